Source: an optimization exercise on an open RTL-to-GDS flow (aim: small area). Production flows keep margins and buffers that such runs may drop. RTL that was checked went through simulation tests only; none was proved equivalent to the original. Order is by start time. A run may have started before the one above it ended, and the first run may already hold edits. Some runs may be left out. An edit can pass the tests and still lose a function that they never use. The RTL of runs 1 to 3 was laid out without a check of its function. No driver is modelled on the clock port, so clocking that relies on it looks cheaper here than on a real chip. Power and IR drop assume default switching activity.

<file path="flow/design.v">
`timescale 1ns/10ps
module async_reset
  (
    input wire    clk,
    input wire    CPU_RESETN,
    output logic  reset,
    output logic  reset_d1,
    output logic  reset_d2
   );
  logic [3:0] reset_sync;
  always_ff @(posedge clk) reset_sync <= {reset_sync[2:0], ~CPU_RESETN};
  assign reset    = reset_sync[1];
  assign reset_d1 = reset_sync[2];
  assign reset_d2 = reset_sync[3];
endmodule  
`timescale 1ns/10ps
module btn_debouncer
  (
    input wire    clk,
    input wire    reset,
    input wire    BTNC,
    output logic  button_down_d2
   );
  logic [2:0] button_sync;
  logic       counter_en;
  logic [7:0] button_debouncer;
  logic       button_down, button_down_d1;
  always @(posedge clk) begin
    button_down <= '0;
    button_sync <= button_sync << 1 | BTNC;
    if (button_sync[2:1] == 2'b01) counter_en <= '1;
    else if (~button_sync[1]) begin
      counter_en <= '0;
      button_debouncer <= '0;
    end
    if (counter_en) begin
      button_debouncer <= button_debouncer + 1'b1;
      if (&button_debouncer) begin
        counter_en <= '0;
        button_debouncer <= '0;
        button_down <= '1;
      end
    end
    if (reset) begin
      counter_en <= '0;
      button_debouncer <= '0;
      button_down <= '0;
    end
  end
  always @(posedge clk) begin
    button_down_d1 <= button_down;
    button_down_d2 <= button_down_d1;
  end
endmodule  
`timescale 1ns/10ps
module cathode_top
  (
   input wire [3:0]   encoded,
   output logic [6:0] cathode
   );
  always_comb begin
    case (encoded)
      4'h0: cathode = 7'b1000000;
      4'h1: cathode = 7'b1111001;
      4'h2: cathode = 7'b0100100;
      4'h3: cathode = 7'b0110000;
      4'h4: cathode = 7'b0011001;
      4'h5: cathode = 7'b0010010;
      4'h6: cathode = 7'b0000010;
      4'h7: cathode = 7'b1111000;
      4'h8: cathode = 7'b0000000;
      4'h9: cathode = 7'b0010000;
      4'hA: cathode = 7'b0001000;
      4'hB: cathode = 7'b0000011;
      4'hC: cathode = 7'b1000110;
      4'hD: cathode = 7'b0100001;
      4'hE: cathode = 7'b0000110;
      default: cathode = 7'b0001110;
    endcase
  end
endmodule
`timescale 1ns/10ps
module counter
  (
    input wire          clk,
    input wire          reset,
    input wire          button_down,
    output logic [7:0]  hex,
    output logic [7:0]  dec
   );
  always @(posedge clk) begin
    if (button_down) begin
      hex <= hex + 1'b1;
      if (dec[3:0] == 4'd9) begin
        dec[3:0] <= 4'd0;
        dec[7:4] <= (dec[7:4] == 4'd9) ? 4'd0 : dec[7:4] + 1'b1;
      end else dec[3:0] <= dec[3:0] + 1'b1;
    end
    if (reset) begin
      hex <= '0;
      dec <= '0;
    end
  end
endmodule  
`timescale 1ns/10ps
module seven_segment
  #
  (
   parameter CLK_PER      = 10,   
   parameter REFR_RATE    = 1000  
   )
  (
   input wire         clk,
   input wire         reset,
   output logic [1:0] anode_count
   );
  localparam INTERVAL = 100000000 / (CLK_PER * REFR_RATE);
  logic [$clog2(INTERVAL)-1:0] refresh_count;
  always @(posedge clk) begin
    if (refresh_count == INTERVAL) begin
      refresh_count <= '0;
      anode_count   <= anode_count + 1'b1;
    end else refresh_count <= refresh_count + 1'b1;
    if (reset) begin
      refresh_count <= '0;
      anode_count   <= '0;
    end
  end
endmodule
`timescale 1ns/10ps
module seven_segment_pmod
  (
   input wire         clk,
   input wire         sel,
   input wire  [6:0]  live,
   output logic [6:0] value
   );
  logic [6:0] held;
  assign value = sel ? live : held;
  always @(posedge clk) held <= value;
endmodule
`timescale 1ns/10ps
module top_2displays_counters
  (
    input wire          clk,
    input wire  [1:0]   BTNC_flat,
    input wire          CPU_RESETN,
    output logic [7:0]  anode_flat,
    output logic [15:0] cathode_flat,
    output logic        pmod_anodeSel,
    output logic [6:0]  pmod_cathode,
    output logic [23:0] LED_flat
   );
  logic reset, reset_d1, reset_d2;
  async_reset resetCleaner
    (
     .clk(clk), .CPU_RESETN(CPU_RESETN),
     .reset(reset), .reset_d1(reset_d1), .reset_d2(reset_d2)
    );
  logic [1:0] button_down;
  logic [1:0][7:0] hex, dec;
  logic [1:0][6:0] seg;
  logic [1:0] anode_count;
  seven_segment refresh_i
    (
     .clk(clk), .reset(reset_d1), .anode_count(anode_count)
    );
  generate
    genvar i;
    for (i = 0; i < 2; i = i + 1) begin : connects
      btn_debouncer btnClean_i
        (
         .clk(clk), .reset(reset), .BTNC(BTNC_flat[i]),
         .button_down_d2(button_down[i])
        );
      counter counter_i
        (
         .clk(clk), .reset(reset_d2), .button_down(button_down[i]),
         .hex(hex[i]), .dec(dec[i])
        );
      logic [3:0] digit;
      always_comb begin
        case (anode_count)
          2'd0: digit = dec[i][3:0];
          2'd1: digit = dec[i][7:4];
          2'd2: digit = hex[i][3:0];
          default: digit = hex[i][7:4];
        endcase
      end
      cathode_top ct_i (.encoded(digit), .cathode(seg[i]));
      assign anode_flat[4*i +: 4] = ~(4'b0001 << (2'd3 - anode_count));
      assign cathode_flat[8*i +: 8] = {1'b1, seg[i]};
    end
  endgenerate
  logic [6:0] pmod_seg;
  cathode_top ct_pmod_i
    (
     .encoded(anode_count[0] ? hex[0][7:4] : hex[0][3:0]),
     .cathode(pmod_seg)
    );
  assign pmod_cathode  = pmod_seg;
  assign pmod_anodeSel = ~anode_count[0];
  logic [6:0] led0, led1, led2;
  seven_segment_pmod led0_i (.clk(clk), .sel(anode_count == 2'd2), .live(~seg[0]), .value(led0));
  seven_segment_pmod led1_i (.clk(clk), .sel(anode_count == 2'd3), .live(~seg[0]), .value(led1));
  seven_segment_pmod led2_i (.clk(clk), .sel(~anode_count[0]),     .live(pmod_seg), .value(led2));
  assign LED_flat = {1'b1, led2, 1'b0, led1, 1'b0, led0};
endmodule  
</file>
<file path="flow/run.sh">
#!/bin/bash
# synth_recipe.tcl (not shown) runs the flow's synth.tcl, then flattens the netlist and writes it again
# the make line also repeats each setting of config.mk as NAME=value (left out here)
make -C /OpenROAD-flow-scripts/flow DESIGN_CONFIG=/design/flow/config.mk WORK_HOME=/design/flow/orfs CLKGATE_MAP_FILE= SYNTH_SCRIPT=/design/flow/synth_recipe.tcl finish
</file>
<file path="flow/config.mk">
export PLATFORM = sky130hd
export DESIGN_NAME = top_2displays_counters
export DESIGN_NICKNAME = top_2displays_counters
export VERILOG_FILES = /design/flow/design.v
export SDC_FILE = /design/flow/constraint.sdc
export NUM_CORES = 4
export LEC_CHECK = 0
export CAP_MARGIN = 20
export CORE_MARGIN = 2
export CORE_UTILIZATION = 40
export SLEW_MARGIN = 20
</file>
<file path="flow/constraint.sdc">
create_clock -name core_clock -period 10.0 [get_ports {clk}]
set_input_delay 2.0000 -clock core_clock [delete_from_list [all_inputs] [get_ports {clk}]]
set_output_delay 2.0000 -clock core_clock [all_outputs]
set_load 0.01 [all_outputs]
</file>
==> results of run 1 <==
cell usage after synthesis, types with 9 or more instances:
library cell,n
nor2_1,75
nor2b_1,14
a21oi_1,34
nand3_1,16
dfxtp_1,103
mux2_2,23
mux2i_1,18
ha_1,31
buf_4,9
nand2_1,42
xnor2_1,17
xor2_1,17
clkbuf_1,15
inv_1,29
nor3_1,10
o21ai_0,30
where the power goes:
part / internal, µW / switching (µW)
combinational: 19.9 / 16.2
clock: 228 / 156
sequential: 421 / 8.53
total: 669 / 181
cell type report:
class / count / area, µm²
fillers: 1232 / 6491
clock buffers: 10 / 239.0
well taps: 172 / 215.2
inverters: 32 / 120.1
multi-input cells: 413 / 2756
clock inverters: 6 / 91.34
repair buffers: 54 / 540.5
flip-flops and latches: 103 / 2063
worst min path at each step:
stage,endpoint,cells after the start
2_1_floorplan,connects[0].btnClean_i.button_down_d1,0
3_3_place_gp,connects[0].btnClean_i.button_down_d2,0
3_5_place_dp,resetCleaner.reset_sync[1],0
4_1_cts,resetCleaner.reset_sync[1],0
5_1_grt,connects[1].btnClean_i.button_down_d2,0
6_report,connects[1].btnClean_i.button_down_d2,0
flip-flops by register name, summed over array words and instances (netlist names):
signal,flops
connects.btnClean_i.button_down_d1,2
connects.btnClean_i.button_down_d2,2
refresh_i.refresh_count,14
connects.btnClean_i.button_debouncer,16
led2_i.held,7
connects.btnClean_i.button_down,2
led0_i.held,7
connects.counter_i.hex,16
refresh_i.anode_count,2
connects.counter_i.dec,16
led1_i.held,7
resetCleaner.reset_sync,4
connects.btnClean_i.button_sync,6
connects.btnClean_i.counter_en,2
through the flow:
step           std cells  power, µW  util, %  hold slack, ns
2_1_floorplan        577      457.6        -          0.3096
6_report             790      850.2    48.14          0.3272
3_3_place_gp         774      474.7    45.49          0.3102
5_1_grt              790      883.6    48.14          0.3347
3_5_place_dp         774      476.0    45.49          0.3121
4_1_cts              790      861.6    48.13          0.3288
worst max-delay path: stages, from the launching register on:
cell and delay (ns):
dfxtp_1 0.59, inv_2 0.22, ha_1 0.49, a222oi_1 0.43, mux2_2 0.31, inv_1 0.08, ha_1 0.24, and3_1 0.15
a221o_1 0.29, a21oi_1 0.20, clkdlybuf4s50_1 0.56
cell families (layout without fill, tap and decap cells):
group / after synthesis / count (layout)
XOR/XNOR: 34 / 34
multiplexers: 44 / 44
buffers and inverters: 61 / 102
flip-flops: 103 / 103
adder cells (fa/ha/maj): 31 / 31
AO/OA/AOI/OAI: 100 / 100
other: 2 / 5
AND/OR/NAND/NOR: 199 / 199
routing by layer:
metal  vias up  share of wire [%]  GRT usage, %
met4         0                1.9         7.059
li1       2039                  -             -
met1      1886                 46         19.58
met5         -                  0             0
met3        13                3.7         2.575
met2        78                 48         26.28
==> results.toml, run 1 <==
[outcome]
status = "no timing/DRC/antenna violations"

[critical_path]
path_max_fanout = 16
worstPathArrival_ns = 3.93
ff2ff_setup_slack_ns = 6.90
cp.required_ns = 8.00
cp-start-kind = "register"
r2r-start = "refresh_i.anode_count[0]"
cp-end-kind = "primary output"
endpoint = "LED_flat[0]"
crit_start = "refresh_i.anode_count[0]"
critPathKind = "reg -> out"
reg2regPathDepth = 9
timing.rr.end = "led0_i.held[0]"

[logic_synthesis]
synth_cells = 574
netlist_area_um2 = 5087
yosys.area.top_type_share_pct = 40.53
synth_area_per_cell_um2 = 8.863
synthAdderAreaFrac_pct = 7.624
synth_edf_count = 0
synth_area_leaders = "dfxtp_1 41%, ha_1 7.6%, nor2_1 5.5%"
synthXorXnorAreaFrac_pct = 5.853
yosys.area.top_type = "dfxtp_1"
synthMuxAreaShare_pct = 9.567
yosys_warnings = 7
yosysSeqAreaShare_pct = 40.53
synthArstFlopShare_pct = 0
ys_types = 50
synth_top_family_by_area = "simple AND/OR/NAND/NOR gates"
ys_ff_latch = 103
synthFlopType = "dfxtp_1"
synth_simple_gate_area_share_pct = 18.69
synth_compound_area_share_pct = 12.08

[floorplanning]
die_w_um = 116.8
std_cell_rows = 41
coreArea_um2 = 12520
initial_core_util_pct = 40.64
pin_count = 60
chipHeight_um = 116.8
fp.dieArea_um2 = 13640

[routing]
viasPerCell = 5.084
drtPass1Iterations = 5
initialDrtViolationCount = 248
drt_wl_total_um = 10040
drcViolationCount = 0
antenna_left = 0
wl_per_cell_um = 12.71
via_count = 4016

[clock_network]
post_cts_buffers = 0
h-tree-depth = 3
hold_buffers = 0
cts_sinks = 103
cts_buffers = 9
path_clk_slew_ns = 0.07
cts_tree = "done"
cts-resized-gates = 0
cts_root_buf = "clkbuf_16"
cts_buffer_depth = 2
clock_latency_ns = 0.35

[place]
dpl_cell_area_um2 = 5694
io_buffers = 54
place_hpwl_um = 7247
gp_congestion = 0.8386
post-place-ws_ns = 4.450

[global_routing]
gr-total-overflow = 0
grt_pass1_wl_um = 17000
antenna_found_initial = 0
grt_max_degree = 33
grt_pass1_vias = 3746
grt_use_total_pct = 15.57

[timing]
tns_ns = 0
fmax_mhz = 168.6
fin_ws_ns = 4.069
hold_violations = 0
maxSlewHeadroom_pct = 41.10
tightest_slew_ns = 0.8836
drv_slew = 0
fin_skew_ns = 0.005434
min_period_over_period_pct = 59.31
setup_viol = 0
rsz0062_at_grt = "false"
period_needed_ns = 5.931

[pwr]
ir_worst_vdd_uv = 81.57
cellLeakagePower_uw = 0.002366
p_per_area_nw_per_um2 = 141.1

[min_path]
worstHoldStart = "connects[1].btnClean_i.button_down_d1"
hp-class = "reg -> reg"

[layout]
areaGrowthSynthToFinish_pct = 18.45
layout_common_cells = "102 x dfxtp_1, 75 x nor2_1, 54 x clkdlybuf4s50_1"
final_common_cell = "dfxtp_1"
drive_gt1_share_pct = 7.605
antenna_cells = 0
fin_area_um2 = 6026
layout.nets = 648

[run]
max_cap_violations = 0
==> run 2: changes to the inputs <==
==> flow/flow/run.sh (new file) <==
#!/bin/bash
# Standard ORFS layout (standard.sh) with these changes:
#  - synthesis without the half/full-adder extraction and the Kogge-Stone
#    adder map, so ABC maps all combinational logic (registers unchanged);
#  - port buffers use the smallest buffer cell;
#  - CTS without dummy loads.
set -euo pipefail
CTS_ARGS_V="-sink_clustering_enable -repair_clock_nets -dont_use_dummy_load"
bash standard.sh ADDER_MAP_FILE= SYNTH_OPERATIONS_ARGS=-nofsm synth > synth.log 2>&1
bash standard.sh ADDER_MAP_FILE= SYNTH_OPERATIONS_ARGS=-nofsm \
  "BUFFER_PORTS_ARGS=-buffer_cell sky130_fd_sc_hd__buf_1" \
  "CTS_ARGS=$CTS_ARGS_V" finish > finish.log 2>&1
==> flow/standard.sh (new file) <==
#!/bin/bash
# synth_recipe.tcl (not shown) runs the flow's synth.tcl, then flattens the netlist and writes it again
# the make line also repeats each setting of config.mk as NAME=value (left out here)
make -C /OpenROAD-flow-scripts/flow DESIGN_CONFIG=/design/flow/config.mk WORK_HOME=/design/flow/orfs CLKGATE_MAP_FILE= SYNTH_SCRIPT=/design/flow/synth_recipe.tcl "${@:-finish}"
removed: flow/run.sh
==> run 2 against run 1 <==
  * Clock-buffer cell count fell by 1
  * Flip-flop and latch count did not move
  * Die area fell by 8.6%
  * Final cell count fell by 12%
  * Worst setup slack improved by 1.3 ns
  * First-iteration DRC count fell by 43%
  * Area after synthesis fell by 8.9%
  * Synthesized cell count fell by 10%
  * Still clean
  * Combinational power fell by 34%
  * Critical path depth fell by 4
  * Clock power fell by 23%
==> results.toml, run 2 <==
[timing]
drv_slew = 0
period_needed_ns = 4.681
tns_ns = 0
tightest_slew_ns = 0.8047
rsz0062_at_grt = "false"
fmax_mhz = 213.6
maxSlewHeadroom_pct = 44.82
setup_viol = 0
min_period_over_period_pct = 46.81
hold_violations = 0
fin_ws_ns = 5.319
fin_skew_ns = 0.01898

[layout]
layout.nets = 557
reg_top3 = "connects.btnClean_i.button_debouncer (16), connects.counter_i.dec (16), connects.counter_i.hex (16)"
antenna_cells = 0
drive_gt1_share_pct = 7.260
areaGrowthSynthToFinish_pct = 9.452
fin_area_um2 = 5071
layout_common_cells = "101 x dfxtp_1, 75 x nor2_1, 54 x buf_1"
final_common_cell = "dfxtp_1"

[logic_synthesis]
yosys.area.top_type_share_pct = 44.50
synth_edf_count = 0
ys_types = 50
synth_cells = 516
ys_ff_latch = 103
yosys.area.top_type = "dfxtp_1"
synth_area_leaders = "dfxtp_1 45%, nor2_1 6.1%, xor2_1 4.3%"
synth_common_cells = "103 x dfxtp_1, 75 x nor2_1, 43 x nand2_1"
yosysSeqAreaShare_pct = 44.50
synthFlopType = "dfxtp_1"
yosys.cell_count.top_type = "dfxtp_1"
synthArstFlopShare_pct = 0
yosys_warnings = 7
netlist_area_um2 = 4633
synth_area_per_cell_um2 = 8.979

[clock_network]
cts-resized-gates = 0
cts_buffers = 9
post_cts_buffers = 0
path_clk_slew_ns = 0.06
cts_tree = "done"
clock_latency_ns = 0.35
cts_root_buf = "clkbuf_16"
cts_buffer_depth = 2
h-tree-depth = 3
hold_buffers = 0
cts_sinks = 103

[global_routing]
grt_pass1_wl_um = 14860
grt_pass1_vias = 3276
grt_max_degree = 33
antenna_found_initial = 0
grt_use_total_pct = 14.21
gr-total-overflow = 0

[routing]
via_count = 3527
drcViolationCount = 0
wl_per_cell_um = 12.23
drt_wl_total_um = 8487
viasPerCell = 5.082
antenna_left = 0
drtPass1Iterations = 4
initialDrtViolationCount = 142

[pwr]
cellLeakagePower_uw = 0.001808
p_per_area_nw_per_um2 = 147.4
ir_worst_vdd_uv = 125.4
fin_total_pwr_uw = 747.6

[critical_path]
critPathKind = "reg -> out"
cp-start-kind = "register"
r2r-start = "refresh_i.anode_count[0]"
worstPathArrival_ns = 2.68
crit_start = "refresh_i.anode_count[0]"
cp.required_ns = 8.00
path_max_fanout = 22
cp-end-kind = "primary output"

[place]
dpl_cell_area_um2 = 4843
io_buffers = 54
place_hpwl_um = 6004
gp_congestion = 0.8525
post-place-ws_ns = 5.221

[floorplanning]
std_cell_rows = 39
die_w_um = 111.6
pin_count = 60
coreArea_um2 = 11370
chipHeight_um = 111.6
initial_core_util_pct = 40.75
fp.dieArea_um2 = 12460

[outcome]
status = "no timing/DRC/antenna violations"

[min_path]
hp-class = "reg -> reg"
worstHoldStart = "connects[0].btnClean_i.button_sync[0]"

[run]
max_cap_violations = 0
## run 2: area by class of cell
type	count	area [µm²]
repair buffers	54	202.7
inverters	11	41.29
well taps	143	178.9
flip-flops and latches	103	2064
multi-input cells	374	2359
clock buffers	9	225.2
fillers	1136	6299
## run 2: where the power goes
group / internal (µW) / switching [µW] / leakage (µW) / total, µW
Combinational: 8.69 / 15.3 / 0.000858 / 24.0
Clock: 159 / 135 / 0.000111 / 294
Sequential: 421 / 8.27 / 0.000839 / 429
Total: 589 / 159 / 0.00181 / 748
## run 2: worst paths after layout
kind | to | depth (start not counted) | slack (ns)
setup reg to reg | led1_i.held[3] | 5 | 7.67
hold / removal | connects[0].btnClean_i.button_sync[1] | 0 | 0.33
hold reg to reg | connects[0].btnClean_i.button_sync[1] | 0 | 0.33
setup / recovery | LED_flat[11] | 6 | 5.32
## run 2: cells by family (layout without fill, tap and decap cells)
group / Yosys count / in the layout / synth area share (%)
simple gates: 197 / 197 / 20.52
flops: 103 / 103 / 44.50
compound gates: 102 / 102 / 12.85
buf+inv: 42 / 74 / 4.834
xor+xnor: 41 / 41 / 7.750
mux: 29 / 29 / 9.371
other cells: 2 / 5 / 0.1621
## run 2: metrics by stage
step,instances,hold WS [ns],utilization [%]
after floorplan,519,0.3096,-
after global placement,685,0.3105,42.60
after detailed placement,685,0.3143,42.60
after global routing,694,0.3341,44.60
after CTS,694,0.3295,44.58
final,694,0.3267,44.60
## run 2: routing by layer
metal  up-vias  track usage [%]  wire length (µm)
met4         0            3.457                59
met1      1636            17.74              4204
li1       1840                -                 -
met5         -                0                 0
met3         5            4.409               278
met2        46            24.08              3945
## run 2: critical path, cell delays in order (launching register included)
cell	delay, ns
dfxtp_2	0.71
mux4_2	0.67
nand2b_1	0.21
a211o_1	0.34
o21ai_2	0.10
a31oi_1	0.13
buf_1	0.18
==> run 3: changes to the inputs <==
--- a/flow/flow/run.sh
+++ b/flow/flow/run.sh
@@ -6,5 +6,5 @@
 #  - CTS without dummy loads.
 set -euo pipefail
-CTS_ARGS_V="-sink_clustering_enable -repair_clock_nets -dont_use_dummy_load"
+CTS_ARGS_V="-sink_clustering_enable -dont_use_dummy_load -buf_list sky130_fd_sc_hd__clkbuf_8 -sink_clustering_size 50 -sink_clustering_max_diameter 200"
 bash standard.sh ADDER_MAP_FILE= SYNTH_OPERATIONS_ARGS=-nofsm synth > synth.log 2>&1
 bash standard.sh ADDER_MAP_FILE= SYNTH_OPERATIONS_ARGS=-nofsm \
==> run 3 against run 2 <==
  * Synthesized cell count unchanged
  * Critical path type unchanged
  * Non-clock buffer count is the same
  * Global-route usage down 0.10 points
  * Sequential share of layout area is 0.83 points higher
  * Largest cell class unchanged
  * Final cell count unchanged
  * Critical path depth is 1 lower
  * Sequential power about the same
  * Register-to-register slack is essentially flat
  * Clock-buffer cell count unchanged
==> results.toml, run 3 <==
[logic_synthesis]
ys_types = 50
synthFlopType = "dfxtp_1"
synthArstFlopShare_pct = 0
ys_ff_latch = 103
synth_cells = 516
synth_area_leaders = "dfxtp_1 45%, nor2_1 6.1%, xor2_1 4.3%"
netlist_area_um2 = 4633
synth_area_per_cell_um2 = 8.979
yosys.area.top_type_share_pct = 44.50
synth_common_cells = "103 x dfxtp_1, 75 x nor2_1, 43 x nand2_1"
synth_edf_count = 0
yosys_warnings = 7
yosys.area.top_type = "dfxtp_1"
yosys.cell_count.top_type = "dfxtp_1"
yosysSeqAreaShare_pct = 44.50

[outcome]
status = "no timing/DRC/antenna violations"

[global_routing]
grt_use_total_pct = 14.11
grt_use_met2_pct = 24.00
grt_max_degree = 33
gr-total-overflow = 0
grt_pass1_vias = 3291
grt_util_met3_pct = 3.430
antenna_found_initial = 0
grt_pass1_wl_um = 14810
top_usage_layer = "met2"
grt.met1_usage_pct = 17.61

[clock_network]
clock_latency_ns = 0.37
cts_buffer_depth = 2
cts-resized-gates = 0
hold_buffers = 0
path_clk_slew_ns = 0.08
h-tree-depth = 3
cts_root_buf = "clkbuf_8"
cts_buffers = 9
cts_sinks = 103
post_cts_buffers = 0
cts_tree = "done"

[layout]
layout.nets = 557
fin_area_um2 = 4970
stdcell_count = 694
n_fill_cell = 1143
areaGrowthSynthToFinish_pct = 7.264
antenna_cells = 0
layout_common_cells = "101 x dfxtp_1, 75 x nor2_1, 54 x buf_1"
reg_top3 = "connects.btnClean_i.button_debouncer (16), connects.counter_i.dec (16), connects.counter_i.hex (16)"
drive_gt1_share_pct = 7.260
final_common_cell = "dfxtp_1"

[place]
dp_cells = 685
dpl_cell_area_um2 = 4843
post-place-ws_ns = 5.221
gp_congestion = 0.8525
place_hpwl_um = 6004
io_buffers = 54

[pwr]
ir_worst_vdd_uv = 103.0
p_per_area_nw_per_um2 = 132.7
cellLeakagePower_uw = 0.001762
fin_total_pwr_uw = 659.7

[timing]
hold_violations = 0
period_needed_ns = 4.711
tns_ns = 0
min_period_over_period_pct = 47.11
maxSlewHeadroom_pct = 44.59
rsz0062_at_grt = "false"
fmax_mhz = 212.3
fin_skew_ns = 0.03217
fin_ws_ns = 5.289
tightest_slew_ns = 0.8080
drv_slew = 0
setup_viol = 0

[floorplanning]
fp.dieArea_um2 = 12460
pin_count = 60
std_cell_rows = 39
chipHeight_um = 111.6
die_w_um = 111.6
initial_core_util_pct = 40.75
coreArea_um2 = 11370

[critical_path]
cp-end-kind = "primary output"
cp-start-kind = "register"
path_max_fanout = 22
worstPathArrival_ns = 2.71
cp.required_ns = 8.00
critPathKind = "reg -> out"

[routing]
drcViolationCount = 0
drtPass1Iterations = 4
initialDrtViolationCount = 146
via_count = 3537
antenna_left = 0
drt_wl_total_um = 8447
wl_per_cell_um = 12.17
viasPerCell = 5.097

[min_path]
hp-class = "reg -> reg"

[run]
max_cap_violations = 0
[run 3: path summary, 6_finish.rpt]
kind	slack (ns)	depth (start not counted)	end	from
min	0.33	0	connects[1].btnClean_i.button_down_d2	connects[1].btnClean_i.button_down_d1
max	5.29	5	LED_flat[6]	refresh_i.anode_count[0]
max reg2reg	7.67	5	led1_i.held[3]	refresh_i.anode_count[0]
min reg2reg	0.33	0	connects[1].btnClean_i.button_down_d2	connects[1].btnClean_i.button_down_d1
[run 3: through the flow]
stage	hold WS, ns	util, %
floorplan	0.3096	-
global placement	0.3105	42.60
detailed placement	0.3143	42.60
CTS	0.3311	43.69
global route	0.3417	43.71
finish	0.3267	43.71
[run 3: power breakdown]
part / internal [µW] / switching [µW]
sequential: 421 / 8.28
combinational: 8.69 / 15.3
clock: 81.1 / 126
[run 3: final cells by class]
cell class                 count  area, µm²  area share [%]
timing repair buffer          54      202.7           4.079
inverter                      11      41.29          0.8308
multi-input combinational    374       2359           47.46
clock buffer                   9      123.9           2.492
sequential                   103       2064           41.54
tap                          143      178.9           3.600
[run 3: cell families (layout without fill, tap and decap cells)]
kind of cell / Yosys count / in the layout / synth area share (%)
flops: 103 / 103 / 44.50
buf+inv: 42 / 74 / 4.834
other cells: 2 / 5 / 0.1621
compound gates: 102 / 102 / 12.85
mux: 29 / 29 / 9.371
simple gates: 197 / 197 / 20.52
xor+xnor: 41 / 41 / 7.750
[run 3: per-layer routing]
layer / wire (µm) / up-vias
li1: - / 1836
met1: 4119 / 1634
met2: 3902 / 57
met3: 302 / 10
met4: 122 / 0
met5: 0 / -
[run 3: worst max-delay path, stage by stage (launching register included)]
cell     delay, ns
dfxtp_2       0.72
mux4_2        0.67
and2_1        0.24
a211o_1       0.34
a21oi_1       0.20
buf_1         0.18
==> run 4: changes to the inputs <==
--- a/flow/design.v
+++ b/flow/design.v
@@ -26,29 +26,22 @@
   logic [7:0] button_debouncer;
   logic       button_down, button_down_d1;
+  logic       rising, keep;
+  logic [8:0] carry;
+  assign rising = button_sync[1] & ~button_sync[2];
+  assign keep   = ~reset & (counter_en | rising);
+  assign carry[0] = counter_en;
+  generate
+    genvar k;
+    for (k = 0; k < 8; k = k + 1) begin : inc
+      assign carry[k+1] = carry[k] & button_debouncer[k];
+    end
+  endgenerate
   always @(posedge clk) begin
-    button_down <= '0;
-    button_sync <= button_sync << 1 | BTNC;
-    if (button_sync[2:1] == 2'b01) counter_en <= '1;
-    else if (~button_sync[1]) begin
-      counter_en <= '0;
-      button_debouncer <= '0;
-    end
-    if (counter_en) begin
-      button_debouncer <= button_debouncer + 1'b1;
-      if (&button_debouncer) begin
-        counter_en <= '0;
-        button_debouncer <= '0;
-        button_down <= '1;
-      end
-    end
-    if (reset) begin
-      counter_en <= '0;
-      button_debouncer <= '0;
-      button_down <= '0;
-    end
-  end
-  always @(posedge clk) begin
-    button_down_d1 <= button_down;
-    button_down_d2 <= button_down_d1;
+    button_sync      <= {button_sync[1:0], BTNC};
+    button_debouncer <= (button_debouncer ^ carry[7:0]) & {8{keep}};
+    counter_en       <= ~reset & ~carry[8] & button_sync[1] & (counter_en | ~button_sync[2]);
+    button_down      <= ~reset & carry[8];
+    button_down_d1   <= button_down;
+    button_down_d2   <= button_down_d1;
   end
 endmodule  
@@ -89,25 +82,29 @@
     output logic [7:0]  dec
    );
+  logic [8:0] hc;
+  logic [7:0] dt;
+  logic       dcarry;
+  assign hc[0] = button_down;
+  generate
+    genvar k;
+    for (k = 0; k < 8; k = k + 1) begin : inc
+      assign hc[k+1] = hc[k] & hex[k];
+    end
+  endgenerate
+  function automatic [3:0] bcd_toggle(input [3:0] d);
+    bcd_toggle[0] = 1'b1;
+    bcd_toggle[1] = d[0] & ~d[3];
+    bcd_toggle[2] = d[0] & d[1];
+    bcd_toggle[3] = d[0] & (d[3] | (d[1] & d[2]));
+  endfunction
+  assign dcarry = button_down & dec[0] & dec[3];
+  assign dt = {bcd_toggle(dec[7:4]) & {4{dcarry}}, bcd_toggle(dec[3:0]) & {4{button_down}}};
   always @(posedge clk) begin
-    if (button_down) begin
-      hex <= hex + 1'b1;
-      if (dec[3:0] == 4'd9) begin
-        dec[3:0] <= 4'd0;
-        dec[7:4] <= (dec[7:4] == 4'd9) ? 4'd0 : dec[7:4] + 1'b1;
-      end else dec[3:0] <= dec[3:0] + 1'b1;
-    end
-    if (reset) begin
-      hex <= '0;
-      dec <= '0;
-    end
+    hex <= (hex ^ hc[7:0]) & {8{~reset}};
+    dec <= (dec ^ dt) & {8{~reset}};
   end
 endmodule  
 `timescale 1ns/10ps
 module seven_segment
-  #
-  (
-   parameter CLK_PER      = 10,   
-   parameter REFR_RATE    = 1000  
-   )
   (
    input wire         clk,
@@ -115,15 +112,14 @@
    output logic [1:0] anode_count
    );
-  localparam INTERVAL = 100000000 / (CLK_PER * REFR_RATE);
-  logic [$clog2(INTERVAL)-1:0] refresh_count;
+  localparam logic [13:0] MASK = 14'h1eff;
+  localparam logic [13:0] TERM = 14'h0675;
+  logic [13:0] refresh_count;
+  logic        last, clear;
+  assign last  = ((refresh_count ^ TERM) & MASK) == 14'd0;
+  assign clear = reset | last;
   always @(posedge clk) begin
-    if (refresh_count == INTERVAL) begin
-      refresh_count <= '0;
-      anode_count   <= anode_count + 1'b1;
-    end else refresh_count <= refresh_count + 1'b1;
-    if (reset) begin
-      refresh_count <= '0;
-      anode_count   <= '0;
-    end
+    refresh_count <= ~({refresh_count[12:0], refresh_count[0] ^ refresh_count[13]} | {14{clear}});
+    if (last) anode_count <= anode_count + 1'b1;
+    if (reset) anode_count <= '0;
   end
 endmodule
==> run 4 against run 3 <==
  * Flip-flop and latch count is the same
  * Combinational power shrank 7%
  * Via count shrank 10%
  * Clock power shrank 4%
  * Largest cell class unchanged
  * Still clean
  * Worst setup slack lost 0.023 ns
==> results.toml, run 4 <==
[clock_network]
cts-resized-gates = 0
clock_latency_ns = 0.35
hold_buffers = 0
cts_root_buf = "clkbuf_8"
post_cts_buffers = 0
cts_tree = "done"
cts_sinks = 103
cts_buffer_depth = 2
cts_buffers = 9
path_clk_slew_ns = 0.08
h-tree-depth = 3

[floorplanning]
chipHeight_um = 108.2
coreArea_um2 = 10700
fp.dieArea_um2 = 11710
initial_core_util_pct = 40.62
std_cell_rows = 38
pin_count = 60
die_w_um = 108.2

[logic_synthesis]
ys_ff_latch = 103
yosys_warnings = 7
synth_cells = 464
yosys.cell_count.top_type = "dfxtp_1"
netlist_area_um2 = 4345
yosysSeqAreaShare_pct = 47.45
synth_area_per_cell_um2 = 9.365
yosys.area.top_type = "dfxtp_1"
ys_types = 49
synthFlopType = "dfxtp_1"
synth_area_leaders = "dfxtp_1 47%, nor2_1 6.1%, xnor2_1 5.2%"
yosys.area.top_type_share_pct = 47.45
synth_common_cells = "103 x dfxtp_1, 71 x nor2_1, 44 x nand2_1"
synthArstFlopShare_pct = 0
synth_edf_count = 0

[critical_path]
cp-end-kind = "primary output"
r2r-start = "refresh_i.anode_count[0]"
worstPathArrival_ns = 2.73
cp.required_ns = 8.00
crit_start = "refresh_i.anode_count[0]"
path_max_fanout = 23
critPathKind = "reg -> out"
cp-start-kind = "register"

[place]
place_hpwl_um = 5445
gp_congestion = 0.8085
dpl_cell_area_um2 = 4553
io_buffers = 54

[global_routing]
grt_pass1_wl_um = 12550
antenna_found_initial = 0
gr-total-overflow = 0
grt_pass1_vias = 2800
grt_use_total_pct = 13.31
grt_max_degree = 33

[timing]
tightest_slew_ns = 0.5657
maxSlewHeadroom_pct = 61.21
setup_viol = 0
tns_ns = 0
min_period_over_period_pct = 47.34
fin_skew_ns = 0.02188
hold_violations = 0
rsz0062_at_grt = "false"
fmax_mhz = 211.2
drv_slew = 0
period_needed_ns = 4.734

[routing]
initialDrtViolationCount = 138
wl_per_cell_um = 11.88
drt_wl_total_um = 7612
drcViolationCount = 0
drtPass1Iterations = 4
via_count = 3172
viasPerCell = 4.949
antenna_left = 0

[layout]
areaGrowthSynthToFinish_pct = 7.688
drive_gt1_share_pct = 8.383
register_area_um2 = 2064
fin_area_um2 = 4679
layout.nets = 507
multi_input_area_um2 = 2072
final_common_cell = "dfxtp_1"
n_fill_cell = 1049
reg_top3 = "connects.btnClean_i.button_debouncer (16), connects.counter_i.dec (16), connects.counter_i.hex (16)"
antenna_cells = 0
layout_common_cells = "101 x dfxtp_1, 71 x nor2_1, 54 x buf_1"

[min_path]
hp-class = "reg -> reg"
worstHoldStart = "connects[1].btnClean_i.button_down_d1"

[pwr]
p_per_area_nw_per_um2 = 139.7
fin_total_pwr_uw = 653.5
cellLeakagePower_uw = 0.001634
ir_worst_vdd_uv = 72.95

[run]
max_cap_violations = 0

[outcome]
status = "no timing/DRC/antenna violations"
==> run 4: cell count changes after synthesis, moves of 3 or more <==
cell / before / now
nor2_1: 75 / 71
clkbuf_1: 13 / 9
o21ai_2: 1 / 5
a211oi_1: 4 / 0
a21oi_1: 37 / 17
nand3b_1: 6 / 0
o22ai_1: 6 / 2
o21ai_0: 27 / 24
xnor2_1: 18 / 26
nor3b_1: 6 / 2
or3_1: 0 / 6
nor2b_1: 12 / 2
a31oi_1: 3 / 0
and3_1: 10 / 5
==> run 4: final timing paths <==
kind,end,slack (ns),depth (start not counted)
setup / recovery,LED_flat[10],5.27,5
hold / removal,connects[1].btnClean_i.button_down_d2,0.33,0
setup reg to reg,led1_i.held[2],7.64,4
hold reg to reg,connects[1].btnClean_i.button_down_d2,0.33,0
==> run 4: stage by stage <==
step | std cells | utilization [%] | hold WS (ns) | setup slack, ns
after floorplan | 467 | - | 0.3096 | 6.143
final | 641 | 43.74 | 0.3292 | 5.266
after global routing | 641 | 43.74 | 0.3384 | 5.103
after detailed placement | 632 | 42.56 | 0.3121 | 5.223
after CTS | 641 | 43.72 | 0.3328 | 4.852
after global placement | 632 | 42.56 | 0.3114 | 5.274
==> run 4: cell type report <==
type                    instances  area share [%]
clock buffers                   9           2.647
repair buffers                 54           4.332
inverters                      11          0.8824
well taps                     140           3.743
flip-flops and latches        103           44.12
multi-input cells             324           44.28
==> run 4: critical path: stages (launching register included) <==
cell and delay, ns:
dfxtp_2 0.72, mux4_2 0.72, or4_4 0.57, o21ai_2 0.13, o21ai_2 0.10, buf_1 0.14
==> run 4: cell families (layout without fill, tap and decap cells) <==
| logic type | after synthesis | in the layout | share of synthesized area [%] |
|---|---|---|---|
| AND/OR/NAND/NOR | 176 | 176 | 19.03 |
| flip-flops | 103 | 103 | 47.45 |
| AO/OA/AOI/OAI | 68 | 68 | 9.358 |
| XOR/XNOR | 48 | 48 | 9.675 |
| buffers and inverters | 40 | 74 | 5.125 |
| multiplexers | 26 | 26 | 8.955 |
| other | 2 | 5 | 0.1728 |
| adder cells (fa/ha/maj) | 1 | 1 | 0.2304 |
==> run 4: metal layers <==
layer  wire, µm  track usage (%)  vias to the layer above
met5          0                0                        -
met4         54            4.579                        0
met3        314            3.315                        6
met2       3644            22.96                       56
met1       3598            16.18                     1492
li1           -                -                     1618
==> run 4: where the power goes <==
| group | switching (µW) | total, µW | leakage, µW | internal, µW |
|---|---|---|---|---|
| combinational | 13.8 | 22.4 | 0.000726 | 8.63 |
| clock | 118 | 199 | 0.0000647 | 81.0 |
| sequential | 8.02 | 432 | 0.000843 | 424 |
==> run 5: changes to the inputs <==
--- a/flow/flow/run.sh
+++ b/flow/flow/run.sh
@@ -7,6 +7,6 @@
 set -euo pipefail
 CTS_ARGS_V="-sink_clustering_enable -dont_use_dummy_load -buf_list sky130_fd_sc_hd__clkbuf_8 -sink_clustering_size 50 -sink_clustering_max_diameter 200"
-bash standard.sh ADDER_MAP_FILE= SYNTH_OPERATIONS_ARGS=-nofsm synth > synth.log 2>&1
-bash standard.sh ADDER_MAP_FILE= SYNTH_OPERATIONS_ARGS=-nofsm \
+bash standard.sh ADDER_MAP_FILE= SYNTH_OPERATIONS_ARGS=-nofsm ABC_AREA=1 synth > synth.log 2>&1
+bash standard.sh ADDER_MAP_FILE= SYNTH_OPERATIONS_ARGS=-nofsm ABC_AREA=1 \
   "BUFFER_PORTS_ARGS=-buffer_cell sky130_fd_sc_hd__buf_1" \
   "CTS_ARGS=$CTS_ARGS_V" finish > finish.log 2>&1
==> run 5 against run 4 <==
  * Critical path type unchanged
  * Clock power increased by 3%
  * Clock skew rose by 0.0090 ns
  * Largest cell class is now flip-flops and latches
  * Worst setup slack lost 0.34 ns
  * Critical endpoint is now LED_flat[4]
  * Combinational power increased by 12%
  * Largest power group unchanged
  * Design area is 0.62% higher
  * Final cell count rose by 21%
  * Utilization grew 1.5 points
  * Global-route usage is 2.3 points higher
  * Clock-buffer cell count unchanged
  * Area after synthesis fell by 0.35%
  * Worst hold slack hardly changed
  * Register-to-register slack got worse by 0.32 ns
==> results.toml, run 5 <==
[outcome]
status = "no timing/DRC/antenna violations"

[clock_network]
cts_buffers = 9
h-tree-depth = 3
cts-resized-gates = 0
cts_root_buf = "clkbuf_8"
cts_tree = "done"
cts_buffer_depth = 2
clock_latency_ns = 0.38
path_clk_slew_ns = 0.10
post_cts_buffers = 0
hold_buffers = 0
cts_sinks = 103

[layout]
fin_area_um2 = 4708
final_common_cell = "nand2_1"
antenna_cells = 0
areaGrowthSynthToFinish_pct = 8.726
drive_gt1_share_pct = 5.651
final_util_pct = 45.20
n_fill_cell = 1075
layout_common_cells = "139 x nand2_1, 103 x dfxtp_1, 78 x nor2_1"
reg_top3 = "connects.btnClean_i.button_debouncer (16), connects.counter_i.dec (16), connects.counter_i.hex (16)"
stdcell_count = 773
layout.nets = 643

[logic_synthesis]
synth_edf_count = 0
netlist_area_um2 = 4330
synthAdderAreaFrac_pct = 0
synth_simple_gate_area_share_pct = 30.19
yosys_warnings = 7
synthArstFlopShare_pct = 0
ys_ff_latch = 103
ys_types = 35
synth_cells = 591
synth_top_family_by_area = "simple AND/OR/NAND/NOR gates"
synthFlopType = "dfxtp_1"
synthXorXnorAreaFrac_pct = 0.6068
yosys.cell_count.top_type = "nand2_1"
yosys.area.top_type = "dfxtp_1"
synthMuxAreaShare_pct = 0
synth_area_per_cell_um2 = 7.327
synth_compound_area_share_pct = 11.47
synth_area_leaders = "dfxtp_1 48%, nand2_1 12%, nor2_1 6.8%"
yosysSeqAreaShare_pct = 47.62
synth_common_cells = "139 x nand2_1, 103 x dfxtp_1, 78 x nor2_1"
yosys.area.top_type_share_pct = 47.62

[critical_path]
critPathKind = "reg -> out"
cp_common_cell = "o21ai_1"
critical-path-top-delay-family = "flip-flops"
worstPathArrival_ns = 3.07
cp-end-kind = "primary output"
max_stage_delay_ns = 1.00
path_cells = "inv_2 > nor2_2 > nand2_1 > o211ai_1 > nand2_2 > nand3_1 > o21ai_1 > o21ai_1 > buf_1"
path_max_fanout = 25
cp.required_ns = 8.00
path_buf_inv = 2
cpMaxStageDelayCell = "dfxtp_1"
cp-start-kind = "register"

[timing]
fmax_mhz = 197.2
fin_skew_ns = 0.03090
tns_ns = 0
period_needed_ns = 5.070
maxSlewHeadroom_pct = 33.05
rsz0062_at_grt = "false"
setup_viol = 0
drv_slew = 0
hold_violations = 0
tightest_slew_ns = 1.003
min_period_over_period_pct = 50.70

[run]
max_cap_violations = 0

[pwr]
ir_worst_vdd_uv = 73.01
p_per_area_nw_per_um2 = 139.9
cellLeakagePower_uw = 0.002072

[place]
place_hpwl_um = 6306
io_buffers = 54
dp_cells = 764
dpl_cell_area_um2 = 4584
gp_congestion = 0.8268

[routing]
via_count = 3685
initialDrtViolationCount = 173
antenna_left = 0
viasPerCell = 4.767
drtPass1Iterations = 5
wl_per_cell_um = 11.00
drt_wl_total_um = 8504
drcViolationCount = 0

[global_routing]
grt_max_degree = 26
grt_pass1_wl_um = 14660
antenna_found_initial = 0
grt_pass1_vias = 3358
gr-total-overflow = 0
grt_use_total_pct = 15.59

[floorplanning]
initial_core_util_pct = 41.57
chipHeight_um = 108.1
std_cell_rows = 37
pin_count = 60
die_w_um = 108.1
fp.dieArea_um2 = 11670
coreArea_um2 = 10420

[min_path]
hp-class = "reg -> reg"
## run 5: final cells by class
type                       instances  area (µm²)  share of cell area [%]
timing repair buffer              54       202.7                   4.305
inverter                          80       300.3                   6.378
multi-input combinational        391        1849                   39.28
sequential                       103        2062                   43.79
clock buffer                       9       123.9                   2.631
tap                              136       170.2                   3.614
## run 5: power breakdown
part	internal [µW]	total [µW]	switching (µW)
sequential	423	429	6.04
clock	81.0	204	123
combinational	8.59	25.1	16.5
## run 5: logic make-up after synthesis
group / Yosys count
AO/OA/AOI/OAI: 86
XOR/XNOR: 3
buffers and inverters: 100
flip-flops: 103
other: 2
AND/OR/NAND/NOR: 297
## run 5: path summary, 6_finish.rpt
path / cells after the start / to / slack, ns / start
min reg2reg: 0 / resetCleaner.reset_sync[1] / 0.33 / resetCleaner.reset_sync[0]
max: 9 / LED_flat[4] / 4.93 / refresh_i.anode_count[0]
max reg2reg: 7 / led0_i.held[4] / 7.32 / refresh_i.anode_count[0]
min: 0 / resetCleaner.reset_sync[1] / 0.33 / resetCleaner.reset_sync[0]
## run 5: routing by layer
layer | share of wire [%] | track usage, % | routed length [µm]
met1 | 48 | 18.98 | 4058
met2 | 46 | 26.24 | 3928
met3 | 4.5 | 4.521 | 380
met4 | 1.6 | 5.586 | 136
met5 | 0 | 0 | 0
## run 5: metrics by stage
stage	hold WS, ns	power [µW]	setup WS [ns]
after floorplan	0.3096	456.8	6.511
after global placement	0.3097	463.6	5.369
after detailed placement	0.3121	464.6	5.319
after CTS	0.3310	668.5	4.875
after global routing	0.3384	691.7	4.578
final	0.3292	658.8	4.930
==> run 6: changes to the inputs <==
==> flow/flow/run.sh (replaced) <==
#!/bin/bash
# Standard ORFS layout (standard.sh) with these changes:
#  - synthesis without the half/full-adder extraction and the Kogge-Stone
#    adder map, and with an area-oriented ABC script (flow/area.abc) in place
#    of the delay-oriented one; registers are mapped exactly as in the
#    standard synthesis;
#  - port buffers use the smallest buffer cell;
#  - CTS with clkbuf_8 and no dummy loads.
set -euo pipefail
HERE=$(pwd)
{ cat <<'TCL'
proc abc {args} {
  set i [lsearch -exact $args -script]
  if {$i >= 0} { set args [lreplace $args [expr {$i + 1}] [expr {$i + 1}] $::env(AREA_ABC_SCRIPT)] }
  puts "abc (area script): $args"
  yosys abc {*}$args
}
TCL
cat synth_recipe.tcl; } > flow_synth.tcl
export AREA_ABC_SCRIPT=$HERE/flow/area.abc
SYN=(ADDER_MAP_FILE= SYNTH_OPERATIONS_ARGS=-nofsm SYNTH_SCRIPT=$HERE/flow_synth.tcl)
CTS="-sink_clustering_enable -dont_use_dummy_load -buf_list sky130_fd_sc_hd__clkbuf_8 -sink_clustering_size 50 -sink_clustering_max_diameter 200"
bash standard.sh "${SYN[@]}" synth > synth.log 2>&1
grep -q "abc (area script)" orfs/logs/sky130hd/top_2displays_counters/base/1_2_yosys.log
bash standard.sh "${SYN[@]}" \
  "BUFFER_PORTS_ARGS=-buffer_cell sky130_fd_sc_hd__buf_1" \
  "CTS_ARGS=$CTS" finish > finish.log 2>&1
==> flow/flow/area.abc (new file) <==
strash
&get -n
&st
&synch2
&if -K 6
&mfs
&st
&dch
&nf -R 1000
&put
topo
==> run 6 against run 5 <==
  * Register-to-register slack got worse by 0.83 ns
  * Worst setup slack got worse by 0.81 ns
  * Design area decreased by 7.9%
  * Wire length decreased by 7.4%
  * Die area decreased by 9.6%
  * Utilization about the same
  * Critical path type unchanged
  * Largest power group unchanged
  * Sequential share of layout area increased by 3.8 points
  * Combinational power decreased by 31%
  * Non-clock buffer count unchanged
  * Area after synthesis decreased by 10%
==> results.toml, run 6 <==
[critical_path]
worstPathArrival_ns = 3.88
cp.required_ns = 8.00
cp-end-kind = "primary output"
path_max_fanout = 18
critPathKind = "reg -> out"
cp-start-kind = "register"

[floorplanning]
coreArea_um2 = 9594
initial_core_util_pct = 40.64
die_w_um = 102.7
fp.dieArea_um2 = 10550
pin_count = 60
chipHeight_um = 102.7
std_cell_rows = 36

[timing]
rsz0062_at_grt = "false"
hold_violations = 0
fmax_mhz = 170.1
setup_viol = 0
maxSlewHeadroom_pct = 39.76
drv_slew = 0
fin_skew_ns = 0.02956
min_period_over_period_pct = 58.81
tightest_slew_ns = 0.9035
period_needed_ns = 5.881
tns_ns = 0

[layout]
n_fill_cell = 950
stdcell_count = 622
multi_input_area_um2 = 1739
register_area_um2 = 2063
areaGrowthSynthToFinish_pct = 11.23
antenna_cells = 0
reg_top3 = "connects.btnClean_i.button_debouncer (16), connects.counter_i.dec (16), connects.counter_i.hex (16)"
layout.nets = 495
layout_common_cells = "102 x dfxtp_1, 71 x nor2_1, 54 x buf_1"
drive_gt1_share_pct = 2.045
final_common_cell = "dfxtp_1"

[logic_synthesis]
synth_common_cells = "103 x dfxtp_1, 71 x nor2_1, 41 x a21oi_1"
yosys.area.top_type_share_pct = 52.89
yosys_warnings = 7
ys_types = 35
netlist_area_um2 = 3899
synth_edf_count = 0
ys_ff_latch = 103
synth_area_leaders = "dfxtp_1 53%, nor2_1 6.8%, a21oi_1 5.3%"
synth_area_per_cell_um2 = 9.025
synthFlopType = "dfxtp_1"
synth_cells = 432
yosys.area.top_type = "dfxtp_1"
synthArstFlopShare_pct = 0
yosysSeqAreaShare_pct = 52.89
yosys.cell_count.top_type = "dfxtp_1"

[routing]
wl_per_cell_um = 12.67
initialDrtViolationCount = 157
drt_wl_total_um = 7878
viasPerCell = 5.061
via_count = 3148
drtPass1Iterations = 4
drcViolationCount = 0
antenna_left = 0

[pwr]
seqPwrFrac_pct = 66.2
combPwrFrac_pct = 2.7
net-switching-power_uw = 139.3
internal_power_uw = 509.4
p_per_area_nw_per_um2 = 149.6
ir_worst_vdd_uv = 74.76
cellLeakagePower_uw = 0.001617
clkPwrFrac_pct = 31.1
switching_share_pct = 21.47

[place]
io_buffers = 54
gp_congestion = 0.7676
place_hpwl_um = 5652
dp_cells = 613

[outcome]
status = "no timing/DRC/antenna violations"

[run]
max_cap_violations = 0

[global_routing]
grt_use_total_pct = 15.82
grt_pass1_wl_um = 13180
grt_max_degree = 33
antenna_found_initial = 0
gr-total-overflow = 0
grt_pass1_vias = 2795

[clock_network]
cts_root_buf = "clkbuf_8"
path_clk_slew_ns = 0.09
cts_sinks = 103
cts_buffer_depth = 2
cts_buffers = 9
post_cts_buffers = 0
cts_tree = "done"
clock_latency_ns = 0.36
hold_buffers = 0
h-tree-depth = 3
cts-resized-gates = 0

[min_path]
hp-class = "reg -> reg"
==> run 6: final timing paths <==
check                                startpoint                               endpoint  slack (ns)  depth (start not counted)
max reg2reg            refresh_i.anode_count[0]                         led1_i.held[0]        6.49                         10
max                    refresh_i.anode_count[0]                            LED_flat[8]        4.12                         11
min          connects[1].btnClean_i.button_down  connects[1].btnClean_i.button_down_d1        0.33                          0
min reg2reg  connects[1].btnClean_i.button_down  connects[1].btnClean_i.button_down_d1        0.33                          0
==> run 6: worst max-delay path, stage by stage, from the launching register on <==
cell      delay, ns
dfxtp_1        0.75
clkinv_1       0.48
nor2_1         0.46
clkinv_1       0.29
o22ai_1        0.27
a21o_1         0.27
a21oi_1        0.15
a211oi_1       0.26
a21oi_1        0.06
nor2_1         0.24
a21oi_1        0.13
buf_1          0.17
==> run 6: area by class of cell <==
cell class	instances	area share [%]
clock buffer	9	2.856
sequential	103	47.58
tap	133	3.837
timing repair buffer	54	4.674
inverter	11	0.9521
multi-input combinational	312	40.10
==> run 6: cell families after synthesis <==
| group | Yosys count | synth area share, % |
|---|---|---|
| xor gates and xnor gates | 15 | 3.370 |
| and+or+nand+nor | 172 | 20.12 |
| muxes | 14 | 3.883 |
| DFF | 103 | 52.89 |
| buffers and inverters | 20 | 2.792 |
| other | 2 | 0.1926 |
| AOI/OAI and AO/OA | 106 | 16.75 |
==> run 6: per-stage QoR <==
stage / area [µm²] / setup slack (ns) / util (%) / total power (µW) / hold WS, ns
final: 4337 / 4.119 / 45.20 / 648.7 / 0.3327
after global routing: 4337 / 3.663 / 45.20 / 677.6 / 0.3414
after CTS: 4335 / 4.151 / 45.19 / 657.4 / 0.3328
after detailed placement: 4212 / 4.554 / 43.90 / 456.8 / 0.3121
after global placement: 4212 / 4.777 / 43.90 / 455.6 / 0.3110
after floorplan: 3910 / 4.985 / - / 450.5 / 0.3096
==> run 6: power by group through the flow <==
| stage | Combinational, µW | Clock (µW) | Sequential [µW] |
|---|---|---|---|
| after floorplan | 13.6 | 0 | 437 |
| after global routing | 20.2 | 226 | 431 |
| after detailed placement | 17.7 | 0 | 439 |
| after global placement | 16.9 | 0 | 439 |
| after CTS | 17.7 | 210 | 430 |
| final | 17.2 | 202 | 429 |
==> run 6: per-layer routing <==
metal  GRT usage [%]  vias up  wire, µm
met5               0        -         0
met4           3.692        0        75
met3           4.271       10       308
met2           25.59       52      3598
met1           21.22     1457      3896
li1                -     1629         -
==> run 7: changes to the inputs <==
--- a/flow/flow/run.sh
+++ b/flow/flow/run.sh
@@ -20,5 +20,5 @@
 export AREA_ABC_SCRIPT=$HERE/flow/area.abc
 SYN=(ADDER_MAP_FILE= SYNTH_OPERATIONS_ARGS=-nofsm SYNTH_SCRIPT=$HERE/flow_synth.tcl)
-CTS="-sink_clustering_enable -dont_use_dummy_load -buf_list sky130_fd_sc_hd__clkbuf_8 -sink_clustering_size 50 -sink_clustering_max_diameter 200"
+CTS="-sink_clustering_enable -dont_use_dummy_load -buf_list {sky130_fd_sc_hd__clkbuf_2 sky130_fd_sc_hd__clkbuf_4 sky130_fd_sc_hd__clkbuf_8} -sink_clustering_size 20 -sink_clustering_max_diameter 100"
 bash standard.sh "${SYN[@]}" synth > synth.log 2>&1
 grep -q "abc (area script)" orfs/logs/sky130hd/top_2displays_counters/base/1_2_yosys.log
==> run 7 against run 6 <==
  * Still clean
  * Largest cell class unchanged
  * Combinational power about the same
  * Utilization unchanged
  * Design area is the same
  * Worst setup slack unchanged
  * Sequential share of layout area is the same
  * Clock skew unchanged
  * Critical path depth unchanged
  * Register-to-register slack hardly changed
  * Highest routed layer unchanged
  * Clock power hardly changed
  * Die area unchanged
==> results.toml, run 7 <==
[logic_synthesis]
synth_area_leaders = "dfxtp_1 53%, nor2_1 6.8%, a21oi_1 5.3%"
ys_ff_latch = 103
synth_area_per_cell_um2 = 9.025
yosys_warnings = 7
yosysSeqAreaShare_pct = 52.89
synth_edf_count = 0
synth_cells = 432
synthFlopType = "dfxtp_1"
synthArstFlopShare_pct = 0
synth_common_cells = "103 x dfxtp_1, 71 x nor2_1, 41 x a21oi_1"
yosys.cell_count.top_type = "dfxtp_1"
yosys.area.top_type_share_pct = 52.89
ys_types = 35
yosys.area.top_type = "dfxtp_1"
netlist_area_um2 = 3899

[clock_network]
path_clk_slew_ns = 0.09
post_cts_buffers = 0
clock_latency_ns = 0.36
cts_tree = "done"
cts-resized-gates = 0
cts_root_buf = "clkbuf_8"
cts_buffers = 9
cts_sinks = 103
hold_buffers = 0
cts_buffer_depth = 2
h-tree-depth = 3

[routing]
initialDrtViolationCount = 157
wl_per_cell_um = 12.67
dr_wl_met2_um = 3598
viasPerCell = 5.061
antenna_left = 0
via_count = 3148
drt_wl_total_um = 7878
highest_layer = "met4"
drcViolationCount = 0
wl_met3_um = 308
drtPass1Iterations = 4
wl_met1_um = 3896

[place]
dpl_cell_area_um2 = 4212
place_hpwl_um = 5652
gp_congestion = 0.7676
io_buffers = 54

[critical_path]
cp.required_ns = 8.00
path_max_fanout = 18
worstPathArrival_ns = 3.88
cp-start-kind = "register"
critPathKind = "reg -> out"
cp-end-kind = "primary output"

[timing]
setup_viol = 0
fin_skew_ns = 0.02956
maxSlewHeadroom_pct = 39.76
rsz0062_at_grt = "false"
drv_slew = 0
tightest_slew_ns = 0.9035
hold_violations = 0
min_period_over_period_pct = 58.81
period_needed_ns = 5.881
hold_ws_ns = 0.3327
tns_ns = 0
fmax_mhz = 170.1

[global_routing]
grt_pass1_vias = 2795
antenna_found_initial = 0
grt_pass1_wl_um = 13180
grt_max_degree = 33
grt_use_total_pct = 15.82
gr-total-overflow = 0

[layout]
final_common_cell = "dfxtp_1"
drive_gt1_share_pct = 2.045
antenna_cells = 0
layout_common_cells = "102 x dfxtp_1, 71 x nor2_1, 54 x buf_1"
fin_area_um2 = 4337
layout.nets = 495
areaGrowthSynthToFinish_pct = 11.23
reg_top3 = "connects.btnClean_i.button_debouncer (16), connects.counter_i.dec (16), connects.counter_i.hex (16)"

[outcome]
status = "no timing/DRC/antenna violations"

[floorplanning]
initial_core_util_pct = 40.64
std_cell_rows = 36
fp.dieArea_um2 = 10550
die_w_um = 102.7
coreArea_um2 = 9594
pin_count = 60
chipHeight_um = 102.7

[run]
max_cap_violations = 0

[pwr]
p_per_area_nw_per_um2 = 149.6
cellLeakagePower_uw = 0.001617
ir_worst_vdd_uv = 74.76

[min_path]
hp-class = "reg -> reg"
[run 7: cell counts after synthesis]
Identical to the previous run, type by type.
[run 7: path summary, 6_finish.rpt]
path / startpoint / endpoint / slack, ns / cells after the start
worst max-delay path: refresh_i.anode_count[0] / LED_flat[8] / 4.12 / 11
worst min-delay path: connects[1].btnClean_i.button_down / connects[1].btnClean_i.button_down_d1 / 0.33 / 0
worst max register to register: refresh_i.anode_count[0] / led1_i.held[0] / 6.49 / 10
worst min register to register: connects[1].btnClean_i.button_down / connects[1].btnClean_i.button_down_d1 / 0.33 / 0
[run 7: cells by family (layout without fill, tap and decap cells)]
logic type	after synthesis	count (layout)	synth area share, %
xor gates and xnor gates	15	15	3.370
muxes	14	14	3.883
DFF	103	103	52.89
other	2	5	0.1926
buffers and inverters	20	74	2.792
and+or+nand+nor	172	172	20.12
AOI/OAI and AO/OA	106	106	16.75
[run 7: per-stage QoR]
step                      worst slack [ns]  cells  power [µW]  util, %
after floorplan                      4.985    435       450.5        -
after global placement               4.777    613       455.6    43.90
after detailed placement             4.554    613       456.8    43.90
after CTS                            4.151    622       657.4    45.19
after global routing                 3.663    622       677.6    45.20
final                                4.119    622       648.7    45.20
[run 7: power by group]
group          internal [µW]  switching (µW)  leakage (µW)  total [µW]
logic                   6.26            11.0      0.000712        17.2
clock network           81.1             121     0.0000647         202
registers                422            7.42      0.000841         429
[run 7: final cells by class]
type                       count  area [µm²]
fill                         950        5258
sequential                   103        2063
multi-input combinational    312        1739
timing repair buffer          54       202.7
tap                          133       166.4
clock buffer                   9       123.9
inverter                      11       41.29
[run 7: worst max-delay path: stages, from the launching register on]
cell	delay (ns)
dfxtp_1	0.75
clkinv_1	0.48
nor2_1	0.46
clkinv_1	0.29
o22ai_1	0.27
a21o_1	0.27
a21oi_1	0.15
a211oi_1	0.26
a21oi_1	0.06
nor2_1	0.24
a21oi_1	0.13
buf_1	0.17
[run 7: layer usage]
layer | vias up | GRT usage (%)
met2 | 52 | 25.59
li1 | 1629 | -
met4 | 0 | 3.692
met3 | 10 | 4.271
met5 | - | 0
met1 | 1457 | 21.22
==> run 8: changes to the inputs <==
--- a/flow/flow/run.sh
+++ b/flow/flow/run.sh
@@ -20,5 +20,5 @@
 export AREA_ABC_SCRIPT=$HERE/flow/area.abc
 SYN=(ADDER_MAP_FILE= SYNTH_OPERATIONS_ARGS=-nofsm SYNTH_SCRIPT=$HERE/flow_synth.tcl)
-CTS="-sink_clustering_enable -dont_use_dummy_load -buf_list {sky130_fd_sc_hd__clkbuf_2 sky130_fd_sc_hd__clkbuf_4 sky130_fd_sc_hd__clkbuf_8} -sink_clustering_size 20 -sink_clustering_max_diameter 100"
+CTS="-sink_clustering_enable -dont_use_dummy_load -buf_list sky130_fd_sc_hd__clkbuf_8 -sink_clustering_size 50 -sink_clustering_max_diameter 200"
 bash standard.sh "${SYN[@]}" synth > synth.log 2>&1
 grep -q "abc (area script)" orfs/logs/sky130hd/top_2displays_counters/base/1_2_yosys.log
==> flow/flow/area.abc (replaced) <==
strash
&get -n
&st
&synch2
&if -K 6
&mfs
&st
&deepsyn -T 30
&st
&dch
&nf -R 1000 -p
&put
topo
==> run 8 against run 7 <==
  * Design area shrank 2.3%
  * Largest power group unchanged
  * Register-to-register slack gained 0.38 ns
  * Critical path depth is the same
  * Still clean on timing, DRC and antenna
  * Total power increased by 3.2%
  * Utilization increased by 0.64 points
  * Worst hold slack gained 0.0015 ns
  * Synthesized cell count down 2.8%
  * Flip-flop and latch count is the same
==> results.toml, run 8 <==
[routing]
drt_wl_total_um = 6910
initialDrtViolationCount = 79
drtPass1Iterations = 4
antenna_left = 0
drcViolationCount = 0
wl_per_cell_um = 11.40
via_count = 3028
viasPerCell = 4.997

[pwr]
ir_worst_vdd_uv = 89.39
cellLeakagePower_uw = 0.001582
p_per_area_nw_per_um2 = 158.1
net-switching-power_uw = 146.6
internal_power_uw = 523.0
clkPwrFrac_pct = 29.3
combPwrFrac_pct = 5.3
seqPwrFrac_pct = 65.4
fin_total_pwr_uw = 669.6
switching_share_pct = 21.90

[global_routing]
antenna_found_initial = 0
grt_pass1_wl_um = 11670
grt_use_total_pct = 13.87
grt_max_degree = 33
gr-total-overflow = 0
grt_pass1_vias = 2726

[logic_synthesis]
synthArstFlopShare_pct = 0
yosysSeqAreaShare_pct = 54.23
yosys.area.top_type = "dfxtp_1"
synth_common_cells = "103 x dfxtp_1, 57 x nor2_1, 36 x a21oi_1"
yosys.cell_count.top_type = "dfxtp_1"
synth_edf_count = 0
synth_cells = 420
synthFlopType = "dfxtp_1"
synth_area_leaders = "dfxtp_1 54%, nor2_1 5.6%, a21oi_1 4.7%"
yosys.area.top_type_share_pct = 54.23
ys_ff_latch = 103
synth_area_per_cell_um2 = 9.053
netlist_area_um2 = 3802
yosys_warnings = 7
ys_types = 36

[timing]
fin_skew_ns = 0.02615
period_needed_ns = 5.881
drv_slew = 0
fin_ws_ns = 4.119
min_period_over_period_pct = 58.81
maxSlewHeadroom_pct = 54.99
fmax_mhz = 170.0
tns_ns = 0
rsz0062_at_grt = "false"
hold_ws_ns = 0.3342
tightest_slew_ns = 0.6681
hold_violations = 0
setup_viol = 0

[layout]
final_util_pct = 45.84
drive_gt1_share_pct = 2.096
reg_top3 = "connects.btnClean_i.button_debouncer (16), connects.counter_i.dec (16), connects.counter_i.hex (16)"
n_fill_cell = 900
antenna_cells = 0
areaGrowthSynthToFinish_pct = 11.39
layout.nets = 483
layout_common_cells = "102 x dfxtp_1, 57 x nor2_1, 54 x buf_1"
final_common_cell = "dfxtp_1"

[floorplanning]
pin_count = 60
chipHeight_um = 101.5
die_w_um = 101.5
coreArea_um2 = 9240
std_cell_rows = 35
initial_core_util_pct = 41.15
fp.dieArea_um2 = 10300

[clock_network]
h-tree-depth = 3
cts-resized-gates = 0
cts_sinks = 103
cts_buffers = 9
hold_buffers = 0
cts_root_buf = "clkbuf_8"
path_clk_slew_ns = 0.09
cts_tree = "done"
cts_buffer_depth = 2
post_cts_buffers = 0
clock_latency_ns = 0.35

[place]
gp_congestion = 0.8670
post-place-ws_ns = 4.486
place_hpwl_um = 5072
io_buffers = 54

[critical_path]
cp-end-kind = "primary output"
reg2regPathDepth = 10
r2r-start = "refresh_i.anode_count[0]"
ff2ff_setup_slack_ns = 6.87
worstPathArrival_ns = 3.88
cp-start-kind = "register"
cp.required_ns = 8.00
timing.rr.end = "led2_i.held[5]"
path_max_fanout = 20
critPathKind = "reg -> out"

[min_path]
worstHoldStart = "resetCleaner.reset_sync[0]"
hp-class = "reg -> reg"
whs_path_depth = 0
min_to = "resetCleaner.reset_sync[1]"

[run]
max_cap_violations = 0

[outcome]
status = "no timing/DRC/antenna violations"
-- run 8: cell types whose count changed after synthesis, sizes merged, moves of 5 or more --
cell / previous run / this run
o21a: 1 / 13
a21oi: 41 / 36
and3: 21 / 16
xnor2: 12 / 6
a211oi: 11 / 3
nor2b: 1 / 7
nor3: 25 / 30
nor2: 71 / 57
-- run 8: through the flow --
| step | instance area (µm²) | cells |
|---|---|---|
| global placement | 4110 | 597 |
| detailed placement | 4110 | 597 |
| floorplan | 3814 | 423 |
| global route | 4235 | 606 |
| CTS | 4234 | 606 |
| finish | 4235 | 606 |
-- run 8: logic make-up after synthesis --
| kind of cell | Yosys count | synth area share [%] |
|---|---|---|
| AND/OR/NAND/NOR | 178 | 22.38 |
| flip-flops | 103 | 54.23 |
| AO/OA/AOI/OAI | 102 | 16.03 |
| buffers and inverters | 17 | 2.567 |
| XOR/XNOR | 9 | 2.073 |
| multiplexers | 9 | 2.534 |
| other | 2 | 0.1975 |
-- run 8: area by class of cell --
cell class | instances | area (µm²) | share of cell area (%)
Timing Repair Buffer | 54 | 202.7 | 4.786
Multi-Input combinational cell | 303 | 1654 | 39.05
Sequential cell | 103 | 2063 | 48.71
Clock buffer | 9 | 123.9 | 2.925
Inverter | 8 | 30.03 | 0.7090
Tap cell | 129 | 161.4 | 3.811
-- run 8: how the worst max path moves through the flow --
stage	start	depth (start not counted)	end	slack (ns)
finish	refresh_i.anode_count[0]	11	cathode_flat[12]	4.12
detailed placement	refresh_i.anode_count[0]	11	cathode_flat[10]	4.49
floorplan	refresh_i.anode_count[0]	10	cathode_flat[10]	4.83
CTS	refresh_i.anode_count[0]	11	cathode_flat[10]	4.08
global route	refresh_i.anode_count[0]	11	cathode_flat[10]	3.71
global placement	refresh_i.anode_count[0]	11	cathode_flat[10]	4.77
-- run 8: power by group through the flow --
stage | combinational, µW | sequential, µW | clock (µW)
2_1_floorplan | 25.2 | 446 | 0
3_3_place_gp | 34.7 | 448 | 0
3_5_place_dp | 35.8 | 448 | 0
4_1_cts | 35.9 | 439 | 207
5_1_grt | 41.1 | 441 | 221
6_report | 35.3 | 438 | 196
-- run 8: worst max-delay path: stages (launching register included) --
cell	delay [ns]
dfxtp_1	0.68
clkinv_1	0.38
nand2_1	0.53
o22ai_1	0.15
nor2_1	0.20
clkinv_1	0.20
xnor2_1	0.29
or3_1	0.17
o21ai_0	0.11
o31ai_1	0.48
o22ai_1	0.17
buf_1	0.16
-- run 8: routing by layer --
metal / up-vias / share of wire (%) / GRT usage [%]
li1: 1587 / - / -
met1: 1376 / 49 / 16.90
met2: 61 / 46 / 23.53
met3: 4 / 4.7 / 4.555
met4: 0 / 0.74 / 3.742
met5: - / 0 / 0
==> run 9: changes to the inputs <==
--- a/flow/config.mk
+++ b/flow/config.mk
@@ -8,4 +8,5 @@
 export CAP_MARGIN = 20
 export CORE_MARGIN = 2
-export CORE_UTILIZATION = 40
+export CORE_UTILIZATION = 65
+export PLACE_DENSITY = 0.8
 export SLEW_MARGIN = 20
==> run 9 against run 8 <==
  * Still clean
  * Non-clock buffer count unchanged
  * Global-route usage up 9.3 points
  * Die area down 36%
  * Worst setup slack worse by 0.056 ns
  * Clock skew up 0.0038 ns
  * Synthesized cell count up 3.8%
  * Design area down 0.65%
  * Highest routed layer unchanged
==> results.toml, run 9 <==
[layout]
n_fill_cell = 438
layout.nets = 499
multi_input_area_um2 = 1694
antenna_cells = 0
layout_common_cells = "102 x dfxtp_1, 66 x nor2_1, 54 x buf_1"
final_common_cell = "dfxtp_1"
register_area_um2 = 2063
areaGrowthSynthToFinish_pct = 9.508
drive_gt1_share_pct = 2.028
reg_top3 = "connects.btnClean_i.button_debouncer (16), connects.counter_i.dec (16), connects.counter_i.hex (16)"
fin_area_um2 = 4208

[logic_synthesis]
yosysSeqAreaShare_pct = 53.66
yosys.area.top_type_share_pct = 53.66
synthArstFlopShare_pct = 0
synth_area_leaders = "dfxtp_1 54%, nor2_1 6.4%, a21oi_1 4.7%"
ys_ff_latch = 103
synthFlopType = "dfxtp_1"
netlist_area_um2 = 3842
yosys_warnings = 7
ys_types = 34
synth_common_cells = "103 x dfxtp_1, 66 x nor2_1, 46 x nand2_1"
yosys.cell_count.top_type = "dfxtp_1"
synth_cells = 436
synth_edf_count = 0
yosys.area.top_type = "dfxtp_1"
synth_area_per_cell_um2 = 8.813

[critical_path]
ff2ff_setup_slack_ns = 6.50
worstPathArrival_ns = 3.94
critPathKind = "reg -> out"
cp-end-kind = "primary output"
path_max_fanout = 22
reg2regPathDepth = 12
cp_common_cell = "nor2_1"
path_cells = "clkinv_1 > nor2_1 > a22oi_1 > nand2_1 > nor2_1 > nor2b_1 > clkinv_1 > a221oi_1 > nor2_1 > a21oi_1 > nor2_1 > o21ai_0 > buf_1"
cp-start-kind = "register"
cpMaxStageDelayCell = "dfxtp_1"
cp.required_ns = 8.00
r2r-start = "refresh_i.anode_count[0]"
timing.rr.end = "led1_i.held[1]"
max_stage_delay_ns = 0.83

[global_routing]
grt_use_met2_pct = 41.07
grt_pass1_vias = 2803
grt.met1_usage_pct = 27.34
top_usage_layer = "met2"
gr-total-overflow = 0
grt_util_met3_pct = 3.556
grt_max_degree = 33
grt_use_total_pct = 23.18
grt_pass1_wl_um = 11900
antenna_found_initial = 0

[run]
max_cap_violations = 0

[place]
io_buffers = 54
place_hpwl_um = 5233
gp_congestion = 0.8847
dpl_cell_area_um2 = 4083

[timing]
rsz0062_at_grt = "false"
tns_ns = 0
period_needed_ns = 5.937
fin_skew_ns = 0.03000
tightest_slew_ns = 0.7807
drv_slew = 0
setup_viol = 0
maxSlewHeadroom_pct = 47.88
fmax_mhz = 168.4
hold_violations = 0
min_period_over_period_pct = 59.37

[floorplanning]
coreArea_um2 = 5816
die_w_um = 80.89
chipHeight_um = 80.89
fp.dieArea_um2 = 6542
std_cell_rows = 28
initial_core_util_pct = 66.07
pin_count = 60

[routing]
wl_per_cell_um = 12.95
viasPerCell = 5.544
drt_wl_total_um = 7357
antenna_left = 0
drcViolationCount = 0
drtPass1Iterations = 4
initialDrtViolationCount = 135
via_count = 3149

[pwr]
ir_worst_vdd_uv = 157.0
p_per_area_nw_per_um2 = 156.0
cellLeakagePower_uw = 0.001639

[clock_network]
cts_sinks = 103
post_cts_buffers = 0
cts_buffer_depth = 2
h-tree-depth = 3
clock_latency_ns = 0.36
hold_buffers = 0
path_clk_slew_ns = 0.10
cts_root_buf = "clkbuf_8"
cts_tree = "done"
cts-resized-gates = 0
cts_buffers = 9

[min_path]
whs_path_depth = 0
worstHoldStart = "connects[1].btnClean_i.button_sync[0]"
min_to = "connects[1].btnClean_i.button_sync[1]"
hp-class = "reg -> reg"

[outcome]
status = "no timing/DRC/antenna violations"
==> run 9: cell families (layout without fill, tap and decap cells) <==
kind of cell | after synthesis | after routing | synth area share [%]
flip-flops | 103 | 103 | 53.66
AND/OR/NAND/NOR | 192 | 192 | 23.09
multiplexers | 11 | 11 | 3.061
other | 2 | 5 | 0.1954
AO/OA/AOI/OAI | 106 | 106 | 16.31
XOR/XNOR | 5 | 5 | 1.140
buffers and inverters | 17 | 71 | 2.540
==> run 9: final cells by class <==
type / count / area share (%)
clock buffer: 9 / 2.944
inverter: 8 / 0.7136
multi-input combinational: 319 / 40.26
sequential: 103 / 49.03
tap: 75 / 2.230
timing repair buffer: 54 / 4.817
==> run 9: routing by layer <==
| metal | vias up | wire length (µm) |
|---|---|---|
| met5 | - | 0 |
| met4 | 0 | 136 |
| met3 | 14 | 307 |
| met2 | 83 | 3624 |
| met1 | 1428 | 3288 |
| li1 | 1624 | - |
==> run 9: stage by stage <==
stage	worst slack, ns	hold WS [ns]	util, %	power [µW]	cells
floorplan	4.806	0.3096	-	458.8	439
global placement	4.768	0.3101	70.20	466.0	559
detailed placement	4.517	0.3132	70.20	468.0	559
CTS	4.094	0.3074	72.33	659.3	568
global route	3.613	0.3177	72.35	679.5	568
finish	4.063	0.3085	72.35	656.3	568
==> run 9: worst max-delay path by stage <==
| stage | startpoint | to | slack, ns | cells after the start |
|---|---|---|---|---|
| 3_5_place_dp | refresh_i.anode_count[0] | LED_flat[9] | 4.52 | 13 |
| 3_3_place_gp | refresh_i.anode_count[0] | LED_flat[9] | 4.77 | 13 |
| 6_report | refresh_i.anode_count[0] | LED_flat[9] | 4.06 | 13 |
| 2_1_floorplan | refresh_i.anode_count[0] | LED_flat[9] | 4.81 | 12 |
| 5_1_grt | refresh_i.anode_count[0] | LED_flat[9] | 3.61 | 13 |
| 4_1_cts | refresh_i.anode_count[0] | LED_flat[9] | 4.09 | 13 |
==> run 9: critical path, delay by kind of cell, from the launching register on <==
family	cells	cell delay, ns
AOI/OAI and AO/OA	4	1.05
DFF	1	0.83
and+or+nand+nor	6	0.99
buffers and inverters	3	0.74
==> run 9: report_power, final <==
group | internal, µW | total, µW | switching, µW
Combinational | 9.24 | 25.4 | 16.1
Sequential | 425 | 433 | 8.00
Clock | 81.0 | 198 | 117
==> run 10: changes to the inputs <==
==> flow/flow/area.abc (replaced) <==
strash
&get -n
&st
&synch2
&if -K 6
&mfs
&st
&deepsyn -J 1000 -T 300
&st
&dch
&nf -R 1000 -p
&put
topo
--- a/flow/config.mk
+++ b/flow/config.mk
@@ -8,5 +8,4 @@
 export CAP_MARGIN = 20
 export CORE_MARGIN = 2
-export CORE_UTILIZATION = 65
-export PLACE_DENSITY = 0.8
+export CORE_UTILIZATION = 40
 export SLEW_MARGIN = 20
==> run 10 against run 9 <==
  * Area after synthesis did not move
  * Worst hold slack better by 0.024 ns
  * Non-clock buffer count stayed put
==> results.toml, run 10 <==
[floorplanning]
die_w_um = 102.0
pin_count = 60
fp.dieArea_um2 = 10410
chipHeight_um = 102.0
coreArea_um2 = 9284
initial_core_util_pct = 41.39
std_cell_rows = 35

[layout]
layout.nets = 499
areaGrowthSynthToFinish_pct = 11.27
drive_gt1_share_pct = 2.028
final_common_cell = "dfxtp_1"
antenna_cells = 0
fin_area_um2 = 4275
reg_top3 = "connects.btnClean_i.button_debouncer (16), connects.counter_i.dec (16), connects.counter_i.hex (16)"
layout_common_cells = "102 x dfxtp_1, 66 x nor2_1, 54 x buf_1"
n_fill_cell = 910

[timing]
period_needed_ns = 5.937
min_period_over_period_pct = 59.37
tightest_slew_ns = 0.7981
rsz0062_at_grt = "false"
hold_ws_ns = 0.3323
fin_skew_ns = 0.02998
drv_slew = 0
fmax_mhz = 168.4
hold_violations = 0
tns_ns = 0
setup_viol = 0
maxSlewHeadroom_pct = 46.72

[global_routing]
grt_pass1_wl_um = 12630
gr-total-overflow = 0
grt_pass1_vias = 2758
grt_max_degree = 33
antenna_found_initial = 0
grt_use_total_pct = 15.34

[pwr]
ir_worst_vdd_uv = 90.49
fin_total_pwr_uw = 658.6
internal_power_uw = 515.0
p_per_area_nw_per_um2 = 154.0
clkPwrFrac_pct = 30.5
combPwrFrac_pct = 3.8
seqPwrFrac_pct = 65.7
net-switching-power_uw = 143.6
switching_share_pct = 21.80
cellLeakagePower_uw = 0.001639

[routing]
drtPass1Iterations = 4
initialDrtViolationCount = 149
wl_per_cell_um = 12.19
antenna_left = 0
drt_wl_total_um = 7584
drcViolationCount = 0
viasPerCell = 5.013
via_count = 3118

[logic_synthesis]
yosys_warnings = 7
synthFlopType = "dfxtp_1"
yosysSeqAreaShare_pct = 53.66
synthArstFlopShare_pct = 0
synth_common_cells = "103 x dfxtp_1, 66 x nor2_1, 46 x nand2_1"
yosys.area.top_type = "dfxtp_1"
synth_area_leaders = "dfxtp_1 54%, nor2_1 6.4%, a21oi_1 4.7%"
ys_ff_latch = 103
synth_cells = 436
yosys.area.top_type_share_pct = 53.66
synth_area_per_cell_um2 = 8.813
ys_types = 34
synth_edf_count = 0
yosys.cell_count.top_type = "dfxtp_1"
netlist_area_um2 = 3842

[critical_path]
path_max_fanout = 22
critPathKind = "reg -> out"
path_cells = "clkinv_1 > nor2_1 > a22oi_1 > nand2_1 > nor2_1 > nor2b_1 > clkinv_1 > a221oi_1 > nor2_1 > a21oi_1 > nor2_1 > o21ai_0 > buf_1"
critical-path-top-delay-family = "simple AND/OR/NAND/NOR gates"
worstPathArrival_ns = 3.94
path_buf_inv = 3
cpMaxStageDelayCell = "dfxtp_1"
max_stage_delay_ns = 0.84
cp_common_cell = "nor2_1"
cp-start-kind = "register"
cp-end-kind = "primary output"
cp.required_ns = 8.00

[clock_network]
cts_sinks = 103
hold_buffers = 0
cts_buffer_depth = 2
h-tree-depth = 3
cts_root_buf = "clkbuf_8"
cts_buffers = 9
clock_latency_ns = 0.37
cts-resized-gates = 0
post_cts_buffers = 0
path_clk_slew_ns = 0.08
cts_tree = "done"

[run]
max_cap_violations = 0

[place]
io_buffers = 54
place_hpwl_um = 5535
gp_congestion = 0.8554
dpl_cell_area_um2 = 4150

[outcome]
status = "no timing/DRC/antenna violations"

[min_path]
hp-class = "reg -> reg"
## run 10: power groups by stage
stage,combinational (µW),sequential [µW],clock (µW)
after detailed placement,25.5,442,0
after floorplan,19.0,440,0
after global placement,24.9,442,0
final,25.1,433,201
after global routing,29.2,435,224
after CTS,25.6,433,211
## run 10: worst register-to-register path: stages (launching register included)
cell      delay [ns]
dfxtp_1         0.84
clkinv_1        0.44
nor2_1          0.39
a22oi_1         0.17
nand2_1         0.15
nor2_1          0.09
nor2b_1         0.16
clkinv_1        0.12
a221oi_1        0.47
nor2_1          0.13
a21oi_1         0.14
nor2_1          0.08
o21ai_0         0.22
## run 10: logic make-up (layout without fill, tap and decap cells)
logic type | Yosys count | after routing | synth area share, %
compound gates | 106 | 106 | 16.31
xor+xnor | 5 | 5 | 1.140
buf+inv | 17 | 71 | 2.540
flops | 103 | 103 | 53.66
mux | 11 | 11 | 3.061
other cells | 2 | 5 | 0.1954
simple gates | 192 | 192 | 23.09
## run 10: path summary, 6_finish.rpt
path                                         start  slack, ns  cells after the start                                    end
max                       refresh_i.anode_count[0]       4.06                     13                            LED_flat[1]
min reg2reg  connects[1].btnClean_i.button_down_d1       0.33                      0  connects[1].btnClean_i.button_down_d2
max reg2reg               refresh_i.anode_count[0]       6.49                     12                         led0_i.held[1]
min          connects[1].btnClean_i.button_down_d1       0.33                      0  connects[1].btnClean_i.button_down_d2
## run 10: area by class of cell
| type | instances | area (µm²) | share of cell area, % |
|---|---|---|---|
| inverters | 8 | 30.03 | 0.7024 |
| well taps | 129 | 161.4 | 3.775 |
| multi-input cells | 319 | 1694 | 39.63 |
| clock buffers | 9 | 123.9 | 2.897 |
| flip-flops and latches | 103 | 2063 | 48.26 |
| repair buffers | 54 | 202.7 | 4.741 |
## run 10: per-stage QoR
| stage | setup slack [ns] | util (%) | std cells |
|---|---|---|---|
| after global placement | 4.662 | 44.70 | 613 |
| after detailed placement | 4.440 | 44.70 | 613 |
| after CTS | 4.058 | 46.04 | 622 |
| after global routing | 3.517 | 46.05 | 622 |
| final | 4.063 | 46.05 | 622 |
| after floorplan | 4.806 | - | 439 |
## run 10: routing by layer
| layer | wire, µm | GRT usage, % | up-vias |
|---|---|---|---|
| met5 | 0 | 0 | - |
| met4 | 144 | 6.769 | 0 |
| met3 | 354 | 4.036 | 11 |
| met2 | 3489 | 24.80 | 70 |
| met1 | 3595 | 19.34 | 1416 |
| li1 | - | - | 1621 |
==> run 11: changes to the inputs <==
--- a/flow/flow/run.sh
+++ b/flow/flow/run.sh
@@ -6,5 +6,7 @@
 #    standard synthesis;
 #  - port buffers use the smallest buffer cell;
-#  - CTS with clkbuf_8 and no dummy loads.
+#  - CTS with clkbuf_8 and no dummy loads, then each clock buffer shrunk to
+#    the smallest size that keeps the clock pins' slew within a target
+#    (flow/shrink.tcl).
 set -euo pipefail
 HERE=$(pwd)
@@ -25,3 +27,3 @@
 bash standard.sh "${SYN[@]}" \
   "BUFFER_PORTS_ARGS=-buffer_cell sky130_fd_sc_hd__buf_1" \
-  "CTS_ARGS=$CTS" finish > finish.log 2>&1
+  "CTS_ARGS=$CTS" "POST_CTS_TCL=$HERE/flow/shrink.tcl" finish > finish.log 2>&1
==> flow/flow/shrink.tcl (new file) <==
# Clock buffer downsizing after CTS: each clock buffer becomes the smallest
# clkbuf whose use keeps every flip-flop clock pin's slew below the target.
proc shrink_worst_clk_slew {} {
  set w 0
  foreach p [get_pins -hierarchical */CLK] {
    foreach k {slew_max_rise slew_max_fall} {
      set s [get_property $p $k]
      if {$s > $w} { set w $s }
    }
  }
  return $w
}
set shrink_target 0.105
set shrink_sizes {sky130_fd_sc_hd__clkbuf_1 sky130_fd_sc_hd__clkbuf_2 sky130_fd_sc_hd__clkbuf_4 sky130_fd_sc_hd__clkbuf_8 sky130_fd_sc_hd__clkbuf_16}
estimate_parasitics -placement
set shrink_start [shrink_worst_clk_slew]
set shrink_limit [expr {max($shrink_target, $shrink_start)}]
foreach inst [get_cells clkbuf_*] {
  set orig [get_property $inst ref_name]
  set oi [lsearch $shrink_sizes $orig]
  if {$oi < 0} { continue }
  set chosen $orig
  for {set i 0} {$i < $oi} {incr i} {
    set m [lindex $shrink_sizes $i]
    replace_cell $inst $m
    estimate_parasitics -placement
    if {[shrink_worst_clk_slew] <= $shrink_limit} { set chosen $m; break }
  }
  replace_cell $inst $chosen
  estimate_parasitics -placement
  puts "shrink: [get_full_name $inst] $orig -> $chosen"
}
puts "shrink: worst clock pin slew [format %.1f [expr {$shrink_start * 1000}]] -> [format %.1f [expr {[shrink_worst_clk_slew] * 1000}]] ps"
==> run 11 against run 10 <==
  * Worst hold slack better by 0.0053 ns
  * Clock power down 7%
  * Non-clock buffer count unchanged
  * Area after synthesis unchanged
  * Die area unchanged
  * Maximum frequency down 0.63%
  * Synthesized cell count unchanged
  * Utilization down 0.20 points
  * Combinational power about the same
  * Global-route usage about the same
  * Critical path type unchanged
  * Critical endpoint unchanged
==> results.toml, run 11 <==
[outcome]
status = "no timing/DRC/antenna violations"

[layout]
fin_area_um2 = 4257
layout_common_cells = "102 x dfxtp_1, 66 x nor2_1, 54 x buf_1"
stdcell_count = 622
layout.nets = 499
final_common_cell = "dfxtp_1"
multi_input_area_um2 = 1694
antenna_cells = 0
reg_top3 = "connects.btnClean_i.button_debouncer (16), connects.counter_i.dec (16), connects.counter_i.hex (16)"
final_util_pct = 45.85
areaGrowthSynthToFinish_pct = 10.78
drive_gt1_share_pct = 2.028
register_area_um2 = 2063
n_fill_cell = 914

[logic_synthesis]
yosys.area.top_type = "dfxtp_1"
yosys.cell_count.top_type = "dfxtp_1"
synth_edf_count = 0
synth_common_cells = "103 x dfxtp_1, 66 x nor2_1, 46 x nand2_1"
synth_area_per_cell_um2 = 8.813
synth_area_leaders = "dfxtp_1 54%, nor2_1 6.4%, a21oi_1 4.7%"
synth_cells = 436
netlist_area_um2 = 3842
ys_ff_latch = 103
synthFlopType = "dfxtp_1"
yosysSeqAreaShare_pct = 53.66
ys_types = 34
synthArstFlopShare_pct = 0
yosys_warnings = 7
yosys.area.top_type_share_pct = 53.66

[pwr]
cellLeakagePower_uw = 0.001631
p_per_area_nw_per_um2 = 151.3
ir_worst_vdd_uv = 90.53

[routing]
wl_per_cell_um = 12.25
highest_layer = "met4"
viasPerCell = 5.018
wl_met1_um = 3577
dr_wl_met2_um = 3517
via_count = 3121
antenna_left = 0
wl_met3_um = 373
drcViolationCount = 0
drtPass1Iterations = 4
drt_wl_total_um = 7620
initialDrtViolationCount = 134

[clock_network]
clock_latency_ns = 0.37
cts_tree = "done"
cts_sinks = 103
path_clk_slew_ns = 0.12

[critical_path]
crit_start = "refresh_i.anode_count[0]"
critPathKind = "reg -> out"
max_stage_delay_ns = 0.86
cp-start-kind = "register"
cpMaxStageDelayCell = "dfxtp_1"
r2r-start = "refresh_i.anode_count[0]"
cp-end-kind = "primary output"
timing.rr.end = "led0_i.held[1]"
worstPathArrival_ns = 3.97
cp.required_ns = 8.00
reg2regPathDepth = 12
cp_common_cell = "nor2_1"
path_cells = "clkinv_1 > nor2_1 > a22oi_1 > nand2_1 > nor2_1 > nor2b_1 > clkinv_1 > a221oi_1 > nor2_1 > a21oi_1 > nor2_1 > o21ai_0 > buf_1"
ff2ff_setup_slack_ns = 6.48
path_max_fanout = 22
endpoint = "LED_flat[1]"

[global_routing]
grt_pass1_wl_um = 12620
antenna_found_initial = 0
grt_pass1_vias = 2763
grt_use_total_pct = 15.32
grt_max_degree = 33
gr-total-overflow = 0

[floorplanning]
fp.dieArea_um2 = 10410
pin_count = 60
std_cell_rows = 35
coreArea_um2 = 9284
die_w_um = 102.0
initial_core_util_pct = 41.39
chipHeight_um = 102.0

[place]
dpl_cell_area_um2 = 4150
dp_cells = 613
post-place-ws_ns = 4.440
gp_congestion = 0.8554
place_hpwl_um = 5535
io_buffers = 54

[timing]
fmax_mhz = 167.4
tightest_slew_ns = 0.7917
fin_skew_ns = 0.03960
min_period_over_period_pct = 59.74
hold_violations = 0
drv_slew = 0
tns_ns = 0
maxSlewHeadroom_pct = 47.15
period_needed_ns = 5.974
fin_ws_ns = 4.026
rsz0062_at_grt = "false"
setup_viol = 0

[run]
max_cap_violations = 0

[min_path]
hp-class = "reg -> reg"
[run 11: cell counts after synthesis]
No cell type changed its count.
[run 11: layer usage]
layer  GRT usage, %  up-vias
li1               -     1622
met1          19.21     1415
met2          24.90       72
met3          4.036       12
met4          6.769        0
met5              0        -
[run 11: how the worst min path moves through the flow]
stage | startpoint | end | slack (ns) | cells after the start
after floorplan | connects[0].btnClean_i.button_down | connects[0].btnClean_i.button_down_d1 | 0.31 | 0
after global placement | resetCleaner.reset_sync[0] | resetCleaner.reset_sync[1] | 0.31 | 0
after detailed placement | connects[1].btnClean_i.button_down_d1 | connects[1].btnClean_i.button_down_d2 | 0.31 | 0
after global routing | connects[0].btnClean_i.button_down_d1 | connects[0].btnClean_i.button_down_d2 | 0.35 | 0
final | connects[0].btnClean_i.button_down_d1 | connects[0].btnClean_i.button_down_d2 | 0.34 | 0
[run 11: final cells by class]
type	instances	share of cell area, %
tap	129	3.792
clock buffer	9	2.469
sequential	103	48.47
inverter	8	0.7055
multi-input combinational	319	39.80
timing repair buffer	54	4.762
[run 11: critical path: cells and delay by family, from the launching register on]
kind,cells,cell delay [ns]
AND/OR/NAND/NOR,6,1.00
flip-flops,1,0.86
AO/OA/AOI/OAI,4,1.00
buffers and inverters,3,0.74
[run 11: kinds of logic after synthesis]
kind of cell | synth area share, %
simple gates | 23.09
other cells | 0.1954
mux | 3.061
flops | 53.66
xor+xnor | 1.140
compound gates | 16.31
buf+inv | 2.540
[run 11: power breakdown]
part | switching (µW) | total (µW) | internal [µW]
Combinational | 15.8 | 25.1 | 9.24
Sequential | 7.83 | 433 | 425
Clock | 118 | 186 | 68.4
[run 11: metrics by stage]
step | total power [µW] | hold WS, ns
floorplan | 458.8 | 0.3096
global placement | 466.7 | 0.3133
detailed placement | 467.8 | 0.3136
global route | 672.9 | 0.3455
finish | 644.2 | 0.3375
==> run 12: changes to the inputs <==
--- a/flow/flow/run.sh
+++ b/flow/flow/run.sh
@@ -26,4 +26,4 @@
 grep -q "abc (area script)" orfs/logs/sky130hd/top_2displays_counters/base/1_2_yosys.log
 bash standard.sh "${SYN[@]}" \
-  "BUFFER_PORTS_ARGS=-buffer_cell sky130_fd_sc_hd__buf_1" \
+  "BUFFER_PORTS_ARGS=-buffer_cell sky130_fd_sc_hd__buf_1" SKIP_REPAIR_TIE_FANOUT=1 \
   "CTS_ARGS=$CTS" "POST_CTS_TCL=$HERE/flow/shrink.tcl" finish > finish.log 2>&1
==> run 12 against run 11 <==
  * Sequential share of layout area shrank 0.085 points
  * Clock power grew 9%
  * Combinational power is essentially flat
  * Worst hold slack lost 0.0057 ns
  * Global-route usage shrank 0.48 points
  * Highest routed layer unchanged
  * Design area grew 0.18%
==> results.toml, run 12 <==
[place]
gp_congestion = 0.8751
place_hpwl_um = 5509
io_buffers = 54
dp_cells = 610

[global_routing]
gr-total-overflow = 0
grt_use_total_pct = 14.84
grt_pass1_wl_um = 12170
grt_pass1_vias = 2737
grt_max_degree = 33
antenna_found_initial = 0

[routing]
drcViolationCount = 0
initialDrtViolationCount = 116
wl_per_cell_um = 12.20
viasPerCell = 5.027
drt_wl_total_um = 7549
drtPass1Iterations = 4
via_count = 3112
antenna_left = 0

[timing]
fmax_mhz = 169.9
setup_viol = 0
tns_ns = 0
rsz0062_at_grt = "false"
min_period_over_period_pct = 58.85
fin_skew_ns = 0.02878
hold_violations = 0
drv_slew = 0
period_needed_ns = 5.885
tightest_slew_ns = 0.7801
maxSlewHeadroom_pct = 47.92

[layout]
stdcell_count = 619
drive_gt1_share_pct = 2.041
final_common_cell = "dfxtp_1"
layout_common_cells = "102 x dfxtp_1, 66 x nor2_1, 54 x buf_1"
areaGrowthSynthToFinish_pct = 10.97
reg_top3 = "connects.btnClean_i.button_debouncer (16), connects.counter_i.dec (16), connects.counter_i.hex (16)"
layout.nets = 496
multi_input_area_um2 = 1683
n_fill_cell = 944
register_area_um2 = 2063
antenna_cells = 0

[critical_path]
cp_common_cell = "nor2_1"
cpMaxStageDelayCell = "dfxtp_1"
cp-end-kind = "primary output"
worstPathArrival_ns = 3.88
path_max_fanout = 22
cp-start-kind = "register"
critPathKind = "reg -> out"
max_stage_delay_ns = 0.83
path_buf_inv = 3
critical-path-top-delay-family = "simple AND/OR/NAND/NOR gates"
path_cells = "clkinv_1 > nor2_1 > a22oi_1 > nand2_1 > nor2_1 > nor2b_1 > clkinv_1 > a221oi_1 > nor2_1 > a21oi_1 > nor2_1 > o21ai_0 > buf_1"
cp.required_ns = 8.00

[pwr]
ir_worst_vdd_uv = 100.8
seqPwrFrac_pct = 65.5
combPwrFrac_pct = 3.8
cellLeakagePower_uw = 0.001629
net-switching-power_uw = 144.9
internal_power_uw = 515.1
p_per_area_nw_per_um2 = 154.8
switching_share_pct = 21.96
clkPwrFrac_pct = 30.7

[logic_synthesis]
netlist_area_um2 = 3842
synthArstFlopShare_pct = 0
synth_area_per_cell_um2 = 8.813
yosys.area.top_type_share_pct = 53.66
synth_edf_count = 0
synth_common_cells = "103 x dfxtp_1, 66 x nor2_1, 46 x nand2_1"
ys_ff_latch = 103
yosysSeqAreaShare_pct = 53.66
yosys.cell_count.top_type = "dfxtp_1"
synth_cells = 436
yosys.area.top_type = "dfxtp_1"
yosys_warnings = 7
synthFlopType = "dfxtp_1"
ys_types = 34
synth_area_leaders = "dfxtp_1 54%, nor2_1 6.4%, a21oi_1 4.7%"

[floorplanning]
initial_core_util_pct = 41.39
std_cell_rows = 35
die_w_um = 102.0
pin_count = 60
chipHeight_um = 102.0
coreArea_um2 = 9284
fp.dieArea_um2 = 10410

[outcome]
status = "no timing/DRC/antenna violations"

[run]
max_cap_violations = 0

[clock_network]
path_clk_slew_ns = 0.08
cts_tree = "done"
clock_latency_ns = 0.36
cts_sinks = 103

[min_path]
hp-class = "reg -> reg"
[run 12: cell types whose count changed in the layout (fill, tap and decap cells not counted), sizes merged]
cell  before  now
conb       5    2
[run 12: layer usage]
layer | global-route usage (%) | up-vias | share of wire (%)
li1 | - | 1627 | -
met2 | 25.15 | 74 | 46
met1 | 18.33 | 1403 | 48
met5 | 0 | - | 0
met3 | 3.420 | 8 | 4.2
met4 | 5.846 | 0 | 1.5
[run 12: worst reg2reg max path, delay by kind of cell (launching register included)]
kind	cells	cell delay [ns]
AND/OR/NAND/NOR	6	1.17
AO/OA/AOI/OAI	3	0.77
buffers and inverters	2	0.57
flip-flops	1	0.83
[run 12: worst paths after layout]
path              slack, ns  cells past startpoint                               start                               endpoint
setup / recovery       4.12                     13            refresh_i.anode_count[0]                            LED_flat[9]
hold / removal         0.33                      0  connects[1].btnClean_i.button_down  connects[1].btnClean_i.button_down_d1
setup reg to reg       6.52                     11            refresh_i.anode_count[0]                         led1_i.held[4]
hold reg to reg        0.33                      0  connects[1].btnClean_i.button_down  connects[1].btnClean_i.button_down_d1
[run 12: logic make-up (layout without fill, tap and decap cells)]
logic type,Yosys count,count (layout),synth area share [%]
AO/OA/AOI/OAI,106,106,16.31
other,2,2,0.1954
flip-flops,103,103,53.66
AND/OR/NAND/NOR,192,192,23.09
XOR/XNOR,5,5,1.140
buffers and inverters,17,71,2.540
multiplexers,11,11,3.061
[run 12: area by class of cell]
class | instances | area share [%]
tap | 129 | 3.785
clock buffer | 9 | 2.905
timing repair buffer | 54 | 4.754
multi-input combinational | 316 | 39.47
sequential | 103 | 48.39
inverter | 8 | 0.7042
[run 12: power by group through the flow]
stage / clock [µW] / combinational, µW / sequential (µW)
2_1_floorplan: 0 / 19.0 / 440
5_1_grt: 222 / 28.9 / 434
6_report: 203 / 24.8 / 432
3_5_place_dp: 0 / 25.4 / 442
3_3_place_gp: 0 / 24.9 / 442
[run 12: through the flow]
stage / area, µm² / hold WS [ns] / total power [µW] / utilization (%) / setup slack, ns
after detailed placement: 4139 / 0.3121 / 467.7 / 44.58 / 4.437
after global routing: 4264 / 0.3397 / 685.3 / 45.93 / 3.583
final: 4264 / 0.3318 / 660.0 / 45.93 / 4.115
after global placement: 4139 / 0.3116 / 466.7 / 44.58 / 4.613
after floorplan: 3842 / 0.3096 / 458.8 / - / 4.806
==> run 13: changes to the inputs <==
--- a/flow/flow/shrink.tcl
+++ b/flow/flow/shrink.tcl
@@ -11,5 +11,5 @@
   return $w
 }
-set shrink_target 0.105
+set shrink_target 0.115
 set shrink_sizes {sky130_fd_sc_hd__clkbuf_1 sky130_fd_sc_hd__clkbuf_2 sky130_fd_sc_hd__clkbuf_4 sky130_fd_sc_hd__clkbuf_8 sky130_fd_sc_hd__clkbuf_16}
 estimate_parasitics -placement
--- a/flow/config.mk
+++ b/flow/config.mk
@@ -8,4 +8,4 @@
 export CAP_MARGIN = 20
 export CORE_MARGIN = 2
-export CORE_UTILIZATION = 40
+export CORE_UTILIZATION = 60
 export SLEW_MARGIN = 20
==> run 13 against run 12 <==
  * Maximum frequency decreased by 8.0%
  * Critical path type unchanged
  * Total power decreased by 3.2%
  * First-iteration DRC count decreased by 6.9%
  * Die area decreased by 32%
  * Utilization increased by 21 points
  * Highest routed layer unchanged
  * Critical endpoint unchanged
  * Clock power decreased by 11%
==> results.toml, run 13 <==
[outcome]
status = "no timing/DRC/antenna violations"

[critical_path]
cp-end-kind = "primary output"
timing.rr.end = "led1_i.held[1]"
critPathKind = "reg -> out"
endpoint = "LED_flat[9]"
path_max_fanout = 22
cp-start-kind = "register"
r2r-start = "refresh_i.anode_count[0]"
crit_start = "refresh_i.anode_count[0]"
cp.required_ns = 8.00
reg2regPathDepth = 12
worstPathArrival_ns = 4.39
ff2ff_setup_slack_ns = 6.47

[logic_synthesis]
yosys.area.top_type_share_pct = 53.66
ys_types = 34
ys_ff_latch = 103
synth_cells = 436
synth_common_cells = "103 x dfxtp_1, 66 x nor2_1, 46 x nand2_1"
yosysSeqAreaShare_pct = 53.66
yosys.cell_count.top_type = "dfxtp_1"
synth_area_per_cell_um2 = 8.813
synthArstFlopShare_pct = 0
yosys_warnings = 7
synth_edf_count = 0
synth_area_leaders = "dfxtp_1 54%, nor2_1 6.4%, a21oi_1 4.7%"
yosys.area.top_type = "dfxtp_1"
netlist_area_um2 = 3842
synthFlopType = "dfxtp_1"

[routing]
drcViolationCount = 0
viasPerCell = 5.507
drt_wl_total_um = 7017
via_count = 3128
antenna_left = 0
initialDrtViolationCount = 108
drtPass1Iterations = 4
wl_per_cell_um = 12.35

[timing]
min_period_over_period_pct = 63.95
period_needed_ns = 6.395
tns_ns = 0
rsz0062_at_grt = "false"
hold_violations = 0
maxSlewHeadroom_pct = 46.33
drv_slew = 0
fin_ws_ns = 3.605
fmax_mhz = 156.4
tightest_slew_ns = 0.8039
setup_viol = 0
fin_skew_ns = 0.03749

[pwr]
fin_total_pwr_uw = 639.1
p_per_area_nw_per_um2 = 152.7
cellLeakagePower_uw = 0.001621
ir_worst_vdd_uv = 123.4

[layout]
layout.nets = 496
final_common_cell = "dfxtp_1"
reg_top3 = "connects.btnClean_i.button_debouncer (16), connects.counter_i.dec (16), connects.counter_i.hex (16)"
areaGrowthSynthToFinish_pct = 8.922
layout_common_cells = "102 x dfxtp_1, 66 x nor2_1, 54 x buf_1"
drive_gt1_share_pct = 1.837

[global_routing]
gr-total-overflow = 0
antenna_found_initial = 0
grt_pass1_wl_um = 12590
grt_pass1_vias = 2885
grt_max_degree = 33
grt_use_total_pct = 21.84

[min_path]
hp-class = "reg -> reg"

[clock_network]
clock_latency_ns = 0.81
cts_sinks = 103
cts_tree = "done"
path_clk_slew_ns = 0.09

[place]
post-place-ws_ns = 4.493
place_hpwl_um = 4972
gp_congestion = 0.8948
io_buffers = 54

[run]
max_cap_violations = 0

[floorplanning]
pin_count = 60
fp.dieArea_um2 = 7060
std_cell_rows = 29
chipHeight_um = 84.03
die_w_um = 84.03
initial_core_util_pct = 61.21
coreArea_um2 = 6277
## run 13: cell families after synthesis
family	after synthesis	share of synthesized area, %
XOR/XNOR	5	1.140
AO/OA/AOI/OAI	106	16.31
other	2	0.1954
buffers and inverters	17	2.540
multiplexers	11	3.061
AND/OR/NAND/NOR	192	23.09
flip-flops	103	53.66
## run 13: worst min-delay path by stage
stage | startpoint | slack, ns | depth (start not counted) | to
6_report | connects[0].btnClean_i.button_down_d1 | 0.33 | 0 | connects[0].btnClean_i.button_down_d2
2_1_floorplan | connects[0].btnClean_i.button_down | 0.31 | 0 | connects[0].btnClean_i.button_down_d1
3_3_place_gp | connects[0].btnClean_i.button_down | 0.31 | 0 | connects[0].btnClean_i.button_down_d1
5_1_grt | resetCleaner.reset_sync[0] | 0.34 | 0 | resetCleaner.reset_sync[1]
3_5_place_dp | connects[0].btnClean_i.button_down_d1 | 0.31 | 0 | connects[0].btnClean_i.button_down_d2
## run 13: per-layer routing
layer	vias to the layer above	track usage (%)	share of wire, %
met5	-	0	0
li1	1628	-	-
met2	88	34.85	45
met3	8	6.231	4.9
met4	0	7.478	1.6
met1	1404	28.46	49
## run 13: where the power goes
group	switching (µW)	internal (µW)
clock	114	67.8
sequential	7.79	425
combinational	15.8	9.23
## run 13: stage by stage
stage	instance area [µm²]	std cells	hold slack [ns]	utilization [%]
floorplan	3842	436	0.3096	-
global placement	4074	558	0.3104	64.90
detailed placement	4074	558	0.3143	64.90
global route	4183	567	0.3435	66.63
finish	4185	568	0.3334	66.67
## run 13: layout make-up
class | count | area (µm²)
fillers | 536 | 2092
flip-flops and latches | 103 | 2063
multi-input cells | 316 | 1683
repair buffers | 54 | 202.7
clock buffers | 9 | 107.6
well taps | 77 | 96.34
inverters | 8 | 30.03
diodes | 1 | 2.502
## run 13: critical path: stages (launching register included)
cell and delay [ns]:
dfxtp_1 0.85, clkinv_1 0.46, nor2_1 0.36, a22oi_1 0.16, nand2_1 0.15, nor2_1 0.09
nor2b_1 0.19, clkinv_1 0.13, a221oi_1 0.49, nor2_1 0.13, a21oi_1 0.13, nor2_1 0.08
o21ai_0 0.21, buf_1 0.18
==> run 14: changes to the inputs <==
--- a/flow/config.mk
+++ b/flow/config.mk
@@ -8,4 +8,4 @@
 export CAP_MARGIN = 20
 export CORE_MARGIN = 2
-export CORE_UTILIZATION = 60
+export CORE_UTILIZATION = 40
 export SLEW_MARGIN = 20
==> run 14 against run 13 <==
  * Critical path depth is the same
  * Largest power group unchanged
  * Sequential power is essentially flat
  * Wire length up 7.4%
  * Critical endpoint unchanged
  * Flip-flop and latch count did not move
  * Combinational power barely moved
  * Clock skew decreased by 0.0090 ns
  * Area after synthesis is the same
  * Global-route usage down 7.0 points
  * Utilization shrank 21 points
  * Worst hold slack worse by 0.00079 ns
  * Largest cell class unchanged
  * Clock-buffer cell count did not move
  * Critical path type unchanged
  * Worst setup slack better by 0.33 ns
==> results.toml, run 14 <==
[timing]
fin_skew_ns = 0.02850
drv_slew = 0
hold_ws_ns = 0.3326
rsz0062_at_grt = "false"
fmax_mhz = 164.9
maxSlewHeadroom_pct = 47.98
period_needed_ns = 6.064
setup_viol = 0
tns_ns = 0
tightest_slew_ns = 0.7793
min_period_over_period_pct = 60.64
hold_violations = 0

[logic_synthesis]
synthArstFlopShare_pct = 0
synth_cells = 436
synth_compound_area_share_pct = 16.31
synth_top_family_by_area = "simple AND/OR/NAND/NOR gates"
ys_ff_latch = 103
synth_area_leaders = "dfxtp_1 54%, nor2_1 6.4%, a21oi_1 4.7%"
synth_area_per_cell_um2 = 8.813
synthXorXnorAreaFrac_pct = 1.140
synth_common_cells = "103 x dfxtp_1, 66 x nor2_1, 46 x nand2_1"
yosys.area.top_type = "dfxtp_1"
synthFlopType = "dfxtp_1"
yosys.area.top_type_share_pct = 53.66
netlist_area_um2 = 3842
yosysSeqAreaShare_pct = 53.66
yosys.cell_count.top_type = "dfxtp_1"
synthAdderAreaFrac_pct = 0
synth_simple_gate_area_share_pct = 23.09
yosys_warnings = 7
ys_types = 34
synthMuxAreaShare_pct = 3.061
synth_edf_count = 0

[global_routing]
grt_use_total_pct = 14.84
grt_pass1_wl_um = 12170
gr-total-overflow = 0
grt_max_degree = 33
grt_pass1_vias = 2737
antenna_found_initial = 0

[critical_path]
critPathKind = "reg -> out"
cp-end-kind = "primary output"
cp_common_cell = "nor2_1"
path_max_fanout = 22
worstPathArrival_ns = 4.06
max_stage_delay_ns = 0.83
cpMaxStageDelayCell = "dfxtp_1"
cp-start-kind = "register"
cp.required_ns = 8.00
path_cells = "clkinv_1 > nor2_1 > a22oi_1 > nand2_1 > nor2_1 > nor2b_1 > clkinv_1 > a221oi_1 > nor2_1 > a21oi_1 > nor2_1 > o21ai_0 > buf_1"

[layout]
drive_gt1_share_pct = 2.041
final_common_cell = "dfxtp_1"
antenna_cells = 0
areaGrowthSynthToFinish_pct = 10.75
layout_common_cells = "102 x dfxtp_1, 66 x nor2_1, 54 x buf_1"
layout.nets = 496
reg_top3 = "connects.btnClean_i.button_debouncer (16), connects.counter_i.dec (16), connects.counter_i.hex (16)"
fin_area_um2 = 4255
n_fill_cell = 947

[pwr]
net-switching-power_uw = 145.1
internal_power_uw = 506.9
clkPwrFrac_pct = 29.9
switching_share_pct = 22.25
ir_worst_vdd_uv = 100.2
cellLeakagePower_uw = 0.001626
p_per_area_nw_per_um2 = 153.2
fin_total_pwr_uw = 651.9
seqPwrFrac_pct = 66.3
combPwrFrac_pct = 3.8

[routing]
initialDrtViolationCount = 114
drt_wl_total_um = 7537
drtPass1Iterations = 4
antenna_left = 0
via_count = 3105
drcViolationCount = 0
viasPerCell = 5.016
wl_per_cell_um = 12.18

[place]
place_hpwl_um = 5509
gp_congestion = 0.8751
dpl_cell_area_um2 = 4139
io_buffers = 54

[floorplanning]
pin_count = 60
die_w_um = 102.0
std_cell_rows = 35
fp.dieArea_um2 = 10410
chipHeight_um = 102.0
coreArea_um2 = 9284
initial_core_util_pct = 41.39

[clock_network]
cts_sinks = 103
path_clk_slew_ns = 0.09
cts_tree = "done"
clock_latency_ns = 0.54

[min_path]
hp-class = "reg -> reg"

[outcome]
status = "no timing/DRC/antenna violations"

[run]
max_cap_violations = 0
==> run 14: cells by family (layout without fill, tap and decap cells) <==
kind of cell	after synthesis	in the layout
flip-flops	103	103
AND/OR/NAND/NOR	192	192
XOR/XNOR	5	5
multiplexers	11	11
AO/OA/AOI/OAI	106	106
other	2	2
buffers and inverters	17	71
==> run 14: final cells by class <==
cell class              count  area, µm²  share of cell area [%]
multi-input cells         316       1683                   39.55
repair buffers             54      202.7                   4.763
clock buffers               9      115.1                   2.705
flip-flops and latches    103       2063                   48.49
inverters                   8      30.03                  0.7057
well taps                 129      161.4                   3.793
==> run 14: critical path, delay by kind of cell, from the launching register on <==
family                 cells  cell delay [ns]
AO/OA/AOI/OAI              4             0.96
buffers and inverters      3             0.75
flip-flops                 1             0.83
AND/OR/NAND/NOR            6             1.00
==> run 14: power by group through the flow <==
| stage | sequential (µW) | clock, µW | combinational [µW] |
|---|---|---|---|
| 2_1_floorplan | 440 | 0 | 19.0 |
| 3_3_place_gp | 442 | 0 | 24.9 |
| 3_5_place_dp | 442 | 0 | 25.4 |
| 5_1_grt | 434 | 214 | 28.9 |
| 6_report | 432 | 195 | 24.8 |
==> run 14: stage by stage <==
| step | worst slack (ns) | instances | util (%) |
|---|---|---|---|
| 3_5_place_dp | 4.437 | 610 | 44.58 |
| 2_1_floorplan | 4.806 | 436 | - |
| 6_report | 3.936 | 619 | 45.84 |
| 5_1_grt | 3.385 | 619 | 45.84 |
| 3_3_place_gp | 4.613 | 610 | 44.58 |
==> run 14: per-layer routing <==
layer / global-route usage (%) / wire (µm) / up-vias
met5: 0 / 0 / -
met4: 5.846 / 65 / 0
met3: 3.420 / 308 / 4
met2: 25.15 / 3518 / 72
met1: 18.33 / 3644 / 1403
li1: - / - / 1626
==> run 14: final timing paths <==
path / cells past startpoint / end / from / slack [ns]
setup / recovery: 13 / LED_flat[9] / refresh_i.anode_count[0] / 3.94
hold reg to reg: 0 / connects[1].btnClean_i.button_down_d1 / connects[1].btnClean_i.button_down / 0.33
hold / removal: 0 / connects[1].btnClean_i.button_down_d1 / connects[1].btnClean_i.button_down / 0.33
setup reg to reg: 11 / led1_i.held[4] / refresh_i.anode_count[0] / 6.52
==> run 15: changes to the inputs <==
--- a/flow/flow/shrink.tcl
+++ b/flow/flow/shrink.tcl
@@ -11,10 +11,12 @@
   return $w
 }
-set shrink_target 0.115
+set shrink_target 0.118
 set shrink_sizes {sky130_fd_sc_hd__clkbuf_1 sky130_fd_sc_hd__clkbuf_2 sky130_fd_sc_hd__clkbuf_4 sky130_fd_sc_hd__clkbuf_8 sky130_fd_sc_hd__clkbuf_16}
 estimate_parasitics -placement
 set shrink_start [shrink_worst_clk_slew]
 set shrink_limit [expr {max($shrink_target, $shrink_start)}]
-foreach inst [get_cells clkbuf_*] {
+# leaf buffers (clkbuf_<level>_...) before the root (clkbuf_0_...)
+set shrink_insts [lsort -decreasing -command {apply {{a b} {string compare [get_full_name $a] [get_full_name $b]}}} [get_cells clkbuf_*]]
+foreach inst $shrink_insts {
   set orig [get_property $inst ref_name]
   set oi [lsearch $shrink_sizes $orig]
--- a/flow/config.mk
+++ b/flow/config.mk
@@ -8,4 +8,4 @@
 export CAP_MARGIN = 20
 export CORE_MARGIN = 2
-export CORE_UTILIZATION = 40
+export CORE_UTILIZATION = 60
 export SLEW_MARGIN = 20
==> run 15 against run 14 <==
  * Combinational power about the same
  * Clock power shrank 9.7%
  * Sequential share of layout area grew 0.92 points
  * Via count is 0.35% higher
  * Synthesized cell count is the same
  * Worst setup slack worse by 0.28 ns
  * Critical path depth stayed put
  * Wire length shrank 7.1%
  * Clock-buffer cell count did not move
  * Global-route usage grew 7.1 points
  * Worst hold slack better by 0.00070 ns
==> results.toml, run 15 <==
[critical_path]
r2r-start = "refresh_i.anode_count[0]"
endpoint = "LED_flat[9]"
cp.required_ns = 8.00
path_max_fanout = 22
worstPathArrival_ns = 4.35
cp-start-kind = "register"
crit_start = "refresh_i.anode_count[0]"
critPathKind = "reg -> out"
reg2regPathDepth = 11
timing.rr.end = "led1_i.held[4]"
cp-end-kind = "primary output"
ff2ff_setup_slack_ns = 6.52

[layout]
n_fill_cell = 536
layout.nets = 496
stdcell_count = 567
reg_top3 = "connects.btnClean_i.button_debouncer (16), connects.counter_i.dec (16), connects.counter_i.hex (16)"
layout_common_cells = "102 x dfxtp_1, 66 x nor2_1, 54 x buf_1"
multi_input_area_um2 = 1683
final_common_cell = "dfxtp_1"
register_area_um2 = 2063
antenna_cells = 0
areaGrowthSynthToFinish_pct = 8.694
drive_gt1_share_pct = 1.837

[routing]
antenna_left = 0
viasPerCell = 5.496
wl_per_cell_um = 12.35
initialDrtViolationCount = 98
drcViolationCount = 0
via_count = 3116
drtPass1Iterations = 4
drt_wl_total_um = 7005

[logic_synthesis]
netlist_area_um2 = 3842
yosys.cell_count.top_type = "dfxtp_1"
ys_types = 34
synth_common_cells = "103 x dfxtp_1, 66 x nor2_1, 46 x nand2_1"
yosys_warnings = 7
synth_edf_count = 0
ys_ff_latch = 103
synth_area_per_cell_um2 = 8.813
yosys.area.top_type_share_pct = 53.66
synthArstFlopShare_pct = 0
synthFlopType = "dfxtp_1"
yosysSeqAreaShare_pct = 53.66
synth_cells = 436
synth_area_leaders = "dfxtp_1 54%, nor2_1 6.4%, a21oi_1 4.7%"
yosys.area.top_type = "dfxtp_1"

[clock_network]
path_clk_slew_ns = 0.09
cts_sinks = 103
cts_tree = "done"
clock_latency_ns = 0.79

[place]
io_buffers = 54
gp_congestion = 0.8948
place_hpwl_um = 4972
dp_cells = 558

[global_routing]
gr-total-overflow = 0
grt_max_degree = 33
grt_pass1_wl_um = 12580
grt_pass1_vias = 2891
grt_use_total_pct = 21.90
antenna_found_initial = 0

[timing]
fmax_mhz = 157.6
drv_slew = 0
tightest_slew_ns = 0.7987
maxSlewHeadroom_pct = 46.68
hold_violations = 0
tns_ns = 0
fin_skew_ns = 0.03810
period_needed_ns = 6.347
rsz0062_at_grt = "false"
min_period_over_period_pct = 63.47
setup_viol = 0

[floorplanning]
chipHeight_um = 84.03
pin_count = 60
coreArea_um2 = 6277
std_cell_rows = 29
die_w_um = 84.03
fp.dieArea_um2 = 7060
initial_core_util_pct = 61.21

[pwr]
p_per_area_nw_per_um2 = 151.7
ir_worst_vdd_uv = 123.7
cellLeakagePower_uw = 0.001618

[min_path]
hp-class = "reg -> reg"
worstHoldStart = "connects[0].btnClean_i.button_down_d1"

[run]
max_cap_violations = 0

[outcome]
status = "no timing/DRC/antenna violations"
## run 15: layer usage
layer	routed length, µm	up-vias	GRT usage, %
li1	-	1626	-
met1	3453	1400	28.46
met2	3099	84	34.85
met3	355	6	6.825
met4	97	0	7.038
met5	0	-	0
## run 15: cells by family (layout without fill, tap and decap cells)
family                    count (synthesis)  in the layout  synth area share (%)
and+or+nand+nor                         192            192                 23.09
AOI/OAI and AO/OA                       106            106                 16.31
DFF                                     103            103                 53.66
buffers and inverters                    17             71                 2.540
muxes                                    11             11                 3.061
xor gates and xnor gates                  5              5                 1.140
other                                     2              2                0.1954
## run 15: cell type report
cell class,count,share of cell area (%)
multi-input cells,316,40.29
clock buffers,9,2.427
flip-flops and latches,103,49.40
well taps,77,2.307
inverters,8,0.7190
repair buffers,54,4.853
## run 15: critical path, cell delays in order (launching register included)
cell and delay, ns:
dfxtp_1 0.85, clkinv_1 0.46, nor2_1 0.36, a22oi_1 0.16
nand2_1 0.15, nor2_1 0.09, nor2b_1 0.18, clkinv_1 0.13
a221oi_1 0.48, nor2_1 0.13, a21oi_1 0.13, nor2_1 0.08
o21ai_0 0.21, buf_1 0.18
## run 15: how the worst min path moves through the flow
stage                                                 end  slack [ns]  cells past startpoint
floorplan           connects[0].btnClean_i.button_down_d1        0.31                      0
global placement    connects[0].btnClean_i.button_down_d1        0.31                      0
detailed placement  connects[0].btnClean_i.button_down_d2        0.31                      0
global route                   resetCleaner.reset_sync[1]        0.34                      0
finish              connects[0].btnClean_i.button_down_d2        0.33                      0
## run 15: power breakdown
| group | total (µW) | internal [µW] | switching, µW |
|---|---|---|---|
| Clock | 176 | 63.6 | 113 |
| Combinational | 25.1 | 9.23 | 15.8 |
| Sequential | 432 | 425 | 7.75 |
## run 15: per-stage QoR
stage               instance area, µm²  utilization [%]  total power [µW]  hold WS, ns  worst slack, ns
global route                      4177            66.53             663.7       0.3435            2.966
global placement                  4074            64.90             466.1       0.3104            4.736
detailed placement                4074            64.90             467.4       0.3143            4.493
floorplan                         3842                -             458.8       0.3096            4.806
finish                            4177            66.53             633.8       0.3333            3.653
==> run 16: changes to the inputs <==
--- a/flow/config.mk
+++ b/flow/config.mk
@@ -8,4 +8,4 @@
 export CAP_MARGIN = 20
 export CORE_MARGIN = 2
-export CORE_UTILIZATION = 60
+export CORE_UTILIZATION = 40
 export SLEW_MARGIN = 20
==> run 16 against run 15 <==
  * Flip-flop and latch count is the same
  * Total power grew 0.46%
  * Highest routed layer unchanged
  * Largest power group unchanged
  * Worst setup slack gained 0.33 ns
  * Area after synthesis is the same
  * Still clean on timing, DRC and antenna
  * Sequential share of layout area shrank 0.70 points
  * Wire length grew 7.5%
  * Maximum frequency grew 5.5%
  * Combinational power is essentially flat
  * Worst hold slack lost 0.012 ns
  * Sequential power is essentially flat
  * Design area grew 1.4%
  * Utilization shrank 21 points
==> results.toml, run 16 <==
[outcome]
status = "no timing/DRC/antenna violations"

[place]
post-place-ws_ns = 4.437
gp_congestion = 0.8751
io_buffers = 54
place_hpwl_um = 5509

[run]
max_cap_violations = 0

[layout]
layout.nets = 496
n_fill_cell = 952
drive_gt1_share_pct = 2.041
final_common_cell = "dfxtp_1"
antenna_cells = 0
reg_top3 = "connects.btnClean_i.button_debouncer (16), connects.counter_i.dec (16), connects.counter_i.hex (16)"
multi_input_area_um2 = 1683
layout_common_cells = "102 x dfxtp_1, 66 x nor2_1, 54 x buf_1"
final_util_pct = 45.63
areaGrowthSynthToFinish_pct = 10.26
register_area_um2 = 2063

[floorplanning]
die_w_um = 102.0
coreArea_um2 = 9284
pin_count = 60
initial_core_util_pct = 41.39
chipHeight_um = 102.0
fp.dieArea_um2 = 10410
std_cell_rows = 35

[timing]
fin_skew_ns = 0.03023
maxSlewHeadroom_pct = 47.94
hold_violations = 0
rsz0062_at_grt = "false"
period_needed_ns = 6.015
fin_ws_ns = 3.985
tns_ns = 0
tightest_slew_ns = 0.7798
min_period_over_period_pct = 60.15
drv_slew = 0
fmax_mhz = 166.3
setup_viol = 0

[logic_synthesis]
ys_ff_latch = 103
synth_area_leaders = "dfxtp_1 54%, nor2_1 6.4%, a21oi_1 4.7%"
yosys.area.top_type = "dfxtp_1"
synthFlopType = "dfxtp_1"
yosys_warnings = 7
synthArstFlopShare_pct = 0
yosysSeqAreaShare_pct = 53.66
synth_cells = 436
ys_types = 34
synth_area_per_cell_um2 = 8.813
synth_edf_count = 0
yosys.area.top_type_share_pct = 53.66
netlist_area_um2 = 3842
synth_common_cells = "103 x dfxtp_1, 66 x nor2_1, 46 x nand2_1"
yosys.cell_count.top_type = "dfxtp_1"

[routing]
wl_per_cell_um = 12.16
drcViolationCount = 0
drtPass1Iterations = 4
viasPerCell = 5.021
antenna_left = 0
via_count = 3108
initialDrtViolationCount = 115
drt_wl_total_um = 7530

[global_routing]
grt_pass1_wl_um = 12170
grt_max_degree = 33
antenna_found_initial = 0
grt_use_total_pct = 14.84
gr-total-overflow = 0
grt_pass1_vias = 2737

[critical_path]
cp-start-kind = "register"
critPathKind = "reg -> out"
path_cells = "clkinv_1 > nor2_1 > a22oi_1 > nand2_1 > nor2_1 > nor2b_1 > clkinv_1 > a221oi_1 > nor2_1 > a21oi_1 > nor2_1 > o21ai_0 > buf_1"
cp.required_ns = 8.00
cpMaxStageDelayCell = "dfxtp_1"
worstPathArrival_ns = 4.01
max_stage_delay_ns = 0.83
path_buf_inv = 3
critical-path-top-delay-family = "simple AND/OR/NAND/NOR gates"
path_max_fanout = 22
cp-end-kind = "primary output"
cp_common_cell = "nor2_1"

[pwr]
internal_power_uw = 494.4
combPwrFrac_pct = 3.9
ir_worst_vdd_uv = 100.2
seqPwrFrac_pct = 67.9
switching_share_pct = 22.34
p_per_area_nw_per_um2 = 150.3
cellLeakagePower_uw = 0.001619
net-switching-power_uw = 142.3
clkPwrFrac_pct = 28.2

[clock_network]
cts_tree = "done"
clock_latency_ns = 0.51
path_clk_slew_ns = 0.11
cts_sinks = 103

[min_path]
hp-class = "reg -> reg"
==> run 16: cell counts after synthesis <==
No cell type changed its count.
==> run 16: area by class of cell <==
cell class                      count  share of cell area [%]
Clock buffer                        9                   2.274
Inverter                            8                  0.7088
Multi-Input combinational cell    316                   39.72
Sequential cell                   103                   48.70
Tap cell                          129                   3.810
Timing Repair Buffer               54                   4.784
==> run 16: worst paths after layout <==
path | start | end | slack [ns] | cells after the start
worst max-delay path | refresh_i.anode_count[0] | LED_flat[9] | 3.99 | 13
worst min-delay path | connects[1].btnClean_i.button_down_d1 | connects[1].btnClean_i.button_down_d2 | 0.32 | 0
worst min register to register | connects[1].btnClean_i.button_down_d1 | connects[1].btnClean_i.button_down_d2 | 0.32 | 0
worst max register to register | refresh_i.anode_count[0] | led1_i.held[4] | 6.52 | 11
==> run 16: logic make-up after synthesis <==
kind of cell | Yosys count | synth area share, %
AND/OR/NAND/NOR | 192 | 23.09
AO/OA/AOI/OAI | 106 | 16.31
flip-flops | 103 | 53.66
buffers and inverters | 17 | 2.540
multiplexers | 11 | 3.061
XOR/XNOR | 5 | 1.140
other | 2 | 0.1954
==> run 16: power by group through the flow <==
stage          clock (µW)  sequential (µW)  combinational (µW)
5_1_grt               199              435                28.9
3_3_place_gp            0              442                24.9
3_5_place_dp            0              442                25.4
6_report              179              432                24.8
2_1_floorplan           0              440                19.0
==> run 16: metal layers <==
| layer | GRT usage (%) | part of all wire [%] | wire, µm | vias up |
|---|---|---|---|---|
| met5 | 0 | 0 | 0 | - |
| met4 | 5.846 | 1.5 | 116 | 0 |
| met3 | 3.420 | 4.2 | 315 | 8 |
| met2 | 25.15 | 46 | 3464 | 70 |
| met1 | 18.33 | 48 | 3633 | 1401 |
| li1 | - | - | - | 1629 |
==> run 16: worst reg2reg max path, cell delays in order (launching register included) <==
cell and delay (ns):
dfxtp_1 0.83, clkinv_1 0.44, nor2_1 0.41, a22oi_1 0.17, nand2_1 0.14, nor2_1 0.09, nor2b_1 0.16, clkinv_1 0.12
a221oi_1 0.44, nor2_1 0.12, nor2b_1 0.26, o21ai_0 0.16
==> run 16: per-stage QoR <==
stage          hold slack [ns]  instances  area (µm²)  power [µW]
2_1_floorplan           0.3096        436        3842       458.8
3_3_place_gp            0.3116        610        4139       466.7
3_5_place_dp            0.3121        610        4139       467.7
5_1_grt                 0.3245        619        4237       662.5
6_report                0.3217        619        4237       636.7
==> run 17: changes to the inputs <==
--- a/flow/config.mk
+++ b/flow/config.mk
@@ -8,4 +8,5 @@
 export CAP_MARGIN = 20
 export CORE_MARGIN = 2
-export CORE_UTILIZATION = 40
+export CORE_UTILIZATION = 70
+export PLACE_DENSITY = 0.9
 export SLEW_MARGIN = 20
==> run 17 against run 16 <==
  * Sequential share of layout area increased by 0.86 points
  * Highest routed layer unchanged
  * Die area decreased by 41%
  * Sequential power about the same
  * Clock-buffer cell count unchanged
==> results.toml, run 17 <==
[routing]
via_count = 3198
viasPerCell = 5.711
drt_wl_total_um = 7395
drcViolationCount = 0
wl_per_cell_um = 13.21
drtPass1Iterations = 4
antenna_left = 0
initialDrtViolationCount = 193

[global_routing]
grt_pass1_vias = 3027
grt_max_degree = 33
grt_use_total_pct = 26.26
grt_pass1_wl_um = 12880
gr-total-overflow = 0
antenna_found_initial = 0

[layout]
final_util_pct = 79.93
multi_input_area_um2 = 1683
final_common_cell = "dfxtp_1"
antenna_cells = 0
areaGrowthSynthToFinish_pct = 8.271
n_fill_cell = 367
layout_common_cells = "103 x dfxtp_1, 66 x nor2_1, 54 x buf_1"
reg_top3 = "connects.btnClean_i.button_debouncer (16), connects.counter_i.dec (16), connects.counter_i.hex (16)"
register_area_um2 = 2062
drive_gt1_share_pct = 1.633
layout.nets = 496

[floorplanning]
std_cell_rows = 26
fp.dieArea_um2 = 6098
die_w_um = 78.09
chipHeight_um = 78.09
coreArea_um2 = 5205
pin_count = 60
initial_core_util_pct = 73.82

[clock_network]
cts_sinks = 103
clock_latency_ns = 0.79
path_clk_slew_ns = 0.10
cts_tree = "done"

[timing]
period_needed_ns = 6.443
drv_slew = 0
min_period_over_period_pct = 64.43
rsz0062_at_grt = "false"
tns_ns = 0
fin_skew_ns = 0.03225
maxSlewHeadroom_pct = 27.90
setup_viol = 0
fmax_mhz = 155.2
tightest_slew_ns = 1.080
hold_violations = 0

[logic_synthesis]
synth_area_per_cell_um2 = 8.813
yosys.area.top_type_share_pct = 53.66
yosys.area.top_type = "dfxtp_1"
yosys.cell_count.top_type = "dfxtp_1"
synthXorXnorAreaFrac_pct = 1.140
synth_compound_area_share_pct = 16.31
ys_types = 34
yosys_warnings = 7
synth_top_family_by_area = "simple AND/OR/NAND/NOR gates"
synthAdderAreaFrac_pct = 0
synthFlopType = "dfxtp_1"
synth_area_leaders = "dfxtp_1 54%, nor2_1 6.4%, a21oi_1 4.7%"
ys_ff_latch = 103
synthArstFlopShare_pct = 0
synth_simple_gate_area_share_pct = 23.09
yosysSeqAreaShare_pct = 53.66
netlist_area_um2 = 3842
synth_common_cells = "103 x dfxtp_1, 66 x nor2_1, 46 x nand2_1"
synth_cells = 436
synthMuxAreaShare_pct = 3.061
synth_edf_count = 0

[min_path]
hp-class = "reg -> reg"
min_to = "connects[0].btnClean_i.button_sync[1]"
worstHoldStart = "connects[0].btnClean_i.button_sync[0]"
whs_path_depth = 0

[critical_path]
timing.rr.end = "led1_i.held[1]"
ff2ff_setup_slack_ns = 6.44
r2r-start = "refresh_i.anode_count[0]"
critPathKind = "reg -> out"
cp-start-kind = "register"
cp.required_ns = 8.00
cp-end-kind = "primary output"
reg2regPathDepth = 12
worstPathArrival_ns = 4.44
path_max_fanout = 22

[run]
max_cap_violations = 0

[outcome]
status = "no timing/DRC/antenna violations"

[place]
place_hpwl_um = 5237
io_buffers = 54
gp_congestion = 0.8766

[pwr]
cellLeakagePower_uw = 0.001616
p_per_area_nw_per_um2 = 152.0
ir_worst_vdd_uv = 186.7
## run 17: cell counts after synthesis
Identical to the previous run, type by type.
## run 17: layout make-up
cell class | count | area share (%)
inverter | 8 | 0.7218
multi-input combinational | 316 | 40.45
sequential | 103 | 49.56
clock buffer | 9 | 2.286
timing repair buffer | 54 | 4.872
tap | 70 | 2.105
## run 17: stage by stage
stage / cell area (µm²) / hold slack, ns / worst slack (ns) / total power [µW] / instances
2_1_floorplan: 3842 / 0.3096 / 4.806 / 458.8 / 436
3_3_place_gp: 4065 / 0.3099 / 4.752 / 466.2 / 551
3_5_place_dp: 4065 / 0.3132 / 4.454 / 468.1 / 551
5_1_grt: 4160 / 0.3414 / 2.966 / 662.0 / 560
6_report: 4160 / 0.3343 / 3.557 / 632.2 / 560
## run 17: worst max-delay path, stage by stage (launching register included)
cell	delay, ns
dfxtp_1	0.84
clkinv_1	0.43
nor2_1	0.40
a22oi_1	0.18
nand2_1	0.16
nor2_1	0.09
nor2b_1	0.21
clkinv_1	0.16
a221oi_1	0.44
nor2_1	0.13
a21oi_1	0.13
nor2_1	0.08
o21ai_0	0.23
buf_1	0.19
## run 17: cells by family after synthesis
kind of cell | Yosys count
DFF | 103
other | 2
muxes | 11
and+or+nand+nor | 192
AOI/OAI and AO/OA | 106
buffers and inverters | 17
xor gates and xnor gates | 5
## run 17: worst max path at each step
stage                                        start          end  slack [ns]  cells after the start
after floorplan           refresh_i.anode_count[0]  LED_flat[9]        4.81                     12
after global placement    refresh_i.anode_count[0]  LED_flat[9]        4.75                     13
after detailed placement  refresh_i.anode_count[0]  LED_flat[1]        4.45                     13
after global routing      refresh_i.anode_count[0]  LED_flat[1]        2.97                     13
final                     refresh_i.anode_count[0]  LED_flat[9]        3.56                     13
## run 17: routing by layer
metal	part of all wire, %	up-vias	track usage (%)
met5	0	-	0
met4	1.3	0	9.298
met1	44	1490	29.11
li1	-	1628	-
met3	4.2	11	7.701
met2	50	69	47.76
## run 17: power breakdown
part / total [µW] / switching [µW] / leakage, µW / internal, µW
clock network: 174 / 115 / 0.0000509 / 59.3
logic: 25.4 / 16.1 / 0.000724 / 9.30
registers: 433 / 7.87 / 0.000841 / 425
total: 632 / 139 / 0.00162 / 493
==> run 18: changes to the inputs <==
--- a/flow/config.mk
+++ b/flow/config.mk
@@ -8,5 +8,5 @@
 export CAP_MARGIN = 20
 export CORE_MARGIN = 2
-export CORE_UTILIZATION = 70
+export CORE_UTILIZATION = 40
 export PLACE_DENSITY = 0.9
 export SLEW_MARGIN = 20
==> run 18 against run 17 <==
  * Still clean on timing, DRC and antenna
  * Total power is 0.76% higher
  * Sequential share of layout area is 0.92 points lower
  * Worst setup slack worse by 0.10 ns
  * Combinational power hardly changed
  * Non-clock buffer count stayed put
  * Via count is 2.1% higher
  * Wire length is 7.2% higher
  * Final cell count is 11% higher
  * Worst hold slack worse by 0.024 ns
  * Design area is 2.0% higher
  * Area after synthesis stayed put
  * Clock-buffer cell count stayed put
==> results.toml, run 18 <==
[critical_path]
path_max_fanout = 22
cp-end-kind = "primary output"
critPathKind = "reg -> out"
worstPathArrival_ns = 4.54
cp.required_ns = 8.00
cp-start-kind = "register"

[min_path]
hp-class = "reg -> reg"

[logic_synthesis]
yosys.cell_count.top_type = "dfxtp_1"
yosys.area.top_type_share_pct = 53.66
synthFlopType = "dfxtp_1"
synthArstFlopShare_pct = 0
yosysSeqAreaShare_pct = 53.66
netlist_area_um2 = 3842
yosys_warnings = 7
synth_edf_count = 0
synth_area_leaders = "dfxtp_1 54%, nor2_1 6.4%, a21oi_1 4.7%"
synth_cells = 436
synth_common_cells = "103 x dfxtp_1, 66 x nor2_1, 46 x nand2_1"
yosys.area.top_type = "dfxtp_1"
ys_ff_latch = 103
ys_types = 34
synth_area_per_cell_um2 = 8.813

[timing]
setup_viol = 0
min_period_over_period_pct = 65.44
hold_violations = 0
fin_skew_ns = 0.03551
fmax_mhz = 152.8
rsz0062_at_grt = "false"
tns_ns = 0
period_needed_ns = 6.544
tightest_slew_ns = 0.8106
maxSlewHeadroom_pct = 45.89
hold_ws_ns = 0.3102
drv_slew = 0

[floorplanning]
initial_core_util_pct = 41.39
die_w_um = 102.0
coreArea_um2 = 9284
fp.dieArea_um2 = 10410
std_cell_rows = 35
chipHeight_um = 102.0
pin_count = 60

[clock_network]
cts_sinks = 103
path_clk_slew_ns = 0.11
cts_tree = "done"
clock_latency_ns = 0.81

[global_routing]
grt_pass1_wl_um = 13030
gr-total-overflow = 0
antenna_found_initial = 0
grt_max_degree = 33
grt_pass1_vias = 3025
grt_use_total_pct = 15.53

[pwr]
ir_worst_vdd_uv = 87.81
fin_total_pwr_uw = 637.0
p_per_area_nw_per_um2 = 150.2
cellLeakagePower_uw = 0.001618

[routing]
drcViolationCount = 0
via_count = 3265
drt_wl_total_um = 7926
wl_per_cell_um = 12.80
viasPerCell = 5.275
initialDrtViolationCount = 197
drtPass1Iterations = 5
antenna_left = 0

[place]
gp_congestion = 0.8021
io_buffers = 54
place_hpwl_um = 5837

[layout]
layout.nets = 496
final_common_cell = "dfxtp_1"
n_fill_cell = 882
reg_top3 = "connects.btnClean_i.button_debouncer (16), connects.counter_i.dec (16), connects.counter_i.hex (16)"
drive_gt1_share_pct = 1.837
layout_common_cells = "102 x dfxtp_1, 66 x nor2_1, 54 x buf_1"
antenna_cells = 0
areaGrowthSynthToFinish_pct = 10.39

[run]
max_cap_violations = 0

[outcome]
status = "no timing/DRC/antenna violations"
[run 18: per-stage QoR]
stage	cells	instance area [µm²]	utilization, %	worst slack [ns]
final	619	4242	45.69	3.456
after global routing	619	4242	45.69	3.003
after detailed placement	610	4139	44.58	4.471
after global placement	610	4139	44.58	4.739
after floorplan	436	3842	-	4.806
[run 18: worst paths after layout]
kind                                         startpoint                                     to  slack [ns]  cells after the start
setup / recovery               refresh_i.anode_count[0]                            LED_flat[9]        3.46                     13
hold / removal    connects[0].btnClean_i.button_down_d1  connects[0].btnClean_i.button_down_d2        0.31                      0
setup reg to reg               refresh_i.anode_count[0]                         led1_i.held[1]        6.32                     12
hold reg to reg   connects[0].btnClean_i.button_down_d1  connects[0].btnClean_i.button_down_d2        0.31                      0
[run 18: worst max-delay path, stage by stage, from the launching register on]
cell and delay [ns]:
dfxtp_1 0.87, clkinv_1 0.45, nor2_1 0.37, a22oi_1 0.17, nand2_1 0.15, nor2_1 0.10
nor2b_1 0.21, clkinv_1 0.16, a221oi_1 0.45, nor2_1 0.13, a21oi_1 0.14, nor2_1 0.07
o21ai_0 0.25, buf_1 0.19
[run 18: per-layer routing]
metal / share of wire, % / GRT usage, %
met1: 42 / 17.52
met2: 50 / 28.09
met3: 6.7 / 4.788
met4: 1.8 / 4.718
met5: 0 / 0
[run 18: report_power, final]
group | total, µW | switching (µW) | internal (µW)
clock network | 179 | 116 | 63.6
logic | 25.3 | 16.1 | 9.25
registers | 432 | 7.68 | 425
total | 637 | 139 | 498
[run 18: cell families (layout without fill, tap and decap cells)]
| kind of cell | after synthesis | after routing | share of synthesized area (%) |
|---|---|---|---|
| AO/OA/AOI/OAI | 106 | 106 | 16.31 |
| buffers and inverters | 17 | 71 | 2.540 |
| AND/OR/NAND/NOR | 192 | 192 | 23.09 |
| multiplexers | 11 | 11 | 3.061 |
| XOR/XNOR | 5 | 5 | 1.140 |
| other | 2 | 2 | 0.1954 |
| flip-flops | 103 | 103 | 53.66 |
[run 18: area by class of cell]
cell class / count / area [µm²] / area share [%]
Tap cell: 129 / 161.4 / 3.805
Timing Repair Buffer: 54 / 202.7 / 4.779
Sequential cell: 103 / 2063 / 48.64
Clock buffer: 9 / 101.3 / 2.389
Multi-Input combinational cell: 316 / 1683 / 39.68
Inverter: 8 / 30.03 / 0.7080
==> run 19: changes to the inputs <==
--- a/flow/design.v
+++ b/flow/design.v
@@ -82,11 +82,13 @@
     output logic [7:0]  dec
    );
-  logic [8:0] hc;
+  logic [7:2] hex_hi;
+  logic [8:2] hc;
   logic [7:0] dt;
   logic       dcarry;
-  assign hc[0] = button_down;
+  assign hex = {hex_hi, dec[1] ^ dec[4], dec[0]};
+  assign hc[2] = button_down & hex[0] & hex[1];
   generate
     genvar k;
-    for (k = 0; k < 8; k = k + 1) begin : inc
+    for (k = 2; k < 8; k = k + 1) begin : inc
       assign hc[k+1] = hc[k] & hex[k];
     end
@@ -101,6 +103,6 @@
   assign dt = {bcd_toggle(dec[7:4]) & {4{dcarry}}, bcd_toggle(dec[3:0]) & {4{button_down}}};
   always @(posedge clk) begin
-    hex <= (hex ^ hc[7:0]) & {8{~reset}};
-    dec <= (dec ^ dt) & {8{~reset}};
+    hex_hi <= (hex_hi ^ hc[7:2]) & {6{~reset}};
+    dec    <= (dec ^ dt) & {8{~reset}};
   end
 endmodule  
--- a/flow/config.mk
+++ b/flow/config.mk
@@ -9,4 +9,3 @@
 export CORE_MARGIN = 2
 export CORE_UTILIZATION = 40
-export PLACE_DENSITY = 0.9
 export SLEW_MARGIN = 20
==> run 19 against run 18 <==
  * First-iteration DRC count decreased by 52%
  * Area after synthesis decreased by 3.9%
  * Clock skew decreased by 0.0014 ns
  * Critical endpoint is now LED_flat[2]
  * Design area decreased by 4.1%
  * Critical path depth decreased by 2
==> results.toml, run 19 <==
[critical_path]
reg2regPathDepth = 10
crit_start = "refresh_i.anode_count[0]"
timing.rr.end = "led0_i.held[2]"
r2r-start = "refresh_i.anode_count[0]"
ff2ff_setup_slack_ns = 6.25
path_max_fanout = 19
worstPathArrival_ns = 4.36
cp.required_ns = 8.00
endpoint = "LED_flat[2]"
cp-start-kind = "register"
critPathKind = "reg -> out"
cp-end-kind = "primary output"

[layout]
areaGrowthSynthToFinish_pct = 10.20
antenna_cells = 0
layout.nets = 475
final_common_cell = "dfxtp_1"
layout_common_cells = "99 x dfxtp_1, 57 x nor2_1, 54 x buf_1"
drive_gt1_share_pct = 1.919
reg_top3 = "connects.btnClean_i.button_debouncer (16), connects.counter_i.dec (16), refresh_i.refresh_count (14)"
stdcell_count = 580

[routing]
drtPass1Iterations = 4
viasPerCell = 5.031
via_count = 2918
wl_per_cell_um = 12.15
initialDrtViolationCount = 95
drt_wl_total_um = 7046
drcViolationCount = 0
antenna_left = 0

[pwr]
net-switching-power_uw = 137.7
internal_power_uw = 482.2
switching_share_pct = 22.21
cellLeakagePower_uw = 0.001578
ir_worst_vdd_uv = 93.96
p_per_area_nw_per_um2 = 152.3
seqPwrFrac_pct = 67.1
combPwrFrac_pct = 3.9
clkPwrFrac_pct = 28.9

[floorplanning]
die_w_um = 100.1
initial_core_util_pct = 40.54
std_cell_rows = 35
chipHeight_um = 100.1
coreArea_um2 = 9109
fp.dieArea_um2 = 10020
pin_count = 60

[logic_synthesis]
synth_edf_count = 0
yosys.area.top_type = "dfxtp_1"
synth_common_cells = "99 x dfxtp_1, 57 x nor2_1, 50 x nand2_1"
yosys.area.top_type_share_pct = 53.68
synth_cells = 415
ys_types = 35
synthFlopType = "dfxtp_1"
netlist_area_um2 = 3692
ys_ff_latch = 99
yosys.cell_count.top_type = "dfxtp_1"
yosysSeqAreaShare_pct = 53.68
synth_area_leaders = "dfxtp_1 54%, nor2_1 5.8%, nand2_1 5.1%"
yosys_warnings = 7
synthArstFlopShare_pct = 0
synth_area_per_cell_um2 = 8.897

[global_routing]
antenna_found_initial = 0
grt_use_met2_pct = 23.91
grt_use_total_pct = 14.96
grt.met1_usage_pct = 19.42
top_usage_layer = "met2"
grt_pass1_vias = 2744
grt_pass1_wl_um = 12050
grt_max_degree = 29
grt_util_met3_pct = 3.621
gr-total-overflow = 0

[place]
dp_cells = 571
gp_congestion = 0.8082
place_hpwl_um = 5035
io_buffers = 54

[clock_network]
cts_tree = "done"
clock_latency_ns = 0.52
cts_sinks = 99
path_clk_slew_ns = 0.08

[timing]
setup_viol = 0
tightest_slew_ns = 0.9968
maxSlewHeadroom_pct = 33.46
fmax_mhz = 157.2
fin_skew_ns = 0.03407
min_period_over_period_pct = 63.63
rsz0062_at_grt = "false"
drv_slew = 0
hold_violations = 0
period_needed_ns = 6.363
tns_ns = 0

[outcome]
status = "no timing/DRC/antenna violations"

[min_path]
hp-class = "reg -> reg"
worstHoldStart = "connects[0].btnClean_i.button_down"

[run]
max_cap_violations = 0
-- run 19: changes by cell type after synthesis, sizes merged, moves of 5 or more --
cell   before  now
a31oi       5    0
nor2b       9    4
nor2       66   57
o21a       16   11
o21ai      25   30
a21oi      36   29
-- run 19: worst min-delay path by stage --
stage                                                  to  depth (start not counted)
finish              connects[0].btnClean_i.button_down_d1                          0
global route        connects[1].btnClean_i.button_down_d2                          0
detailed placement  connects[1].btnClean_i.button_down_d2                          0
global placement               resetCleaner.reset_sync[1]                          0
floorplan           connects[0].btnClean_i.button_down_d1                          0
-- run 19: cell families (layout without fill, tap and decap cells) --
logic type	after synthesis	count (layout)	synth area share [%]
AOI/OAI and AO/OA	90	90	14.33
xor gates and xnor gates	6	6	1.423
buffers and inverters	13	67	2.236
DFF	99	99	53.68
muxes	10	10	2.914
other	2	2	0.2034
and+or+nand+nor	195	195	25.21
-- run 19: per-stage QoR --
| stage | hold slack (ns) | setup WS (ns) | cell area (µm²) | power [µW] | utilization, % |
|---|---|---|---|---|---|
| floorplan | 0.3096 | 4.557 | 3692 | 441.9 | - |
| global placement | 0.3128 | 4.353 | 3966 | 449.4 | 43.54 |
| detailed placement | 0.3121 | 4.111 | 3966 | 450.5 | 43.54 |
| global route | 0.3366 | 2.958 | 4069 | 651.9 | 44.67 |
| finish | 0.3302 | 3.637 | 4069 | 619.9 | 44.67 |
-- run 19: routing by layer --
layer | up-vias | share of wire, % | wire length, µm
met1 | 1291 | 50 | 3552
met5 | - | 0 | 0
met2 | 77 | 43 | 3005
li1 | 1542 | - | -
met4 | 0 | 1.4 | 97
met3 | 8 | 5.5 | 390
-- run 19: layout make-up --
type                       instances  area, µm²
fill                             934       5040
timing repair buffer              54      202.7
multi-input combinational        303       1628
sequential                        99       1982
clock buffer                       9      102.6
inverter                           4      15.01
tap                              111      138.9
-- run 19: power groups by stage --
stage / clock, µW / combinational, µW / sequential, µW
2_1_floorplan: 0 / 18.5 / 423
3_5_place_dp: 0 / 24.8 / 426
5_1_grt: 204 / 29.2 / 419
6_report: 179 / 24.5 / 416
3_3_place_gp: 0 / 24.1 / 425
-- run 19: critical path: stages, from the launching register on --
cell and delay (ns):
dfxtp_1 0.75, clkinv_1 0.53, nor2_1 0.40, clkinv_1 0.28, mux2i_1 0.31, nand2b_1 0.23
nor3b_1 0.29, a21oi_1 0.12, a211oi_1 0.41, a21oi_1 0.14, o21ai_0 0.23, buf_1 0.18
==> run 20: changes to the inputs <==
--- a/flow/design.v
+++ b/flow/design.v
@@ -19,4 +19,5 @@
     input wire    clk,
     input wire    reset,
+    input wire    reset_d2,
     input wire    BTNC,
     output logic  button_down_d2
@@ -25,5 +26,6 @@
   logic       counter_en;
   logic [7:0] button_debouncer;
-  logic       button_down, button_down_d1;
+  logic       fire;
+  logic [1:0] pulse;    
   logic       rising, keep;
   logic [8:0] carry;
@@ -31,4 +33,6 @@
   assign keep   = ~reset & (counter_en | rising);
   assign carry[0] = counter_en;
+  assign fire = ~reset & carry[8];
+  assign button_down_d2 = pulse[1] & ~pulse[0];
   generate
     genvar k;
@@ -41,7 +45,5 @@
     button_debouncer <= (button_debouncer ^ carry[7:0]) & {8{keep}};
     counter_en       <= ~reset & ~carry[8] & button_sync[1] & (counter_en | ~button_sync[2]);
-    button_down      <= ~reset & carry[8];
-    button_down_d1   <= button_down;
-    button_down_d2   <= button_down_d1;
+    pulse            <= {pulse[0], ~reset_d2 & (fire | (pulse[0] & ~pulse[1]))};
   end
 endmodule  
@@ -169,5 +171,5 @@
       btn_debouncer btnClean_i
         (
-         .clk(clk), .reset(reset), .BTNC(BTNC_flat[i]),
+         .clk(clk), .reset(reset), .reset_d2(reset_d2), .BTNC(BTNC_flat[i]),
          .button_down_d2(button_down[i])
         );
==> run 20 against run 19 <==
  * Wire length down 0.81%
  * Die area grew 0.43%
  * Worst setup slack worse by 0.70 ns
  * Total power is 4.2% lower
  * Largest power group unchanged
  * Register-to-register slack worse by 0.46 ns
  * Sequential share of layout area fell by 1.1 points
  * Combinational power down 17%
  * Largest cell class unchanged
  * Global-route usage fell by 0.49 points
  * Final cell count rose by 1.0%
  * First-iteration DRC count shrank 35%
  * Synthesized cell count up 1.4%
==> results.toml, run 20 <==
[critical_path]
path_max_fanout = 20
ff2ff_setup_slack_ns = 5.79
cp_common_cell = "o21ai_0"
path_cells = "clkinv_1 > nor2_1 > clkinv_1 > o21ai_0 > nor2b_1 > nor3_1 > o21ai_0 > o21ai_0 > a31oi_1 > o21ai_0 > o21bai_1 > o21ai_0 > buf_1"
cp.required_ns = 8.00
max_stage_delay_ns = 0.78
critPathKind = "reg -> out"
worstPathArrival_ns = 5.06
cpMaxStageDelayCell = "dfxtp_1"
cp-start-kind = "register"
cp-end-kind = "primary output"

[pwr]
p_per_area_nw_per_um2 = 145.6
seqPwrFrac_pct = 68.4
net-switching-power_uw = 128.2
combPwrFrac_pct = 3.4
internal_power_uw = 465.8
clkPwrFrac_pct = 28.2
switching_share_pct = 21.59
ir_worst_vdd_uv = 98.66
cellLeakagePower_uw = 0.001551

[timing]
period_needed_ns = 7.059
maxSlewHeadroom_pct = 37.24
tns_ns = 0
min_period_over_period_pct = 70.59
setup_viol = 0
rsz0062_at_grt = "false"
fmax_mhz = 141.7
tightest_slew_ns = 0.9394
drv_slew = 0
fin_skew_ns = 0.03821
hold_violations = 0

[layout]
reg_top3 = "connects.btnClean_i.button_debouncer (16), connects.counter_i.dec (16), refresh_i.refresh_count (14)"
fin_area_um2 = 4079
final_util_pct = 44.78
layout.nets = 481
layout_common_cells = "96 x dfxtp_1, 54 x buf_1, 53 x nor2_1"
areaGrowthSynthToFinish_pct = 9.986
antenna_cells = 0
drive_gt1_share_pct = 1.895
final_common_cell = "dfxtp_1"

[logic_synthesis]
synth_cells = 421
netlist_area_um2 = 3709
synth_edf_count = 0
ys_ff_latch = 97
synth_area_per_cell_um2 = 8.809
yosys.area.top_type_share_pct = 52.36
synthFlopType = "dfxtp_1"
synthArstFlopShare_pct = 0
ys_types = 37
yosys.cell_count.top_type = "dfxtp_1"
yosys_warnings = 7
yosys.area.top_type = "dfxtp_1"
synth_area_leaders = "dfxtp_1 52%, nor2_1 5.4%, a21oi_1 4.7%"
yosysSeqAreaShare_pct = 52.36
synth_common_cells = "97 x dfxtp_1, 53 x nor2_1, 39 x nand2_1"

[routing]
drcViolationCount = 0
wl_per_cell_um = 11.93
viasPerCell = 5.090
initialDrtViolationCount = 62
drt_wl_total_um = 6989
drtPass1Iterations = 4
via_count = 2983
antenna_left = 0

[floorplanning]
chipHeight_um = 100.3
pin_count = 60
die_w_um = 100.3
std_cell_rows = 35
fp.dieArea_um2 = 10060
coreArea_um2 = 9109
initial_core_util_pct = 40.71

[global_routing]
antenna_found_initial = 0
grt_pass1_wl_um = 11830
gr-total-overflow = 0
grt_pass1_vias = 2635
grt_use_total_pct = 14.47
grt_max_degree = 33

[clock_network]
path_clk_slew_ns = 0.10
cts_tree = "done"
clock_latency_ns = 0.75
cts_sinks = 97

[min_path]
hp-class = "reg -> reg"

[place]
dpl_cell_area_um2 = 3983
gp_congestion = 0.8550
io_buffers = 54
place_hpwl_um = 5153

[outcome]
status = "no timing/DRC/antenna violations"

[run]
max_cap_violations = 0
[run 20: cell types whose count changed in the layout (fill, tap and decap cells not counted), moves of 4 or more]
cell | previous run | this run
clkinv_1 | 4 | 14
o22ai_1 | 6 | 2
o21ai_0 | 30 | 23
nor2_1 | 57 | 53
nor3_1 | 29 | 35
nand2_1 | 50 | 39
or3_1 | 0 | 4
a21oi_1 | 29 | 35
o21a_1 | 11 | 7
nand2b_1 | 4 | 0
[run 20: power groups by stage]
stage	Combinational, µW	Sequential [µW]	Clock (µW)
floorplan	15.8	413	0
finish	20.4	406	167
detailed placement	20.8	415	0
global placement	20.2	415	0
global route	23.7	408	196
[run 20: cells by family (layout without fill, tap and decap cells)]
| kind of cell | Yosys count | after routing | synth area share [%] |
|---|---|---|---|
| AOI/OAI and AO/OA | 92 | 92 | 15.01 |
| xor gates and xnor gates | 7 | 7 | 1.653 |
| buffers and inverters | 23 | 77 | 3.239 |
| DFF | 97 | 97 | 52.36 |
| muxes | 9 | 9 | 2.631 |
| other | 2 | 2 | 0.2025 |
| and+or+nand+nor | 191 | 191 | 24.90 |
[run 20: layout make-up]
cell class | count | area (µm²)
clock buffer | 9 | 95.09
inverter | 14 | 52.55
tap | 111 | 138.9
multi-input combinational | 301 | 1647
timing repair buffer | 54 | 202.7
fill | 918 | 5030
sequential | 97 | 1943
[run 20: critical path, delay by kind of cell, from the launching register on]
kind | cells | cell delay, ns
AOI/OAI and AO/OA | 7 | 1.83
DFF | 1 | 0.78
buffers and inverters | 3 | 0.88
and+or+nand+nor | 3 | 0.81
[run 20: through the flow]
stage               total power [µW]  hold WS (ns)  worst slack, ns  instances
detailed placement             436.1        0.3128            3.746        577
global placement               435.4        0.3126            3.946        577
global route                   627.8        0.3416            2.183        586
floorplan                      429.0        0.3096            4.020        421
finish                         594.1        0.3349            2.941        586
[run 20: worst paths after layout]
check / from / end / cells past startpoint
worst min register to register: resetCleaner.reset_sync[0] / resetCleaner.reset_sync[1] / 0
worst max register to register: refresh_i.anode_count[0] / led1_i.held[1] / 12
worst min-delay path: resetCleaner.reset_sync[0] / resetCleaner.reset_sync[1] / 0
worst max-delay path: refresh_i.anode_count[0] / LED_flat[9] / 13
[run 20: routing by layer]
| metal | vias to the layer above | GRT usage [%] | wire length (µm) | share of wire, % |
|---|---|---|---|---|
| li1 | 1577 | - | - | - |
| met1 | 1340 | 18.76 | 3427 | 49 |
| met2 | 57 | 23.28 | 3112 | 45 |
| met3 | 9 | 3.900 | 356 | 5.1 |
| met4 | 0 | 5.058 | 93 | 1.3 |
| met5 | - | 0 | 0 | 0 |
==> run 21: changes to the inputs <==
==> flow/flow/run.sh (replaced) <==
#!/bin/bash
# Standard ORFS layout (standard.sh) with these changes:
#  - synthesis without the half/full-adder extraction and the Kogge-Stone
#    adder map, and with an area-oriented ABC script (flow/area.abc) in place
#    of the delay-oriented one, run with six seeds of its randomised step,
#    keeping the smallest mapping; registers are mapped exactly as in the
#    standard synthesis;
#  - port buffers use the smallest buffer cell;
#  - CTS with clkbuf_8 and no dummy loads, then each clock buffer shrunk to
#    the smallest size that keeps the clock pins' slew within a target
#    (flow/shrink.tcl).
set -euo pipefail
HERE=$(pwd)
{ cat <<'TCL'
# ABC mapping with an area-oriented script (AREA_ABC_SCRIPT), run once per
# seed in AREA_ABC_SEEDS; the mapping with the smallest cell area is kept.
proc abc {args} {
  set i [lsearch -exact $args -script]
  set lib [lindex $args [expr {[lsearch -exact $args -liberty] + 1}]]
  set tf [open $::env(AREA_ABC_SCRIPT)]
  set template [read $tf]
  close $tf
  yosys design -save abc_pre
  set best_area ""
  set best_seed ""
  foreach seed $::env(AREA_ABC_SEEDS) {
    yosys design -load abc_pre
    set script [file join $::env(OBJECTS_DIR) "area_abc_seed$seed.abc"]
    set f [open $script w]
    puts -nonewline $f [string map [list @SEED@ $seed] $template]
    close $f
    set a [lreplace $args [expr {$i + 1}] [expr {$i + 1}] $script]
    puts "abc (area script, seed $seed): $a"
    yosys abc {*}$a
    set st [tee -q -s result.string stat -liberty $lib]
    regexp {Chip area for module[^:]*:\s*([0-9.]+)} $st -> area
    puts "abc seed $seed: area $area"
    yosys design -save abc_seed$seed
    if {$best_area eq "" || $area < $best_area} {
      set best_area $area
      set best_seed $seed
    }
  }
  puts "abc: keeping seed $best_seed (area $best_area)"
  yosys design -load abc_seed$best_seed
}
TCL
cat synth_recipe.tcl; } > flow_synth.tcl
export AREA_ABC_SCRIPT=$HERE/flow/area.abc
export AREA_ABC_SEEDS="0 1 2 3 4 5"
SYN=(ADDER_MAP_FILE= SYNTH_OPERATIONS_ARGS=-nofsm SYNTH_SCRIPT=$HERE/flow_synth.tcl)
CTS="-sink_clustering_enable -dont_use_dummy_load -buf_list sky130_fd_sc_hd__clkbuf_8 -sink_clustering_size 50 -sink_clustering_max_diameter 200"
bash standard.sh "${SYN[@]}" synth > synth.log 2>&1
grep -q "abc: keeping seed" orfs/logs/sky130hd/top_2displays_counters/base/1_2_yosys.log
bash standard.sh "${SYN[@]}" \
  "BUFFER_PORTS_ARGS=-buffer_cell sky130_fd_sc_hd__buf_1" SKIP_REPAIR_TIE_FANOUT=1 \
  "CTS_ARGS=$CTS" "POST_CTS_TCL=$HERE/flow/shrink.tcl" finish > finish.log 2>&1
==> flow/flow/area.abc (replaced) <==
strash
&get -n
&st
&synch2
&if -K 6
&mfs
&st
&deepsyn -J 1000 -T 300 -S @SEED@
&st
&dch
&nf -R 1000 -p
&put
topo
==> run 21 against run 20 <==
  * Clock-buffer cell count is the same
  * Clock skew fell by 0.013 ns
  * Design area decreased by 1.1%
  * Area after synthesis decreased by 1.0%
  * Synthesized cell count decreased by 2.4%
  * Via count shrank 1.6%
  * Non-clock buffer count rose by 1
  * Sequential share of layout area is 0.55 points higher
  * Combinational power grew 12%
  * Sequential power about the same
  * Critical path type unchanged
  * Still clean
==> results.toml, run 21 <==
[outcome]
status = "no timing/DRC/antenna violations"

[routing]
via_count = 2935
drcViolationCount = 0
drt_wl_total_um = 6947
initialDrtViolationCount = 183
viasPerCell = 5.113
antenna_left = 0
wl_per_cell_um = 12.10
drtPass1Iterations = 5

[logic_synthesis]
synth_edf_count = 0
netlist_area_um2 = 3670
ys_ff_latch = 97
synthFlopType = "dfxtp_1"
yosys.cell_count.top_type = "dfxtp_1"
yosys_warnings = 7
synth_area_leaders = "dfxtp_1 53%, nor2_1 6.6%, a21oi_1 5.3%"
yosysSeqAreaShare_pct = 52.92
synth_cells = 411
ys_types = 38
synthArstFlopShare_pct = 0
synth_area_per_cell_um2 = 8.929
yosys.area.top_type_share_pct = 52.92
synth_common_cells = "97 x dfxtp_1, 65 x nor2_1, 39 x a21oi_1"
yosys.area.top_type = "dfxtp_1"

[critical_path]
cp-start-kind = "register"
r2r-start = "refresh_i.anode_count[0]"
crit_start = "refresh_i.anode_count[0]"
path_max_fanout = 13
cp_common_cell = "o21ai_0"
cp.required_ns = 8.00
critPathKind = "reg -> out"
path_buf_inv = 3
max_stage_delay_ns = 0.62
critical-path-top-delay-family = "simple AND/OR/NAND/NOR gates"
cp-end-kind = "primary output"
cpMaxStageDelayCell = "dfxtp_1"
path_cells = "clkinv_1 > nor2_1 > clkinv_1 > o22ai_1 > a21oi_1 > nor2b_1 > a21oi_1 > nor2_1 > or3_1 > o21ai_0 > nand2b_1 > o21ai_0 > o21ai_0 > buf_1"
worstPathArrival_ns = 4.53

[min_path]
hp-class = "reg -> reg"
worstHoldStart = "connects[1].btnClean_i.button_sync[0]"

[global_routing]
grt_pass1_vias = 2586
gr-total-overflow = 0
grt_use_total_pct = 14.75
antenna_found_initial = 0
grt_max_degree = 33
grt_pass1_wl_um = 11820

[layout]
n_fill_cell = 865
final_util_pct = 45.79
reg_top3 = "connects.btnClean_i.button_debouncer (16), connects.counter_i.dec (16), refresh_i.refresh_count (14)"
stdcell_count = 574
layout_common_cells = "96 x dfxtp_1, 65 x nor2_1, 54 x buf_1"
drive_gt1_share_pct = 2.361
final_common_cell = "dfxtp_1"
antenna_cells = 0
layout.nets = 472
areaGrowthSynthToFinish_pct = 9.888

[place]
dp_cells = 565
gp_congestion = 0.8226
place_hpwl_um = 5114
io_buffers = 54

[timing]
rsz0062_at_grt = "false"
setup_viol = 0
fmax_mhz = 153.2
hold_violations = 0
tns_ns = 0
fin_skew_ns = 0.02495
maxSlewHeadroom_pct = 45.82
min_period_over_period_pct = 65.27
tightest_slew_ns = 0.8098
period_needed_ns = 6.527
drv_slew = 0

[pwr]
p_per_area_nw_per_um2 = 146.4
cellLeakagePower_uw = 0.001545
ir_worst_vdd_uv = 85.17

[floorplanning]
initial_core_util_pct = 41.67
fp.dieArea_um2 = 9957
std_cell_rows = 34
chipHeight_um = 99.79
pin_count = 60
die_w_um = 99.79
coreArea_um2 = 8806

[clock_network]
path_clk_slew_ns = 0.10
cts_tree = "done"
clock_latency_ns = 0.50
cts_sinks = 97

[run]
max_cap_violations = 0
## run 21: cell count changes after synthesis, moves of 5 or more
cell	change
o21a_1	+5
clkinv_1	-6
o21ai_0	-11
nand2_1	-8
nand2b_1	+7
nor2_1	+12
## run 21: final timing paths
check                                                             end  slack [ns]  cells past startpoint
worst max-delay path                                      LED_flat[8]        3.47                     14
worst min-delay path            connects[1].btnClean_i.button_sync[1]        0.32                      0
worst max register to register                         led1_i.held[0]        6.05                     13
worst min register to register  connects[1].btnClean_i.button_sync[1]        0.32                      0
## run 21: cells by family (layout without fill, tap and decap cells)
kind of cell / count (synthesis) / count (layout) / synth area share (%)
AND/OR/NAND/NOR: 190 / 190 / 24.99
flip-flops: 97 / 97 / 52.92
AO/OA/AOI/OAI: 89 / 89 / 14.97
buffers and inverters: 17 / 72 / 2.659
XOR/XNOR: 8 / 8 / 1.909
multiplexers: 8 / 8 / 2.352
other: 2 / 2 / 0.2046
## run 21: final cells by class
class	count	area, µm²	area share [%]
flip-flops and latches	97	1943	48.18
multi-input cells	297	1630	40.43
repair buffers	55	210.2	5.213
well taps	108	135.1	3.351
clock buffers	9	83.83	2.079
inverters	8	30.03	0.7446
## run 21: per-stage QoR
stage	total power, µW	cell area, µm²	hold slack [ns]	setup slack [ns]
floorplan	431.9	3670	0.3096	4.235
global placement	439.0	3948	0.3131	4.211
detailed placement	439.7	3948	0.3121	4.040
global route	620.2	4033	0.3396	2.985
finish	590.4	4033	0.3240	3.473
## run 21: power by group
| part | internal, µW | switching [µW] |
|---|---|---|
| clock | 52.0 | 108 |
| sequential | 400 | 7.34 |
| combinational | 8.75 | 14.1 |
| total | 461 | 130 |
## run 21: metal layers
metal  up-vias  part of all wire, %  track usage, %
met5         -                    0               0
met4         0                  1.9           7.376
met3        10                  3.5           3.064
met2        55                   45           22.04
met1      1325                   50           20.33
li1       1545                    -               -
==> run 22: changes to the inputs <==
--- a/flow/flow/run.sh
+++ b/flow/flow/run.sh
@@ -3,5 +3,5 @@
 #  - synthesis without the half/full-adder extraction and the Kogge-Stone
 #    adder map, and with an area-oriented ABC script (flow/area.abc) in place
-#    of the delay-oriented one, run with six seeds of its randomised step,
+#    of the delay-oriented one, run with ten seeds of its randomised step,
 #    keeping the smallest mapping; registers are mapped exactly as in the
 #    standard synthesis;
@@ -48,5 +48,5 @@
 cat synth_recipe.tcl; } > flow_synth.tcl
 export AREA_ABC_SCRIPT=$HERE/flow/area.abc
-export AREA_ABC_SEEDS="0 1 2 3 4 5"
+export AREA_ABC_SEEDS="0 1 2 3 4 5 6 7 8 9"
 SYN=(ADDER_MAP_FILE= SYNTH_OPERATIONS_ARGS=-nofsm SYNTH_SCRIPT=$HERE/flow_synth.tcl)
 CTS="-sink_clustering_enable -dont_use_dummy_load -buf_list sky130_fd_sc_hd__clkbuf_8 -sink_clustering_size 50 -sink_clustering_max_diameter 200"
==> run 22 against run 21 <==
  * Still clean
  * Clock power about the same
  * Non-clock buffer count unchanged
  * Clock skew did not move
==> results.toml, run 22 <==
[timing]
period_needed_ns = 6.527
setup_viol = 0
maxSlewHeadroom_pct = 45.82
drv_slew = 0
tns_ns = 0
tightest_slew_ns = 0.8098
fmax_mhz = 153.2
fin_skew_ns = 0.02495
hold_ws_ns = 0.3240
hold_violations = 0
min_period_over_period_pct = 65.27
rsz0062_at_grt = "false"

[floorplanning]
chipHeight_um = 99.79
initial_core_util_pct = 41.67
die_w_um = 99.79
std_cell_rows = 34
pin_count = 60
fp.dieArea_um2 = 9957
coreArea_um2 = 8806

[routing]
initialDrtViolationCount = 183
antenna_left = 0
drcViolationCount = 0
via_count = 2935
viasPerCell = 5.113
drt_wl_total_um = 6947
drtPass1Iterations = 5
wl_per_cell_um = 12.10

[critical_path]
ff2ff_setup_slack_ns = 6.05
cp.required_ns = 8.00
path_cells = "clkinv_1 > nor2_1 > clkinv_1 > o22ai_1 > a21oi_1 > nor2b_1 > a21oi_1 > nor2_1 > or3_1 > o21ai_0 > nand2b_1 > o21ai_0 > o21ai_0 > buf_1"
crit_start = "refresh_i.anode_count[0]"
worst-path-stages = 14
critical-path-top-delay-family = "simple AND/OR/NAND/NOR gates"
cpMaxStageDelayCell = "dfxtp_1"
reg2regPathDepth = 13
path_buf_inv = 3
cp-start-kind = "register"
path_max_fanout = 13
critPathKind = "reg -> out"
worstPathArrival_ns = 4.53
cp_common_cell = "o21ai_0"
max_stage_delay_ns = 0.62
r2r-start = "refresh_i.anode_count[0]"
cp-end-kind = "primary output"
timing.rr.end = "led1_i.held[0]"

[clock_network]
cts_tree = "done"
clock_latency_ns = 0.50
path_clk_slew_ns = 0.10
cts_sinks = 97

[pwr]
internal_power_uw = 460.6
clkPwrFrac_pct = 27.2
switching_share_pct = 21.99
cellLeakagePower_uw = 0.001545
fin_total_pwr_uw = 590.4
ir_worst_vdd_uv = 85.17
net-switching-power_uw = 129.8
seqPwrFrac_pct = 69.0
combPwrFrac_pct = 3.9
p_per_area_nw_per_um2 = 146.4

[logic_synthesis]
yosysSeqAreaShare_pct = 52.92
synth_edf_count = 0
ys_ff_latch = 97
yosys.area.top_type = "dfxtp_1"
yosys.cell_count.top_type = "dfxtp_1"
synthArstFlopShare_pct = 0
synth_area_per_cell_um2 = 8.929
synth_area_leaders = "dfxtp_1 53%, nor2_1 6.6%, a21oi_1 5.3%"
synthFlopType = "dfxtp_1"
netlist_area_um2 = 3670
synth_common_cells = "97 x dfxtp_1, 65 x nor2_1, 39 x a21oi_1"
synth_cells = 411
yosys_warnings = 7
ys_types = 38
yosys.area.top_type_share_pct = 52.92

[global_routing]
grt_pass1_wl_um = 11820
grt_max_degree = 33
grt_use_total_pct = 14.75
antenna_found_initial = 0
grt_pass1_vias = 2586
gr-total-overflow = 0

[layout]
final_util_pct = 45.79
stdcell_count = 574
areaGrowthSynthToFinish_pct = 9.888
reg_top3 = "connects.btnClean_i.button_debouncer (16), connects.counter_i.dec (16), refresh_i.refresh_count (14)"
final_common_cell = "dfxtp_1"
layout.nets = 472
drive_gt1_share_pct = 2.361
antenna_cells = 0
layout_common_cells = "96 x dfxtp_1, 65 x nor2_1, 54 x buf_1"

[min_path]
min_to = "connects[1].btnClean_i.button_sync[1]"
hp-class = "reg -> reg"
whs_path_depth = 0
worstHoldStart = "connects[1].btnClean_i.button_sync[0]"

[run]
max_cap_violations = 0

[place]
gp_congestion = 0.8226
place_hpwl_um = 5114
io_buffers = 54
dp_cells = 565

[outcome]
status = "no timing/DRC/antenna violations"
-- run 22: worst max path at each step --
stage | slack, ns | end
6_report | 3.47 | LED_flat[8]
5_1_grt | 2.99 | LED_flat[8]
3_5_place_dp | 4.04 | LED_flat[8]
3_3_place_gp | 4.21 | LED_flat[8]
2_1_floorplan | 4.23 | LED_flat[8]
-- run 22: area by class of cell --
type	instances	area (µm²)
fill	865	4773
tap	108	135.1
timing repair buffer	55	210.2
inverter	8	30.03
sequential	97	1943
multi-input combinational	297	1630
clock buffer	9	83.83
-- run 22: logic make-up (layout without fill, tap and decap cells) --
family                    Yosys count  count (layout)  synth area share [%]
and+or+nand+nor                   190             190                 24.99
DFF                                97              97                 52.92
AOI/OAI and AO/OA                  89              89                 14.97
buffers and inverters              17              72                 2.659
xor gates and xnor gates            8               8                 1.909
muxes                               8               8                 2.352
other                               2               2                0.2046
-- run 22: power groups by stage --
stage | Combinational (µW) | Clock (µW) | Sequential (µW)
finish | 22.9 | 160 | 407
global route | 26.2 | 185 | 409
detailed placement | 23.2 | 0 | 416
global placement | 22.8 | 0 | 416
floorplan | 17.7 | 0 | 414
-- run 22: worst register-to-register path, delay by kind of cell (launching register included) --
family | cells | cell delay (ns)
and+or+nand+nor | 5 | 1.32
buffers and inverters | 2 | 0.68
DFF | 1 | 0.62
AOI/OAI and AO/OA | 6 | 1.26
-- run 22: metrics by stage --
| step | area, µm² | setup slack [ns] |
|---|---|---|
| 6_report | 4033 | 3.473 |
| 5_1_grt | 4033 | 2.985 |
| 3_5_place_dp | 3948 | 4.040 |
| 3_3_place_gp | 3948 | 4.211 |
| 2_1_floorplan | 3670 | 4.235 |
-- run 22: metal layers --
metal	GRT usage (%)	up-vias	wire, µm
met1	20.33	1325	3451
met5	0	-	0
met4	7.376	0	130
li1	-	1545	-
met3	3.064	10	245
met2	22.04	55	3119
==> run 23: changes to the inputs <==
--- a/flow/flow/run.sh
+++ b/flow/flow/run.sh
@@ -3,5 +3,5 @@
 #  - synthesis without the half/full-adder extraction and the Kogge-Stone
 #    adder map, and with an area-oriented ABC script (flow/area.abc) in place
-#    of the delay-oriented one, run with ten seeds of its randomised step,
+#    of the delay-oriented one, run with six seeds of its randomised step,
 #    keeping the smallest mapping; registers are mapped exactly as in the
 #    standard synthesis;
@@ -48,5 +48,5 @@
 cat synth_recipe.tcl; } > flow_synth.tcl
 export AREA_ABC_SCRIPT=$HERE/flow/area.abc
-export AREA_ABC_SEEDS="0 1 2 3 4 5 6 7 8 9"
+export AREA_ABC_SEEDS="0 1 2 3 4 5"
 SYN=(ADDER_MAP_FILE= SYNTH_OPERATIONS_ARGS=-nofsm SYNTH_SCRIPT=$HERE/flow_synth.tcl)
 CTS="-sink_clustering_enable -dont_use_dummy_load -buf_list sky130_fd_sc_hd__clkbuf_8 -sink_clustering_size 50 -sink_clustering_max_diameter 200"
--- a/flow/config.mk
+++ b/flow/config.mk
@@ -6,6 +6,6 @@
 export NUM_CORES = 4
 export LEC_CHECK = 0
-export CAP_MARGIN = 20
+export CAP_MARGIN = 5
 export CORE_MARGIN = 2
 export CORE_UTILIZATION = 40
-export SLEW_MARGIN = 20
+export SLEW_MARGIN = 5
==> run 23 against run 22 <==
  * Sequential power hardly changed
  * Largest cell class unchanged
  * Still clean
  * Flip-flop and latch count stayed put
  * Synthesized cell count is the same
==> results.toml, run 23 <==
[global_routing]
antenna_found_initial = 0
grt_pass1_wl_um = 11820
grt_use_total_pct = 14.75
grt_pass1_vias = 2586
grt_max_degree = 33
gr-total-overflow = 0

[timing]
period_needed_ns = 6.527
tns_ns = 0
tightest_slew_ns = 1.075
hold_violations = 0
fmax_mhz = 153.2
setup_viol = 0
min_period_over_period_pct = 65.27
drv_slew = 0
fin_skew_ns = 0.02495
maxSlewHeadroom_pct = 28.21
rsz0062_at_grt = "false"
fin_ws_ns = 3.473

[layout]
layout_common_cells = "97 x dfxtp_1, 65 x nor2_1, 54 x buf_1"
final_common_cell = "dfxtp_1"
register_area_um2 = 1942
reg_top3 = "connects.btnClean_i.button_debouncer (16), connects.counter_i.dec (16), refresh_i.refresh_count (14)"
antenna_cells = 0
multi_input_area_um2 = 1630
drive_gt1_share_pct = 2.146
n_fill_cell = 866
areaGrowthSynthToFinish_pct = 9.853
layout.nets = 472

[critical_path]
reg2regPathDepth = 13
r2r-start = "refresh_i.anode_count[0]"
cp-end-kind = "primary output"
worstPathArrival_ns = 4.53
cp-start-kind = "register"
critPathKind = "reg -> out"
path_max_fanout = 13
endpoint = "LED_flat[8]"
crit_start = "refresh_i.anode_count[0]"
cp.required_ns = 8.00
timing.rr.end = "led1_i.held[0]"
ff2ff_setup_slack_ns = 6.05

[logic_synthesis]
netlist_area_um2 = 3670
ys_ff_latch = 97
synthArstFlopShare_pct = 0
synth_edf_count = 0
yosys.cell_count.top_type = "dfxtp_1"
synthFlopType = "dfxtp_1"
yosys.area.top_type_share_pct = 52.92
yosysSeqAreaShare_pct = 52.92
synth_area_per_cell_um2 = 8.929
yosys_warnings = 7
ys_types = 38
synth_area_leaders = "dfxtp_1 53%, nor2_1 6.6%, a21oi_1 5.3%"
synth_cells = 411
synth_common_cells = "97 x dfxtp_1, 65 x nor2_1, 39 x a21oi_1"
yosys.area.top_type = "dfxtp_1"

[routing]
wl_per_cell_um = 12.10
antenna_left = 0
drtPass1Iterations = 5
initialDrtViolationCount = 183
viasPerCell = 5.113
drt_wl_total_um = 6947
drcViolationCount = 0
via_count = 2935

[min_path]
whs_path_depth = 0
hp-class = "reg -> reg"
worstHoldStart = "connects[1].btnClean_i.button_sync[0]"

[outcome]
status = "no timing/DRC/antenna violations"

[clock_network]
clock_latency_ns = 0.50
path_clk_slew_ns = 0.10
cts_sinks = 97
cts_tree = "done"

[floorplanning]
chipHeight_um = 99.79
die_w_um = 99.79
initial_core_util_pct = 41.67
pin_count = 60
std_cell_rows = 34
fp.dieArea_um2 = 9957
coreArea_um2 = 8806

[run]
max_cap_violations = 0

[pwr]
cellLeakagePower_uw = 0.001545
ir_worst_vdd_uv = 85.17
p_per_area_nw_per_um2 = 146.4

[place]
gp_congestion = 0.8226
io_buffers = 54
place_hpwl_um = 5114
post-place-ws_ns = 4.040
==> run 23: area by class of cell <==
cell class | count | share of cell area, %
Multi-Input combinational cell | 297 | 40.44
Clock buffer | 9 | 2.079
Tap cell | 108 | 3.352
Sequential cell | 97 | 48.17
Timing Repair Buffer | 55 | 5.214
Inverter | 8 | 0.7449
==> run 23: through the flow <==
step | power (µW) | instance area, µm² | hold slack, ns | std cells | utilization, %
floorplan | 431.9 | 3670 | 0.3096 | 411 | -
global placement | 439.0 | 3948 | 0.3131 | 565 | 44.83
detailed placement | 439.7 | 3948 | 0.3121 | 565 | 44.83
global route | 620.2 | 4031 | 0.3396 | 574 | 45.78
finish | 590.4 | 4031 | 0.3240 | 574 | 45.78
==> run 23: where the power goes <==
group	total (µW)	internal [µW]	switching, µW
Sequential	407	400	7.34
Combinational	22.9	8.79	14.1
Clock	160	52.0	108
Total	590	461	130
==> run 23: kinds of logic (layout without fill, tap and decap cells) <==
kind of cell              Yosys count  in the layout  synth area share, %
other                               2              2               0.2046
AOI/OAI and AO/OA                  89             89                14.97
and+or+nand+nor                   190            190                24.99
DFF                                97             97                52.92
xor gates and xnor gates            8              8                1.909
muxes                               8              8                2.352
buffers and inverters              17             72                2.659
==> run 23: worst min path at each step <==
stage                                                 end  slack (ns)
floorplan           connects[0].btnClean_i.button_sync[1]        0.31
global placement    connects[0].btnClean_i.button_sync[1]        0.31
detailed placement  connects[0].btnClean_i.button_sync[1]        0.31
global route        connects[1].btnClean_i.button_sync[1]        0.34
finish              connects[1].btnClean_i.button_sync[1]        0.32
==> run 23: per-layer routing <==
metal | up-vias | share of wire (%) | wire (µm) | GRT usage [%]
li1 | 1545 | - | - | -
met1 | 1325 | 50 | 3451 | 20.33
met2 | 55 | 45 | 3119 | 22.04
met3 | 10 | 3.5 | 245 | 3.064
met4 | 0 | 1.9 | 130 | 7.376
met5 | - | 0 | 0 | 0
==> run 23: worst max-delay path, stage by stage (launching register included) <==
cell,delay (ns)
dfxtp_1,0.62
clkinv_1,0.41
nor2_1,0.50
clkinv_1,0.27
o22ai_1,0.23
a21oi_1,0.13
nor2b_1,0.20
a21oi_1,0.18
nor2_1,0.11
or3_1,0.35
o21ai_0,0.35
nand2b_1,0.15
o21ai_0,0.13
o21ai_0,0.23
buf_1,0.18

## what the ideal ports hide
Ports are ideal in the flow. The routed layouts listed here were re-timed in OpenROAD.
Step 1, drivers: a clkbuf_16 drives clk and a buf_2 each remaining input, both assumed.
Step 2 also shifts input and output timing later by t, the mid clock arrival at the registers, as if the neighbouring blocks saw the same clock.
a / b / c = ideal / step 1 / step 2; a / b = the first two.
run | shift t [ns] | slack for setup (ns) | slew at the worst register clock pin (ns) | worst data-port slew with drivers (ns)
run 1 | 0.385 | 4.069 / 4.030 / 4.415 | 0.07 / 0.07 | 0.03
run 2 | 0.371 | 5.319 / 5.283 / 5.655 | 0.07 / 0.07 | 0.03
run 3 | 0.390 | 5.289 / 5.258 / 5.648 | 0.11 / 0.11 | 0.03
run 4 | 0.377 | 5.266 / 5.234 / 5.611 | 0.10 / 0.10 | 0.03
run 5 | 0.394 | 4.930 / 4.900 / 5.294 | 0.10 / 0.10 | 0.03
run 6 | 0.374 | 4.119 / 4.089 / 4.464 | 0.10 / 0.10 | 0.03
run 7 | 0.374 | 4.119 / 4.089 / 4.464 | 0.10 / 0.10 | 0.03
run 8 | 0.369 | 4.119 / 4.088 / 4.458 | 0.09 / 0.09 | 0.03
run 9 | 0.371 | 4.063 / 4.033 / 4.405 | 0.10 / 0.10 | 0.03
run 10 | 0.387 | 4.063 / 4.032 / 4.418 | 0.11 / 0.11 | 0.03
run 11 | 0.383 | 4.026 / 3.994 / 4.377 | 0.12 / 0.12 | 0.03
run 12 | 0.381 | 4.115 / 4.084 / 4.465 | 0.11 / 0.11 | 0.03
run 13 | 0.831 | 3.605 / 3.568 / 4.399 | 0.10 / 0.10 | 0.03
run 14 | 0.556 | 3.936 / 3.907 / 4.463 | 0.11 / 0.11 | 0.03
run 15 | 0.804 | 3.653 / 3.619 / 4.423 | 0.11 / 0.11 | 0.03
run 16 | 0.527 | 3.985 / 3.956 / 4.483 | 0.11 / 0.11 | 0.03
run 17 | 0.803 | 3.557 / 3.527 / 4.330 | 0.11 / 0.11 | 0.03
run 18 | 0.826 | 3.456 / 3.427 / 4.253 | 0.11 / 0.11 | 0.03
run 19 | 0.536 | 3.637 / 3.608 / 4.144 | 0.11 / 0.11 | 0.03
run 20 | 0.764 | 2.941 / 2.911 / 3.675 | 0.11 / 0.11 | 0.03
run 21 | 0.518 | 3.473 / 3.443 / 3.961 | 0.11 / 0.11 | 0.03
run 22 | 0.518 | 3.473 / 3.443 / 3.961 | 0.11 / 0.11 | 0.03
run 23 | 0.518 | 3.473 / 3.443 / 3.961 | 0.11 / 0.11 | 0.03
After both steps every run listed still meets setup and hold.
